This design comes from an exercise in tuning for small area on the open sky130 flow, not from production work.
Where RTL was checked, it was by simulation tests only, not by an equivalence proof against the original.
Order is by start time. A run may have started before the one above it ended, and the first run may already hold edits.
Not every run is shown, and edits may drop behaviour that the tests do not exercise.
For run 8, only the layout was checked, not whether the RTL still works.
No activity file was given, so power comes from the tool's default toggle rates.

$ cat flow/run.sh
#!/bin/bash
# synth_recipe.tcl (not shown) runs the flow's synth.tcl, then flattens the netlist and writes it again
# the make line also repeats each setting of config.mk as NAME=value (left out here)
make -C /OpenROAD-flow-scripts/flow DESIGN_CONFIG=/design/flow/config.mk WORK_HOME=/design/flow/orfs CLKGATE_MAP_FILE= SYNTH_SCRIPT=/design/flow/synth_recipe.tcl finish
$ cat flow/config.mk
export PLATFORM = sky130hd
export DESIGN_NAME = exe_unit_w48
export DESIGN_NICKNAME = exe_unit_w48
export VERILOG_FILES = /design/flow/design.v
export SDC_FILE = /design/flow/constraint.sdc
export NUM_CORES = 4
export LEC_CHECK = 0
export CAP_MARGIN = 20
export CORE_MARGIN = 2
export CORE_UTILIZATION = 40
export PLACE_DENSITY = 0.6
export SLEW_MARGIN = 20
$ cat flow/constraint.sdc
create_clock -name core_clock -period 7.0 [get_ports {i_clk}]
set_input_delay 1.4000 -clock core_clock [delete_from_list [all_inputs] [get_ports {i_clk}]]
set_output_delay 1.4000 -clock core_clock [all_outputs]
set_load 0.01 [all_outputs]
$ cat flow/design.v
module Dodawanie (i_argA, i_argB, o_result, o_carry);
parameter WIDTH=32;
input logic [WIDTH-1:0]  i_argA, i_argB;
output logic [WIDTH-1:0] o_result;
output logic             o_carry;
always_comb
begin
{o_carry, o_result} = i_argA + i_argB;
end
endmodule
module Porownywanie (i_argA, i_argB, o_result);
    parameter BITS = 32;
    input  logic [BITS-1:0] i_argA, i_argB;
    output logic            o_result;
    always_comb
    begin
        if (i_argA <= i_argB)
        begin
        o_result = 1;
        end
        else o_result = 0;
    end
endmodule
module ustawianie (i_argA, i_argB, o_result, o_error);
    parameter BITS=32;
    localparam MAXINTEGER = 2**BITS-1;
    input logic  [BITS-1:0] i_argA;
    input logic  [BITS-1:0] i_argB;
          logic  [BITS-1:0] tymczasowy_rejestr;
    output logic [BITS-1:0] o_result;
    output logic o_error;
    integer n;
    always_comb begin
        tymczasowy_rejestr=0;
        o_error=0;
    for (n=0;n<BITS;n=n+1) begin
    if (i_argB==n) begin
        tymczasowy_rejestr[n]=1;
    end
    end
    if (i_argB[BITS-1]==1) begin
        o_error = 1;
    end
    if (i_argB>BITS-1) begin
        o_error = 1;
    end
    o_result=tymczasowy_rejestr|i_argA;
    end
endmodule
module konwersja (i_argA, o_result, o_error);
parameter WIDTH=32;
input  logic [WIDTH-1:0]  i_argA;
output logic [WIDTH-1:0]  o_result;
output logic              o_error;
always_comb
begin
    if (i_argA[WIDTH-1]==1) begin
      o_result = {1'b1, ~i_argA[WIDTH-2:0]+1'b1};
      if ((i_argA[WIDTH-1] == 1'b1) && (|i_argA[WIDTH-2:0] == 0) ) begin
         o_error = 1'b1;
         end
      else begin
         o_error = 1'b0;
         end
   end
   else begin
      o_result=i_argA;
      o_error=1'b0;
   end
end
endmodule
module exe_unit_w48 (i_argA, i_argB, i_oper, i_clk, i_rst, o_carry, o_result, o_status, o_error_konw, o_error_ust);
    parameter WIDTH = 32;
    input logic              i_clk;
    input logic              i_rst;
    input logic  [1:0]       i_oper;
    input logic  [WIDTH-1:0] i_argB;
    input logic  [WIDTH-1:0] i_argA;
    output logic [WIDTH-1:0] o_result;
    output logic [3:0]       o_status;
    output logic             o_error_konw;
    output logic             o_error_ust;
    output logic             o_carry;
     logic [WIDTH-1:0] wynik;
     logic [WIDTH-1:0] w_dod;
     logic [WIDTH-1:0] w_por;
     logic w_por_bit;
     logic [WIDTH-1:0] w_ust;
     logic [WIDTH-1:0] w_konw;
     logic flaga_carry;
     logic flaga_error;
     logic flaga_zero;
     logic flaga_negative;
     logic flaga_even;
    Dodawanie           #(.WIDTH(WIDTH))        
    Dodawanie            (.i_argA(i_argA), .i_argB(i_argB), .o_result(w_dod), .o_carry(o_carry));    
    Porownywanie        #(.BITS(WIDTH))        
    Porownywanie         (.i_argA(i_argA), .i_argB(i_argB), .o_result(w_por_bit));
    assign w_por = {{(WIDTH-1){1'b0}}, w_por_bit};
    ustawianie          #(.BITS(WIDTH))        
    ustawianie           (.i_argA(i_argA), .i_argB(i_argB), .o_result(w_ust), .o_error(o_error_ust));
    konwersja           #(.WIDTH(WIDTH))  
    konwersja            (.i_argA(i_argA), .o_result(w_konw), .o_error(o_error_konw));
    always_comb
    begin
        case(i_oper)
        2'b00 : wynik=w_dod;
        2'b01 : wynik=w_por; 
        2'b10 : wynik=w_ust; 
        2'b11 : wynik=w_konw; 
        default :
        wynik=0;
        endcase        
        if((o_error_konw==1'b1)||(o_error_ust==1'b1))
        flaga_error=1'b1;
        else
        flaga_error=1'b0;
        if(wynik=='0) 
        flaga_zero=1'b1;
        else
        flaga_zero=1'b0;
        if(wynik[WIDTH-1]==1)
        flaga_negative=1'b1;
        else
        flaga_negative=1'b0;
        if (^wynik==0)
        flaga_even=1'b1;
        else
        flaga_even=1'b0;
    end
    always_ff @(posedge i_clk, posedge i_rst) begin
        if(i_rst==1'b1)begin
            o_result<='0;
            o_status<='0;
    end
        else begin
            o_result<=wynik;
            o_status<={flaga_even, flaga_negative, flaga_zero, flaga_error};
    end
    end
endmodule
==> results of run 1 <==
[sequential cells by signal (all words and copies together) (netlist names)]
signal / cells
o_result: 31
o_status: 4
[per-layer routing]
metal  share of wire (%)  wire [µm]  global-route usage, %  up-vias
li1                    -          -                      -     2964
met1                  46      10100                   43.0     2880
met2                  42       9200                   42.6      299
met3                  10       2180                   6.09       34
met4                 1.6        341                   6.32        0
met5                   0          0                      0        -
[through the flow]
step / setup slack, ns / cells
global placement: 0.622 / 1016
finish: 0.581 / 1024
floorplan: 1.85 / 750
detailed placement: 0.586 / 1016
global route: 0.424 / 1024
CTS: 0.590 / 1024
[placed cells by master (no fill, tap or decap), drive strengths merged, types with 26 or more instances in the layout]
master / count
clkdlybuf4s50: 105
nand2: 38
nor2: 63
dfrtp: 35
a21oi: 60
o21ai: 35
inv: 73
xnor2: 33
ha: 81
xor2: 26
[final cells by class]
cell class / instances / area share [%]
sequential: 35 / 12.2
timing repair buffer: 119 / 16.1
inverter: 73 / 3.82
tap: 180 / 3.14
multi-input combinational: 609 / 62.3
clock inverter: 2 / 0.489
clock buffer: 6 / 1.94
[how the worst max path moves through the flow]
stage / slack, ns / depth (start not counted) / to
floorplan: 1.85 / 11 / o_carry
detailed placement: 0.59 / 11 / o_carry
finish: 0.58 / 11 / o_carry
global route: 0.42 / 11 / o_carry
CTS: 0.59 / 11 / o_carry
global placement: 0.62 / 12 / o_carry
[report_power, final]
part           switching (W)  internal [W]
Sequential        0.00000656      0.000231
Clock              0.0000713      0.000176
Combinational       0.000351      0.000285
[cell families (layout without fill, tap and decap cells)]
logic type | count (synthesis) | count (layout)
AND/OR/NAND/NOR | 226 | 226
XOR/XNOR | 59 | 59
buffers and inverters | 106 | 200
adder cells (fa/ha/maj) | 82 | 82
AO/OA/AOI/OAI | 238 | 238
flip-flops | 35 | 35
multiplexers | 4 | 4
==> flow_summary.html, run 1 <==
<table>
<tr><th>Metric</th><th>Value</th></tr>
<tr><th colspan="2">Die</th></tr>
<tr><td>Effective utilization at floorplan</td><td>between 40% and 50%</td></tr>
<tr><td>Die Outline Area</td><td>around 0.015 mm²</td></tr>
<tr><td>Chip width</td><td>between 100 and 150 µm</td></tr>
<tr><td>Number of standard-cell rows in the floorplan</td><td>43</td></tr>
<tr><td>Placeable Area</td><td>~0.014 mm²</td></tr>
<tr><td>Total I/O pin count</td><td>107</td></tr>
<tr><td>Die H</td><td>between 100 and 150 µm</td></tr>
<tr><th colspan="2">Yosys</th></tr>
<tr><td>Top cells by area in the synthesized netlist</td><td>sky130_fd_sc_hd__ha_1 (18%), sky130_fd_sc_hd__dfrtp_1 (15%), sky130_fd_sc_hd__a21oi_1 (5.2%)</td></tr>
<tr><td>Number of distinct library cells after synthesis</td><td>just under 70</td></tr>
<tr><td>Net Count, Synth</td><td>900</td></tr>
<tr><td>Area of the mapped netlist</td><td>roughly 0.0058 mm²</td></tr>
<tr><td>Synth Area in Compound Gates</td><td>a little under 30%</td></tr>
<tr><td>Synth warnings</td><td>5</td></tr>
<tr><td>Instance count of the mapped netlist</td><td>750</td></tr>
<tr><td>Syn avg cell area</td><td>~7.7 µm²</td></tr>
<tr><td>Largest family of logic cells by synthesized area</td><td>compound AO/OA/AOI/OAI gates</td></tr>
<tr><td>Yosys top cell by area</td><td>sky130_fd_sc_hd__ha_1</td></tr>
<tr><td>Post-synth top area share</td><td>about 18%</td></tr>
<tr><td>Library cell with the highest instance count after synthesis</td><td>sky130_fd_sc_hd__ha_1</td></tr>
<tr><td>Post-synthesis share of cell area spent on and, or, nand and nor gates</td><td>20.3%</td></tr>
<tr><td>Post-synthesis adder-cell area fraction</td><td>roughly 18%</td></tr>
<tr><td>Synth Flop Type</td><td>sky130_fd_sc_hd__dfrtp_1</td></tr>
<tr><td>Xor/xnor share of the synthesized area</td><td>8.98%</td></tr>
<tr><td>Most common library cells after synthesis</td><td>sky130_fd_sc_hd__ha_1 (81), sky130_fd_sc_hd__inv_1 (73), sky130_fd_sc_hd__nor2_1 (63), sky130_fd_sc_hd__a21oi_1 (60), sky130_fd_sc_hd__nand2_1 (38)</td></tr>
<tr><td>Mux cell area share after synthesis</td><td>less than 1%</td></tr>
<tr><td>Asr flop ratio synth</td><td>100%</td></tr>
<tr><td>EDFF count, synth</td><td>0</td></tr>
<tr><td>Sequential share of the synthesized area</td><td>roughly 15%</td></tr>
<tr><td>FF+latch count, synth</td><td>35</td></tr>
<tr><th colspan="2">Worst setup path</th></tr>
<tr><td>Crit. Startpoint</td><td>i_argA[9]</td></tr>
<tr><td>Cell repeated most along the worst path</td><td>sky130_fd_sc_hd__clkdlybuf4s50_1</td></tr>
<tr><td>Largest driver fanout on the critical path</td><td>7</td></tr>
<tr><td>Worst path required time</td><td>5.60 ns</td></tr>
<tr><td>Sort of element at the end of the critical path</td><td>primary output</td></tr>
<tr><td>Cell with the largest stage delay on the worst path</td><td>sky130_fd_sc_hd__clkdlybuf4s50_1</td></tr>
<tr><td>Critical Setup Path Class</td><td>primary input to primary output</td></tr>
<tr><td>Highest cell delay on the worst timing path</td><td>0.63 ns</td></tr>
<tr><td>Kind of cell adding the most delay to the critical path</td><td>simple AND/OR/NAND/NOR gates</td></tr>
<tr><td>Buffer and inverter count on the worst path</td><td>2</td></tr>
<tr><td>Crit path DAT</td><td>around 5 ns</td></tr>
<tr><td>CP cell instances</td><td>clkdlybuf4s50_1 &gt; ha_1 &gt; or3_1 &gt; or4_4 &gt; o21bai_4 &gt; o211a_1 &gt; nand3_1 &gt; a31oi_2 &gt; nor3_1 &gt; o32a_1 &gt; clkdlybuf4s50_1</td></tr>
<tr><td>Critical path startpoint category</td><td>primary input</td></tr>
<tr><th colspan="2">Placed design</th></tr>
<tr><td>Post-placement cell area</td><td>~0.007 mm²</td></tr>
<tr><td>Final HPWL DP</td><td>18000 µm</td></tr>
<tr><td>Count of input and output buffers</td><td>roughly 110</td></tr>
<tr><td>Final weighted congestion of routability-driven global placement</td><td>roughly 1.0</td></tr>
<tr><th colspan="2">Layout</th></tr>
<tr><td>Antenna Cells</td><td>0</td></tr>
<tr><td>Utilization after layout</td><td>51.3%</td></tr>
<tr><td>Layout cells sized above 1</td><td>about 4.4%</td></tr>
<tr><td>Number of filler cells placed in the layout</td><td>roughly 1400</td></tr>
<tr><td>Multi-input combinational cell area</td><td>between 0.004 and 0.005 mm²</td></tr>
<tr><td>Register Area</td><td>slightly below 900 µm²</td></tr>
<tr><td>Fin area</td><td>between 0.007 and 0.008 mm²</td></tr>
<tr><td>Area growth syn-to-layout</td><td>24.6%</td></tr>
<tr><td># nets final</td><td>between 900 and 1000</td></tr>
<tr><th colspan="2">Clock network</th></tr>
<tr><td># hold bufs at CTS</td><td>0</td></tr>
<tr><td>H-tree levels</td><td>2</td></tr>
<tr><td>Number of sinks on the clock net</td><td>35</td></tr>
<tr><td>Clock transition time at the flip-flop clock pins of the worst setup and hold paths</td><td>approximately 0.05 ns</td></tr>
<tr><td>Post-cts gate resize count</td><td>0</td></tr>
<tr><td>Library cell used as clock root buffer</td><td>sky130_fd_sc_hd__clkbuf_16</td></tr>
<tr><td>Maximum buffer depth of the clock tree</td><td>2</td></tr>
<tr><td>CTS tree</td><td>built</td></tr>
<tr><td>Number of buffers created by CTS</td><td>5</td></tr>
<tr><td>Buffers inserted by post-CTS timing repair</td><td>0</td></tr>
<tr><th colspan="2">STA</th></tr>
<tr><td>Relative slew slack</td><td>between 30% and 40%</td></tr>
<tr><td>Final setup violation count</td><td>0</td></tr>
<tr><td>Final Critical Period</td><td>~6.4 ns</td></tr>
<tr><td>Part of the cycle the worst path needs</td><td>91.7%</td></tr>
<tr><td>Unrepaired setup endpoints after global routing</td><td>false</td></tr>
<tr><td>Post-Route Setup TNS</td><td>0 ns</td></tr>
<tr><td>Min Hold Slack</td><td>roughly 1.5 ns</td></tr>
<tr><td>Peak clock frequency supported by timing</td><td>about 160 MHz</td></tr>
<tr><td>Max-slew violation count</td><td>0</td></tr>
<tr><td>Transition time at the pin with the least slew margin</td><td>1.03 ns</td></tr>
<tr><td>Hold Vio Cnt, Final</td><td>0</td></tr>
<tr><th colspan="2">Hold path</th></tr>
<tr><td>Type of the worst min-delay path</td><td>primary input to async pin</td></tr>
<tr><th colspan="2">Power and ir drop</th></tr>
<tr><td>Total power of the final layout</td><td>around 0.0011 W</td></tr>
<tr><td>Power density relative to cell area</td><td>156 mW/mm²</td></tr>
<tr><td>Peak ir drop on the vdd network</td><td>just over 0.09 mV</td></tr>
<tr><td>LEAKAGE</td><td>~3.0 nW</td></tr>
<tr><th colspan="2">Global route</th></tr>
<tr><td>All-Layer GR Usage</td><td>between 20% and 30%</td></tr>
<tr><td>Number of global-route vias before repair</td><td>roughly 5700</td></tr>
<tr><td>Wire length of the first global-routing pass</td><td>roughly 33000 µm</td></tr>
<tr><td>Total grt overflow</td><td>0</td></tr>
<tr><td>Largest net degree at the start of global routing</td><td>61</td></tr>
<tr><td>Antenna violations before repair</td><td>1</td></tr>
<tr><th colspan="2">Route</th></tr>
<tr><td>Final ANT Viol Nets</td><td>0</td></tr>
<tr><td>DR vias</td><td>6177</td></tr>
<tr><td>Post-detailed-route via-to-cell ratio</td><td>6.03</td></tr>
<tr><td>Length of the first detailed-routing pass in iterations</td><td>6</td></tr>
<tr><td>Routed wire length</td><td>approximately 22000 µm</td></tr>
<tr><td>Total DRC errors in the routed layout</td><td>0</td></tr>
<tr><td>Routed wire per std cell</td><td>between 20 and 25 µm</td></tr>
<tr><td>DRC marker count from the first detailed-route iteration</td><td>~570</td></tr>
<tr><th colspan="2">Outcome</th></tr>
<tr><td>Result of the run</td><td>finished clean</td></tr>
<tr><th colspan="2">Job</th></tr>
<tr><td>Max-cap viol count</td><td>0</td></tr>
</table>
==> inputs of run 2 (changes only) <==
==> flow/design.v (replaced) <==
module k_a21o(input logic a1, input logic a2, input logic b1, output logic y); assign y = (a1 & a2) | b1; endmodule
module k_a21oi(input logic a1, input logic a2, input logic b1, output logic y); assign y = ~((a1 & a2) | b1); endmodule
module k_a222oi(input logic a1, input logic a2, input logic b1, input logic b2, input logic c1, input logic c2, output logic y); assign y = ~((a1 & a2) | (b1 & b2) | (c1 & c2)); endmodule
module k_and2(input logic a, input logic b, output logic y); assign y = a & b; endmodule
module k_and3(input logic a, input logic b, input logic c, output logic y); assign y = a & b & c; endmodule
module k_inv(input logic a, output logic y); assign y = ~a; endmodule
module k_mux2i(input logic a0, input logic a1, input logic s, output logic y); assign y = ~(s ? a1 : a0); endmodule
module k_nand2(input logic a, input logic b, output logic y); assign y = ~(a & b); endmodule
module k_nand2b(input logic an, input logic b, output logic y); assign y = ~(~an & b); endmodule
module k_nor2(input logic a, input logic b, output logic y); assign y = ~(a | b); endmodule
module k_nor2b(input logic a, input logic bn, output logic y); assign y = ~(a | ~bn); endmodule
module k_nor3b(input logic a, input logic b, input logic cn, output logic y); assign y = ~(a | b | ~cn); endmodule
module k_o21a(input logic a1, input logic a2, input logic b1, output logic y); assign y = (a1 | a2) & b1; endmodule
module k_o21ai(input logic a1, input logic a2, input logic b1, output logic y); assign y = ~((a1 | a2) & b1); endmodule
module k_or2(input logic a, input logic b, output logic y); assign y = a | b; endmodule
module k_or3(input logic a, input logic b, input logic c, output logic y); assign y = a | b | c; endmodule
module k_or4(input logic a, input logic b, input logic c, input logic d, output logic y); assign y = a | b | c | d; endmodule
module k_xnor2(input logic a, input logic b, output logic y); assign y = ~(a ^ b); endmodule
module k_xor2(input logic a, input logic b, output logic y); assign y = a ^ b; endmodule
module k_ha(input logic a, input logic b, output logic s, output logic co); assign s = a ^ b; assign co = a & b; endmodule
module exe_unit_w48 (i_argA, i_argB, i_oper, i_clk, i_rst, o_carry, o_result, o_status, o_error_konw, o_error_ust);
    input  logic        i_clk;
    input  logic        i_rst;
    input  logic [1:0]  i_oper;
    input  logic [31:0] i_argB;
    input  logic [31:0] i_argA;
    output logic [31:0] o_result;
    output logic [3:0]  o_status;
    output logic        o_error_konw;
    output logic        o_error_ust;
    output logic        o_carry;
    logic [31:0] a, b, w;
    logic [1:0]  op;
    logic        err_d, err_q, v_q;
    assign a  = i_argA;
    assign b  = i_argB;
    assign op = i_oper;
    logic t0, g0, t1, g1, t2, g2, t3, g3, t4, g4, t5, g5, t6, g6, t7, g7, t8, g8, t9, g9, t10, g10, t11, g11, t12, g12, t13, g13, t14, g14, t15, g15, t16, g16, t17, g17, t18, g18, t19, g19, t20, g20, t21, g21, t22, g22, t23, g23, t24, g24, t25, g25, t26, g26, t27, g27, t28, g28, t29, g29, t30, g30, t31, g31, n33, n34, n35, n36, n37, n38, n39, n40, n41, n42, n43, n44, n45, n46, n47, n48, n49, n50, n51, n52, n53, n54, n55, n56, n57, n58, n59, n60, n61, n62, n63, n64, n65, n66, n67, n68, n69, n70, n71, n72, n73, n74, n75, n76, n77, n78, n79, n80, n81, n82, n83, n84, n85, n86, n87, n88, n89, n90, n91, n92, n93, n94, n95, n96, n97, n98, n99, n100, n101, n102, n103, n104, n105, n106, n107, n108, n109, n110, n111, n112, n113, n114, n115, n116, n117, n118, n119, n120, n121, n122, n123, n124, n125, n126, n127, n128, n129, n130, n131, n132, n133, n134, n135, n136, n137, n138, n139, n140, n141, n142, n143, n144, n145, n146, n147, n148, n149, n150, n151, n152, n153, n154, n155, n156, n157, n158, n159, n160, n161, n162, n163, n164, n165, n166, n167, n168, n169, n170, n171, n172, n173, n174, n175, n176, n177, n178, n179, n180, n181, n182, n183, n184, n185, n186, n187, n188, n189, n190, n191, n192, n193, n194, n195, n196, n197, n198, n199, n200, n201, n202, n203, n204, n205, n206, n207, n208, n209, n210, n211, n212, n213, n214, n215, n216, n217, n218, n219, n220, n221, n222, n223, n224, n225, n226, n227, n228, n229, n230, n231, n232, n233, n234, n235, n236, n237, n238, n239, n240, n241, n242, n243, n244, n245, n246, n247, n248, n249, n250, n251, n252, n253, n254, n255, n256, n257, n258, n259, n260, n261, n262, n263, n264, n265, n266, n267, n268, n269, n270, n271, n272, n273, n274, n275, n276, n277, n278, n279, n280, n281, n282, n283, n284, n285, n286, n287, n288, n289, n290, n291, n292, n293, n294, n295, n296, n297, n298, n299, n300, n301, n302, n303, n304, n305, n306, n307, n308, n309, n310, n311, n312, n313, n314, n315, n316, n317, n318, n319, n320, n321, n322, n323, n324, n325, n326, n327, n328, n329, n330, n331, n332, n333, n334, n335, n336, n337, n338, n339, n340, n341, n342, n343, n344, n345, n346, n347, n348, n349, n350, n351, n352, n353, n354, n355, n356, n357, n358, n359, n360, n361, n362, n363, n364, n365, n366, n367, n368, n369, n370, n371, n372, n373, n374, n375, n376;
    k_ha u1 (a[0], b[0], t0, g0);
    k_ha u2 (a[1], b[1], t1, g1);
    k_ha u3 (a[2], b[2], t2, g2);
    k_ha u4 (a[3], b[3], t3, g3);
    k_ha u5 (a[4], b[4], t4, g4);
    k_ha u6 (a[5], b[5], t5, g5);
    k_ha u7 (a[6], b[6], t6, g6);
    k_ha u8 (a[7], b[7], t7, g7);
    k_ha u9 (a[8], b[8], t8, g8);
    k_ha u10 (a[9], b[9], t9, g9);
    k_ha u11 (a[10], b[10], t10, g10);
    k_ha u12 (a[11], b[11], t11, g11);
    k_ha u13 (a[12], b[12], t12, g12);
    k_ha u14 (a[13], b[13], t13, g13);
    k_ha u15 (a[14], b[14], t14, g14);
    k_ha u16 (a[15], b[15], t15, g15);
    k_ha u17 (a[16], b[16], t16, g16);
    k_ha u18 (a[17], b[17], t17, g17);
    k_ha u19 (a[18], b[18], t18, g18);
    k_ha u20 (a[19], b[19], t19, g19);
    k_ha u21 (a[20], b[20], t20, g20);
    k_ha u22 (a[21], b[21], t21, g21);
    k_ha u23 (a[22], b[22], t22, g22);
    k_ha u24 (a[23], b[23], t23, g23);
    k_ha u25 (a[24], b[24], t24, g24);
    k_ha u26 (a[25], b[25], t25, g25);
    k_ha u27 (a[26], b[26], t26, g26);
    k_ha u28 (a[27], b[27], t27, g27);
    k_ha u29 (a[28], b[28], t28, g28);
    k_ha u30 (a[29], b[29], t29, g29);
    k_ha u31 (a[30], b[30], t30, g30);
    k_ha u32 (a[31], b[31], t31, g31);
    k_a21oi u33 (t5, g4, g5, n33);
    k_nand2 u34 (t5, t4, n34);
    k_a21oi u35 (t7, g6, g7, n35);
    k_nand2 u36 (t7, t6, n36);
    k_o21ai u37 (n36, n33, n35, n37);
    k_nor2 u38 (n36, n34, n38);
    k_a21oi u39 (t9, g8, g9, n39);
    k_nand2 u40 (t9, t8, n40);
    k_a21oi u41 (t11, g10, g11, n41);
    k_nand2 u42 (t11, t10, n42);
    k_o21ai u43 (n42, n39, n41, n43);
    k_nor2 u44 (n42, n40, n44);
    k_a21oi u45 (t13, g12, g13, n45);
    k_nand2 u46 (t13, t12, n46);
    k_a21oi u47 (t15, g14, g15, n47);
    k_nand2 u48 (t15, t14, n48);
    k_o21ai u49 (n48, n45, n47, n49);
    k_nor2 u50 (n48, n46, n50);
    k_a21oi u51 (t17, g16, g17, n51);
    k_nand2 u52 (t17, t16, n52);
    k_a21oi u53 (t19, g18, g19, n53);
    k_nand2 u54 (t19, t18, n54);
    k_o21ai u55 (n54, n51, n53, n55);
    k_nor2 u56 (n54, n52, n56);
    k_a21oi u57 (t21, g20, g21, n57);
    k_nand2 u58 (t21, t20, n58);
    k_a21oi u59 (t23, g22, g23, n59);
    k_nand2 u60 (t23, t22, n60);
    k_o21ai u61 (n60, n57, n59, n61);
    k_nor2 u62 (n60, n58, n62);
    k_a21oi u63 (t25, g24, g25, n63);
    k_nand2 u64 (t25, t24, n64);
    k_a21oi u65 (t27, g26, g27, n65);
    k_nand2 u66 (t27, t26, n66);
    k_o21ai u67 (n66, n63, n65, n67);
    k_nor2 u68 (n66, n64, n68);
    k_a21oi u69 (t29, g28, g29, n69);
    k_nand2 u70 (t29, t28, n70);
    k_a21oi u71 (t31, g30, g31, n71);
    k_nand2 u72 (t31, t30, n72);
    k_o21ai u73 (n72, n69, n71, n73);
    k_nor2 u74 (n72, n70, n74);
    k_a21o u75 (t1, g0, g1, n75);
    k_a21o u76 (t2, n75, g2, n76);
    k_a21o u77 (t3, n76, g3, n77);
    k_a21o u78 (n38, n77, n37, n78);
    k_a21o u79 (t4, n77, g4, n79);
    k_a21o u80 (t5, n79, g5, n80);
    k_a21o u81 (t6, n80, g6, n81);
    k_a21o u82 (n44, n78, n43, n82);
    k_a21o u83 (t8, n78, g8, n83);
    k_a21o u84 (t9, n83, g9, n84);
    k_a21o u85 (t10, n84, g10, n85);
    k_a21o u86 (n50, n82, n49, n86);
    k_a21o u87 (t12, n82, g12, n87);
    k_a21o u88 (t13, n87, g13, n88);
    k_a21o u89 (t14, n88, g14, n89);
    k_a21o u90 (n56, n86, n55, n90);
    k_a21o u91 (t16, n86, g16, n91);
    k_a21o u92 (t17, n91, g17, n92);
    k_a21o u93 (t18, n92, g18, n93);
    k_a21o u94 (n62, n90, n61, n94);
    k_a21o u95 (t20, n90, g20, n95);
    k_a21o u96 (t21, n95, g21, n96);
    k_a21o u97 (t22, n96, g22, n97);
    k_a21o u98 (n68, n94, n67, n98);
    k_a21o u99 (t24, n94, g24, n99);
    k_a21o u100 (t25, n99, g25, n100);
    k_a21o u101 (t26, n100, g26, n101);
    k_a21o u102 (n74, n98, n73, n102);
    k_a21o u103 (t28, n98, g28, n103);
    k_a21o u104 (t29, n103, g29, n104);
    k_a21o u105 (t30, n104, g30, n105);
    assign o_carry = n102;
    k_nand2 u106 (t0, a[0], n106);
    k_mux2i u107 (n106, b[1], t1, n107);
    k_mux2i u108 (n107, a[2], t2, n108);
    k_mux2i u109 (n108, b[3], t3, n109);
    k_nand2 u110 (t4, a[4], n110);
    k_mux2i u111 (n110, b[5], t5, n111);
    k_mux2i u112 (n111, a[6], t6, n112);
    k_mux2i u113 (n112, b[7], t7, n113);
    k_or4 u114 (t4, t5, t6, t7, n114);
    k_mux2i u115 (n109, n113, n114, n115);
    k_and2 u116 (t8, a[8], n116);
    k_mux2i u117 (n116, a[9], t9, n117);
    k_mux2i u118 (n117, b[10], t10, n118);
    k_mux2i u119 (n118, a[11], t11, n119);
    k_or4 u120 (t8, t9, t10, t11, n120);
    k_mux2i u121 (n115, n119, n120, n121);
    k_nand2 u122 (t12, a[12], n122);
    k_mux2i u123 (n122, b[13], t13, n123);
    k_mux2i u124 (n123, a[14], t14, n124);
    k_mux2i u125 (n124, b[15], t15, n125);
    k_or4 u126 (t12, t13, t14, t15, n126);
    k_mux2i u127 (n121, n125, n126, n127);
    k_and2 u128 (t16, a[16], n128);
    k_mux2i u129 (n128, a[17], t17, n129);
    k_mux2i u130 (n129, b[18], t18, n130);
    k_mux2i u131 (n130, a[19], t19, n131);
    k_or4 u132 (t16, t17, t18, t19, n132);
    k_mux2i u133 (n127, n131, n132, n133);
    k_nand2 u134 (t20, a[20], n134);
    k_mux2i u135 (n134, b[21], t21, n135);
    k_mux2i u136 (n135, a[22], t22, n136);
    k_mux2i u137 (n136, b[23], t23, n137);
    k_or4 u138 (t20, t21, t22, t23, n138);
    k_mux2i u139 (n133, n137, n138, n139);
    k_and2 u140 (t24, a[24], n140);
    k_mux2i u141 (n140, a[25], t25, n141);
    k_mux2i u142 (n141, b[26], t26, n142);
    k_mux2i u143 (n142, a[27], t27, n143);
    k_or4 u144 (t24, t25, t26, t27, n144);
    k_mux2i u145 (n139, n143, n144, n145);
    k_nand2 u146 (t28, a[28], n146);
    k_mux2i u147 (n146, b[29], t29, n147);
    k_mux2i u148 (n147, a[30], t30, n148);
    k_mux2i u149 (n148, b[31], t31, n149);
    k_or4 u150 (t28, t29, t30, t31, n150);
    k_mux2i u151 (n145, n149, n150, n151);
    k_inv u152 (n151, n152);
    k_or4 u153 (b[5], b[6], b[7], b[8], n153);
    k_or4 u154 (b[9], b[10], b[11], b[12], n154);
    k_or4 u155 (b[13], b[14], b[15], b[16], n155);
    k_or4 u156 (b[17], b[18], b[19], b[20], n156);
    k_or4 u157 (b[21], b[22], b[23], b[24], n157);
    k_or4 u158 (b[25], b[26], b[27], b[28], n158);
    k_or3 u159 (b[29], b[30], b[31], n159);
    k_or4 u160 (n153, n154, n155, n156, n160);
    k_or3 u161 (n157, n158, n159, n161);
    k_or2 u162 (n160, n161, n162);
    assign o_error_ust = n162;
    k_or4 u163 (a[0], a[1], a[2], a[3], n163);
    k_or4 u164 (a[4], a[5], a[6], a[7], n164);
    k_or4 u165 (a[8], a[9], a[10], a[11], n165);
    k_or4 u166 (a[12], a[13], a[14], a[15], n166);
    k_or4 u167 (a[16], a[17], a[18], a[19], n167);
    k_or4 u168 (a[20], a[21], a[22], a[23], n168);
    k_or4 u169 (a[24], a[25], a[26], a[27], n169);
    k_or3 u170 (a[28], a[29], a[30], n170);
    k_or4 u171 (n163, n164, n165, n166, n171);
    k_or3 u172 (n171, n167, n168, n172);
    k_or3 u173 (n172, n169, n170, n173);
    k_nor2b u174 (n173, a[31], n174);
    assign o_error_konw = n174;
    k_or2 u175 (n174, n162, n175);
    k_nor2 u176 (op[0], op[1], n176);
    k_nand2b u177 (op[1], op[0], n177);
    k_and3 u178 (op[0], op[1], a[31], n178);
    k_nor3b u179 (op[0], n162, op[1], n179);
    k_and2 u180 (n178, a[0], n180);
    k_o21a u181 (n163, n164, n178, n181);
    k_and2 u182 (n178, n171, n182);
    k_and2 u183 (n178, n172, n183);
    k_a21oi u184 (n178, a[1], n180, n184);
    k_nand2 u185 (n178, a[2], n185);
    k_nand2 u186 (n184, n185, n186);
    k_a21oi u187 (n178, a[3], n186, n187);
    k_nand2 u188 (n178, a[4], n188);
    k_nand2 u189 (n187, n188, n189);
    k_a21oi u190 (n178, a[5], n189, n190);
    k_nand2 u191 (n178, a[6], n191);
    k_nand2 u192 (n190, n191, n192);
    k_a21oi u193 (n178, a[8], n181, n193);
    k_nand2 u194 (n178, a[9], n194);
    k_nand2 u195 (n193, n194, n195);
    k_a21oi u196 (n178, a[10], n195, n196);
    k_nand2 u197 (n178, a[11], n197);
    k_nand2 u198 (n196, n197, n198);
    k_a21oi u199 (n178, a[12], n198, n199);
    k_nand2 u200 (n178, a[13], n200);
    k_nand2 u201 (n199, n200, n201);
    k_a21oi u202 (n178, a[14], n201, n202);
    k_a21oi u203 (n178, a[16], n182, n203);
    k_nand2 u204 (n178, a[17], n204);
    k_nand2 u205 (n203, n204, n205);
    k_a21oi u206 (n178, a[18], n205, n206);
    k_nand2 u207 (n178, a[19], n207);
    k_nand2 u208 (n206, n207, n208);
    k_a21oi u209 (n178, a[20], n208, n209);
    k_nand2 u210 (n178, a[21], n210);
    k_nand2 u211 (n209, n210, n211);
    k_a21oi u212 (n178, a[22], n211, n212);
    k_a21oi u213 (n178, a[24], n183, n213);
    k_nand2 u214 (n178, a[25], n214);
    k_nand2 u215 (n213, n214, n215);
    k_a21oi u216 (n178, a[26], n215, n216);
    k_nand2 u217 (n178, a[27], n217);
    k_nand2 u218 (n216, n217, n218);
    k_a21oi u219 (n178, a[28], n218, n219);
    k_nand2 u220 (n178, a[29], n220);
    k_nand2 u221 (n219, n220, n221);
    k_inv u222 (b[0], n222);
    k_inv u223 (b[1], n223);
    k_inv u224 (b[2], n224);
    k_inv u225 (b[3], n225);
    k_inv u226 (b[4], n226);
    k_and3 u227 (n222, n223, n179, n227);
    k_and3 u228 (b[0], n223, n179, n228);
    k_and3 u229 (n222, b[1], n179, n229);
    k_and3 u230 (b[0], b[1], n179, n230);
    k_and3 u231 (n224, n225, n226, n231);
    k_and3 u232 (b[2], n225, n226, n232);
    k_and3 u233 (n224, b[3], n226, n233);
    k_and3 u234 (b[2], b[3], n226, n234);
    k_and3 u235 (n224, n225, b[4], n235);
    k_and3 u236 (b[2], n225, b[4], n236);
    k_and3 u237 (n224, b[3], b[4], n237);
    k_and3 u238 (b[2], b[3], b[4], n238);
    k_a222oi u239 (n176, t0, op[1], a[0], n227, n231, n239);
    k_o21ai u240 (n177, n152, n239, n240);
    k_xor2 u241 (t1, g0, n241);
    k_a222oi u242 (n176, n241, op[1], a[1], n228, n231, n242);
    k_xnor2 u243 (n242, n180, n243);
    k_xor2 u244 (t2, n75, n244);
    k_a222oi u245 (n176, n244, op[1], a[2], n229, n231, n245);
    k_xor2 u246 (n245, n184, n246);
    k_xor2 u247 (t3, n76, n247);
    k_a222oi u248 (n176, n247, op[1], a[3], n230, n231, n248);
    k_xnor2 u249 (n248, n186, n249);
    k_xor2 u250 (t4, n77, n250);
    k_a222oi u251 (n176, n250, op[1], a[4], n227, n232, n251);
    k_xor2 u252 (n251, n187, n252);
    k_xor2 u253 (t5, n79, n253);
    k_a222oi u254 (n176, n253, op[1], a[5], n228, n232, n254);
    k_xnor2 u255 (n254, n189, n255);
    k_xor2 u256 (t6, n80, n256);
    k_a222oi u257 (n176, n256, op[1], a[6], n229, n232, n257);
    k_xor2 u258 (n257, n190, n258);
    k_xor2 u259 (t7, n81, n259);
    k_a222oi u260 (n176, n259, op[1], a[7], n230, n232, n260);
    k_xnor2 u261 (n260, n192, n261);
    k_xor2 u262 (t8, n78, n262);
    k_a222oi u263 (n176, n262, op[1], a[8], n227, n233, n263);
    k_xnor2 u264 (n263, n181, n264);
    k_xor2 u265 (t9, n83, n265);
    k_a222oi u266 (n176, n265, op[1], a[9], n228, n233, n266);
    k_xor2 u267 (n266, n193, n267);
    k_xor2 u268 (t10, n84, n268);
    k_a222oi u269 (n176, n268, op[1], a[10], n229, n233, n269);
    k_xnor2 u270 (n269, n195, n270);
    k_xor2 u271 (t11, n85, n271);
    k_a222oi u272 (n176, n271, op[1], a[11], n230, n233, n272);
    k_xor2 u273 (n272, n196, n273);
    k_xor2 u274 (t12, n82, n274);
    k_a222oi u275 (n176, n274, op[1], a[12], n227, n234, n275);
    k_xnor2 u276 (n275, n198, n276);
    k_xor2 u277 (t13, n87, n277);
    k_a222oi u278 (n176, n277, op[1], a[13], n228, n234, n278);
    k_xor2 u279 (n278, n199, n279);
    k_xor2 u280 (t14, n88, n280);
    k_a222oi u281 (n176, n280, op[1], a[14], n229, n234, n281);
    k_xnor2 u282 (n281, n201, n282);
    k_xor2 u283 (t15, n89, n283);
    k_a222oi u284 (n176, n283, op[1], a[15], n230, n234, n284);
    k_xor2 u285 (n284, n202, n285);
    k_xor2 u286 (t16, n86, n286);
    k_a222oi u287 (n176, n286, op[1], a[16], n227, n235, n287);
    k_xnor2 u288 (n287, n182, n288);
    k_xor2 u289 (t17, n91, n289);
    k_a222oi u290 (n176, n289, op[1], a[17], n228, n235, n290);
    k_xor2 u291 (n290, n203, n291);
    k_xor2 u292 (t18, n92, n292);
    k_a222oi u293 (n176, n292, op[1], a[18], n229, n235, n293);
    k_xnor2 u294 (n293, n205, n294);
    k_xor2 u295 (t19, n93, n295);
    k_a222oi u296 (n176, n295, op[1], a[19], n230, n235, n296);
    k_xor2 u297 (n296, n206, n297);
    k_xor2 u298 (t20, n90, n298);
    k_a222oi u299 (n176, n298, op[1], a[20], n227, n236, n299);
    k_xnor2 u300 (n299, n208, n300);
    k_xor2 u301 (t21, n95, n301);
    k_a222oi u302 (n176, n301, op[1], a[21], n228, n236, n302);
    k_xor2 u303 (n302, n209, n303);
    k_xor2 u304 (t22, n96, n304);
    k_a222oi u305 (n176, n304, op[1], a[22], n229, n236, n305);
    k_xnor2 u306 (n305, n211, n306);
    k_xor2 u307 (t23, n97, n307);
    k_a222oi u308 (n176, n307, op[1], a[23], n230, n236, n308);
    k_xor2 u309 (n308, n212, n309);
    k_xor2 u310 (t24, n94, n310);
    k_a222oi u311 (n176, n310, op[1], a[24], n227, n237, n311);
    k_xnor2 u312 (n311, n183, n312);
    k_xor2 u313 (t25, n99, n313);
    k_a222oi u314 (n176, n313, op[1], a[25], n228, n237, n314);
    k_xor2 u315 (n314, n213, n315);
    k_xor2 u316 (t26, n100, n316);
    k_a222oi u317 (n176, n316, op[1], a[26], n229, n237, n317);
    k_xnor2 u318 (n317, n215, n318);
    k_xor2 u319 (t27, n101, n319);
    k_a222oi u320 (n176, n319, op[1], a[27], n230, n237, n320);
    k_xor2 u321 (n320, n216, n321);
    k_xor2 u322 (t28, n98, n322);
    k_a222oi u323 (n176, n322, op[1], a[28], n227, n238, n323);
    k_xnor2 u324 (n323, n218, n324);
    k_xor2 u325 (t29, n103, n325);
    k_a222oi u326 (n176, n325, op[1], a[29], n228, n238, n326);
    k_xor2 u327 (n326, n219, n327);
    k_xor2 u328 (t30, n104, n328);
    k_a222oi u329 (n176, n328, op[1], a[30], n229, n238, n329);
    k_xnor2 u330 (n329, n221, n330);
    k_xor2 u331 (t31, n105, n331);
    k_a222oi u332 (n176, n331, op[1], a[31], n230, n238, n332);
    k_inv u333 (n332, n333);
    assign w = {n333, n330, n327, n324, n321, n318, n315, n312, n309, n306, n303, n300, n297, n294, n291, n288, n285, n282, n279, n276, n273, n270, n267, n264, n261, n258, n255, n252, n249, n246, n243, n240};
    assign err_d = n175;
    k_xor2 u334 (o_result[0], o_result[1], n334);
    k_xor2 u335 (o_result[2], o_result[3], n335);
    k_xor2 u336 (o_result[4], o_result[5], n336);
    k_xor2 u337 (o_result[6], o_result[7], n337);
    k_xor2 u338 (o_result[8], o_result[9], n338);
    k_xor2 u339 (o_result[10], o_result[11], n339);
    k_xor2 u340 (o_result[12], o_result[13], n340);
    k_xor2 u341 (o_result[14], o_result[15], n341);
    k_xor2 u342 (o_result[16], o_result[17], n342);
    k_xor2 u343 (o_result[18], o_result[19], n343);
    k_xor2 u344 (o_result[20], o_result[21], n344);
    k_xor2 u345 (o_result[22], o_result[23], n345);
    k_xor2 u346 (o_result[24], o_result[25], n346);
    k_xor2 u347 (o_result[26], o_result[27], n347);
    k_xor2 u348 (o_result[28], o_result[29], n348);
    k_xor2 u349 (o_result[30], o_result[31], n349);
    k_xor2 u350 (n334, n335, n350);
    k_xor2 u351 (n336, n337, n351);
    k_xor2 u352 (n338, n339, n352);
    k_xor2 u353 (n340, n341, n353);
    k_xor2 u354 (n342, n343, n354);
    k_xor2 u355 (n344, n345, n355);
    k_xor2 u356 (n346, n347, n356);
    k_xor2 u357 (n348, n349, n357);
    k_xor2 u358 (n350, n351, n358);
    k_xor2 u359 (n352, n353, n359);
    k_xor2 u360 (n354, n355, n360);
    k_xor2 u361 (n356, n357, n361);
    k_xor2 u362 (n358, n359, n362);
    k_xor2 u363 (n360, n361, n363);
    k_xor2 u364 (n362, n363, n364);
    k_xor2 u365 (n364, v_q, n365);
    k_or4 u366 (o_result[0], o_result[1], o_result[2], o_result[3], n366);
    k_or4 u367 (o_result[4], o_result[5], o_result[6], o_result[7], n367);
    k_or4 u368 (o_result[8], o_result[9], o_result[10], o_result[11], n368);
    k_or4 u369 (o_result[12], o_result[13], o_result[14], o_result[15], n369);
    k_or4 u370 (o_result[16], o_result[17], o_result[18], o_result[19], n370);
    k_or4 u371 (o_result[20], o_result[21], o_result[22], o_result[23], n371);
    k_or4 u372 (o_result[24], o_result[25], o_result[26], o_result[27], n372);
    k_or4 u373 (o_result[28], o_result[29], o_result[30], o_result[31], n373);
    k_or4 u374 (n366, n367, n368, n369, n374);
    k_or4 u375 (n370, n371, n372, n373, n375);
    k_nor3b u376 (n374, n375, v_q, n376);
    assign o_status = {n365, o_result[31], n376, err_q};
    always_ff @(posedge i_clk, posedge i_rst) begin
        if (i_rst) begin
            o_result <= '0;
            err_q    <= 1'b0;
            v_q      <= 1'b0;
        end else begin
            o_result <= w;
            err_q    <= err_d;
            v_q      <= 1'b1;
        end
    end
endmodule
--- a/flow/config.mk
+++ b/flow/config.mk
@@ -12 +12,2 @@
 export SLEW_MARGIN = 20
+export SYNTH_HIERARCHICAL = 1
==> run 2 against run 1 <==
Net effect:
- still clean on timing, DRC and antenna
- synthesized area decreased by 32%
- maximum frequency is 4.6% higher
- critical path depth rose by 2
- final area is 27% lower
- worst hold slack got worse by 0.0051 ns
==> flow_summary.html, run 2 <==
<table>
<tr><th>Metric</th><th>Value</th></tr>
<tr><th colspan="2">Clock network</th></tr>
<tr><td>Number of sinks on the clock net</td><td>34</td></tr>
<tr><td>Post-cts gate resize count</td><td>0</td></tr>
<tr><td>CTS tree</td><td>built</td></tr>
<tr><td>Library cell used as clock root buffer</td><td>sky130_fd_sc_hd__clkbuf_8</td></tr>
<tr><td>Maximum buffer depth of the clock tree</td><td>2</td></tr>
<tr><td>Number of buffers created by CTS</td><td>5</td></tr>
<tr><td># hold bufs at CTS</td><td>0</td></tr>
<tr><td>Clock transition time at the flip-flop clock pins of the worst setup and hold paths</td><td>~0.06 ns</td></tr>
<tr><td>H-tree levels</td><td>2</td></tr>
<tr><td>Buffers inserted by post-CTS timing repair</td><td>0</td></tr>
<tr><th colspan="2">Yosys</th></tr>
<tr><td>FF+latch count, synth</td><td>34</td></tr>
<tr><td>Asr flop ratio synth</td><td>100%</td></tr>
<tr><td>Sequential share of the synthesized area</td><td>between 20 and 25%</td></tr>
<tr><td>Post-synth top area share</td><td>around 22%</td></tr>
<tr><td>Top cells by area in the synthesized netlist</td><td>sky130_fd_sc_hd__dfrtp_1 (22%), sky130_fd_sc_hd__xor2_1 (17%), sky130_fd_sc_hd__ha_1 (10%)</td></tr>
<tr><td>Instance count of the mapped netlist</td><td>between 400 and 500</td></tr>
<tr><td>Yosys top cell by area</td><td>sky130_fd_sc_hd__dfrtp_1</td></tr>
<tr><td>Most common library cells after synthesis</td><td>sky130_fd_sc_hd__xor2_1 (77), sky130_fd_sc_hd__nand2_1 (43), sky130_fd_sc_hd__dfrtp_1 (34)</td></tr>
<tr><td>Synth warnings</td><td>7</td></tr>
<tr><td>Synth Flop Type</td><td>sky130_fd_sc_hd__dfrtp_1</td></tr>
<tr><td>Syn avg cell area</td><td>between 9 and 10 µm²</td></tr>
<tr><td>Net Count, Synth</td><td>roughly 520</td></tr>
<tr><td>Area of the mapped netlist</td><td>around 0.0039 mm²</td></tr>
<tr><td>Library cell with the highest instance count after synthesis</td><td>sky130_fd_sc_hd__xor2_1</td></tr>
<tr><td>Number of distinct library cells after synthesis</td><td>23</td></tr>
<tr><td>EDFF count, synth</td><td>0</td></tr>
<tr><th colspan="2">Route</th></tr>
<tr><td>Total DRC errors in the routed layout</td><td>0</td></tr>
<tr><td>Top layer reached by signal wires</td><td>met4</td></tr>
<tr><td>Detail Route met3 WL</td><td>~620 µm</td></tr>
<tr><td>Final ANT Viol Nets</td><td>0</td></tr>
<tr><td>Length of the first detailed-routing pass in iterations</td><td>8</td></tr>
<tr><td>Routed wire length</td><td>around 11000 µm</td></tr>
<tr><td>M1 wire length</td><td>between 5000 and 6000 µm</td></tr>
<tr><td>DRC marker count from the first detailed-route iteration</td><td>just under 400</td></tr>
<tr><td>Met2 WL post-DR</td><td>roughly 5000 µm</td></tr>
<tr><td>Post-detailed-route via-to-cell ratio</td><td>around 5.5</td></tr>
<tr><td>Routed wire per std cell</td><td>approximately 17 µm</td></tr>
<tr><td>DR vias</td><td>3665</td></tr>
<tr><th colspan="2">Die</th></tr>
<tr><td>Effective utilization at floorplan</td><td>between 40% and 50%</td></tr>
<tr><td>Number of standard-cell rows in the floorplan</td><td>36</td></tr>
<tr><td>Chip width</td><td>103 µm</td></tr>
<tr><td>Die Outline Area</td><td>0.0106 mm²</td></tr>
<tr><td>Die H</td><td>a little over 100 µm</td></tr>
<tr><td>Placeable Area</td><td>around 0.0096 mm²</td></tr>
<tr><td>Total I/O pin count</td><td>~110</td></tr>
<tr><th colspan="2">Job</th></tr>
<tr><td>Max-cap viol count</td><td>0</td></tr>
<tr><th colspan="2">STA</th></tr>
<tr><td>Worst-case setup margin in the final layout</td><td>between 0.8 and 0.9 ns</td></tr>
<tr><td>Unrepaired setup endpoints after global routing</td><td>false</td></tr>
<tr><td>Peak clock frequency supported by timing</td><td>roughly 160 MHz</td></tr>
<tr><td>Post-Route Setup TNS</td><td>0 ns</td></tr>
<tr><td>Final setup violation count</td><td>0</td></tr>
<tr><td>Part of the cycle the worst path needs</td><td>between 80% and 90%</td></tr>
<tr><td>Max-slew violation count</td><td>0</td></tr>
<tr><td>Final Critical Period</td><td>a little over 6 ns</td></tr>
<tr><td>Hold Vio Cnt, Final</td><td>0</td></tr>
<tr><th colspan="2">Global route</th></tr>
<tr><td>All-Layer GR Usage</td><td>20.8%</td></tr>
<tr><td>Number of global-route vias before repair</td><td>between 3000 and 4000</td></tr>
<tr><td>Total grt overflow</td><td>0</td></tr>
<tr><td>Largest net degree at the start of global routing</td><td>37</td></tr>
<tr><td>Antenna violations before repair</td><td>0</td></tr>
<tr><td>Wire length of the first global-routing pass</td><td>17300 µm</td></tr>
<tr><th colspan="2">Outcome</th></tr>
<tr><td>Result of the run</td><td>finished clean</td></tr>
<tr><th colspan="2">Layout</th></tr>
<tr><td>Leading cell types in the layout, fill and taps excluded</td><td>sky130_fd_sc_hd__clkdlybuf4s50_1 (106), sky130_fd_sc_hd__xor2_1 (77), sky130_fd_sc_hd__nand2_1 (43), sky130_fd_sc_hd__dfrtp_1 (34)</td></tr>
<tr><td>Area growth syn-to-layout</td><td>33.6%</td></tr>
<tr><td>Top register by number of flip-flops</td><td>o_result</td></tr>
<tr><td>Fin area</td><td>approximately 0.0052 mm²</td></tr>
<tr><td>Final standard cell count with taps included and fillers excluded</td><td>663</td></tr>
<tr><td>Utilization after layout</td><td>around 54%</td></tr>
<tr><td>Layout cells sized above 1</td><td>under 10%</td></tr>
<tr><td>Leading cell type in the layout, fill and taps excluded</td><td>sky130_fd_sc_hd__clkdlybuf4s50_1</td></tr>
<tr><td>Regs by FF count</td><td>o_result: 32 flops, err_q: 1 flops, v_q: 1 flops</td></tr>
<tr><td>Max FFs per register</td><td>32</td></tr>
<tr><td>Antenna Cells</td><td>0</td></tr>
<tr><td># nets final</td><td>approximately 630</td></tr>
<tr><th colspan="2">Worst setup path</th></tr>
<tr><td>Cell with the largest stage delay on the worst path</td><td>sky130_fd_sc_hd__clkdlybuf4s50_1</td></tr>
<tr><td>Worst path required time</td><td>approximately 5.6 ns</td></tr>
<tr><td>Sort of element at the end of the critical path</td><td>primary output</td></tr>
<tr><td>Crit path DAT</td><td>around 4.7 ns</td></tr>
<tr><td>Kind of cell adding the most delay to the critical path</td><td>compound AO/OA/AOI/OAI gates</td></tr>
<tr><td>Critical Setup Path Class</td><td>primary input to primary output</td></tr>
<tr><td>Critical path startpoint category</td><td>primary input</td></tr>
<tr><td>Largest driver fanout on the critical path</td><td>4</td></tr>
<tr><td>CP cell instances</td><td>clkdlybuf4s50_1 &gt; ha_1 &gt; a21o_1 &gt; a21o_1 &gt; a21o_1 &gt; a21o_1 &gt; a21o_1 &gt; a21o_1 &gt; a21o_1 &gt; a21o_1 &gt; a21o_1 &gt; a21o_1 &gt; clkdlybuf4s50_1</td></tr>
<tr><td>Buffer and inverter count on the worst path</td><td>2</td></tr>
<tr><td>Cell repeated most along the worst path</td><td>sky130_fd_sc_hd__a21o_1</td></tr>
<tr><td>Highest cell delay on the worst timing path</td><td>about 0.50 ns</td></tr>
<tr><th colspan="2">Placed design</th></tr>
<tr><td>Final weighted congestion of routability-driven global placement</td><td>0.888</td></tr>
<tr><td>Count of input and output buffers</td><td>~110</td></tr>
<tr><td>Placed cell count</td><td>between 600 and 700</td></tr>
<tr><td>Place WS</td><td>around 0.86 ns</td></tr>
<tr><td>Post-placement cell area</td><td>about 0.005 mm²</td></tr>
<tr><td>Final HPWL DP</td><td>around 9000 µm</td></tr>
<tr><th colspan="2">Power and ir drop</th></tr>
<tr><td>Peak ir drop on the vdd network</td><td>between 0.3 and 0.4 mV</td></tr>
<tr><td>Power density relative to cell area</td><td>between 150 and 200 mW/mm²</td></tr>
<tr><td>LEAKAGE</td><td>around 2.4 nW</td></tr>
<tr><th colspan="2">Hold path</th></tr>
<tr><td>Type of the worst min-delay path</td><td>primary input to async pin</td></tr>
</table>
==> run 2: cells by family (layout without fill, tap and decap cells) <==
logic type / after synthesis / count (layout) / synth area share, %
AND/OR/NAND/NOR: 113 / 113 / 16.3
AO/OA/AOI/OAI: 100 / 100 / 21.5
XOR/XNOR: 93 / 93 / 20.8
flip-flops: 34 / 34 / 21.7
adder cells (fa/ha/maj): 32 / 32 / 10.2
multiplexers: 31 / 31 / 7.91
buffers and inverters: 12 / 126 / 1.53
other: 1 / 1 / 0.0955
==> run 2: layout make-up <==
class,instances,area [µm²]
clock buffer,7,86.3
clock inverter,1,5.00
fill,921,4400
inverter,8,30.0
multi-input combinational,370,3010
sequential,34,851
tap,133,166
timing repair buffer,110,1090
==> run 2: through the flow <==
| stage | total power, W | hold WS [ns] |
|---|---|---|
| detailed placement | 0.000911 | 1.81 |
| floorplan | 0.000693 | 1.52 |
| CTS | 0.00105 | 1.52 |
| global route | 0.00112 | 1.58 |
| global placement | 0.000904 | 1.82 |
| finish | 0.00104 | 1.51 |
==> run 2: worst min-delay path, cell delays in order <==
cell and delay, ns:
sky130_fd_sc_hd__clkdlybuf4s50_1 0.40, sky130_fd_sc_hd__inv_1 0.05, sky130_fd_sc_hd__buf_4 0.35
==> run 2: modules after synthesis, one instance, submodules excluded, excerpt <==
| module | cell area, µm² | copies in the design | flops+latches | cells |
|---|---|---|---|---|
| exe_unit_w48 | 888 | 1 | 34 | 40 |
| k_nor3b | 12.5 | 2 | 0 | 1 |
| k_a222oi | 10.0 | 32 | 0 | 1 |
| k_o21a | 7.51 | 1 | 0 | 1 |
| k_or4 | 7.51 | 32 | 0 | 1 |
| k_or3 | 6.26 | 5 | 0 | 1 |
| k_o21ai | 5.00 | 8 | 0 | 1 |
| k_nor2 | 3.75 | 8 | 0 | 1 |
==> run 2: where the power goes <==
part | switching (W) | internal (W)
registers | 0.0000317 | 0.000232
clock network | 0.0000592 | 0.0000791
logic | 0.000303 | 0.000339
==> run 2: layer usage <==
layer | track usage (%) | vias to the layer above
li1 | - | 1816
met1 | 30.8 | 1702
met2 | 32.6 | 135
met3 | 1.56 | 12
met4 | 5.67 | 0
met5 | 0 | -
==> run 2: worst max path at each step <==
stage / startpoint / endpoint / slack (ns) / cells after the start
6_report: i_argA[1] / o_carry / 0.86 / 13
5_1_grt: i_argA[1] / o_carry / 0.73 / 13
4_1_cts: i_argA[1] / o_carry / 0.85 / 13
3_5_place_dp: i_argA[1] / o_carry / 0.86 / 13
3_3_place_gp: i_argA[1] / o_carry / 0.88 / 13
2_1_floorplan: i_argA[1] / o_carry / 2.03 / 11
==> inputs of run 3 (changes only) <==
==> flow/design.v (replaced) <==
module k_a21o(input logic a1, input logic a2, input logic b1, output logic y); assign y = (a1 & a2) | b1; endmodule
module k_a21oi(input logic a1, input logic a2, input logic b1, output logic y); assign y = ~((a1 & a2) | b1); endmodule
module k_a222oi(input logic a1, input logic a2, input logic b1, input logic b2, input logic c1, input logic c2, output logic y); assign y = ~((a1 & a2) | (b1 & b2) | (c1 & c2)); endmodule
module k_and2(input logic a, input logic b, output logic y); assign y = a & b; endmodule
module k_and3(input logic a, input logic b, input logic c, output logic y); assign y = a & b & c; endmodule
module k_inv(input logic a, output logic y); assign y = ~a; endmodule
module k_mux2i(input logic a0, input logic a1, input logic s, output logic y); assign y = ~(s ? a1 : a0); endmodule
module k_nand2(input logic a, input logic b, output logic y); assign y = ~(a & b); endmodule
module k_nand2b(input logic an, input logic b, output logic y); assign y = ~(~an & b); endmodule
module k_nor2(input logic a, input logic b, output logic y); assign y = ~(a | b); endmodule
module k_nor2b(input logic a, input logic bn, output logic y); assign y = ~(a | ~bn); endmodule
module k_nor3b(input logic a, input logic b, input logic cn, output logic y); assign y = ~(a | b | ~cn); endmodule
module k_o21a(input logic a1, input logic a2, input logic b1, output logic y); assign y = (a1 | a2) & b1; endmodule
module k_o21ai(input logic a1, input logic a2, input logic b1, output logic y); assign y = ~((a1 | a2) & b1); endmodule
module k_or2(input logic a, input logic b, output logic y); assign y = a | b; endmodule
module k_or3(input logic a, input logic b, input logic c, output logic y); assign y = a | b | c; endmodule
module k_or4(input logic a, input logic b, input logic c, input logic d, output logic y); assign y = a | b | c | d; endmodule
module k_xor2(input logic a, input logic b, output logic y); assign y = a ^ b; endmodule
module k_ha(input logic a, input logic b, output logic s, output logic co); assign s = a ^ b; assign co = a & b; endmodule
module exe_unit_w48 (i_argA, i_argB, i_oper, i_clk, i_rst, o_carry, o_result, o_status, o_error_konw, o_error_ust);
    input  logic        i_clk;
    input  logic        i_rst;
    input  logic [1:0]  i_oper;
    input  logic [31:0] i_argB;
    input  logic [31:0] i_argA;
    output logic [31:0] o_result;
    output logic [3:0]  o_status;
    output logic        o_error_konw;
    output logic        o_error_ust;
    output logic        o_carry;
    logic [31:0] a, b, w;
    logic [1:0]  op;
    logic        err_d, err_q, v_q;
    assign a  = i_argA;
    assign b  = i_argB;
    assign op = i_oper;
    logic t0, g0, t1, g1, t2, g2, t3, g3, t4, g4, t5, g5, t6, g6, t7, g7, t8, g8, t9, g9, t10, g10, t11, g11, t12, g12, t13, g13, t14, g14, t15, g15, t16, g16, t17, g17, t18, g18, t19, g19, t20, g20, t21, g21, t22, g22, t23, g23, t24, g24, t25, g25, t26, g26, t27, g27, t28, g28, t29, g29, t30, g30, t31, g31, n33, n34, n35, n36, n37, n38, n39, n40, n41, n42, n43, n44, n45, n46, n47, n48, n49, n50, n51, n52, n53, n54, n55, n56, n57, n58, n59, n60, n61, n62, n63, n64, n65, n66, n67, n68, n69, n70, n71, n72, n73, n74, n75, n76, n77, n78, n79, n80, n81, n82, n83, n84, n85, n86, n87, n88, n89, n90, n91, n92, n93, n94, n95, n96, n97, n98, n99, n100, n101, n102, n103, n104, n105, n106, n107, n108, n109, n110, n111, n112, n113, n114, n115, n116, n117, n118, n119, n120, n121, n122, n123, n124, n125, n126, n127, n128, n129, n130, n131, n132, n133, n134, n135, n136, n137, n138, n139, n140, n141, n142, n143, n144, n145, n146, n147, n148, n149, n150, n151, n152, n153, n154, n155, n156, n157, n158, n159, n160, n161, n162, n163, n164, n165, n166, n167, n168, n169, n170, n171, n172, n173, n174, n175, n176, n177, n178, n179, n180, n181, n182, n183, n184, n185, n186, n187, n188, n189, n190, n191, n192, n193, n194, n195, n196, n197, n198, n199, n200, n201, n202, n203, n204, n205, n206, n207, n208, n209, n210, n211, n212, n213, n214, n215, n216, n217, n218, n219, n220, n221, n222, n223, n224, n225, n226, n227, n228, n229, n230, n231, n232, n233, n234, n235, n236, n237, n238, n239, n240, n241, n242, n243, n244, n245, n246, n247, n248, n249, n250, n251, n252, n253, n254, n255, n256, n257, n258, n259, n260, n261, n262, n263, n264, n265, n266, n267, n268, n269, n270, n271, n272, n273, n274, n275, n276, n277, n278, n279, n280, n281, n282, n283, n284, n285, n286, n287, n288, n289, n290, n291, n292, n293, n294, n295, n296, n297, n298, n299, n300, n301, n302, n303, n304, n305, n306, n307, n308, n309, n310, n311, n312, n313, n314, n315, n316, n317, n318, n319, n320, n321, n322, n323, n324, n325, n326, n327, n328, n329, n330, n331, n332, n333, n334, n335, n336, n337, n338, n339, n340, n341, n342, n343, n344, n345, n346, n347, n348, n349, n350, n351, n352, n353, n354, n355, n356, n357, n358;
    k_ha u1 (a[0], b[0], t0, g0);
    k_ha u2 (a[1], b[1], t1, g1);
    k_ha u3 (a[2], b[2], t2, g2);
    k_ha u4 (a[3], b[3], t3, g3);
    k_ha u5 (a[4], b[4], t4, g4);
    k_ha u6 (a[5], b[5], t5, g5);
    k_ha u7 (a[6], b[6], t6, g6);
    k_ha u8 (a[7], b[7], t7, g7);
    k_ha u9 (a[8], b[8], t8, g8);
    k_ha u10 (a[9], b[9], t9, g9);
    k_ha u11 (a[10], b[10], t10, g10);
    k_ha u12 (a[11], b[11], t11, g11);
    k_ha u13 (a[12], b[12], t12, g12);
    k_ha u14 (a[13], b[13], t13, g13);
    k_ha u15 (a[14], b[14], t14, g14);
    k_ha u16 (a[15], b[15], t15, g15);
    k_ha u17 (a[16], b[16], t16, g16);
    k_ha u18 (a[17], b[17], t17, g17);
    k_ha u19 (a[18], b[18], t18, g18);
    k_ha u20 (a[19], b[19], t19, g19);
    k_ha u21 (a[20], b[20], t20, g20);
    k_ha u22 (a[21], b[21], t21, g21);
    k_ha u23 (a[22], b[22], t22, g22);
    k_ha u24 (a[23], b[23], t23, g23);
    k_ha u25 (a[24], b[24], t24, g24);
    k_ha u26 (a[25], b[25], t25, g25);
    k_ha u27 (a[26], b[26], t26, g26);
    k_ha u28 (a[27], b[27], t27, g27);
    k_ha u29 (a[28], b[28], t28, g28);
    k_ha u30 (a[29], b[29], t29, g29);
    k_ha u31 (a[30], b[30], t30, g30);
    k_ha u32 (a[31], b[31], t31, g31);
    k_a21oi u33 (t9, g8, g9, n33);
    k_nand2 u34 (t9, t8, n34);
    k_a21oi u35 (t11, g10, g11, n35);
    k_nand2 u36 (t11, t10, n36);
    k_o21ai u37 (n36, n33, n35, n37);
    k_nor2 u38 (n36, n34, n38);
    k_a21oi u39 (t13, g12, g13, n39);
    k_nand2 u40 (t13, t12, n40);
    k_a21oi u41 (t15, g14, g15, n41);
    k_nand2 u42 (t15, t14, n42);
    k_o21ai u43 (n42, n39, n41, n43);
    k_nor2 u44 (n42, n40, n44);
    k_a21oi u45 (t17, g16, g17, n45);
    k_nand2 u46 (t17, t16, n46);
    k_a21oi u47 (t19, g18, g19, n47);
    k_nand2 u48 (t19, t18, n48);
    k_o21ai u49 (n48, n45, n47, n49);
    k_nor2 u50 (n48, n46, n50);
    k_a21oi u51 (t21, g20, g21, n51);
    k_nand2 u52 (t21, t20, n52);
    k_a21oi u53 (t23, g22, g23, n53);
    k_nand2 u54 (t23, t22, n54);
    k_o21ai u55 (n54, n51, n53, n55);
    k_nor2 u56 (n54, n52, n56);
    k_a21oi u57 (t25, g24, g25, n57);
    k_nand2 u58 (t25, t24, n58);
    k_a21oi u59 (t27, g26, g27, n59);
    k_nand2 u60 (t27, t26, n60);
    k_o21ai u61 (n60, n57, n59, n61);
    k_nor2 u62 (n60, n58, n62);
    k_a21oi u63 (t29, g28, g29, n63);
    k_nand2 u64 (t29, t28, n64);
    k_a21oi u65 (t31, g30, g31, n65);
    k_nand2 u66 (t31, t30, n66);
    k_o21ai u67 (n66, n63, n65, n67);
    k_nor2 u68 (n66, n64, n68);
    k_a21o u69 (t1, g0, g1, n69);
    k_a21o u70 (t2, n69, g2, n70);
    k_a21o u71 (t3, n70, g3, n71);
    k_a21o u72 (t4, n71, g4, n72);
    k_a21o u73 (t5, n72, g5, n73);
    k_a21o u74 (t6, n73, g6, n74);
    k_a21o u75 (t7, n74, g7, n75);
    k_a21o u76 (n38, n75, n37, n76);
    k_a21o u77 (t8, n75, g8, n77);
    k_a21o u78 (t9, n77, g9, n78);
    k_a21o u79 (t10, n78, g10, n79);
    k_a21o u80 (n44, n76, n43, n80);
    k_a21o u81 (t12, n76, g12, n81);
    k_a21o u82 (t13, n81, g13, n82);
    k_a21o u83 (t14, n82, g14, n83);
    k_a21o u84 (n50, n80, n49, n84);
    k_a21o u85 (t16, n80, g16, n85);
    k_a21o u86 (t17, n85, g17, n86);
    k_a21o u87 (t18, n86, g18, n87);
    k_a21o u88 (n56, n84, n55, n88);
    k_a21o u89 (t20, n84, g20, n89);
    k_a21o u90 (t21, n89, g21, n90);
    k_a21o u91 (t22, n90, g22, n91);
    k_a21o u92 (n62, n88, n61, n92);
    k_a21o u93 (t24, n88, g24, n93);
    k_a21o u94 (t25, n93, g25, n94);
    k_a21o u95 (t26, n94, g26, n95);
    k_a21o u96 (n68, n92, n67, n96);
    k_a21o u97 (t28, n92, g28, n97);
    k_a21o u98 (t29, n97, g29, n98);
    k_a21o u99 (t30, n98, g30, n99);
    assign o_carry = n96;
    k_nand2 u100 (t0, a[0], n100);
    k_mux2i u101 (n100, b[1], t1, n101);
    k_mux2i u102 (n101, a[2], t2, n102);
    k_mux2i u103 (n102, b[3], t3, n103);
    k_nand2 u104 (t4, a[4], n104);
    k_mux2i u105 (n104, b[5], t5, n105);
    k_mux2i u106 (n105, a[6], t6, n106);
    k_mux2i u107 (n106, b[7], t7, n107);
    k_or4 u108 (t4, t5, t6, t7, n108);
    k_mux2i u109 (n103, n107, n108, n109);
    k_and2 u110 (t8, a[8], n110);
    k_mux2i u111 (n110, a[9], t9, n111);
    k_mux2i u112 (n111, b[10], t10, n112);
    k_mux2i u113 (n112, a[11], t11, n113);
    k_or4 u114 (t8, t9, t10, t11, n114);
    k_mux2i u115 (n109, n113, n114, n115);
    k_nand2 u116 (t12, a[12], n116);
    k_mux2i u117 (n116, b[13], t13, n117);
    k_mux2i u118 (n117, a[14], t14, n118);
    k_mux2i u119 (n118, b[15], t15, n119);
    k_or4 u120 (t12, t13, t14, t15, n120);
    k_mux2i u121 (n115, n119, n120, n121);
    k_and2 u122 (t16, a[16], n122);
    k_mux2i u123 (n122, a[17], t17, n123);
    k_mux2i u124 (n123, b[18], t18, n124);
    k_mux2i u125 (n124, a[19], t19, n125);
    k_or4 u126 (t16, t17, t18, t19, n126);
    k_mux2i u127 (n121, n125, n126, n127);
    k_nand2 u128 (t20, a[20], n128);
    k_mux2i u129 (n128, b[21], t21, n129);
    k_mux2i u130 (n129, a[22], t22, n130);
    k_mux2i u131 (n130, b[23], t23, n131);
    k_or4 u132 (t20, t21, t22, t23, n132);
    k_mux2i u133 (n127, n131, n132, n133);
    k_and2 u134 (t24, a[24], n134);
    k_mux2i u135 (n134, a[25], t25, n135);
    k_mux2i u136 (n135, b[26], t26, n136);
    k_mux2i u137 (n136, a[27], t27, n137);
    k_or4 u138 (t24, t25, t26, t27, n138);
    k_mux2i u139 (n133, n137, n138, n139);
    k_nand2 u140 (t28, a[28], n140);
    k_mux2i u141 (n140, b[29], t29, n141);
    k_mux2i u142 (n141, a[30], t30, n142);
    k_mux2i u143 (n142, b[31], t31, n143);
    k_or4 u144 (t28, t29, t30, t31, n144);
    k_mux2i u145 (n139, n143, n144, n145);
    k_inv u146 (n145, n146);
    k_or4 u147 (b[5], b[6], b[7], b[8], n147);
    k_or4 u148 (b[9], b[10], b[11], b[12], n148);
    k_or4 u149 (b[13], b[14], b[15], b[16], n149);
    k_or4 u150 (b[17], b[18], b[19], b[20], n150);
    k_or4 u151 (b[21], b[22], b[23], b[24], n151);
    k_or4 u152 (b[25], b[26], b[27], b[28], n152);
    k_or3 u153 (b[29], b[30], b[31], n153);
    k_or4 u154 (n147, n148, n149, n150, n154);
    k_or3 u155 (n151, n152, n153, n155);
    k_or2 u156 (n154, n155, n156);
    assign o_error_ust = n156;
    k_or4 u157 (a[0], a[1], a[2], a[3], n157);
    k_or4 u158 (a[4], a[5], a[6], a[7], n158);
    k_or4 u159 (a[8], a[9], a[10], a[11], n159);
    k_or4 u160 (a[12], a[13], a[14], a[15], n160);
    k_or4 u161 (a[16], a[17], a[18], a[19], n161);
    k_or4 u162 (a[20], a[21], a[22], a[23], n162);
    k_or4 u163 (a[24], a[25], a[26], a[27], n163);
    k_or3 u164 (a[28], a[29], a[30], n164);
    k_or4 u165 (n157, n158, n159, n160, n165);
    k_or3 u166 (n165, n161, n162, n166);
    k_or3 u167 (n166, n163, n164, n167);
    k_nor2b u168 (n167, a[31], n168);
    assign o_error_konw = n168;
    k_or2 u169 (n168, n156, n169);
    k_nor2 u170 (op[0], op[1], n170);
    k_nand2b u171 (op[1], op[0], n171);
    k_and3 u172 (op[0], op[1], a[31], n172);
    k_nor3b u173 (op[0], n156, op[1], n173);
    k_and2 u174 (n172, a[0], n174);
    k_o21a u175 (n157, n158, n172, n175);
    k_and2 u176 (n172, n165, n176);
    k_and2 u177 (n172, n166, n177);
    k_a21o u178 (n172, a[1], n174, n178);
    k_a21o u179 (n172, a[2], n178, n179);
    k_a21o u180 (n172, a[3], n179, n180);
    k_a21o u181 (n172, a[4], n180, n181);
    k_a21o u182 (n172, a[5], n181, n182);
    k_a21o u183 (n172, a[6], n182, n183);
    k_a21o u184 (n172, a[8], n175, n184);
    k_a21o u185 (n172, a[9], n184, n185);
    k_a21o u186 (n172, a[10], n185, n186);
    k_a21o u187 (n172, a[11], n186, n187);
    k_a21o u188 (n172, a[12], n187, n188);
    k_a21o u189 (n172, a[13], n188, n189);
    k_a21o u190 (n172, a[14], n189, n190);
    k_a21o u191 (n172, a[16], n176, n191);
    k_a21o u192 (n172, a[17], n191, n192);
    k_a21o u193 (n172, a[18], n192, n193);
    k_a21o u194 (n172, a[19], n193, n194);
    k_a21o u195 (n172, a[20], n194, n195);
    k_a21o u196 (n172, a[21], n195, n196);
    k_a21o u197 (n172, a[22], n196, n197);
    k_a21o u198 (n172, a[24], n177, n198);
    k_a21o u199 (n172, a[25], n198, n199);
    k_a21o u200 (n172, a[26], n199, n200);
    k_a21o u201 (n172, a[27], n200, n201);
    k_a21o u202 (n172, a[28], n201, n202);
    k_a21o u203 (n172, a[29], n202, n203);
    k_inv u204 (b[0], n204);
    k_inv u205 (b[1], n205);
    k_inv u206 (b[2], n206);
    k_inv u207 (b[3], n207);
    k_inv u208 (b[4], n208);
    k_and3 u209 (n204, n205, n173, n209);
    k_and3 u210 (b[0], n205, n173, n210);
    k_and3 u211 (n204, b[1], n173, n211);
    k_and3 u212 (b[0], b[1], n173, n212);
    k_and3 u213 (n206, n207, n208, n213);
    k_and3 u214 (b[2], n207, n208, n214);
    k_and3 u215 (n206, b[3], n208, n215);
    k_and3 u216 (b[2], b[3], n208, n216);
    k_and3 u217 (n206, n207, b[4], n217);
    k_and3 u218 (b[2], n207, b[4], n218);
    k_and3 u219 (n206, b[3], b[4], n219);
    k_and3 u220 (b[2], b[3], b[4], n220);
    k_a222oi u221 (n170, t0, op[1], a[0], n209, n213, n221);
    k_o21ai u222 (n171, n146, n221, n222);
    k_a222oi u223 (n170, t1, op[1], a[1], n210, n213, n223);
    k_a21oi u224 (n170, g0, n174, n224);
    k_xor2 u225 (n223, n224, n225);
    k_a222oi u226 (n170, t2, op[1], a[2], n211, n213, n226);
    k_a21oi u227 (n170, n69, n178, n227);
    k_xor2 u228 (n226, n227, n228);
    k_a222oi u229 (n170, t3, op[1], a[3], n212, n213, n229);
    k_a21oi u230 (n170, n70, n179, n230);
    k_xor2 u231 (n229, n230, n231);
    k_a222oi u232 (n170, t4, op[1], a[4], n209, n214, n232);
    k_a21oi u233 (n170, n71, n180, n233);
    k_xor2 u234 (n232, n233, n234);
    k_a222oi u235 (n170, t5, op[1], a[5], n210, n214, n235);
    k_a21oi u236 (n170, n72, n181, n236);
    k_xor2 u237 (n235, n236, n237);
    k_a222oi u238 (n170, t6, op[1], a[6], n211, n214, n238);
    k_a21oi u239 (n170, n73, n182, n239);
    k_xor2 u240 (n238, n239, n240);
    k_a222oi u241 (n170, t7, op[1], a[7], n212, n214, n241);
    k_a21oi u242 (n170, n74, n183, n242);
    k_xor2 u243 (n241, n242, n243);
    k_a222oi u244 (n170, t8, op[1], a[8], n209, n215, n244);
    k_a21oi u245 (n170, n75, n175, n245);
    k_xor2 u246 (n244, n245, n246);
    k_a222oi u247 (n170, t9, op[1], a[9], n210, n215, n247);
    k_a21oi u248 (n170, n77, n184, n248);
    k_xor2 u249 (n247, n248, n249);
    k_a222oi u250 (n170, t10, op[1], a[10], n211, n215, n250);
    k_a21oi u251 (n170, n78, n185, n251);
    k_xor2 u252 (n250, n251, n252);
    k_a222oi u253 (n170, t11, op[1], a[11], n212, n215, n253);
    k_a21oi u254 (n170, n79, n186, n254);
    k_xor2 u255 (n253, n254, n255);
    k_a222oi u256 (n170, t12, op[1], a[12], n209, n216, n256);
    k_a21oi u257 (n170, n76, n187, n257);
    k_xor2 u258 (n256, n257, n258);
    k_a222oi u259 (n170, t13, op[1], a[13], n210, n216, n259);
    k_a21oi u260 (n170, n81, n188, n260);
    k_xor2 u261 (n259, n260, n261);
    k_a222oi u262 (n170, t14, op[1], a[14], n211, n216, n262);
    k_a21oi u263 (n170, n82, n189, n263);
    k_xor2 u264 (n262, n263, n264);
    k_a222oi u265 (n170, t15, op[1], a[15], n212, n216, n265);
    k_a21oi u266 (n170, n83, n190, n266);
    k_xor2 u267 (n265, n266, n267);
    k_a222oi u268 (n170, t16, op[1], a[16], n209, n217, n268);
    k_a21oi u269 (n170, n80, n176, n269);
    k_xor2 u270 (n268, n269, n270);
    k_a222oi u271 (n170, t17, op[1], a[17], n210, n217, n271);
    k_a21oi u272 (n170, n85, n191, n272);
    k_xor2 u273 (n271, n272, n273);
    k_a222oi u274 (n170, t18, op[1], a[18], n211, n217, n274);
    k_a21oi u275 (n170, n86, n192, n275);
    k_xor2 u276 (n274, n275, n276);
    k_a222oi u277 (n170, t19, op[1], a[19], n212, n217, n277);
    k_a21oi u278 (n170, n87, n193, n278);
    k_xor2 u279 (n277, n278, n279);
    k_a222oi u280 (n170, t20, op[1], a[20], n209, n218, n280);
    k_a21oi u281 (n170, n84, n194, n281);
    k_xor2 u282 (n280, n281, n282);
    k_a222oi u283 (n170, t21, op[1], a[21], n210, n218, n283);
    k_a21oi u284 (n170, n89, n195, n284);
    k_xor2 u285 (n283, n284, n285);
    k_a222oi u286 (n170, t22, op[1], a[22], n211, n218, n286);
    k_a21oi u287 (n170, n90, n196, n287);
    k_xor2 u288 (n286, n287, n288);
    k_a222oi u289 (n170, t23, op[1], a[23], n212, n218, n289);
    k_a21oi u290 (n170, n91, n197, n290);
    k_xor2 u291 (n289, n290, n291);
    k_a222oi u292 (n170, t24, op[1], a[24], n209, n219, n292);
    k_a21oi u293 (n170, n88, n177, n293);
    k_xor2 u294 (n292, n293, n294);
    k_a222oi u295 (n170, t25, op[1], a[25], n210, n219, n295);
    k_a21oi u296 (n170, n93, n198, n296);
    k_xor2 u297 (n295, n296, n297);
    k_a222oi u298 (n170, t26, op[1], a[26], n211, n219, n298);
    k_a21oi u299 (n170, n94, n199, n299);
    k_xor2 u300 (n298, n299, n300);
    k_a222oi u301 (n170, t27, op[1], a[27], n212, n219, n301);
    k_a21oi u302 (n170, n95, n200, n302);
    k_xor2 u303 (n301, n302, n303);
    k_a222oi u304 (n170, t28, op[1], a[28], n209, n220, n304);
    k_a21oi u305 (n170, n92, n201, n305);
    k_xor2 u306 (n304, n305, n306);
    k_a222oi u307 (n170, t29, op[1], a[29], n210, n220, n307);
    k_a21oi u308 (n170, n97, n202, n308);
    k_xor2 u309 (n307, n308, n309);
    k_a222oi u310 (n170, t30, op[1], a[30], n211, n220, n310);
    k_a21oi u311 (n170, n98, n203, n311);
    k_xor2 u312 (n310, n311, n312);
    k_a222oi u313 (n170, t31, op[1], a[31], n212, n220, n313);
    k_nand2 u314 (n170, n99, n314);
    k_xor2 u315 (n313, n314, n315);
    assign w = {n315, n312, n309, n306, n303, n300, n297, n294, n291, n288, n285, n282, n279, n276, n273, n270, n267, n264, n261, n258, n255, n252, n249, n246, n243, n240, n237, n234, n231, n228, n225, n222};
    assign err_d = n169;
    k_xor2 u316 (o_result[0], o_result[1], n316);
    k_xor2 u317 (o_result[2], o_result[3], n317);
    k_xor2 u318 (o_result[4], o_result[5], n318);
    k_xor2 u319 (o_result[6], o_result[7], n319);
    k_xor2 u320 (o_result[8], o_result[9], n320);
    k_xor2 u321 (o_result[10], o_result[11], n321);
    k_xor2 u322 (o_result[12], o_result[13], n322);
    k_xor2 u323 (o_result[14], o_result[15], n323);
    k_xor2 u324 (o_result[16], o_result[17], n324);
    k_xor2 u325 (o_result[18], o_result[19], n325);
    k_xor2 u326 (o_result[20], o_result[21], n326);
    k_xor2 u327 (o_result[22], o_result[23], n327);
    k_xor2 u328 (o_result[24], o_result[25], n328);
    k_xor2 u329 (o_result[26], o_result[27], n329);
    k_xor2 u330 (o_result[28], o_result[29], n330);
    k_xor2 u331 (o_result[30], o_result[31], n331);
    k_xor2 u332 (n316, n317, n332);
    k_xor2 u333 (n318, n319, n333);
    k_xor2 u334 (n320, n321, n334);
    k_xor2 u335 (n322, n323, n335);
    k_xor2 u336 (n324, n325, n336);
    k_xor2 u337 (n326, n327, n337);
    k_xor2 u338 (n328, n329, n338);
    k_xor2 u339 (n330, n331, n339);
    k_xor2 u340 (n332, n333, n340);
    k_xor2 u341 (n334, n335, n341);
    k_xor2 u342 (n336, n337, n342);
    k_xor2 u343 (n338, n339, n343);
    k_xor2 u344 (n340, n341, n344);
    k_xor2 u345 (n342, n343, n345);
    k_xor2 u346 (n344, n345, n346);
    k_xor2 u347 (n346, v_q, n347);
    k_or4 u348 (o_result[0], o_result[1], o_result[2], o_result[3], n348);
    k_or4 u349 (o_result[4], o_result[5], o_result[6], o_result[7], n349);
    k_or4 u350 (o_result[8], o_result[9], o_result[10], o_result[11], n350);
    k_or4 u351 (o_result[12], o_result[13], o_result[14], o_result[15], n351);
    k_or4 u352 (o_result[16], o_result[17], o_result[18], o_result[19], n352);
    k_or4 u353 (o_result[20], o_result[21], o_result[22], o_result[23], n353);
    k_or4 u354 (o_result[24], o_result[25], o_result[26], o_result[27], n354);
    k_or4 u355 (o_result[28], o_result[29], o_result[30], o_result[31], n355);
    k_or4 u356 (n348, n349, n350, n351, n356);
    k_or4 u357 (n352, n353, n354, n355, n357);
    k_nor3b u358 (n356, n357, v_q, n358);
    assign o_status = {n347, o_result[31], n358, err_q};
    always_ff @(posedge i_clk, posedge i_rst) begin
        if (i_rst) begin
            o_result <= '0;
            err_q    <= 1'b0;
            v_q      <= 1'b0;
        end else begin
            o_result <= w;
            err_q    <= err_d;
            v_q      <= 1'b1;
        end
    end
endmodule
==> flow/flow/run.sh (new file) <==
#!/bin/bash
# Layout flow: the standard flow (standard.sh, ORFS) with two changes:
#  - after synthesis, combinational cells are set back to drive strength 1
#    (flow/downsize.tcl, run through ORFS's POST_SYNTH_TCL hook);
#  - the port buffers that ORFS inserts on every input and output are buf_1.
# The synthesis itself is the standard synthesis, unchanged.
set -euo pipefail
W=$(pwd)
export POST_SYNTH_TCL="$W/flow/downsize.tcl"
export BUFFER_PORTS_ARGS="-buffer_cell sky130_fd_sc_hd__buf_1"
bash standard.sh finish > "$W/orfs_flow.log" 2>&1
==> flow/flow/downsize.tcl (new file) <==
# Sourced by ORFS right after it loads the synthesized netlist (POST_SYNTH_TCL):
# every combinational cell that synthesis sized above drive strength 1 is set
# back to its drive-1 variant; the timing repair later in the flow upsizes
# only what the timing needs. Registers and tie cells are left alone.
set n 0
foreach inst [get_cells *] {
  set ref [get_property $inst ref_name]
  if {![regexp {^(sky130_fd_sc_hd__[a-z0-9]+)_([0-9]+)$} $ref -> base sz]} { continue }
  if {$sz <= 1} { continue }
  if {[string match "*__df*" $base] || [string match "*__conb*" $base]} { continue }
  set target ${base}_1
  if {[llength [get_lib_cells -quiet $target]] == 0} { continue }
  replace_cell $inst $target
  incr n
}
puts "downsize: $n cells set to drive strength 1"
==> flow/standard.sh (new file) <==
#!/bin/bash
# synth_recipe.tcl (not shown) runs the flow's synth.tcl, then flattens the netlist and writes it again
# the make line also repeats each setting of config.mk as NAME=value (left out here)
make -C /OpenROAD-flow-scripts/flow DESIGN_CONFIG=/design/flow/config.mk WORK_HOME=/design/flow/orfs CLKGATE_MAP_FILE= SYNTH_SCRIPT=/design/flow/synth_recipe.tcl "${@:-finish}"
removed: flow/run.sh
==> run 3 against run 2 <==
Net effect:
- still clean
- routed wire length grew 4.4%
- critical path depth grew 3
- worst setup slack gained 0.32 ns
- global-route usage grew 2.1 points
- flip-flop and latch count is the same
==> flow_summary.html, run 3 <==
<table>
<tr><th>Metric</th><th>Value</th></tr>
<tr><th colspan="2">Outcome</th></tr>
<tr><td>Result of the run</td><td>finished clean</td></tr>
<tr><th colspan="2">STA</th></tr>
<tr><td>Relative slew slack</td><td>53.3%</td></tr>
<tr><td>Post-Route Setup TNS</td><td>0 ns</td></tr>
<tr><td>Worst-case setup margin in the final layout</td><td>between 1 and 1.5 ns</td></tr>
<tr><td>Max-slew violation count</td><td>0</td></tr>
<tr><td>Final Critical Period</td><td>~5.8 ns</td></tr>
<tr><td>Peak clock frequency supported by timing</td><td>roughly 170 MHz</td></tr>
<tr><td>Part of the cycle the worst path needs</td><td>roughly 83%</td></tr>
<tr><td>Hold Vio Cnt, Final</td><td>0</td></tr>
<tr><td>Transition time at the pin with the least slew margin</td><td>0.698 ns</td></tr>
<tr><td>Final setup violation count</td><td>0</td></tr>
<tr><td>Unrepaired setup endpoints after global routing</td><td>false</td></tr>
<tr><th colspan="2">Die</th></tr>
<tr><td>Die H</td><td>between 90 and 100 µm</td></tr>
<tr><td>Total I/O pin count</td><td>around 110</td></tr>
<tr><td>Effective utilization at floorplan</td><td>40.6%</td></tr>
<tr><td>Number of standard-cell rows in the floorplan</td><td>35</td></tr>
<tr><td>Chip width</td><td>100 µm</td></tr>
<tr><td>Placeable Area</td><td>slightly above 0.009 mm²</td></tr>
<tr><td>Die Outline Area</td><td>between 0.009 and 0.01 mm²</td></tr>
<tr><th colspan="2">Clock network</th></tr>
<tr><td>Library cell used as clock root buffer</td><td>sky130_fd_sc_hd__clkbuf_8</td></tr>
<tr><td>Maximum buffer depth of the clock tree</td><td>2</td></tr>
<tr><td>Buffers inserted by post-CTS timing repair</td><td>0</td></tr>
<tr><td>H-tree levels</td><td>2</td></tr>
<tr><td>Post-cts gate resize count</td><td>0</td></tr>
<tr><td>Number of buffers created by CTS</td><td>5</td></tr>
<tr><td>Clock transition time at the flip-flop clock pins of the worst setup and hold paths</td><td>roughly 0.070 ns</td></tr>
<tr><td>CTS tree</td><td>built</td></tr>
<tr><td>Number of sinks on the clock net</td><td>34</td></tr>
<tr><td># hold bufs at CTS</td><td>0</td></tr>
<tr><th colspan="2">Worst setup path</th></tr>
<tr><td>CP cell instances</td><td>buf_1 &gt; ha_1 &gt; a21o_1 &gt; a21o_1 &gt; a21o_1 &gt; a21o_1 &gt; a21o_1 &gt; a21o_1 &gt; a21o_1 &gt; a21o_1 &gt; a21o_1 &gt; a21o_1 &gt; a21o_1 &gt; a21o_1 &gt; a21o_1 &gt; buf_1</td></tr>
<tr><td>Critical path startpoint category</td><td>primary input</td></tr>
<tr><td>Critical Setup Path Class</td><td>primary input to primary output</td></tr>
<tr><td>Cell with the largest stage delay on the worst path</td><td>sky130_fd_sc_hd__ha_1</td></tr>
<tr><td>Highest cell delay on the worst timing path</td><td>roughly 0.30 ns</td></tr>
<tr><td>Crit path DAT</td><td>around 4.4 ns</td></tr>
<tr><td>Kind of cell adding the most delay to the critical path</td><td>compound AO/OA/AOI/OAI gates</td></tr>
<tr><td>Largest driver fanout on the critical path</td><td>5</td></tr>
<tr><td>Cell repeated most along the worst path</td><td>sky130_fd_sc_hd__a21o_1</td></tr>
<tr><td>Sort of element at the end of the critical path</td><td>primary output</td></tr>
<tr><td>Worst path required time</td><td>5.60 ns</td></tr>
<tr><td>Buffer and inverter count on the worst path</td><td>2</td></tr>
<tr><th colspan="2">Power and ir drop</th></tr>
<tr><td>Peak ir drop on the vdd network</td><td>between 0.1 and 0.15 mV</td></tr>
<tr><td>Fraction of power spent switching nets</td><td>approximately 43%</td></tr>
<tr><td>Total power of the final layout</td><td>0.000960 W</td></tr>
<tr><td>Logic pwr share</td><td>~53%</td></tr>
<tr><td>Power density relative to cell area</td><td>approximately 220 mW/mm²</td></tr>
<tr><td>P_sw</td><td>roughly 0.00041 W</td></tr>
<tr><td>Share of power burned in registers</td><td>between 20 and 30%</td></tr>
<tr><td>Clock network fraction of total power</td><td>between 10% and 20%</td></tr>
<tr><td>Internal Pwr Total</td><td>between 0.0005 and 0.0006 W</td></tr>
<tr><td>LEAKAGE</td><td>2.14 nW</td></tr>
<tr><th colspan="2">Route</th></tr>
<tr><td>DR vias</td><td>3808</td></tr>
<tr><td>Routed wire per std cell</td><td>approximately 18 µm</td></tr>
<tr><td>Final ANT Viol Nets</td><td>0</td></tr>
<tr><td>Routed wire length</td><td>between 10000 and 15000 µm</td></tr>
<tr><td>DRC marker count from the first detailed-route iteration</td><td>347</td></tr>
<tr><td>Total DRC errors in the routed layout</td><td>0</td></tr>
<tr><td>Post-detailed-route via-to-cell ratio</td><td>6.11</td></tr>
<tr><td>Length of the first detailed-routing pass in iterations</td><td>9</td></tr>
<tr><th colspan="2">Layout</th></tr>
<tr><td>Top register by number of flip-flops</td><td>o_result</td></tr>
<tr><td>Utilization after layout</td><td>between 40 and 50%</td></tr>
<tr><td>Max FFs per register</td><td>32</td></tr>
<tr><td>Antenna Cells</td><td>0</td></tr>
<tr><td>Layout cells sized above 1</td><td>2.54%</td></tr>
<tr><td># nets final</td><td>just over 600</td></tr>
<tr><td>Area growth syn-to-layout</td><td>18.3%</td></tr>
<tr><td>Leading cell types in the layout, fill and taps excluded</td><td>sky130_fd_sc_hd__buf_1 (106), sky130_fd_sc_hd__xor2_1 (63), sky130_fd_sc_hd__a21o_1 (57), sky130_fd_sc_hd__a21oi_1 (42), sky130_fd_sc_hd__dfrtp_1 (34)</td></tr>
<tr><td>Regs by FF count</td><td>o_result: 32 flops, err_q: 1 flops, v_q: 1 flops</td></tr>
<tr><td>Leading cell type in the layout, fill and taps excluded</td><td>sky130_fd_sc_hd__buf_1</td></tr>
<tr><th colspan="2">Yosys</th></tr>
<tr><td>Synth warnings</td><td>7</td></tr>
<tr><td>Net Count, Synth</td><td>approximately 500</td></tr>
<tr><td>Syn avg cell area</td><td>about 9 µm²</td></tr>
<tr><td>Area of the mapped netlist</td><td>about 0.0037 mm²</td></tr>
<tr><td>Instance count of the mapped netlist</td><td>398</td></tr>
<tr><th colspan="2">Hold path</th></tr>
<tr><td>Type of the worst min-delay path</td><td>primary input to async pin</td></tr>
<tr><th colspan="2">Global route</th></tr>
<tr><td>Antenna violations before repair</td><td>0</td></tr>
<tr><td>Number of global-route vias before repair</td><td>between 3000 and 4000</td></tr>
<tr><td>Largest net degree at the start of global routing</td><td>37</td></tr>
<tr><td>All-Layer GR Usage</td><td>22.9%</td></tr>
<tr><td>Wire length of the first global-routing pass</td><td>around 18000 µm</td></tr>
<tr><td>Total grt overflow</td><td>0</td></tr>
<tr><th colspan="2">Placed design</th></tr>
<tr><td>Final weighted congestion of routability-driven global placement</td><td>about 0.9</td></tr>
<tr><td>Place WS</td><td>roughly 1.2 ns</td></tr>
<tr><td>Final HPWL DP</td><td>9080 µm</td></tr>
<tr><td>Count of input and output buffers</td><td>around 110</td></tr>
<tr><th colspan="2">Job</th></tr>
<tr><td>Max-cap viol count</td><td>0</td></tr>
</table>
[run 3: power groups by stage]
| stage | Combinational, W | Sequential [W] | Clock [W] |
|---|---|---|---|
| 2_1_floorplan | 0.000358 | 0.000282 | 0 |
| 3_3_place_gp | 0.000508 | 0.000270 | 0 |
| 3_5_place_dp | 0.000512 | 0.000272 | 0 |
| 4_1_cts | 0.000514 | 0.000268 | 0.000183 |
| 5_1_grt | 0.000568 | 0.000273 | 0.000194 |
| 6_report | 0.000512 | 0.000268 | 0.000180 |
[run 3: final cells by class]
type	instances	area, µm²
Fill cell	911	4710
Multi-Input combinational cell	353	2800
Sequential cell	34	851
Timing Repair Buffer	110	428
Tap cell	111	139
Clock buffer	5	68.8
Clock inverter	3	45.0
Inverter	7	26.3
[run 3: final timing paths]
path | start | end | slack (ns) | depth (start not counted)
max in group asynchronous | i_rst | o_result[3]$_DFF_PP0_ | 5.51 | 3
min in group core_clock | i_oper[0] | o_result[0]$_DFF_PP0_ | 1.46 | 3
min | i_rst | o_result[25]$_DFF_PP0_ | 1.18 | 3
max | i_argB[1] | o_carry | 1.18 | 16
[run 3: metrics by stage]
step	cells	instance area (µm²)	hold slack, ns
final	623	4360	1.18
after global routing	623	4360	1.22
after CTS	623	4360	1.20
after detailed placement	615	4240	1.50
after global placement	615	4240	1.49
after floorplan	398	3680	1.54
[run 3: per-layer routing]
metal / vias up / share of wire (%) / track usage (%) / wire length [µm]
met5: - / 0 / 0 / 0
met4: 0 / 1.7 / 6.64 / 190
met3: 23 / 7.9 / 2.72 / 900
met2: 187 / 49 / 39.9 / 5600
met1: 1786 / 41 / 30.1 / 4740
li1: 1812 / - / - / -
==> inputs of run 4 (changes only) <==
==> flow/design.v (replaced) <==
module k_a21o(input logic a1, input logic a2, input logic b1, output logic y); assign y = (a1 & a2) | b1; endmodule
module k_a21oi(input logic a1, input logic a2, input logic b1, output logic y); assign y = ~((a1 & a2) | b1); endmodule
module k_a222oi(input logic a1, input logic a2, input logic b1, input logic b2, input logic c1, input logic c2, output logic y); assign y = ~((a1 & a2) | (b1 & b2) | (c1 & c2)); endmodule
module k_and2(input logic a, input logic b, output logic y); assign y = a & b; endmodule
module k_and3(input logic a, input logic b, input logic c, output logic y); assign y = a & b & c; endmodule
module k_inv(input logic a, output logic y); assign y = ~a; endmodule
module k_mux2i(input logic a0, input logic a1, input logic s, output logic y); assign y = ~(s ? a1 : a0); endmodule
module k_nand2(input logic a, input logic b, output logic y); assign y = ~(a & b); endmodule
module k_nand2b(input logic an, input logic b, output logic y); assign y = ~(~an & b); endmodule
module k_nand3(input logic a, input logic b, input logic c, output logic y); assign y = ~(a & b & c); endmodule
module k_nand4(input logic a, input logic b, input logic c, input logic d, output logic y); assign y = ~(a & b & c & d); endmodule
module k_nor2(input logic a, input logic b, output logic y); assign y = ~(a | b); endmodule
module k_nor2b(input logic a, input logic bn, output logic y); assign y = ~(a | ~bn); endmodule
module k_nor3(input logic a, input logic b, input logic c, output logic y); assign y = ~(a | b | c); endmodule
module k_nor3b(input logic a, input logic b, input logic cn, output logic y); assign y = ~(a | b | ~cn); endmodule
module k_nor4(input logic a, input logic b, input logic c, input logic d, output logic y); assign y = ~(a | b | c | d); endmodule
module k_o21a(input logic a1, input logic a2, input logic b1, output logic y); assign y = (a1 | a2) & b1; endmodule
module k_o21ai(input logic a1, input logic a2, input logic b1, output logic y); assign y = ~((a1 | a2) & b1); endmodule
module k_or2(input logic a, input logic b, output logic y); assign y = a | b; endmodule
module k_or3(input logic a, input logic b, input logic c, output logic y); assign y = a | b | c; endmodule
module k_or4(input logic a, input logic b, input logic c, input logic d, output logic y); assign y = a | b | c | d; endmodule
module k_xor2(input logic a, input logic b, output logic y); assign y = a ^ b; endmodule
module k_ha(input logic a, input logic b, output logic s, output logic co); assign s = a ^ b; assign co = a & b; endmodule
module exe_unit_w48 (i_argA, i_argB, i_oper, i_clk, i_rst, o_carry, o_result, o_status, o_error_konw, o_error_ust);
    input  logic        i_clk;
    input  logic        i_rst;
    input  logic [1:0]  i_oper;
    input  logic [31:0] i_argB;
    input  logic [31:0] i_argA;
    output logic [31:0] o_result;
    output logic [3:0]  o_status;
    output logic        o_error_konw;
    output logic        o_error_ust;
    output logic        o_carry;
    logic [31:0] a, b, w;
    logic [1:0]  op;
    logic        err_d, err_q, v_q;
    assign a  = i_argA;
    assign b  = i_argB;
    assign op = i_oper;
    logic t0, g0, t1, g1, t2, g2, t3, g3, t4, g4, t5, g5, t6, g6, t7, g7, t8, g8, t9, g9, t10, g10, t11, g11, t12, g12, t13, g13, t14, g14, t15, g15, t16, g16, t17, g17, t18, g18, t19, g19, t20, g20, t21, g21, t22, g22, t23, g23, t24, g24, t25, g25, t26, g26, t27, g27, t28, g28, t29, g29, t30, g30, t31, g31, n33, n34, n35, n36, n37, n38, n39, n40, n41, n42, n43, n44, n45, n46, n47, n48, n49, n50, n51, n52, n53, n54, n55, n56, n57, n58, n59, n60, n61, n62, n63, n64, n65, n66, n67, n68, n69, n70, n71, n72, n73, n74, n75, n76, n77, n78, n79, n80, n81, n82, n83, n84, n85, n86, n87, n88, n89, n90, n91, n92, n93, n94, n95, n96, n97, n98, n99, n100, n101, n102, n103, n104, n105, n106, n107, n108, n109, n110, n111, n112, n113, n114, n115, n116, n117, n118, n119, n120, n121, n122, n123, n124, n125, n126, n127, n128, n129, n130, n131, n132, n133, n134, n135, n136, n137, n138, n139, n140, n141, n142, n143, n144, n145, n146, n147, n148, n149, n150, n151, n152, n153, n154, n155, n156, n157, n158, n159, n160, n161, n162, n163, n164, n165, n166, n167, n168, n169, n170, n171, n172, n173, n174, n175, n176, n177, n178, n179, n180, n181, n182, n183, n184, n185, n186, n187, n188, n189, n190, n191, n192, n193, n194, n195, n196, n197, n198, n199, n200, n201, n202, n203, n204, n205, n206, n207, n208, n209, n210, n211, n212, n213, n214, n215, n216, n217, n218, n219, n220, n221, n222, n223, n224, n225, n226, n227, n228, n229, n230, n231, n232, n233, n234, n235, n236, n237, n238, n239, n240, n241, n242, n243, n244, n245, n246, n247, n248, n249, n250, n251, n252, n253, n254, n255, n256, n257, n258, n259, n260, n261, n262, n263, n264, n265, n266, n267, n268, n269, n270, n271, n272, n273, n274, n275, n276, n277, n278, n279, n280, n281, n282, n283, n284, n285, n286, n287, n288, n289, n290, n291, n292, n293, n294, n295, n296, n297, n298, n299, n300, n301, n302, n303, n304, n305, n306, n307, n308, n309, n310, n311, n312, n313, n314, n315, n316, n317, n318, n319, n320, n321, n322, n323, n324, n325, n326, n327, n328, n329, n330, n331, n332, n333, n334, n335, n336, n337, n338, n339;
    k_ha u1 (a[0], b[0], t0, g0);
    k_ha u2 (a[1], b[1], t1, g1);
    k_ha u3 (a[2], b[2], t2, g2);
    k_ha u4 (a[3], b[3], t3, g3);
    k_ha u5 (a[4], b[4], t4, g4);
    k_ha u6 (a[5], b[5], t5, g5);
    k_ha u7 (a[6], b[6], t6, g6);
    k_ha u8 (a[7], b[7], t7, g7);
    k_ha u9 (a[8], b[8], t8, g8);
    k_ha u10 (a[9], b[9], t9, g9);
    k_ha u11 (a[10], b[10], t10, g10);
    k_ha u12 (a[11], b[11], t11, g11);
    k_ha u13 (a[12], b[12], t12, g12);
    k_ha u14 (a[13], b[13], t13, g13);
    k_ha u15 (a[14], b[14], t14, g14);
    k_ha u16 (a[15], b[15], t15, g15);
    k_ha u17 (a[16], b[16], t16, g16);
    k_ha u18 (a[17], b[17], t17, g17);
    k_ha u19 (a[18], b[18], t18, g18);
    k_ha u20 (a[19], b[19], t19, g19);
    k_ha u21 (a[20], b[20], t20, g20);
    k_ha u22 (a[21], b[21], t21, g21);
    k_ha u23 (a[22], b[22], t22, g22);
    k_ha u24 (a[23], b[23], t23, g23);
    k_ha u25 (a[24], b[24], t24, g24);
    k_ha u26 (a[25], b[25], t25, g25);
    k_ha u27 (a[26], b[26], t26, g26);
    k_ha u28 (a[27], b[27], t27, g27);
    k_ha u29 (a[28], b[28], t28, g28);
    k_ha u30 (a[29], b[29], t29, g29);
    k_ha u31 (a[30], b[30], t30, g30);
    k_ha u32 (a[31], b[31], t31, g31);
    k_a21oi u33 (t13, g12, g13, n33);
    k_nand2 u34 (t13, t12, n34);
    k_a21oi u35 (t15, g14, g15, n35);
    k_nand2 u36 (t15, t14, n36);
    k_o21ai u37 (n36, n33, n35, n37);
    k_nor2 u38 (n36, n34, n38);
    k_a21oi u39 (t17, g16, g17, n39);
    k_nand2 u40 (t17, t16, n40);
    k_a21oi u41 (t19, g18, g19, n41);
    k_nand2 u42 (t19, t18, n42);
    k_o21ai u43 (n42, n39, n41, n43);
    k_nor2 u44 (n42, n40, n44);
    k_a21oi u45 (t21, g20, g21, n45);
    k_nand2 u46 (t21, t20, n46);
    k_a21oi u47 (t23, g22, g23, n47);
    k_nand2 u48 (t23, t22, n48);
    k_o21ai u49 (n48, n45, n47, n49);
    k_nor2 u50 (n48, n46, n50);
    k_a21oi u51 (t25, g24, g25, n51);
    k_nand2 u52 (t25, t24, n52);
    k_a21oi u53 (t27, g26, g27, n53);
    k_nand2 u54 (t27, t26, n54);
    k_o21ai u55 (n54, n51, n53, n55);
    k_nor2 u56 (n54, n52, n56);
    k_a21oi u57 (t29, g28, g29, n57);
    k_nand2 u58 (t29, t28, n58);
    k_a21oi u59 (t31, g30, g31, n59);
    k_nand2 u60 (t31, t30, n60);
    k_o21ai u61 (n60, n57, n59, n61);
    k_nor2 u62 (n60, n58, n62);
    k_a21o u63 (t1, g0, g1, n63);
    k_a21o u64 (t2, n63, g2, n64);
    k_a21o u65 (t3, n64, g3, n65);
    k_a21o u66 (t4, n65, g4, n66);
    k_a21o u67 (t5, n66, g5, n67);
    k_a21o u68 (t6, n67, g6, n68);
    k_a21o u69 (t7, n68, g7, n69);
    k_a21o u70 (t8, n69, g8, n70);
    k_a21o u71 (t9, n70, g9, n71);
    k_a21o u72 (t10, n71, g10, n72);
    k_a21o u73 (t11, n72, g11, n73);
    k_a21o u74 (n38, n73, n37, n74);
    k_a21o u75 (t12, n73, g12, n75);
    k_a21o u76 (t13, n75, g13, n76);
    k_a21o u77 (t14, n76, g14, n77);
    k_a21o u78 (n44, n74, n43, n78);
    k_a21o u79 (t16, n74, g16, n79);
    k_a21o u80 (t17, n79, g17, n80);
    k_a21o u81 (t18, n80, g18, n81);
    k_a21o u82 (n50, n78, n49, n82);
    k_a21o u83 (t20, n78, g20, n83);
    k_a21o u84 (t21, n83, g21, n84);
    k_a21o u85 (t22, n84, g22, n85);
    k_a21o u86 (n56, n82, n55, n86);
    k_a21o u87 (t24, n82, g24, n87);
    k_a21o u88 (t25, n87, g25, n88);
    k_a21o u89 (t26, n88, g26, n89);
    k_a21o u90 (n62, n86, n61, n90);
    k_a21o u91 (t28, n86, g28, n91);
    k_a21o u92 (t29, n91, g29, n92);
    k_a21o u93 (t30, n92, g30, n93);
    assign o_carry = n90;
    k_and2 u94 (t0, a[0], n94);
    k_mux2i u95 (n94, a[1], t1, n95);
    k_mux2i u96 (n95, b[2], t2, n96);
    k_mux2i u97 (n96, a[3], t3, n97);
    k_mux2i u98 (n97, b[4], t4, n98);
    k_mux2i u99 (n98, a[5], t5, n99);
    k_mux2i u100 (n99, b[6], t6, n100);
    k_mux2i u101 (n100, a[7], t7, n101);
    k_mux2i u102 (n101, b[8], t8, n102);
    k_mux2i u103 (n102, a[9], t9, n103);
    k_mux2i u104 (n103, b[10], t10, n104);
    k_mux2i u105 (n104, a[11], t11, n105);
    k_mux2i u106 (n105, b[12], t12, n106);
    k_mux2i u107 (n106, a[13], t13, n107);
    k_mux2i u108 (n107, b[14], t14, n108);
    k_mux2i u109 (n108, a[15], t15, n109);
    k_mux2i u110 (n109, b[16], t16, n110);
    k_mux2i u111 (n110, a[17], t17, n111);
    k_mux2i u112 (n111, b[18], t18, n112);
    k_mux2i u113 (n112, a[19], t19, n113);
    k_mux2i u114 (n113, b[20], t20, n114);
    k_mux2i u115 (n114, a[21], t21, n115);
    k_mux2i u116 (n115, b[22], t22, n116);
    k_mux2i u117 (n116, a[23], t23, n117);
    k_mux2i u118 (n117, b[24], t24, n118);
    k_mux2i u119 (n118, a[25], t25, n119);
    k_mux2i u120 (n119, b[26], t26, n120);
    k_mux2i u121 (n120, a[27], t27, n121);
    k_and2 u122 (t28, a[28], n122);
    k_mux2i u123 (n122, a[29], t29, n123);
    k_mux2i u124 (n123, b[30], t30, n124);
    k_mux2i u125 (n124, a[31], t31, n125);
    k_or4 u126 (t28, t29, t30, t31, n126);
    k_mux2i u127 (n121, n125, n126, n127);
    k_nor4 u128 (b[5], b[6], b[7], b[8], n128);
    k_nor4 u129 (b[9], b[10], b[11], b[12], n129);
    k_nor4 u130 (b[13], b[14], b[15], b[16], n130);
    k_nor4 u131 (b[17], b[18], b[19], b[20], n131);
    k_nor4 u132 (b[21], b[22], b[23], b[24], n132);
    k_nor4 u133 (b[25], b[26], b[27], b[28], n133);
    k_nor3 u134 (b[29], b[30], b[31], n134);
    k_nand4 u135 (n128, n129, n130, n131, n135);
    k_nand3 u136 (n132, n133, n134, n136);
    k_or2 u137 (n135, n136, n137);
    assign o_error_ust = n137;
    k_or4 u138 (a[0], a[1], a[2], a[3], n138);
    k_or4 u139 (a[4], a[5], a[6], a[7], n139);
    k_or4 u140 (a[8], a[9], a[10], a[11], n140);
    k_or4 u141 (a[12], a[13], a[14], a[15], n141);
    k_or4 u142 (a[16], a[17], a[18], a[19], n142);
    k_or4 u143 (a[20], a[21], a[22], a[23], n143);
    k_or4 u144 (a[24], a[25], a[26], a[27], n144);
    k_or3 u145 (a[28], a[29], a[30], n145);
    k_or4 u146 (n138, n139, n140, n141, n146);
    k_or3 u147 (n146, n142, n143, n147);
    k_or3 u148 (n147, n144, n145, n148);
    k_nor2b u149 (n148, a[31], n149);
    assign o_error_konw = n149;
    k_or2 u150 (n149, n137, n150);
    k_nor2 u151 (op[0], op[1], n151);
    k_nand2b u152 (op[1], op[0], n152);
    k_and3 u153 (op[0], op[1], a[31], n153);
    k_nor3b u154 (op[0], n137, op[1], n154);
    k_and2 u155 (n153, a[0], n155);
    k_o21a u156 (n138, n139, n153, n156);
    k_and2 u157 (n153, n146, n157);
    k_and2 u158 (n153, n147, n158);
    k_a21o u159 (n153, a[1], n155, n159);
    k_a21o u160 (n153, a[2], n159, n160);
    k_a21o u161 (n153, a[3], n160, n161);
    k_a21o u162 (n153, a[4], n161, n162);
    k_a21o u163 (n153, a[5], n162, n163);
    k_a21o u164 (n153, a[6], n163, n164);
    k_a21o u165 (n153, a[8], n156, n165);
    k_a21o u166 (n153, a[9], n165, n166);
    k_a21o u167 (n153, a[10], n166, n167);
    k_a21o u168 (n153, a[11], n167, n168);
    k_a21o u169 (n153, a[12], n168, n169);
    k_a21o u170 (n153, a[13], n169, n170);
    k_a21o u171 (n153, a[14], n170, n171);
    k_a21o u172 (n153, a[16], n157, n172);
    k_a21o u173 (n153, a[17], n172, n173);
    k_a21o u174 (n153, a[18], n173, n174);
    k_a21o u175 (n153, a[19], n174, n175);
    k_a21o u176 (n153, a[20], n175, n176);
    k_a21o u177 (n153, a[21], n176, n177);
    k_a21o u178 (n153, a[22], n177, n178);
    k_a21o u179 (n153, a[24], n158, n179);
    k_a21o u180 (n153, a[25], n179, n180);
    k_a21o u181 (n153, a[26], n180, n181);
    k_a21o u182 (n153, a[27], n181, n182);
    k_a21o u183 (n153, a[28], n182, n183);
    k_a21o u184 (n153, a[29], n183, n184);
    k_inv u185 (b[0], n185);
    k_inv u186 (b[1], n186);
    k_inv u187 (b[2], n187);
    k_inv u188 (b[3], n188);
    k_inv u189 (b[4], n189);
    k_and3 u190 (n185, n186, n154, n190);
    k_and3 u191 (b[0], n186, n154, n191);
    k_and3 u192 (n185, b[1], n154, n192);
    k_and3 u193 (b[0], b[1], n154, n193);
    k_and3 u194 (n187, n188, n189, n194);
    k_and3 u195 (b[2], n188, n189, n195);
    k_and3 u196 (n187, b[3], n189, n196);
    k_and3 u197 (b[2], b[3], n189, n197);
    k_and3 u198 (n187, n188, b[4], n198);
    k_and3 u199 (b[2], n188, b[4], n199);
    k_and3 u200 (n187, b[3], b[4], n200);
    k_and3 u201 (b[2], b[3], b[4], n201);
    k_a222oi u202 (n151, t0, op[1], a[0], n190, n194, n202);
    k_o21ai u203 (n152, n127, n202, n203);
    k_a222oi u204 (n151, t1, op[1], a[1], n191, n194, n204);
    k_a21oi u205 (n151, g0, n155, n205);
    k_xor2 u206 (n204, n205, n206);
    k_a222oi u207 (n151, t2, op[1], a[2], n192, n194, n207);
    k_a21oi u208 (n151, n63, n159, n208);
    k_xor2 u209 (n207, n208, n209);
    k_a222oi u210 (n151, t3, op[1], a[3], n193, n194, n210);
    k_a21oi u211 (n151, n64, n160, n211);
    k_xor2 u212 (n210, n211, n212);
    k_a222oi u213 (n151, t4, op[1], a[4], n190, n195, n213);
    k_a21oi u214 (n151, n65, n161, n214);
    k_xor2 u215 (n213, n214, n215);
    k_a222oi u216 (n151, t5, op[1], a[5], n191, n195, n216);
    k_a21oi u217 (n151, n66, n162, n217);
    k_xor2 u218 (n216, n217, n218);
    k_a222oi u219 (n151, t6, op[1], a[6], n192, n195, n219);
    k_a21oi u220 (n151, n67, n163, n220);
    k_xor2 u221 (n219, n220, n221);
    k_a222oi u222 (n151, t7, op[1], a[7], n193, n195, n222);
    k_a21oi u223 (n151, n68, n164, n223);
    k_xor2 u224 (n222, n223, n224);
    k_a222oi u225 (n151, t8, op[1], a[8], n190, n196, n225);
    k_a21oi u226 (n151, n69, n156, n226);
    k_xor2 u227 (n225, n226, n227);
    k_a222oi u228 (n151, t9, op[1], a[9], n191, n196, n228);
    k_a21oi u229 (n151, n70, n165, n229);
    k_xor2 u230 (n228, n229, n230);
    k_a222oi u231 (n151, t10, op[1], a[10], n192, n196, n231);
    k_a21oi u232 (n151, n71, n166, n232);
    k_xor2 u233 (n231, n232, n233);
    k_a222oi u234 (n151, t11, op[1], a[11], n193, n196, n234);
    k_a21oi u235 (n151, n72, n167, n235);
    k_xor2 u236 (n234, n235, n236);
    k_a222oi u237 (n151, t12, op[1], a[12], n190, n197, n237);
    k_a21oi u238 (n151, n73, n168, n238);
    k_xor2 u239 (n237, n238, n239);
    k_a222oi u240 (n151, t13, op[1], a[13], n191, n197, n240);
    k_a21oi u241 (n151, n75, n169, n241);
    k_xor2 u242 (n240, n241, n242);
    k_a222oi u243 (n151, t14, op[1], a[14], n192, n197, n243);
    k_a21oi u244 (n151, n76, n170, n244);
    k_xor2 u245 (n243, n244, n245);
    k_a222oi u246 (n151, t15, op[1], a[15], n193, n197, n246);
    k_a21oi u247 (n151, n77, n171, n247);
    k_xor2 u248 (n246, n247, n248);
    k_a222oi u249 (n151, t16, op[1], a[16], n190, n198, n249);
    k_a21oi u250 (n151, n74, n157, n250);
    k_xor2 u251 (n249, n250, n251);
    k_a222oi u252 (n151, t17, op[1], a[17], n191, n198, n252);
    k_a21oi u253 (n151, n79, n172, n253);
    k_xor2 u254 (n252, n253, n254);
    k_a222oi u255 (n151, t18, op[1], a[18], n192, n198, n255);
    k_a21oi u256 (n151, n80, n173, n256);
    k_xor2 u257 (n255, n256, n257);
    k_a222oi u258 (n151, t19, op[1], a[19], n193, n198, n258);
    k_a21oi u259 (n151, n81, n174, n259);
    k_xor2 u260 (n258, n259, n260);
    k_a222oi u261 (n151, t20, op[1], a[20], n190, n199, n261);
    k_a21oi u262 (n151, n78, n175, n262);
    k_xor2 u263 (n261, n262, n263);
    k_a222oi u264 (n151, t21, op[1], a[21], n191, n199, n264);
    k_a21oi u265 (n151, n83, n176, n265);
    k_xor2 u266 (n264, n265, n266);
    k_a222oi u267 (n151, t22, op[1], a[22], n192, n199, n267);
    k_a21oi u268 (n151, n84, n177, n268);
    k_xor2 u269 (n267, n268, n269);
    k_a222oi u270 (n151, t23, op[1], a[23], n193, n199, n270);
    k_a21oi u271 (n151, n85, n178, n271);
    k_xor2 u272 (n270, n271, n272);
    k_a222oi u273 (n151, t24, op[1], a[24], n190, n200, n273);
    k_a21oi u274 (n151, n82, n158, n274);
    k_xor2 u275 (n273, n274, n275);
    k_a222oi u276 (n151, t25, op[1], a[25], n191, n200, n276);
    k_a21oi u277 (n151, n87, n179, n277);
    k_xor2 u278 (n276, n277, n278);
    k_a222oi u279 (n151, t26, op[1], a[26], n192, n200, n279);
    k_a21oi u280 (n151, n88, n180, n280);
    k_xor2 u281 (n279, n280, n281);
    k_a222oi u282 (n151, t27, op[1], a[27], n193, n200, n282);
    k_a21oi u283 (n151, n89, n181, n283);
    k_xor2 u284 (n282, n283, n284);
    k_a222oi u285 (n151, t28, op[1], a[28], n190, n201, n285);
    k_a21oi u286 (n151, n86, n182, n286);
    k_xor2 u287 (n285, n286, n287);
    k_a222oi u288 (n151, t29, op[1], a[29], n191, n201, n288);
    k_a21oi u289 (n151, n91, n183, n289);
    k_xor2 u290 (n288, n289, n290);
    k_a222oi u291 (n151, t30, op[1], a[30], n192, n201, n291);
    k_a21oi u292 (n151, n92, n184, n292);
    k_xor2 u293 (n291, n292, n293);
    k_a222oi u294 (n151, t31, op[1], a[31], n193, n201, n294);
    k_nand2 u295 (n151, n93, n295);
    k_xor2 u296 (n294, n295, n296);
    assign w = {n296, n293, n290, n287, n284, n281, n278, n275, n272, n269, n266, n263, n260, n257, n254, n251, n248, n245, n242, n239, n236, n233, n230, n227, n224, n221, n218, n215, n212, n209, n206, n203};
    assign err_d = n150;
    k_xor2 u297 (o_result[0], o_result[1], n297);
    k_xor2 u298 (o_result[2], o_result[3], n298);
    k_xor2 u299 (o_result[4], o_result[5], n299);
    k_xor2 u300 (o_result[6], o_result[7], n300);
    k_xor2 u301 (o_result[8], o_result[9], n301);
    k_xor2 u302 (o_result[10], o_result[11], n302);
    k_xor2 u303 (o_result[12], o_result[13], n303);
    k_xor2 u304 (o_result[14], o_result[15], n304);
    k_xor2 u305 (o_result[16], o_result[17], n305);
    k_xor2 u306 (o_result[18], o_result[19], n306);
    k_xor2 u307 (o_result[20], o_result[21], n307);
    k_xor2 u308 (o_result[22], o_result[23], n308);
    k_xor2 u309 (o_result[24], o_result[25], n309);
    k_xor2 u310 (o_result[26], o_result[27], n310);
    k_xor2 u311 (o_result[28], o_result[29], n311);
    k_xor2 u312 (o_result[30], o_result[31], n312);
    k_xor2 u313 (n297, n298, n313);
    k_xor2 u314 (n299, n300, n314);
    k_xor2 u315 (n301, n302, n315);
    k_xor2 u316 (n303, n304, n316);
    k_xor2 u317 (n305, n306, n317);
    k_xor2 u318 (n307, n308, n318);
    k_xor2 u319 (n309, n310, n319);
    k_xor2 u320 (n311, n312, n320);
    k_xor2 u321 (n313, n314, n321);
    k_xor2 u322 (n315, n316, n322);
    k_xor2 u323 (n317, n318, n323);
    k_xor2 u324 (n319, n320, n324);
    k_xor2 u325 (n321, n322, n325);
    k_xor2 u326 (n323, n324, n326);
    k_xor2 u327 (n325, n326, n327);
    k_xor2 u328 (n327, v_q, n328);
    k_nor4 u329 (o_result[0], o_result[1], o_result[2], o_result[3], n329);
    k_nor4 u330 (o_result[4], o_result[5], o_result[6], o_result[7], n330);
    k_nor4 u331 (o_result[8], o_result[9], o_result[10], o_result[11], n331);
    k_nor4 u332 (o_result[12], o_result[13], o_result[14], o_result[15], n332);
    k_nor4 u333 (o_result[16], o_result[17], o_result[18], o_result[19], n333);
    k_nor4 u334 (o_result[20], o_result[21], o_result[22], o_result[23], n334);
    k_nor4 u335 (o_result[24], o_result[25], o_result[26], o_result[27], n335);
    k_nor4 u336 (o_result[28], o_result[29], o_result[30], o_result[31], n336);
    k_nand4 u337 (n329, n330, n331, n332, n337);
    k_nand4 u338 (n333, n334, n335, n336, n338);
    k_nor3b u339 (n337, n338, v_q, n339);
    assign o_status = {n328, o_result[31], n339, err_q};
    always_ff @(posedge i_clk, posedge i_rst) begin
        if (i_rst) begin
            o_result <= '0;
            err_q    <= 1'b0;
            v_q      <= 1'b0;
        end else begin
            o_result <= w;
            err_q    <= err_d;
            v_q      <= 1'b1;
        end
    end
endmodule
==> flow/flow/run.sh (replaced) <==
#!/bin/bash
# Layout flow: the standard flow (standard.sh, ORFS) with these changes:
#  - after synthesis, combinational cells are set back to drive strength 1
#    (flow/downsize.tcl, run through ORFS's POST_SYNTH_TCL hook);
#  - the port buffers that ORFS inserts on every input and output are buf_1;
#  - clock tree: all 34 registers in one sink cluster, no dummy loads.
# The synthesis itself is the standard synthesis, unchanged.
set -euo pipefail
W=$(pwd)
export POST_SYNTH_TCL="$W/flow/downsize.tcl"
export BUFFER_PORTS_ARGS="-buffer_cell sky130_fd_sc_hd__buf_1"
export CTS_ARGS="-sink_clustering_enable -repair_clock_nets -sink_clustering_size 40 -sink_clustering_max_diameter 200 -dont_use_dummy_load -buf_list sky130_fd_sc_hd__clkbuf_4 -root_buf sky130_fd_sc_hd__clkbuf_4"
bash standard.sh finish > "$W/orfs_flow.log" 2>&1
--- a/flow/config.mk
+++ b/flow/config.mk
@@ -7,3 +7,3 @@
 export LEC_CHECK = 0
-export CAP_MARGIN = 20
+export CAP_MARGIN = 0
 export CORE_MARGIN = 2
@@ -11,3 +11,3 @@
 export PLACE_DENSITY = 0.6
-export SLEW_MARGIN = 20
+export SLEW_MARGIN = 0
 export SYNTH_HIERARCHICAL = 1
==> run 4 against run 3 <==
Net effect:
- via count decreased by 4.2%
- power fell by 10%
- routed wire length down 6.3%
- still clean on timing, DRC and antenna
- largest cell class unchanged
- synthesized area fell by 3.4%
- maximum frequency fell by 7.4%
- largest power group unchanged
- critical path depth grew 3
- final area shrank 4.7%
- clock power shrank 48%
- non-clock buffer count is the same
- die area fell by 3.2%
- worst setup slack worse by 0.47 ns
==> flow_summary.html, run 4 <==
<table>
<tr><th>Metric</th><th>Value</th></tr>
<tr><th colspan="2">Layout</th></tr>
<tr><td>Leading cell type in the layout, fill and taps excluded</td><td>sky130_fd_sc_hd__buf_1</td></tr>
<tr><td>Number of filler cells placed in the layout</td><td>~900</td></tr>
<tr><td>Area growth syn-to-layout</td><td>16.7%</td></tr>
<tr><td>Antenna Cells</td><td>0</td></tr>
<tr><td>Layout cells sized above 1</td><td>2.04%</td></tr>
<tr><td>Register Area</td><td>851 µm²</td></tr>
<tr><td>Top register by number of flip-flops</td><td>o_result</td></tr>
<tr><td>Final standard cell count with taps included and fillers excluded</td><td>about 600</td></tr>
<tr><td>Max FFs per register</td><td>32</td></tr>
<tr><td>Multi-input combinational cell area</td><td>between 0.002 and 0.003 mm²</td></tr>
<tr><td>Regs by FF count</td><td>o_result: 32 flops, err_q: 1 flops, v_q: 1 flops</td></tr>
<tr><td># nets final</td><td>592</td></tr>
<tr><td>Leading cell types in the layout, fill and taps excluded</td><td>sky130_fd_sc_hd__buf_1 (106), sky130_fd_sc_hd__xor2_1 (63), sky130_fd_sc_hd__a21o_1 (57), sky130_fd_sc_hd__a21oi_1 (40), sky130_fd_sc_hd__dfrtp_1 (34)</td></tr>
<tr><th colspan="2">Worst setup path</th></tr>
<tr><td>Highest cell delay on the worst timing path</td><td>0.35 ns</td></tr>
<tr><td>Sort of element at the end of the critical path</td><td>primary output</td></tr>
<tr><td>Critical Setup Path Class</td><td>primary input to primary output</td></tr>
<tr><td>Cell repeated most along the worst path</td><td>sky130_fd_sc_hd__a21o_1</td></tr>
<tr><td>CP cell instances</td><td>buf_1 &gt; ha_1 &gt; a21o_1 &gt; a21o_1 &gt; a21o_1 &gt; a21o_1 &gt; a21o_1 &gt; a21o_1 &gt; a21o_1 &gt; a21o_1 &gt; a21o_1 &gt; a21o_1 &gt; a21o_1 &gt; a21o_1 &gt; a21o_1 &gt; a21o_1 &gt; a21o_1 &gt; a21o_1 &gt; buf_1</td></tr>
<tr><td>Crit. Startpoint</td><td>i_argA[1]</td></tr>
<tr><td>Capturing instance or port of the critical path</td><td>o_carry</td></tr>
<tr><td>Critical path startpoint category</td><td>primary input</td></tr>
<tr><td>Worst path required time</td><td>around 5.6 ns</td></tr>
<tr><td>Largest driver fanout on the critical path</td><td>5</td></tr>
<tr><td>Crit path DAT</td><td>approximately 4.9 ns</td></tr>
<tr><td>Cell with the largest stage delay on the worst path</td><td>sky130_fd_sc_hd__ha_1</td></tr>
<tr><th colspan="2">STA</th></tr>
<tr><td>Transition time at the pin with the least slew margin</td><td>0.608 ns</td></tr>
<tr><td>Part of the cycle the worst path needs</td><td>around 90%</td></tr>
<tr><td>Post-Route Setup TNS</td><td>0 ns</td></tr>
<tr><td>Relative slew slack</td><td>roughly three fifths</td></tr>
<tr><td>Peak clock frequency supported by timing</td><td>around 160 MHz</td></tr>
<tr><td>Final setup violation count</td><td>0</td></tr>
<tr><td>Unrepaired setup endpoints after global routing</td><td>false</td></tr>
<tr><td>Hold Vio Cnt, Final</td><td>0</td></tr>
<tr><td>Max-slew violation count</td><td>0</td></tr>
<tr><td>Final Critical Period</td><td>6.29 ns</td></tr>
<tr><th colspan="2">Yosys</th></tr>
<tr><td>Synth warnings</td><td>7</td></tr>
<tr><td>Instance count of the mapped netlist</td><td>379</td></tr>
<tr><td>Net Count, Synth</td><td>479</td></tr>
<tr><td>Area of the mapped netlist</td><td>between 0.003 and 0.004 mm²</td></tr>
<tr><td>Syn avg cell area</td><td>9.39 µm²</td></tr>
<tr><th colspan="2">Outcome</th></tr>
<tr><td>Result of the run</td><td>finished clean</td></tr>
<tr><th colspan="2">Placed design</th></tr>
<tr><td>Count of input and output buffers</td><td>roughly 110</td></tr>
<tr><td>Final HPWL DP</td><td>8320 µm</td></tr>
<tr><td>Final weighted congestion of routability-driven global placement</td><td>slightly below 0.9</td></tr>
<tr><td>Placed cell count</td><td>593</td></tr>
<tr><th colspan="2">Die</th></tr>
<tr><td>Die Outline Area</td><td>just under 0.01 mm²</td></tr>
<tr><td>Effective utilization at floorplan</td><td>between 40% and 50%</td></tr>
<tr><td>Die H</td><td>98.3 µm</td></tr>
<tr><td>Total I/O pin count</td><td>between 100 and 150</td></tr>
<tr><td>Chip width</td><td>between 90 and 100 µm</td></tr>
<tr><td>Number of standard-cell rows in the floorplan</td><td>34</td></tr>
<tr><td>Placeable Area</td><td>just under 0.009 mm²</td></tr>
<tr><th colspan="2">Power and ir drop</th></tr>
<tr><td>Power density relative to cell area</td><td>between 200 and 250 mW/mm²</td></tr>
<tr><td>Clock network fraction of total power</td><td>10.8%</td></tr>
<tr><td>Internal Pwr Total</td><td>0.000474 W</td></tr>
<tr><td>Peak ir drop on the vdd network</td><td>0.121 mV</td></tr>
<tr><td>Fraction of power spent switching nets</td><td>45.1%</td></tr>
<tr><td>P_sw</td><td>about 0.00039 W</td></tr>
<tr><td>Logic pwr share</td><td>approximately 58%</td></tr>
<tr><td>Share of power burned in registers</td><td>a little under a third</td></tr>
<tr><td>LEAKAGE</td><td>2.05 nW</td></tr>
<tr><th colspan="2">Clock network</th></tr>
<tr><td>H-tree levels</td><td>2</td></tr>
<tr><td>Number of sinks on the clock net</td><td>34</td></tr>
<tr><td>Post-cts gate resize count</td><td>0</td></tr>
<tr><td>Buffers inserted by post-CTS timing repair</td><td>0</td></tr>
<tr><td># hold bufs at CTS</td><td>0</td></tr>
<tr><td>Maximum buffer depth of the clock tree</td><td>2</td></tr>
<tr><td>Library cell used as clock root buffer</td><td>sky130_fd_sc_hd__clkbuf_4</td></tr>
<tr><td>Number of buffers created by CTS</td><td>5</td></tr>
<tr><td>Clock transition time at the flip-flop clock pins of the worst setup and hold paths</td><td>0.10 ns</td></tr>
<tr><td>CTS tree</td><td>built</td></tr>
<tr><th colspan="2">Global route</th></tr>
<tr><td>Antenna violations before repair</td><td>0</td></tr>
<tr><td>Largest net degree at the start of global routing</td><td>64</td></tr>
<tr><td>All-Layer GR Usage</td><td>between 20% and 30%</td></tr>
<tr><td>Total grt overflow</td><td>0</td></tr>
<tr><td>Number of global-route vias before repair</td><td>3426</td></tr>
<tr><td>Wire length of the first global-routing pass</td><td>roughly 17000 µm</td></tr>
<tr><th colspan="2">Route</th></tr>
<tr><td>Routed wire length</td><td>between 10000 and 15000 µm</td></tr>
<tr><td>Post-detailed-route via-to-cell ratio</td><td>between 6 and 7</td></tr>
<tr><td>Total DRC errors in the routed layout</td><td>0</td></tr>
<tr><td>DRC marker count from the first detailed-route iteration</td><td>roughly 370</td></tr>
<tr><td>Length of the first detailed-routing pass in iterations</td><td>6</td></tr>
<tr><td>Final ANT Viol Nets</td><td>0</td></tr>
<tr><td>Routed wire per std cell</td><td>17.9 µm</td></tr>
<tr><td>DR vias</td><td>between 3000 and 4000</td></tr>
<tr><th colspan="2">Job</th></tr>
<tr><td>Max-cap viol count</td><td>0</td></tr>
<tr><th colspan="2">Hold path</th></tr>
<tr><td>Type of the worst min-delay path</td><td>primary input to async pin</td></tr>
</table>
[run 4: critical path, delay by kind of cell]
| family | cells | cell delay, ns |
|---|---|---|
| AOI/OAI and AO/OA | 16 | 2.91 |
| buffers and inverters | 2 | 0.24 |
| adders and majority gates | 1 | 0.35 |
[run 4: layout make-up]
type,count,area share (%)
clock buffer,5,0.904
inverter,6,0.542
multi-input combinational,335,64.5
sequential,34,20.5
tap,108,3.25
timing repair buffer,110,10.3
[run 4: stage by stage]
step	total power [W]	util [%]	hold slack [ns]	setup slack (ns)	area [µm²]
after global routing	0.000936	47.9	1.15	0.507	4150
final	0.000864	47.9	1.12	0.715	4150
after CTS	0.000873	47.9	1.12	0.755	4150
after detailed placement	0.000776	47.4	1.49	0.756	4120
after global placement	0.000771	47.4	1.49	0.822	4120
after floorplan	0.000637	-	1.54	1.24	3560
[run 4: worst min-delay path by stage]
stage                        endpoint  slack (ns)
3_3_place_gp   o_result[31]$_DFF_PP0_        1.49
5_1_grt        o_result[26]$_DFF_PP0_        1.15
3_5_place_dp   o_result[30]$_DFF_PP0_        1.49
2_1_floorplan         err_q$_DFF_PP0_        1.54
4_1_cts        o_result[26]$_DFF_PP0_        1.12
6_report       o_result[26]$_DFF_PP0_        1.12
[run 4: metal layers]
metal,global-route usage [%],vias up,routed length (µm)
li1,-,1733,-
met1,29.9,1716,4650
met2,36.2,175,4950
met3,2.43,23,868
met4,5.48,0,248
met5,0,-,0
[run 4: power groups by stage]
stage / combinational (W) / clock, W / sequential [W]
floorplan: 0.000353 / 0 / 0.000284
global placement: 0.000500 / 0 / 0.000271
detailed placement: 0.000503 / 0 / 0.000273
CTS: 0.000504 / 0.0000996 / 0.000269
global route: 0.000553 / 0.000108 / 0.000274
finish: 0.000502 / 0.0000930 / 0.000269
==> inputs of run 5 (changes only) <==
==> flow/design.v (replaced) <==
module k_a21o(input logic a1, input logic a2, input logic b1, output logic y); assign y = (a1 & a2) | b1; endmodule
module k_a21oi(input logic a1, input logic a2, input logic b1, output logic y); assign y = ~((a1 & a2) | b1); endmodule
module k_a222oi(input logic a1, input logic a2, input logic b1, input logic b2, input logic c1, input logic c2, output logic y); assign y = ~((a1 & a2) | (b1 & b2) | (c1 & c2)); endmodule
module k_and2(input logic a, input logic b, output logic y); assign y = a & b; endmodule
module k_and3(input logic a, input logic b, input logic c, output logic y); assign y = a & b & c; endmodule
module k_inv(input logic a, output logic y); assign y = ~a; endmodule
module k_mux2i(input logic a0, input logic a1, input logic s, output logic y); assign y = ~(s ? a1 : a0); endmodule
module k_nand2(input logic a, input logic b, output logic y); assign y = ~(a & b); endmodule
module k_nand2b(input logic an, input logic b, output logic y); assign y = ~(~an & b); endmodule
module k_nand3(input logic a, input logic b, input logic c, output logic y); assign y = ~(a & b & c); endmodule
module k_nand4(input logic a, input logic b, input logic c, input logic d, output logic y); assign y = ~(a & b & c & d); endmodule
module k_nor2(input logic a, input logic b, output logic y); assign y = ~(a | b); endmodule
module k_nor2b(input logic a, input logic bn, output logic y); assign y = ~(a | ~bn); endmodule
module k_nor3(input logic a, input logic b, input logic c, output logic y); assign y = ~(a | b | c); endmodule
module k_nor3b(input logic a, input logic b, input logic cn, output logic y); assign y = ~(a | b | ~cn); endmodule
module k_nor4(input logic a, input logic b, input logic c, input logic d, output logic y); assign y = ~(a | b | c | d); endmodule
module k_o21a(input logic a1, input logic a2, input logic b1, output logic y); assign y = (a1 | a2) & b1; endmodule
module k_o21ai(input logic a1, input logic a2, input logic b1, output logic y); assign y = ~((a1 | a2) & b1); endmodule
module k_or2(input logic a, input logic b, output logic y); assign y = a | b; endmodule
module k_or3(input logic a, input logic b, input logic c, output logic y); assign y = a | b | c; endmodule
module k_or4(input logic a, input logic b, input logic c, input logic d, output logic y); assign y = a | b | c | d; endmodule
module k_xor2(input logic a, input logic b, output logic y); assign y = a ^ b; endmodule
module k_ha(input logic a, input logic b, output logic s, output logic co); assign s = a ^ b; assign co = a & b; endmodule
module exe_unit_w48 (i_argA, i_argB, i_oper, i_clk, i_rst, o_carry, o_result, o_status, o_error_konw, o_error_ust);
    input  logic        i_clk;
    input  logic        i_rst;
    input  logic [1:0]  i_oper;
    input  logic [31:0] i_argB;
    input  logic [31:0] i_argA;
    output logic [31:0] o_result;
    output logic [3:0]  o_status;
    output logic        o_error_konw;
    output logic        o_error_ust;
    output logic        o_carry;
    logic [31:0] a, b, w;
    logic [1:0]  op;
    logic        err_d, err_q, v_q;
    assign a  = i_argA;
    assign b  = i_argB;
    assign op = i_oper;
    logic t0, g0, t1, g1, t2, g2, t3, g3, t4, g4, t5, g5, t6, g6, t7, g7, t8, g8, t9, g9, t10, g10, t11, g11, t12, g12, t13, g13, t14, g14, t15, g15, t16, g16, t17, g17, t18, g18, t19, g19, t20, g20, t21, g21, t22, g22, t23, g23, t24, g24, t25, g25, t26, g26, t27, g27, t28, g28, t29, g29, t30, g30, t31, g31, n33, n34, n35, n36, n37, n38, n39, n40, n41, n42, n43, n44, n45, n46, n47, n48, n49, n50, n51, n52, n53, n54, n55, n56, n57, n58, n59, n60, n61, n62, n63, n64, n65, n66, n67, n68, n69, n70, n71, n72, n73, n74, n75, n76, n77, n78, n79, n80, n81, n82, n83, n84, n85, n86, n87, n88, n89, n90, n91, n92, n93, n94, n95, n96, n97, n98, n99, n100, n101, n102, n103, n104, n105, n106, n107, n108, n109, n110, n111, n112, n113, n114, n115, n116, n117, n118, n119, n120, n121, n122, n123, n124, n125, n126, n127, n128, n129, n130, n131, n132, n133, n134, n135, n136, n137, n138, n139, n140, n141, n142, n143, n144, n145, n146, n147, n148, n149, n150, n151, n152, n153, n154, n155, n156, n157, n158, n159, n160, n161, n162, n163, n164, n165, n166, n167, n168, n169, n170, n171, n172, n173, n174, n175, n176, n177, n178, n179, n180, n181, n182, n183, n184, n185, n186, n187, n188, n189, n190, n191, n192, n193, n194, n195, n196, n197, n198, n199, n200, n201, n202, n203, n204, n205, n206, n207, n208, n209, n210, n211, n212, n213, n214, n215, n216, n217, n218, n219, n220, n221, n222, n223, n224, n225, n226, n227, n228, n229, n230, n231, n232, n233, n234, n235, n236, n237, n238, n239, n240, n241, n242, n243, n244, n245, n246, n247, n248, n249, n250, n251, n252, n253, n254, n255, n256, n257, n258, n259, n260, n261, n262, n263, n264, n265, n266, n267, n268, n269, n270, n271, n272, n273, n274, n275, n276, n277, n278, n279, n280, n281, n282, n283, n284, n285, n286, n287, n288, n289, n290, n291, n292, n293, n294, n295, n296, n297, n298, n299, n300, n301, n302, n303, n304, n305, n306, n307, n308, n309, n310, n311, n312, n313, n314, n315, n316, n317, n318, n319, n320, n321, n322, n323, n324, n325, n326, n327, n328, n329, n330, n331, n332, n333, n334, n335, n336, n337;
    k_ha u1 (a[0], b[0], t0, g0);
    k_ha u2 (a[1], b[1], t1, g1);
    k_ha u3 (a[2], b[2], t2, g2);
    k_ha u4 (a[3], b[3], t3, g3);
    k_ha u5 (a[4], b[4], t4, g4);
    k_ha u6 (a[5], b[5], t5, g5);
    k_ha u7 (a[6], b[6], t6, g6);
    k_ha u8 (a[7], b[7], t7, g7);
    k_ha u9 (a[8], b[8], t8, g8);
    k_ha u10 (a[9], b[9], t9, g9);
    k_ha u11 (a[10], b[10], t10, g10);
    k_ha u12 (a[11], b[11], t11, g11);
    k_ha u13 (a[12], b[12], t12, g12);
    k_ha u14 (a[13], b[13], t13, g13);
    k_ha u15 (a[14], b[14], t14, g14);
    k_ha u16 (a[15], b[15], t15, g15);
    k_ha u17 (a[16], b[16], t16, g16);
    k_ha u18 (a[17], b[17], t17, g17);
    k_ha u19 (a[18], b[18], t18, g18);
    k_ha u20 (a[19], b[19], t19, g19);
    k_ha u21 (a[20], b[20], t20, g20);
    k_ha u22 (a[21], b[21], t21, g21);
    k_ha u23 (a[22], b[22], t22, g22);
    k_ha u24 (a[23], b[23], t23, g23);
    k_ha u25 (a[24], b[24], t24, g24);
    k_ha u26 (a[25], b[25], t25, g25);
    k_ha u27 (a[26], b[26], t26, g26);
    k_ha u28 (a[27], b[27], t27, g27);
    k_ha u29 (a[28], b[28], t28, g28);
    k_ha u30 (a[29], b[29], t29, g29);
    k_ha u31 (a[30], b[30], t30, g30);
    k_ha u32 (a[31], b[31], t31, g31);
    k_a21oi u33 (t13, g12, g13, n33);
    k_nand2 u34 (t13, t12, n34);
    k_a21oi u35 (t15, g14, g15, n35);
    k_nand2 u36 (t15, t14, n36);
    k_o21ai u37 (n36, n33, n35, n37);
    k_nor2 u38 (n36, n34, n38);
    k_a21oi u39 (t17, g16, g17, n39);
    k_nand2 u40 (t17, t16, n40);
    k_a21oi u41 (t19, g18, g19, n41);
    k_nand2 u42 (t19, t18, n42);
    k_o21ai u43 (n42, n39, n41, n43);
    k_nor2 u44 (n42, n40, n44);
    k_a21oi u45 (t21, g20, g21, n45);
    k_nand2 u46 (t21, t20, n46);
    k_a21oi u47 (t23, g22, g23, n47);
    k_nand2 u48 (t23, t22, n48);
    k_o21ai u49 (n48, n45, n47, n49);
    k_nor2 u50 (n48, n46, n50);
    k_a21oi u51 (t25, g24, g25, n51);
    k_nand2 u52 (t25, t24, n52);
    k_a21oi u53 (t27, g26, g27, n53);
    k_nand2 u54 (t27, t26, n54);
    k_o21ai u55 (n54, n51, n53, n55);
    k_nor2 u56 (n54, n52, n56);
    k_a21oi u57 (t29, g28, g29, n57);
    k_nand2 u58 (t29, t28, n58);
    k_a21oi u59 (t31, g30, g31, n59);
    k_nand2 u60 (t31, t30, n60);
    k_o21ai u61 (n60, n57, n59, n61);
    k_nor2 u62 (n60, n58, n62);
    k_a21o u63 (t1, g0, g1, n63);
    k_a21o u64 (t2, n63, g2, n64);
    k_a21o u65 (t3, n64, g3, n65);
    k_a21o u66 (t4, n65, g4, n66);
    k_a21o u67 (t5, n66, g5, n67);
    k_a21o u68 (t6, n67, g6, n68);
    k_a21o u69 (t7, n68, g7, n69);
    k_a21o u70 (t8, n69, g8, n70);
    k_a21o u71 (t9, n70, g9, n71);
    k_a21o u72 (t10, n71, g10, n72);
    k_a21o u73 (t11, n72, g11, n73);
    k_a21o u74 (n38, n73, n37, n74);
    k_a21o u75 (t12, n73, g12, n75);
    k_a21o u76 (t13, n75, g13, n76);
    k_a21o u77 (t14, n76, g14, n77);
    k_a21o u78 (n44, n74, n43, n78);
    k_a21o u79 (t16, n74, g16, n79);
    k_a21o u80 (t17, n79, g17, n80);
    k_a21o u81 (t18, n80, g18, n81);
    k_a21o u82 (n50, n78, n49, n82);
    k_a21o u83 (t20, n78, g20, n83);
    k_a21o u84 (t21, n83, g21, n84);
    k_a21o u85 (t22, n84, g22, n85);
    k_a21o u86 (n56, n82, n55, n86);
    k_a21o u87 (t24, n82, g24, n87);
    k_a21o u88 (t25, n87, g25, n88);
    k_a21o u89 (t26, n88, g26, n89);
    k_a21o u90 (n62, n86, n61, n90);
    k_a21o u91 (t28, n86, g28, n91);
    k_a21o u92 (t29, n91, g29, n92);
    k_a21o u93 (t30, n92, g30, n93);
    assign o_carry = n90;
    k_nand2 u94 (t0, a[0], n94);
    k_mux2i u95 (n94, b[1], t1, n95);
    k_mux2i u96 (n95, a[2], t2, n96);
    k_mux2i u97 (n96, b[3], t3, n97);
    k_mux2i u98 (n97, a[4], t4, n98);
    k_mux2i u99 (n98, b[5], t5, n99);
    k_mux2i u100 (n99, a[6], t6, n100);
    k_mux2i u101 (n100, b[7], t7, n101);
    k_mux2i u102 (n101, a[8], t8, n102);
    k_mux2i u103 (n102, b[9], t9, n103);
    k_mux2i u104 (n103, a[10], t10, n104);
    k_mux2i u105 (n104, b[11], t11, n105);
    k_mux2i u106 (n105, a[12], t12, n106);
    k_mux2i u107 (n106, b[13], t13, n107);
    k_mux2i u108 (n107, a[14], t14, n108);
    k_mux2i u109 (n108, b[15], t15, n109);
    k_mux2i u110 (n109, a[16], t16, n110);
    k_mux2i u111 (n110, b[17], t17, n111);
    k_mux2i u112 (n111, a[18], t18, n112);
    k_mux2i u113 (n112, b[19], t19, n113);
    k_mux2i u114 (n113, a[20], t20, n114);
    k_mux2i u115 (n114, b[21], t21, n115);
    k_mux2i u116 (n115, a[22], t22, n116);
    k_mux2i u117 (n116, b[23], t23, n117);
    k_mux2i u118 (n117, a[24], t24, n118);
    k_mux2i u119 (n118, b[25], t25, n119);
    k_mux2i u120 (n119, a[26], t26, n120);
    k_mux2i u121 (n120, b[27], t27, n121);
    k_mux2i u122 (n121, a[28], t28, n122);
    k_mux2i u123 (n122, b[29], t29, n123);
    k_mux2i u124 (n123, a[30], t30, n124);
    k_mux2i u125 (n124, b[31], t31, n125);
    k_nor4 u126 (b[5], b[6], b[7], b[8], n126);
    k_nor4 u127 (b[9], b[10], b[11], b[12], n127);
    k_nor4 u128 (b[13], b[14], b[15], b[16], n128);
    k_nor4 u129 (b[17], b[18], b[19], b[20], n129);
    k_nor4 u130 (b[21], b[22], b[23], b[24], n130);
    k_nor4 u131 (b[25], b[26], b[27], b[28], n131);
    k_nor3 u132 (b[29], b[30], b[31], n132);
    k_nand4 u133 (n126, n127, n128, n129, n133);
    k_nand3 u134 (n130, n131, n132, n134);
    k_or2 u135 (n133, n134, n135);
    assign o_error_ust = n135;
    k_or4 u136 (a[0], a[1], a[2], a[3], n136);
    k_or4 u137 (a[4], a[5], a[6], a[7], n137);
    k_or4 u138 (a[8], a[9], a[10], a[11], n138);
    k_or4 u139 (a[12], a[13], a[14], a[15], n139);
    k_or4 u140 (a[16], a[17], a[18], a[19], n140);
    k_or4 u141 (a[20], a[21], a[22], a[23], n141);
    k_or4 u142 (a[24], a[25], a[26], a[27], n142);
    k_or3 u143 (a[28], a[29], a[30], n143);
    k_or4 u144 (n136, n137, n138, n139, n144);
    k_or3 u145 (n144, n140, n141, n145);
    k_or3 u146 (n145, n142, n143, n146);
    k_nor2b u147 (n146, a[31], n147);
    assign o_error_konw = n147;
    k_or2 u148 (n147, n135, n148);
    k_nor2 u149 (op[0], op[1], n149);
    k_nand2b u150 (op[1], op[0], n150);
    k_and3 u151 (op[0], op[1], a[31], n151);
    k_nor3b u152 (op[0], n135, op[1], n152);
    k_and2 u153 (n151, a[0], n153);
    k_o21a u154 (n136, n137, n151, n154);
    k_and2 u155 (n151, n144, n155);
    k_and2 u156 (n151, n145, n156);
    k_a21o u157 (n151, a[1], n153, n157);
    k_a21o u158 (n151, a[2], n157, n158);
    k_a21o u159 (n151, a[3], n158, n159);
    k_a21o u160 (n151, a[4], n159, n160);
    k_a21o u161 (n151, a[5], n160, n161);
    k_a21o u162 (n151, a[6], n161, n162);
    k_a21o u163 (n151, a[8], n154, n163);
    k_a21o u164 (n151, a[9], n163, n164);
    k_a21o u165 (n151, a[10], n164, n165);
    k_a21o u166 (n151, a[11], n165, n166);
    k_a21o u167 (n151, a[12], n166, n167);
    k_a21o u168 (n151, a[13], n167, n168);
    k_a21o u169 (n151, a[14], n168, n169);
    k_a21o u170 (n151, a[16], n155, n170);
    k_a21o u171 (n151, a[17], n170, n171);
    k_a21o u172 (n151, a[18], n171, n172);
    k_a21o u173 (n151, a[19], n172, n173);
    k_a21o u174 (n151, a[20], n173, n174);
    k_a21o u175 (n151, a[21], n174, n175);
    k_a21o u176 (n151, a[22], n175, n176);
    k_a21o u177 (n151, a[24], n156, n177);
    k_a21o u178 (n151, a[25], n177, n178);
    k_a21o u179 (n151, a[26], n178, n179);
    k_a21o u180 (n151, a[27], n179, n180);
    k_a21o u181 (n151, a[28], n180, n181);
    k_a21o u182 (n151, a[29], n181, n182);
    k_inv u183 (b[0], n183);
    k_inv u184 (b[1], n184);
    k_inv u185 (b[2], n185);
    k_inv u186 (b[3], n186);
    k_inv u187 (b[4], n187);
    k_and3 u188 (n183, n184, n152, n188);
    k_and3 u189 (b[0], n184, n152, n189);
    k_and3 u190 (n183, b[1], n152, n190);
    k_and3 u191 (b[0], b[1], n152, n191);
    k_and3 u192 (n185, n186, n187, n192);
    k_and3 u193 (b[2], n186, n187, n193);
    k_and3 u194 (n185, b[3], n187, n194);
    k_and3 u195 (b[2], b[3], n187, n195);
    k_and3 u196 (n185, n186, b[4], n196);
    k_and3 u197 (b[2], n186, b[4], n197);
    k_and3 u198 (n185, b[3], b[4], n198);
    k_and3 u199 (b[2], b[3], b[4], n199);
    k_a222oi u200 (n149, t0, op[1], a[0], n188, n192, n200);
    k_o21ai u201 (n150, n125, n200, n201);
    k_a222oi u202 (n149, t1, op[1], a[1], n189, n192, n202);
    k_a21oi u203 (n149, g0, n153, n203);
    k_xor2 u204 (n202, n203, n204);
    k_a222oi u205 (n149, t2, op[1], a[2], n190, n192, n205);
    k_a21oi u206 (n149, n63, n157, n206);
    k_xor2 u207 (n205, n206, n207);
    k_a222oi u208 (n149, t3, op[1], a[3], n191, n192, n208);
    k_a21oi u209 (n149, n64, n158, n209);
    k_xor2 u210 (n208, n209, n210);
    k_a222oi u211 (n149, t4, op[1], a[4], n188, n193, n211);
    k_a21oi u212 (n149, n65, n159, n212);
    k_xor2 u213 (n211, n212, n213);
    k_a222oi u214 (n149, t5, op[1], a[5], n189, n193, n214);
    k_a21oi u215 (n149, n66, n160, n215);
    k_xor2 u216 (n214, n215, n216);
    k_a222oi u217 (n149, t6, op[1], a[6], n190, n193, n217);
    k_a21oi u218 (n149, n67, n161, n218);
    k_xor2 u219 (n217, n218, n219);
    k_a222oi u220 (n149, t7, op[1], a[7], n191, n193, n220);
    k_a21oi u221 (n149, n68, n162, n221);
    k_xor2 u222 (n220, n221, n222);
    k_a222oi u223 (n149, t8, op[1], a[8], n188, n194, n223);
    k_a21oi u224 (n149, n69, n154, n224);
    k_xor2 u225 (n223, n224, n225);
    k_a222oi u226 (n149, t9, op[1], a[9], n189, n194, n226);
    k_a21oi u227 (n149, n70, n163, n227);
    k_xor2 u228 (n226, n227, n228);
    k_a222oi u229 (n149, t10, op[1], a[10], n190, n194, n229);
    k_a21oi u230 (n149, n71, n164, n230);
    k_xor2 u231 (n229, n230, n231);
    k_a222oi u232 (n149, t11, op[1], a[11], n191, n194, n232);
    k_a21oi u233 (n149, n72, n165, n233);
    k_xor2 u234 (n232, n233, n234);
    k_a222oi u235 (n149, t12, op[1], a[12], n188, n195, n235);
    k_a21oi u236 (n149, n73, n166, n236);
    k_xor2 u237 (n235, n236, n237);
    k_a222oi u238 (n149, t13, op[1], a[13], n189, n195, n238);
    k_a21oi u239 (n149, n75, n167, n239);
    k_xor2 u240 (n238, n239, n240);
    k_a222oi u241 (n149, t14, op[1], a[14], n190, n195, n241);
    k_a21oi u242 (n149, n76, n168, n242);
    k_xor2 u243 (n241, n242, n243);
    k_a222oi u244 (n149, t15, op[1], a[15], n191, n195, n244);
    k_a21oi u245 (n149, n77, n169, n245);
    k_xor2 u246 (n244, n245, n246);
    k_a222oi u247 (n149, t16, op[1], a[16], n188, n196, n247);
    k_a21oi u248 (n149, n74, n155, n248);
    k_xor2 u249 (n247, n248, n249);
    k_a222oi u250 (n149, t17, op[1], a[17], n189, n196, n250);
    k_a21oi u251 (n149, n79, n170, n251);
    k_xor2 u252 (n250, n251, n252);
    k_a222oi u253 (n149, t18, op[1], a[18], n190, n196, n253);
    k_a21oi u254 (n149, n80, n171, n254);
    k_xor2 u255 (n253, n254, n255);
    k_a222oi u256 (n149, t19, op[1], a[19], n191, n196, n256);
    k_a21oi u257 (n149, n81, n172, n257);
    k_xor2 u258 (n256, n257, n258);
    k_a222oi u259 (n149, t20, op[1], a[20], n188, n197, n259);
    k_a21oi u260 (n149, n78, n173, n260);
    k_xor2 u261 (n259, n260, n261);
    k_a222oi u262 (n149, t21, op[1], a[21], n189, n197, n262);
    k_a21oi u263 (n149, n83, n174, n263);
    k_xor2 u264 (n262, n263, n264);
    k_a222oi u265 (n149, t22, op[1], a[22], n190, n197, n265);
    k_a21oi u266 (n149, n84, n175, n266);
    k_xor2 u267 (n265, n266, n267);
    k_a222oi u268 (n149, t23, op[1], a[23], n191, n197, n268);
    k_a21oi u269 (n149, n85, n176, n269);
    k_xor2 u270 (n268, n269, n270);
    k_a222oi u271 (n149, t24, op[1], a[24], n188, n198, n271);
    k_a21oi u272 (n149, n82, n156, n272);
    k_xor2 u273 (n271, n272, n273);
    k_a222oi u274 (n149, t25, op[1], a[25], n189, n198, n274);
    k_a21oi u275 (n149, n87, n177, n275);
    k_xor2 u276 (n274, n275, n276);
    k_a222oi u277 (n149, t26, op[1], a[26], n190, n198, n277);
    k_a21oi u278 (n149, n88, n178, n278);
    k_xor2 u279 (n277, n278, n279);
    k_a222oi u280 (n149, t27, op[1], a[27], n191, n198, n280);
    k_a21oi u281 (n149, n89, n179, n281);
    k_xor2 u282 (n280, n281, n282);
    k_a222oi u283 (n149, t28, op[1], a[28], n188, n199, n283);
    k_a21oi u284 (n149, n86, n180, n284);
    k_xor2 u285 (n283, n284, n285);
    k_a222oi u286 (n149, t29, op[1], a[29], n189, n199, n286);
    k_a21oi u287 (n149, n91, n181, n287);
    k_xor2 u288 (n286, n287, n288);
    k_a222oi u289 (n149, t30, op[1], a[30], n190, n199, n289);
    k_a21oi u290 (n149, n92, n182, n290);
    k_xor2 u291 (n289, n290, n291);
    k_a222oi u292 (n149, t31, op[1], a[31], n191, n199, n292);
    k_nand2 u293 (n149, n93, n293);
    k_xor2 u294 (n292, n293, n294);
    assign w = {n294, n291, n288, n285, n282, n279, n276, n273, n270, n267, n264, n261, n258, n255, n252, n249, n246, n243, n240, n237, n234, n231, n228, n225, n222, n219, n216, n213, n210, n207, n204, n201};
    assign err_d = n148;
    k_xor2 u295 (o_result[0], o_result[1], n295);
    k_xor2 u296 (o_result[2], o_result[3], n296);
    k_xor2 u297 (o_result[4], o_result[5], n297);
    k_xor2 u298 (o_result[6], o_result[7], n298);
    k_xor2 u299 (o_result[8], o_result[9], n299);
    k_xor2 u300 (o_result[10], o_result[11], n300);
    k_xor2 u301 (o_result[12], o_result[13], n301);
    k_xor2 u302 (o_result[14], o_result[15], n302);
    k_xor2 u303 (o_result[16], o_result[17], n303);
    k_xor2 u304 (o_result[18], o_result[19], n304);
    k_xor2 u305 (o_result[20], o_result[21], n305);
    k_xor2 u306 (o_result[22], o_result[23], n306);
    k_xor2 u307 (o_result[24], o_result[25], n307);
    k_xor2 u308 (o_result[26], o_result[27], n308);
    k_xor2 u309 (o_result[28], o_result[29], n309);
    k_xor2 u310 (o_result[30], o_result[31], n310);
    k_xor2 u311 (n295, n296, n311);
    k_xor2 u312 (n297, n298, n312);
    k_xor2 u313 (n299, n300, n313);
    k_xor2 u314 (n301, n302, n314);
    k_xor2 u315 (n303, n304, n315);
    k_xor2 u316 (n305, n306, n316);
    k_xor2 u317 (n307, n308, n317);
    k_xor2 u318 (n309, n310, n318);
    k_xor2 u319 (n311, n312, n319);
    k_xor2 u320 (n313, n314, n320);
    k_xor2 u321 (n315, n316, n321);
    k_xor2 u322 (n317, n318, n322);
    k_xor2 u323 (n319, n320, n323);
    k_xor2 u324 (n321, n322, n324);
    k_xor2 u325 (n323, n324, n325);
    k_xor2 u326 (n325, v_q, n326);
    k_nor4 u327 (o_result[0], o_result[1], o_result[2], o_result[3], n327);
    k_nor4 u328 (o_result[4], o_result[5], o_result[6], o_result[7], n328);
    k_nor4 u329 (o_result[8], o_result[9], o_result[10], o_result[11], n329);
    k_nor4 u330 (o_result[12], o_result[13], o_result[14], o_result[15], n330);
    k_nor4 u331 (o_result[16], o_result[17], o_result[18], o_result[19], n331);
    k_nor4 u332 (o_result[20], o_result[21], o_result[22], o_result[23], n332);
    k_nor4 u333 (o_result[24], o_result[25], o_result[26], o_result[27], n333);
    k_nor4 u334 (o_result[28], o_result[29], o_result[30], o_result[31], n334);
    k_nand4 u335 (n327, n328, n329, n330, n335);
    k_nand4 u336 (n331, n332, n333, n334, n336);
    k_nor3b u337 (n335, n336, v_q, n337);
    assign o_status = {n326, o_result[31], n337, err_q};
    always_ff @(posedge i_clk, posedge i_rst) begin
        if (i_rst) begin
            o_result <= '0;
            err_q    <= 1'b0;
            v_q      <= 1'b0;
        end else begin
            o_result <= w;
            err_q    <= err_d;
            v_q      <= ~i_rst;
        end
    end
endmodule
==> run 5 against run 4 <==
Net effect:
- still clean
- critical path depth stayed put
- synthesized cell count down 0.79%
- clock power increased by 2.2%
- maximum frequency is 0.96% lower
- synthesized area is 0.56% lower
- routed wire length down 1.8%
- flip-flop and latch count is the same
- final cell count fell by 0.67%
- utilization shrank 0.083 points
- non-clock buffer count down 1
- largest power group unchanged
==> flow_summary.html, run 5 <==
<table>
<tr><th>Metric</th><th>Value</th></tr>
<tr><th colspan="2">Global route</th></tr>
<tr><td>Wire length of the first global-routing pass</td><td>about 17000 µm</td></tr>
<tr><td>Number of global-route vias before repair</td><td>approximately 3500</td></tr>
<tr><td>Total grt overflow</td><td>0</td></tr>
<tr><td>Antenna violations before repair</td><td>0</td></tr>
<tr><td>Largest net degree at the start of global routing</td><td>64</td></tr>
<tr><td>All-Layer GR Usage</td><td>a little over a fifth</td></tr>
<tr><th colspan="2">Layout</th></tr>
<tr><td>Register Area</td><td>851 µm²</td></tr>
<tr><td>Leading cell types in the layout, fill and taps excluded</td><td>sky130_fd_sc_hd__buf_1 (106), sky130_fd_sc_hd__xor2_1 (63), sky130_fd_sc_hd__a21o_1 (57), sky130_fd_sc_hd__a21oi_1 (40), sky130_fd_sc_hd__dfrtp_1 (34)</td></tr>
<tr><td>Max FFs per register</td><td>32</td></tr>
<tr><td>Leading cell type in the layout, fill and taps excluded</td><td>sky130_fd_sc_hd__buf_1</td></tr>
<tr><td>Top register by number of flip-flops</td><td>o_result</td></tr>
<tr><td>Multi-input combinational cell area</td><td>between 0.002 and 0.003 mm²</td></tr>
<tr><td>Layout cells sized above 1</td><td>under 10%</td></tr>
<tr><td>Number of filler cells placed in the layout</td><td>867</td></tr>
<tr><td>Regs by FF count</td><td>o_result: 32 flops, err_q: 1 flops, v_q: 1 flops</td></tr>
<tr><td>Area growth syn-to-layout</td><td>16.5%</td></tr>
<tr><td># nets final</td><td>588</td></tr>
<tr><td>Antenna Cells</td><td>0</td></tr>
<tr><th colspan="2">Route</th></tr>
<tr><td>DR vias</td><td>approximately 3600</td></tr>
<tr><td>Routed wire length</td><td>roughly 11000 µm</td></tr>
<tr><td>Final ANT Viol Nets</td><td>0</td></tr>
<tr><td>Routed wire per std cell</td><td>17.7 µm</td></tr>
<tr><td>DRC marker count from the first detailed-route iteration</td><td>315</td></tr>
<tr><td>Length of the first detailed-routing pass in iterations</td><td>5</td></tr>
<tr><td>Total DRC errors in the routed layout</td><td>0</td></tr>
<tr><td>Post-detailed-route via-to-cell ratio</td><td>approximately 6</td></tr>
<tr><th colspan="2">Placed design</th></tr>
<tr><td>Count of input and output buffers</td><td>106</td></tr>
<tr><td>Place WS</td><td>between 0.7 and 0.8 ns</td></tr>
<tr><td>Final weighted congestion of routability-driven global placement</td><td>a little under 0.9</td></tr>
<tr><td>Final HPWL DP</td><td>about 8200 µm</td></tr>
<tr><th colspan="2">Clock network</th></tr>
<tr><td># hold bufs at CTS</td><td>0</td></tr>
<tr><td>Library cell used as clock root buffer</td><td>sky130_fd_sc_hd__clkbuf_4</td></tr>
<tr><td>Buffers inserted by post-CTS timing repair</td><td>0</td></tr>
<tr><td>Clock transition time at the flip-flop clock pins of the worst setup and hold paths</td><td>about 0.11 ns</td></tr>
<tr><td>Number of buffers created by CTS</td><td>5</td></tr>
<tr><td>Maximum buffer depth of the clock tree</td><td>2</td></tr>
<tr><td>H-tree levels</td><td>2</td></tr>
<tr><td>Number of sinks on the clock net</td><td>34</td></tr>
<tr><td>CTS tree</td><td>built</td></tr>
<tr><td>Post-cts gate resize count</td><td>0</td></tr>
<tr><th colspan="2">Worst setup path</th></tr>
<tr><td>Critical path startpoint category</td><td>primary input</td></tr>
<tr><td>CP cell instances</td><td>buf_1 &gt; ha_1 &gt; a21o_1 &gt; a21o_1 &gt; a21o_1 &gt; a21o_1 &gt; a21o_1 &gt; a21o_1 &gt; a21o_1 &gt; a21o_1 &gt; a21o_1 &gt; a21o_1 &gt; a21o_1 &gt; a21o_1 &gt; a21o_1 &gt; a21o_1 &gt; a21o_1 &gt; a21o_1 &gt; buf_1</td></tr>
<tr><td>Critical Setup Path Class</td><td>primary input to primary output</td></tr>
<tr><td>Cell with the largest stage delay on the worst path</td><td>sky130_fd_sc_hd__ha_1</td></tr>
<tr><td>Largest driver fanout on the critical path</td><td>5</td></tr>
<tr><td>Worst path required time</td><td>between 5 and 6 ns</td></tr>
<tr><td>Kind of cell adding the most delay to the critical path</td><td>compound AO/OA/AOI/OAI gates</td></tr>
<tr><td>Buffer and inverter count on the worst path</td><td>2</td></tr>
<tr><td>Sort of element at the end of the critical path</td><td>primary output</td></tr>
<tr><td>Crit path DAT</td><td>just under 5 ns</td></tr>
<tr><td>Cell repeated most along the worst path</td><td>sky130_fd_sc_hd__a21o_1</td></tr>
<tr><td>Highest cell delay on the worst timing path</td><td>approximately 0.31 ns</td></tr>
<tr><th colspan="2">Power and ir drop</th></tr>
<tr><td>P_sw</td><td>around 0.00039 W</td></tr>
<tr><td>Fraction of power spent switching nets</td><td>between 40% and 50%</td></tr>
<tr><td>LEAKAGE</td><td>2.03 nW</td></tr>
<tr><td>Peak ir drop on the vdd network</td><td>about 0.11 mV</td></tr>
<tr><td>Logic pwr share</td><td>between 50% and 60%</td></tr>
<tr><td>Clock network fraction of total power</td><td>about 11%</td></tr>
<tr><td>Power density relative to cell area</td><td>approximately 210 mW/mm²</td></tr>
<tr><td>Internal Pwr Total</td><td>0.000474 W</td></tr>
<tr><td>Share of power burned in registers</td><td>approximately 31%</td></tr>
<tr><th colspan="2">Yosys</th></tr>
<tr><td>Syn avg cell area</td><td>around 9.4 µm²</td></tr>
<tr><td>Net Count, Synth</td><td>approximately 480</td></tr>
<tr><td>Synth warnings</td><td>7</td></tr>
<tr><td>Area of the mapped netlist</td><td>between 0.003 and 0.004 mm²</td></tr>
<tr><td>Instance count of the mapped netlist</td><td>between 300 and 400</td></tr>
<tr><th colspan="2">STA</th></tr>
<tr><td>Transition time at the pin with the least slew margin</td><td>1.28 ns</td></tr>
<tr><td>Worst-case setup margin in the final layout</td><td>0.653 ns</td></tr>
<tr><td>Post-Route Setup TNS</td><td>0 ns</td></tr>
<tr><td>Max-slew violation count</td><td>0</td></tr>
<tr><td>Final Critical Period</td><td>6.35 ns</td></tr>
<tr><td>Hold Vio Cnt, Final</td><td>0</td></tr>
<tr><td>Unrepaired setup endpoints after global routing</td><td>false</td></tr>
<tr><td>Part of the cycle the worst path needs</td><td>about nine tenths</td></tr>
<tr><td>Final setup violation count</td><td>0</td></tr>
<tr><td>Relative slew slack</td><td>approximately 14%</td></tr>
<tr><td>Peak clock frequency supported by timing</td><td>around 160 MHz</td></tr>
<tr><th colspan="2">Die</th></tr>
<tr><td>Number of standard-cell rows in the floorplan</td><td>34</td></tr>
<tr><td>Die Outline Area</td><td>~0.0096 mm²</td></tr>
<tr><td>Effective utilization at floorplan</td><td>~41%</td></tr>
<tr><td>Total I/O pin count</td><td>~110</td></tr>
<tr><td>Chip width</td><td>~100 µm</td></tr>
<tr><td>Die H</td><td>98.1 µm</td></tr>
<tr><td>Placeable Area</td><td>0.00864 mm²</td></tr>
<tr><th colspan="2">Job</th></tr>
<tr><td>Max-cap viol count</td><td>0</td></tr>
<tr><th colspan="2">Outcome</th></tr>
<tr><td>Result of the run</td><td>finished clean</td></tr>
<tr><th colspan="2">Hold path</th></tr>
<tr><td>Type of the worst min-delay path</td><td>primary input to async pin</td></tr>
</table>
## run 5: changes by cell type in the layout (fill, tap and decap cells not counted)
cell	delta
sky130_fd_sc_hd__buf_4	-1
sky130_fd_sc_hd__nand2_1	+1
sky130_fd_sc_hd__conb_1	-1
sky130_fd_sc_hd__and2_1	-2
sky130_fd_sc_hd__or4_1	-1
## run 5: path summary, 6_finish.rpt
path	from	endpoint	slack [ns]	cells after the start
setup / recovery	i_argB[1]	o_carry	0.65	19
max in group asynchronous	i_rst	o_result[9]$_DFF_PP0_	5.55	3
hold / removal	i_rst	o_result[27]$_DFF_PP0_	1.12	3
min in group core_clock	i_oper[0]	o_result[0]$_DFF_PP0_	1.42	3
## run 5: power groups by stage
stage | combinational (W) | clock, W | sequential [W]
2_1_floorplan | 0.000352 | 0 | 0.000284
3_3_place_gp | 0.000491 | 0 | 0.000272
3_5_place_dp | 0.000495 | 0 | 0.000274
4_1_cts | 0.000497 | 0.0000997 | 0.000270
5_1_grt | 0.000552 | 0.000108 | 0.000275
6_report | 0.000495 | 0.0000950 | 0.000269
## run 5: final cells by class
| type | instances | share of cell area (%) |
|---|---|---|
| tap | 108 | 3.28 |
| sequential | 34 | 20.6 |
| timing repair buffer | 109 | 10.2 |
| clock buffer | 5 | 0.910 |
| inverter | 6 | 0.546 |
| multi-input combinational | 332 | 64.5 |
## run 5: routing by layer
metal  vias to the layer above  share of wire (%)  global-route usage, %
met5                         -                  0                      0
met4                         0                1.9                   6.84
met2                       143                 47                   36.6
li1                       1722                  -                      -
met3                        16                6.8                   2.29
met1                      1691                 44                   29.7
## run 5: stage by stage
| stage | util (%) | total power, W | hold WS [ns] | area, µm² | instances |
|---|---|---|---|---|---|
| floorplan | - | 0.000636 | 1.54 | 3540 | 376 |
| global placement | 47.3 | 0.000763 | 1.49 | 4090 | 589 |
| detailed placement | 47.3 | 0.000769 | 1.50 | 4090 | 589 |
| CTS | 47.8 | 0.000866 | 1.12 | 4130 | 594 |
| global route | 47.8 | 0.000935 | 1.15 | 4130 | 594 |
| finish | 47.8 | 0.000859 | 1.12 | 4130 | 594 |
==> inputs of run 6 (changes only) <==
--- a/flow/config.mk
+++ b/flow/config.mk
@@ -9,4 +9,4 @@
 export CORE_MARGIN = 2
-export CORE_UTILIZATION = 40
-export PLACE_DENSITY = 0.6
+export CORE_UTILIZATION = 60
+export PLACE_DENSITY = 0.75
 export SLEW_MARGIN = 0
==> run 6 against run 5 <==
Net effect:
- final area is 1.1% lower
- largest power group unchanged
- largest cell class unchanged
- critical path depth stayed put
- flip-flop and latch count stayed put
- combinational power rose by 2%
- utilization increased by 25 points
- still clean on timing, DRC and antenna
- worst setup slack improved by 0.084 ns
==> flow_summary.html, run 6 <==
<table>
<tr><th>Metric</th><th>Value</th></tr>
<tr><th colspan="2">STA</th></tr>
<tr><td>Relative slew slack</td><td>between 10% and 20%</td></tr>
<tr><td>Unrepaired setup endpoints after global routing</td><td>false</td></tr>
<tr><td>Peak clock frequency supported by timing</td><td>approximately 160 MHz</td></tr>
<tr><td>Transition time at the pin with the least slew margin</td><td>1.31 ns</td></tr>
<tr><td>Min Hold Slack</td><td>about 1.1 ns</td></tr>
<tr><td>Max-slew violation count</td><td>0</td></tr>
<tr><td>Part of the cycle the worst path needs</td><td>89.5%</td></tr>
<tr><td>Final setup violation count</td><td>0</td></tr>
<tr><td>Post-Route Setup TNS</td><td>0 ns</td></tr>
<tr><td>Hold Vio Cnt, Final</td><td>0</td></tr>
<tr><td>Final Critical Period</td><td>around 6.3 ns</td></tr>
<tr><th colspan="2">Route</th></tr>
<tr><td>Total DRC errors in the routed layout</td><td>0</td></tr>
<tr><td>DR vias</td><td>around 3700</td></tr>
<tr><td>Routed wire length</td><td>10200 µm</td></tr>
<tr><td>Length of the first detailed-routing pass in iterations</td><td>7</td></tr>
<tr><td>Final ANT Viol Nets</td><td>0</td></tr>
<tr><td>Post-detailed-route via-to-cell ratio</td><td>6.56</td></tr>
<tr><td>DRC marker count from the first detailed-route iteration</td><td>380</td></tr>
<tr><td>Routed wire per std cell</td><td>18.3 µm</td></tr>
<tr><th colspan="2">Worst setup path</th></tr>
<tr><td>Critical path startpoint category</td><td>primary input</td></tr>
<tr><td>Cell repeated most along the worst path</td><td>sky130_fd_sc_hd__a21o_1</td></tr>
<tr><td>Critical Setup Path Class</td><td>primary input to primary output</td></tr>
<tr><td>Worst path required time</td><td>5.60 ns</td></tr>
<tr><td>Largest driver fanout on the critical path</td><td>5</td></tr>
<tr><td>Crit path DAT</td><td>a little under 5 ns</td></tr>
<tr><td>Cell with the largest stage delay on the worst path</td><td>sky130_fd_sc_hd__ha_1</td></tr>
<tr><td>Sort of element at the end of the critical path</td><td>primary output</td></tr>
<tr><td>Kind of cell adding the most delay to the critical path</td><td>compound AO/OA/AOI/OAI gates</td></tr>
<tr><td>CP cell instances</td><td>buf_1 &gt; ha_1 &gt; a21o_1 &gt; a21o_1 &gt; a21o_1 &gt; a21o_1 &gt; a21o_1 &gt; a21o_1 &gt; a21o_1 &gt; a21o_1 &gt; a21o_1 &gt; a21o_1 &gt; a21o_1 &gt; a21o_1 &gt; a21o_1 &gt; a21o_1 &gt; a21o_1 &gt; a21o_1 &gt; buf_1</td></tr>
<tr><td>Buffer and inverter count on the worst path</td><td>2</td></tr>
<tr><td>Highest cell delay on the worst timing path</td><td>just over 0.3 ns</td></tr>
<tr><th colspan="2">Clock network</th></tr>
<tr><td># hold bufs at CTS</td><td>0</td></tr>
<tr><td>H-tree levels</td><td>2</td></tr>
<tr><td>Number of sinks on the clock net</td><td>34</td></tr>
<tr><td>Clock transition time at the flip-flop clock pins of the worst setup and hold paths</td><td>0.10 ns</td></tr>
<tr><td>Buffers inserted by post-CTS timing repair</td><td>0</td></tr>
<tr><td>Post-cts gate resize count</td><td>0</td></tr>
<tr><td>CTS tree</td><td>built</td></tr>
<tr><td>Maximum buffer depth of the clock tree</td><td>2</td></tr>
<tr><td>Library cell used as clock root buffer</td><td>sky130_fd_sc_hd__clkbuf_4</td></tr>
<tr><td>Number of buffers created by CTS</td><td>5</td></tr>
<tr><th colspan="2">Power and ir drop</th></tr>
<tr><td>Peak ir drop on the vdd network</td><td>0.219 mV</td></tr>
<tr><td>Power density relative to cell area</td><td>213 mW/mm²</td></tr>
<tr><td>LEAKAGE</td><td>between 2 and 2.5 nW</td></tr>
<tr><th colspan="2">Global route</th></tr>
<tr><td>All-Layer GR Usage</td><td>31.6%</td></tr>
<tr><td>Total grt overflow</td><td>0</td></tr>
<tr><td>Wire length of the first global-routing pass</td><td>16000 µm</td></tr>
<tr><td>Number of global-route vias before repair</td><td>about 3400</td></tr>
<tr><td>Antenna violations before repair</td><td>0</td></tr>
<tr><td>Largest net degree at the start of global routing</td><td>64</td></tr>
<tr><th colspan="2">Placed design</th></tr>
<tr><td>Final weighted congestion of routability-driven global placement</td><td>roughly 0.9</td></tr>
<tr><td>Final HPWL DP</td><td>between 7000 and 8000 µm</td></tr>
<tr><td>Count of input and output buffers</td><td>roughly 110</td></tr>
<tr><th colspan="2">Die</th></tr>
<tr><td>Number of standard-cell rows in the floorplan</td><td>27</td></tr>
<tr><td>Die H</td><td>80.8 µm</td></tr>
<tr><td>Effective utilization at floorplan</td><td>a little over three fifths</td></tr>
<tr><td>Placeable Area</td><td>0.00561 mm²</td></tr>
<tr><td>Chip width</td><td>a little over 80 µm</td></tr>
<tr><td>Total I/O pin count</td><td>~110</td></tr>
<tr><td>Die Outline Area</td><td>approximately 0.0065 mm²</td></tr>
<tr><th colspan="2">Yosys</th></tr>
<tr><td>Synth warnings</td><td>7</td></tr>
<tr><td>Syn avg cell area</td><td>9.41 µm²</td></tr>
<tr><td>Instance count of the mapped netlist</td><td>roughly 380</td></tr>
<tr><td>Area of the mapped netlist</td><td>~0.0035 mm²</td></tr>
<tr><td>Net Count, Synth</td><td>476</td></tr>
<tr><th colspan="2">Outcome</th></tr>
<tr><td>Result of the run</td><td>finished clean</td></tr>
<tr><th colspan="2">Layout</th></tr>
<tr><td># nets final</td><td>~590</td></tr>
<tr><td>Layout cells sized above 1</td><td>1.85%</td></tr>
<tr><td>Leading cell type in the layout, fill and taps excluded</td><td>sky130_fd_sc_hd__buf_1</td></tr>
<tr><td>Top register by number of flip-flops</td><td>o_result</td></tr>
<tr><td>Regs by FF count</td><td>o_result: 32 flops, err_q: 1 flops, v_q: 1 flops</td></tr>
<tr><td>Antenna Cells</td><td>0</td></tr>
<tr><td>Area growth syn-to-layout</td><td>15.3%</td></tr>
<tr><td>Leading cell types in the layout, fill and taps excluded</td><td>sky130_fd_sc_hd__buf_1 (106), sky130_fd_sc_hd__xor2_1 (63), sky130_fd_sc_hd__a21o_1 (57), sky130_fd_sc_hd__a21oi_1 (40), sky130_fd_sc_hd__dfrtp_1 (34)</td></tr>
<tr><td>Max FFs per register</td><td>32</td></tr>
<tr><th colspan="2">Hold path</th></tr>
<tr><td>Type of the worst min-delay path</td><td>primary input to async pin</td></tr>
<tr><th colspan="2">Job</th></tr>
<tr><td>Max-cap viol count</td><td>0</td></tr>
</table>
run 6: how the worst max path moves through the flow:
stage	start	to	slack [ns]	depth (start not counted)
finish	i_argB[1]	o_carry	0.74	19
global route	i_argB[1]	o_carry	0.58	19
CTS	i_argB[1]	o_carry	0.79	19
detailed placement	i_argB[1]	o_carry	0.79	19
global placement	i_argA[1]	o_carry	0.87	19
floorplan	i_argA[1]	o_carry	1.24	17
run 6: metrics by stage:
step	worst slack [ns]	power (W)	instance area (µm²)	utilization, %	instances
3_3_place_gp	0.868	0.000761	4040	72.1	553
6_report	0.737	0.000867	4080	72.8	558
2_1_floorplan	1.24	0.000636	3540	-	376
4_1_cts	0.788	0.000867	4080	72.8	558
3_5_place_dp	0.789	0.000771	4040	72.1	553
5_1_grt	0.579	0.000924	4080	72.8	558
run 6: report_power, final:
group	internal, W	leakage [nW]	total (W)	switching [W]
clock	0.0000336	0.0230	0.0000934	0.0000599
sequential	0.000232	0.402	0.000270	0.0000375
combinational	0.000208	1.61	0.000504	0.000296
total	0.000474	2.03	0.000867	0.000393
run 6: layout make-up:
| cell class | instances | area, µm² |
|---|---|---|
| fillers | 491 | 1530 |
| flip-flops and latches | 34 | 851 |
| inverters | 6 | 22.5 |
| multi-input cells | 332 | 2660 |
| clock buffers | 5 | 37.5 |
| well taps | 72 | 90.1 |
| repair buffers | 109 | 420 |
run 6: metal layers:
metal | global-route usage, % | vias up | share of wire [%] | wire (µm)
met1 | 41.7 | 1741 | 41 | 4200
met4 | 10.3 | 0 | 1.8 | 185
li1 | - | 1725 | - | -
met3 | 4.56 | 16 | 8.2 | 832
met2 | 53.1 | 181 | 49 | 4970
met5 | 0 | - | 0 | 0
==> inputs of run 7 (changes only) <==
--- a/flow/design.v
+++ b/flow/design.v
@@ -5,2 +5,3 @@
 module k_and3(input logic a, input logic b, input logic c, output logic y); assign y = a & b & c; endmodule
+module k_and4b(input logic an, input logic b, input logic c, input logic d, output logic y); assign y = ~an & b & c & d; endmodule
 module k_inv(input logic a, output logic y); assign y = ~a; endmodule
@@ -10,5 +11,5 @@
 module k_nand3(input logic a, input logic b, input logic c, output logic y); assign y = ~(a & b & c); endmodule
+module k_nand3b(input logic an, input logic b, input logic c, output logic y); assign y = ~(~an & b & c); endmodule
 module k_nand4(input logic a, input logic b, input logic c, input logic d, output logic y); assign y = ~(a & b & c & d); endmodule
 module k_nor2(input logic a, input logic b, output logic y); assign y = ~(a | b); endmodule
-module k_nor2b(input logic a, input logic bn, output logic y); assign y = ~(a | ~bn); endmodule
 module k_nor3(input logic a, input logic b, input logic c, output logic y); assign y = ~(a | b | c); endmodule
@@ -16,7 +17,4 @@
 module k_nor4(input logic a, input logic b, input logic c, input logic d, output logic y); assign y = ~(a | b | c | d); endmodule
-module k_o21a(input logic a1, input logic a2, input logic b1, output logic y); assign y = (a1 | a2) & b1; endmodule
 module k_o21ai(input logic a1, input logic a2, input logic b1, output logic y); assign y = ~((a1 | a2) & b1); endmodule
 module k_or2(input logic a, input logic b, output logic y); assign y = a | b; endmodule
-module k_or3(input logic a, input logic b, input logic c, output logic y); assign y = a | b | c; endmodule
-module k_or4(input logic a, input logic b, input logic c, input logic d, output logic y); assign y = a | b | c | d; endmodule
 module k_xor2(input logic a, input logic b, output logic y); assign y = a ^ b; endmodule
@@ -178,50 +176,50 @@
     assign o_error_ust = n135;
-    k_or4 u136 (a[0], a[1], a[2], a[3], n136);
-    k_or4 u137 (a[4], a[5], a[6], a[7], n137);
-    k_or4 u138 (a[8], a[9], a[10], a[11], n138);
-    k_or4 u139 (a[12], a[13], a[14], a[15], n139);
-    k_or4 u140 (a[16], a[17], a[18], a[19], n140);
-    k_or4 u141 (a[20], a[21], a[22], a[23], n141);
-    k_or4 u142 (a[24], a[25], a[26], a[27], n142);
-    k_or3 u143 (a[28], a[29], a[30], n143);
-    k_or4 u144 (n136, n137, n138, n139, n144);
-    k_or3 u145 (n144, n140, n141, n145);
-    k_or3 u146 (n145, n142, n143, n146);
-    k_nor2b u147 (n146, a[31], n147);
-    assign o_error_konw = n147;
-    k_or2 u148 (n147, n135, n148);
-    k_nor2 u149 (op[0], op[1], n149);
-    k_nand2b u150 (op[1], op[0], n150);
-    k_and3 u151 (op[0], op[1], a[31], n151);
-    k_nor3b u152 (op[0], n135, op[1], n152);
-    k_and2 u153 (n151, a[0], n153);
-    k_o21a u154 (n136, n137, n151, n154);
-    k_and2 u155 (n151, n144, n155);
-    k_and2 u156 (n151, n145, n156);
-    k_a21o u157 (n151, a[1], n153, n157);
-    k_a21o u158 (n151, a[2], n157, n158);
-    k_a21o u159 (n151, a[3], n158, n159);
-    k_a21o u160 (n151, a[4], n159, n160);
-    k_a21o u161 (n151, a[5], n160, n161);
-    k_a21o u162 (n151, a[6], n161, n162);
-    k_a21o u163 (n151, a[8], n154, n163);
-    k_a21o u164 (n151, a[9], n163, n164);
-    k_a21o u165 (n151, a[10], n164, n165);
-    k_a21o u166 (n151, a[11], n165, n166);
-    k_a21o u167 (n151, a[12], n166, n167);
-    k_a21o u168 (n151, a[13], n167, n168);
-    k_a21o u169 (n151, a[14], n168, n169);
-    k_a21o u170 (n151, a[16], n155, n170);
-    k_a21o u171 (n151, a[17], n170, n171);
-    k_a21o u172 (n151, a[18], n171, n172);
-    k_a21o u173 (n151, a[19], n172, n173);
-    k_a21o u174 (n151, a[20], n173, n174);
-    k_a21o u175 (n151, a[21], n174, n175);
-    k_a21o u176 (n151, a[22], n175, n176);
-    k_a21o u177 (n151, a[24], n156, n177);
-    k_a21o u178 (n151, a[25], n177, n178);
-    k_a21o u179 (n151, a[26], n178, n179);
-    k_a21o u180 (n151, a[27], n179, n180);
-    k_a21o u181 (n151, a[28], n180, n181);
-    k_a21o u182 (n151, a[29], n181, n182);
+    k_nor4 u136 (a[0], a[1], a[2], a[3], n136);
+    k_nor4 u137 (a[4], a[5], a[6], a[7], n137);
+    k_nor4 u138 (a[8], a[9], a[10], a[11], n138);
+    k_nor4 u139 (a[12], a[13], a[14], a[15], n139);
+    k_nor4 u140 (a[16], a[17], a[18], a[19], n140);
+    k_nor4 u141 (a[20], a[21], a[22], a[23], n141);
+    k_nor4 u142 (a[24], a[25], a[26], a[27], n142);
+    k_nor3 u143 (a[28], a[29], a[30], n143);
+    k_nand4 u144 (n136, n137, n138, n139, n144);
+    k_nand3b u145 (n144, n140, n141, n145);
+    k_and4b u146 (n145, n142, n143, a[31], n146);
+    assign o_error_konw = n146;
+    k_or2 u147 (n146, n135, n147);
+    k_nor2 u148 (op[0], op[1], n148);
+    k_nand2b u149 (op[1], op[0], n149);
+    k_and3 u150 (op[0], op[1], a[31], n150);
+    k_nor3b u151 (op[0], n135, op[1], n151);
+    k_and2 u152 (n150, a[0], n152);
+    k_nand2 u153 (n136, n137, n153);
+    k_and2 u154 (n150, n153, n154);
+    k_and2 u155 (n150, n144, n155);
+    k_and2 u156 (n150, n145, n156);
+    k_a21o u157 (n150, a[1], n152, n157);
+    k_a21o u158 (n150, a[2], n157, n158);
+    k_a21o u159 (n150, a[3], n158, n159);
+    k_a21o u160 (n150, a[4], n159, n160);
+    k_a21o u161 (n150, a[5], n160, n161);
+    k_a21o u162 (n150, a[6], n161, n162);
+    k_a21o u163 (n150, a[8], n154, n163);
+    k_a21o u164 (n150, a[9], n163, n164);
+    k_a21o u165 (n150, a[10], n164, n165);
+    k_a21o u166 (n150, a[11], n165, n166);
+    k_a21o u167 (n150, a[12], n166, n167);
+    k_a21o u168 (n150, a[13], n167, n168);
+    k_a21o u169 (n150, a[14], n168, n169);
+    k_a21o u170 (n150, a[16], n155, n170);
+    k_a21o u171 (n150, a[17], n170, n171);
+    k_a21o u172 (n150, a[18], n171, n172);
+    k_a21o u173 (n150, a[19], n172, n173);
+    k_a21o u174 (n150, a[20], n173, n174);
+    k_a21o u175 (n150, a[21], n174, n175);
+    k_a21o u176 (n150, a[22], n175, n176);
+    k_a21o u177 (n150, a[24], n156, n177);
+    k_a21o u178 (n150, a[25], n177, n178);
+    k_a21o u179 (n150, a[26], n178, n179);
+    k_a21o u180 (n150, a[27], n179, n180);
+    k_a21o u181 (n150, a[28], n180, n181);
+    k_a21o u182 (n150, a[29], n181, n182);
     k_inv u183 (b[0], n183);
@@ -231,6 +229,6 @@
     k_inv u187 (b[4], n187);
-    k_and3 u188 (n183, n184, n152, n188);
-    k_and3 u189 (b[0], n184, n152, n189);
-    k_and3 u190 (n183, b[1], n152, n190);
-    k_and3 u191 (b[0], b[1], n152, n191);
+    k_and3 u188 (n183, n184, n151, n188);
+    k_and3 u189 (b[0], n184, n151, n189);
+    k_and3 u190 (n183, b[1], n151, n190);
+    k_and3 u191 (b[0], b[1], n151, n191);
     k_and3 u192 (n185, n186, n187, n192);
@@ -243,99 +241,99 @@
     k_and3 u199 (b[2], b[3], b[4], n199);
-    k_a222oi u200 (n149, t0, op[1], a[0], n188, n192, n200);
-    k_o21ai u201 (n150, n125, n200, n201);
-    k_a222oi u202 (n149, t1, op[1], a[1], n189, n192, n202);
-    k_a21oi u203 (n149, g0, n153, n203);
+    k_a222oi u200 (n148, t0, op[1], a[0], n188, n192, n200);
+    k_o21ai u201 (n149, n125, n200, n201);
+    k_a222oi u202 (n148, t1, op[1], a[1], n189, n192, n202);
+    k_a21oi u203 (n148, g0, n152, n203);
     k_xor2 u204 (n202, n203, n204);
-    k_a222oi u205 (n149, t2, op[1], a[2], n190, n192, n205);
-    k_a21oi u206 (n149, n63, n157, n206);
+    k_a222oi u205 (n148, t2, op[1], a[2], n190, n192, n205);
+    k_a21oi u206 (n148, n63, n157, n206);
     k_xor2 u207 (n205, n206, n207);
-    k_a222oi u208 (n149, t3, op[1], a[3], n191, n192, n208);
-    k_a21oi u209 (n149, n64, n158, n209);
+    k_a222oi u208 (n148, t3, op[1], a[3], n191, n192, n208);
+    k_a21oi u209 (n148, n64, n158, n209);
     k_xor2 u210 (n208, n209, n210);
-    k_a222oi u211 (n149, t4, op[1], a[4], n188, n193, n211);
-    k_a21oi u212 (n149, n65, n159, n212);
+    k_a222oi u211 (n148, t4, op[1], a[4], n188, n193, n211);
+    k_a21oi u212 (n148, n65, n159, n212);
     k_xor2 u213 (n211, n212, n213);
-    k_a222oi u214 (n149, t5, op[1], a[5], n189, n193, n214);
-    k_a21oi u215 (n149, n66, n160, n215);
+    k_a222oi u214 (n148, t5, op[1], a[5], n189, n193, n214);
+    k_a21oi u215 (n148, n66, n160, n215);
     k_xor2 u216 (n214, n215, n216);
-    k_a222oi u217 (n149, t6, op[1], a[6], n190, n193, n217);
-    k_a21oi u218 (n149, n67, n161, n218);
+    k_a222oi u217 (n148, t6, op[1], a[6], n190, n193, n217);
+    k_a21oi u218 (n148, n67, n161, n218);
     k_xor2 u219 (n217, n218, n219);
-    k_a222oi u220 (n149, t7, op[1], a[7], n191, n193, n220);
-    k_a21oi u221 (n149, n68, n162, n221);
+    k_a222oi u220 (n148, t7, op[1], a[7], n191, n193, n220);
+    k_a21oi u221 (n148, n68, n162, n221);
     k_xor2 u222 (n220, n221, n222);
-    k_a222oi u223 (n149, t8, op[1], a[8], n188, n194, n223);
-    k_a21oi u224 (n149, n69, n154, n224);
+    k_a222oi u223 (n148, t8, op[1], a[8], n188, n194, n223);
+    k_a21oi u224 (n148, n69, n154, n224);
     k_xor2 u225 (n223, n224, n225);
-    k_a222oi u226 (n149, t9, op[1], a[9], n189, n194, n226);
-    k_a21oi u227 (n149, n70, n163, n227);
+    k_a222oi u226 (n148, t9, op[1], a[9], n189, n194, n226);
+    k_a21oi u227 (n148, n70, n163, n227);
     k_xor2 u228 (n226, n227, n228);
-    k_a222oi u229 (n149, t10, op[1], a[10], n190, n194, n229);
-    k_a21oi u230 (n149, n71, n164, n230);
+    k_a222oi u229 (n148, t10, op[1], a[10], n190, n194, n229);
+    k_a21oi u230 (n148, n71, n164, n230);
     k_xor2 u231 (n229, n230, n231);
-    k_a222oi u232 (n149, t11, op[1], a[11], n191, n194, n232);
-    k_a21oi u233 (n149, n72, n165, n233);
+    k_a222oi u232 (n148, t11, op[1], a[11], n191, n194, n232);
+    k_a21oi u233 (n148, n72, n165, n233);
     k_xor2 u234 (n232, n233, n234);
-    k_a222oi u235 (n149, t12, op[1], a[12], n188, n195, n235);
-    k_a21oi u236 (n149, n73, n166, n236);
+    k_a222oi u235 (n148, t12, op[1], a[12], n188, n195, n235);
+    k_a21oi u236 (n148, n73, n166, n236);
     k_xor2 u237 (n235, n236, n237);
-    k_a222oi u238 (n149, t13, op[1], a[13], n189, n195, n238);
-    k_a21oi u239 (n149, n75, n167, n239);
+    k_a222oi u238 (n148, t13, op[1], a[13], n189, n195, n238);
+    k_a21oi u239 (n148, n75, n167, n239);
     k_xor2 u240 (n238, n239, n240);
-    k_a222oi u241 (n149, t14, op[1], a[14], n190, n195, n241);
-    k_a21oi u242 (n149, n76, n168, n242);
+    k_a222oi u241 (n148, t14, op[1], a[14], n190, n195, n241);
+    k_a21oi u242 (n148, n76, n168, n242);
     k_xor2 u243 (n241, n242, n243);
-    k_a222oi u244 (n149, t15, op[1], a[15], n191, n195, n244);
-    k_a21oi u245 (n149, n77, n169, n245);
+    k_a222oi u244 (n148, t15, op[1], a[15], n191, n195, n244);
+    k_a21oi u245 (n148, n77, n169, n245);
     k_xor2 u246 (n244, n245, n246);
-    k_a222oi u247 (n149, t16, op[1], a[16], n188, n196, n247);
-    k_a21oi u248 (n149, n74, n155, n248);
+    k_a222oi u247 (n148, t16, op[1], a[16], n188, n196, n247);
+    k_a21oi u248 (n148, n74, n155, n248);
     k_xor2 u249 (n247, n248, n249);
-    k_a222oi u250 (n149, t17, op[1], a[17], n189, n196, n250);
-    k_a21oi u251 (n149, n79, n170, n251);
+    k_a222oi u250 (n148, t17, op[1], a[17], n189, n196, n250);
+    k_a21oi u251 (n148, n79, n170, n251);
     k_xor2 u252 (n250, n251, n252);
-    k_a222oi u253 (n149, t18, op[1], a[18], n190, n196, n253);
-    k_a21oi u254 (n149, n80, n171, n254);
+    k_a222oi u253 (n148, t18, op[1], a[18], n190, n196, n253);
+    k_a21oi u254 (n148, n80, n171, n254);
     k_xor2 u255 (n253, n254, n255);
-    k_a222oi u256 (n149, t19, op[1], a[19], n191, n196, n256);
-    k_a21oi u257 (n149, n81, n172, n257);
+    k_a222oi u256 (n148, t19, op[1], a[19], n191, n196, n256);
+    k_a21oi u257 (n148, n81, n172, n257);
     k_xor2 u258 (n256, n257, n258);
-    k_a222oi u259 (n149, t20, op[1], a[20], n188, n197, n259);
-    k_a21oi u260 (n149, n78, n173, n260);
+    k_a222oi u259 (n148, t20, op[1], a[20], n188, n197, n259);
+    k_a21oi u260 (n148, n78, n173, n260);
     k_xor2 u261 (n259, n260, n261);
-    k_a222oi u262 (n149, t21, op[1], a[21], n189, n197, n262);
-    k_a21oi u263 (n149, n83, n174, n263);
+    k_a222oi u262 (n148, t21, op[1], a[21], n189, n197, n262);
+    k_a21oi u263 (n148, n83, n174, n263);
     k_xor2 u264 (n262, n263, n264);
-    k_a222oi u265 (n149, t22, op[1], a[22], n190, n197, n265);
-    k_a21oi u266 (n149, n84, n175, n266);
+    k_a222oi u265 (n148, t22, op[1], a[22], n190, n197, n265);
+    k_a21oi u266 (n148, n84, n175, n266);
     k_xor2 u267 (n265, n266, n267);
-    k_a222oi u268 (n149, t23, op[1], a[23], n191, n197, n268);
-    k_a21oi u269 (n149, n85, n176, n269);
+    k_a222oi u268 (n148, t23, op[1], a[23], n191, n197, n268);
+    k_a21oi u269 (n148, n85, n176, n269);
     k_xor2 u270 (n268, n269, n270);
-    k_a222oi u271 (n149, t24, op[1], a[24], n188, n198, n271);
-    k_a21oi u272 (n149, n82, n156, n272);
+    k_a222oi u271 (n148, t24, op[1], a[24], n188, n198, n271);
+    k_a21oi u272 (n148, n82, n156, n272);
     k_xor2 u273 (n271, n272, n273);
-    k_a222oi u274 (n149, t25, op[1], a[25], n189, n198, n274);
-    k_a21oi u275 (n149, n87, n177, n275);
+    k_a222oi u274 (n148, t25, op[1], a[25], n189, n198, n274);
+    k_a21oi u275 (n148, n87, n177, n275);
     k_xor2 u276 (n274, n275, n276);
-    k_a222oi u277 (n149, t26, op[1], a[26], n190, n198, n277);
-    k_a21oi u278 (n149, n88, n178, n278);
+    k_a222oi u277 (n148, t26, op[1], a[26], n190, n198, n277);
+    k_a21oi u278 (n148, n88, n178, n278);
     k_xor2 u279 (n277, n278, n279);
-    k_a222oi u280 (n149, t27, op[1], a[27], n191, n198, n280);
-    k_a21oi u281 (n149, n89, n179, n281);
+    k_a222oi u280 (n148, t27, op[1], a[27], n191, n198, n280);
+    k_a21oi u281 (n148, n89, n179, n281);
     k_xor2 u282 (n280, n281, n282);
-    k_a222oi u283 (n149, t28, op[1], a[28], n188, n199, n283);
-    k_a21oi u284 (n149, n86, n180, n284);
+    k_a222oi u283 (n148, t28, op[1], a[28], n188, n199, n283);
+    k_a21oi u284 (n148, n86, n180, n284);
     k_xor2 u285 (n283, n284, n285);
-    k_a222oi u286 (n149, t29, op[1], a[29], n189, n199, n286);
-    k_a21oi u287 (n149, n91, n181, n287);
+    k_a222oi u286 (n148, t29, op[1], a[29], n189, n199, n286);
+    k_a21oi u287 (n148, n91, n181, n287);
     k_xor2 u288 (n286, n287, n288);
-    k_a222oi u289 (n149, t30, op[1], a[30], n190, n199, n289);
-    k_a21oi u290 (n149, n92, n182, n290);
+    k_a222oi u289 (n148, t30, op[1], a[30], n190, n199, n289);
+    k_a21oi u290 (n148, n92, n182, n290);
     k_xor2 u291 (n289, n290, n291);
-    k_a222oi u292 (n149, t31, op[1], a[31], n191, n199, n292);
-    k_nand2 u293 (n149, n93, n293);
+    k_a222oi u292 (n148, t31, op[1], a[31], n191, n199, n292);
+    k_nand2 u293 (n148, n93, n293);
     k_xor2 u294 (n292, n293, n294);
     assign w = {n294, n291, n288, n285, n282, n279, n276, n273, n270, n267, n264, n261, n258, n255, n252, n249, n246, n243, n240, n237, n234, n231, n228, n225, n222, n219, n216, n213, n210, n207, n204, n201};
-    assign err_d = n148;
+    assign err_d = n147;
     k_xor2 u295 (o_result[0], o_result[1], n295);
--- a/flow/config.mk
+++ b/flow/config.mk
@@ -9,4 +9,4 @@
 export CORE_MARGIN = 2
-export CORE_UTILIZATION = 60
-export PLACE_DENSITY = 0.75
+export CORE_UTILIZATION = 40
+export PLACE_DENSITY = 0.6
 export SLEW_MARGIN = 0
==> run 7 against run 6 <==
Net effect:
- flip-flop and latch count unchanged
- synthesized cell count unchanged
- worst hold slack improved by 0.042 ns
- critical path depth unchanged
- still clean on timing, DRC and antenna
- critical path type unchanged
==> flow_summary.html, run 7 <==
<table>
<tr><th>Metric</th><th>Value</th></tr>
<tr><th colspan="2">Route</th></tr>
<tr><td>Routed wire per std cell</td><td>17.7 µm</td></tr>
<tr><td>DRC marker count from the first detailed-route iteration</td><td>about 360</td></tr>
<tr><td>Total DRC errors in the routed layout</td><td>0</td></tr>
<tr><td>Post-detailed-route via-to-cell ratio</td><td>5.97</td></tr>
<tr><td>Final ANT Viol Nets</td><td>0</td></tr>
<tr><td>Routed wire length</td><td>around 11000 µm</td></tr>
<tr><td>DR vias</td><td>roughly 3500</td></tr>
<tr><td>Length of the first detailed-routing pass in iterations</td><td>7</td></tr>
<tr><th colspan="2">Worst setup path</th></tr>
<tr><td>Largest driver fanout on the critical path</td><td>5</td></tr>
<tr><td>Cell with the largest stage delay on the worst path</td><td>sky130_fd_sc_hd__ha_1</td></tr>
<tr><td>Sort of element at the end of the critical path</td><td>primary output</td></tr>
<tr><td>Kind of cell adding the most delay to the critical path</td><td>compound AO/OA/AOI/OAI gates</td></tr>
<tr><td>CP cell instances</td><td>buf_1 &gt; ha_1 &gt; a21o_1 &gt; a21o_1 &gt; a21o_1 &gt; a21o_1 &gt; a21o_1 &gt; a21o_1 &gt; a21o_1 &gt; a21o_1 &gt; a21o_1 &gt; a21o_1 &gt; a21o_1 &gt; a21o_1 &gt; a21o_1 &gt; a21o_1 &gt; a21o_1 &gt; a21o_1 &gt; buf_1</td></tr>
<tr><td>Worst path required time</td><td>about 5.6 ns</td></tr>
<tr><td>Highest cell delay on the worst timing path</td><td>~0.31 ns</td></tr>
<tr><td>Critical Setup Path Class</td><td>primary input to primary output</td></tr>
<tr><td>Buffer and inverter count on the worst path</td><td>2</td></tr>
<tr><td>Critical path startpoint category</td><td>primary input</td></tr>
<tr><td>Crit path DAT</td><td>roughly 4.9 ns</td></tr>
<tr><td>Cell repeated most along the worst path</td><td>sky130_fd_sc_hd__a21o_1</td></tr>
<tr><th colspan="2">Clock network</th></tr>
<tr><td>Post-cts gate resize count</td><td>0</td></tr>
<tr><td># hold bufs at CTS</td><td>0</td></tr>
<tr><td>Clock transition time at the flip-flop clock pins of the worst setup and hold paths</td><td>roughly 0.10 ns</td></tr>
<tr><td>Maximum buffer depth of the clock tree</td><td>2</td></tr>
<tr><td>H-tree levels</td><td>2</td></tr>
<tr><td>CTS tree</td><td>built</td></tr>
<tr><td>Buffers inserted by post-CTS timing repair</td><td>0</td></tr>
<tr><td>Number of sinks on the clock net</td><td>34</td></tr>
<tr><td>Number of buffers created by CTS</td><td>5</td></tr>
<tr><td>Library cell used as clock root buffer</td><td>sky130_fd_sc_hd__clkbuf_4</td></tr>
<tr><th colspan="2">Die</th></tr>
<tr><td>Number of standard-cell rows in the floorplan</td><td>34</td></tr>
<tr><td>Placeable Area</td><td>about 0.0086 mm²</td></tr>
<tr><td>Total I/O pin count</td><td>107</td></tr>
<tr><td>Die H</td><td>about 100 µm</td></tr>
<tr><td>Effective utilization at floorplan</td><td>40.9%</td></tr>
<tr><td>Chip width</td><td>97.9 µm</td></tr>
<tr><td>Die Outline Area</td><td>approximately 0.0096 mm²</td></tr>
<tr><th colspan="2">Global route</th></tr>
<tr><td>Number of global-route vias before repair</td><td>between 3000 and 4000</td></tr>
<tr><td>Largest net degree at the start of global routing</td><td>64</td></tr>
<tr><td>All-Layer GR Usage</td><td>21.5%</td></tr>
<tr><td>Wire length of the first global-routing pass</td><td>between 15000 and 20000 µm</td></tr>
<tr><td>Antenna violations before repair</td><td>0</td></tr>
<tr><td>Total grt overflow</td><td>0</td></tr>
<tr><th colspan="2">Power and ir drop</th></tr>
<tr><td>Peak ir drop on the vdd network</td><td>about 0.17 mV</td></tr>
<tr><td>Power density relative to cell area</td><td>207 mW/mm²</td></tr>
<tr><td>LEAKAGE</td><td>a little over 2 nW</td></tr>
<tr><td>Total power of the final layout</td><td>0.000852 W</td></tr>
<tr><th colspan="2">Layout</th></tr>
<tr><td>Max FFs per register</td><td>32</td></tr>
<tr><td>Leading cell type in the layout, fill and taps excluded</td><td>sky130_fd_sc_hd__buf_1</td></tr>
<tr><td>Top register by number of flip-flops</td><td>o_result</td></tr>
<tr><td>Register Area</td><td>between 800 and 900 µm²</td></tr>
<tr><td>Antenna Cells</td><td>0</td></tr>
<tr><td>Area growth syn-to-layout</td><td>16.6%</td></tr>
<tr><td>Leading cell types in the layout, fill and taps excluded</td><td>sky130_fd_sc_hd__buf_1 (106), sky130_fd_sc_hd__xor2_1 (63), sky130_fd_sc_hd__a21o_1 (57), sky130_fd_sc_hd__a21oi_1 (40), sky130_fd_sc_hd__dfrtp_1 (34)</td></tr>
<tr><td>Number of filler cells placed in the layout</td><td>900</td></tr>
<tr><td># nets final</td><td>588</td></tr>
<tr><td>Utilization after layout</td><td>between 40% and 50%</td></tr>
<tr><td>Layout cells sized above 1</td><td>approximately 1.9%</td></tr>
<tr><td>Multi-input combinational cell area</td><td>0.00265 mm²</td></tr>
<tr><td>Regs by FF count</td><td>o_result: 32 flops, err_q: 1 flops, v_q: 1 flops</td></tr>
<tr><th colspan="2">STA</th></tr>
<tr><td>Part of the cycle the worst path needs</td><td>between 90 and 100%</td></tr>
<tr><td>Post-Route Setup TNS</td><td>0 ns</td></tr>
<tr><td>Relative slew slack</td><td>between 10% and 20%</td></tr>
<tr><td>Peak clock frequency supported by timing</td><td>~160 MHz</td></tr>
<tr><td>Transition time at the pin with the least slew margin</td><td>approximately 1.3 ns</td></tr>
<tr><td>Max-slew violation count</td><td>0</td></tr>
<tr><td>Min Hold Slack</td><td>roughly 1.1 ns</td></tr>
<tr><td>Unrepaired setup endpoints after global routing</td><td>false</td></tr>
<tr><td>Final setup violation count</td><td>0</td></tr>
<tr><td>Final Critical Period</td><td>around 6.3 ns</td></tr>
<tr><td>Hold Vio Cnt, Final</td><td>0</td></tr>
<tr><th colspan="2">Placed design</th></tr>
<tr><td>Count of input and output buffers</td><td>between 100 and 150</td></tr>
<tr><td>Final HPWL DP</td><td>approximately 8200 µm</td></tr>
<tr><td>Final weighted congestion of routability-driven global placement</td><td>a little under 0.9</td></tr>
<tr><th colspan="2">Yosys</th></tr>
<tr><td>Net Count, Synth</td><td>476</td></tr>
<tr><td>Syn avg cell area</td><td>~9.4 µm²</td></tr>
<tr><td>Synth warnings</td><td>7</td></tr>
<tr><td>Area of the mapped netlist</td><td>around 0.0035 mm²</td></tr>
<tr><td>Instance count of the mapped netlist</td><td>around 380</td></tr>
<tr><th colspan="2">Hold path</th></tr>
<tr><td>Type of the worst min-delay path</td><td>primary input to async pin</td></tr>
<tr><th colspan="2">Job</th></tr>
<tr><td>Max-cap viol count</td><td>0</td></tr>
<tr><th colspan="2">Outcome</th></tr>
<tr><td>Result of the run</td><td>finished clean</td></tr>
</table>
run 7: path summary, 6_finish.rpt:
check / startpoint / endpoint / depth (start not counted)
worst max-delay path: i_argB[1] / o_carry / 19
worst min-delay path: i_rst / o_result[27]$_DFF_PP0_ / 3
max in group asynchronous: i_rst / o_result[9]$_DFF_PP0_ / 3
min in group core_clock: i_oper[0] / o_result[0]$_DFF_PP0_ / 3
run 7: layout make-up:
cell class	instances	share of cell area, %
Timing Repair Buffer	109	10.2
Tap cell	108	3.28
Clock buffer	5	0.912
Multi-Input combinational cell	332	64.4
Inverter	6	0.547
Sequential cell	34	20.7
run 7: tightest hold or removal path, delay by kind of cell:
kind     cells  cell delay [ns]
buf+inv      3             0.50
run 7: where the power goes:
| group | leakage [nW] | total, W | internal (W) | switching [W] |
|---|---|---|---|---|
| Clock | 0.0230 | 0.0000911 | 0.0000335 | 0.0000576 |
| Combinational | 1.61 | 0.000492 | 0.000208 | 0.000284 |
| Sequential | 0.402 | 0.000269 | 0.000232 | 0.0000367 |
run 7: per-stage QoR:
stage / instance area, µm² / setup slack (ns) / instances
floorplan: 3530 / 1.24 / 376
global placement: 4080 / 0.834 / 589
detailed placement: 4080 / 0.754 / 589
CTS: 4120 / 0.735 / 594
global route: 4120 / 0.510 / 594
finish: 4120 / 0.685 / 594
run 7: routing by layer:
metal / share of wire (%) / vias to the layer above / track usage, %
met4: 2.0 / 0 / 6.62
met1: 45 / 1665 / 29.6
met2: 47 / 144 / 35.2
met3: 5.8 / 14 / 2.65
met5: 0 / - / 0
li1: - / 1721 / -
==> inputs of run 8 (changes only) <==
==> flow/design.v (replaced) <==
module k_a21o(input logic a1, input logic a2, input logic b1, output logic y); assign y = (a1 & a2) | b1; endmodule
module k_a21oi(input logic a1, input logic a2, input logic b1, output logic y); assign y = ~((a1 & a2) | b1); endmodule
module k_a222oi(input logic a1, input logic a2, input logic b1, input logic b2, input logic c1, input logic c2, output logic y); assign y = ~((a1 & a2) | (b1 & b2) | (c1 & c2)); endmodule
module k_and2(input logic a, input logic b, output logic y); assign y = a & b; endmodule
module k_and3(input logic a, input logic b, input logic c, output logic y); assign y = a & b & c; endmodule
module k_and4b(input logic an, input logic b, input logic c, input logic d, output logic y); assign y = ~an & b & c & d; endmodule
module k_inv(input logic a, output logic y); assign y = ~a; endmodule
module k_mux2i(input logic a0, input logic a1, input logic s, output logic y); assign y = ~(s ? a1 : a0); endmodule
module k_nand2(input logic a, input logic b, output logic y); assign y = ~(a & b); endmodule
module k_nand2b(input logic an, input logic b, output logic y); assign y = ~(~an & b); endmodule
module k_nand3(input logic a, input logic b, input logic c, output logic y); assign y = ~(a & b & c); endmodule
module k_nand3b(input logic an, input logic b, input logic c, output logic y); assign y = ~(~an & b & c); endmodule
module k_nand4(input logic a, input logic b, input logic c, input logic d, output logic y); assign y = ~(a & b & c & d); endmodule
module k_nor2(input logic a, input logic b, output logic y); assign y = ~(a | b); endmodule
module k_nor3(input logic a, input logic b, input logic c, output logic y); assign y = ~(a | b | c); endmodule
module k_nor3b(input logic a, input logic b, input logic cn, output logic y); assign y = ~(a | b | ~cn); endmodule
module k_nor4(input logic a, input logic b, input logic c, input logic d, output logic y); assign y = ~(a | b | c | d); endmodule
module k_o21ai(input logic a1, input logic a2, input logic b1, output logic y); assign y = ~((a1 | a2) & b1); endmodule
module k_or2(input logic a, input logic b, output logic y); assign y = a | b; endmodule
module k_xor2(input logic a, input logic b, output logic y); assign y = a ^ b; endmodule
module k_ha(input logic a, input logic b, output logic s, output logic co); assign s = a ^ b; assign co = a & b; endmodule
module exe_unit_w48 (i_argA, i_argB, i_oper, i_clk, i_rst, o_carry, o_result, o_status, o_error_konw, o_error_ust);
    input  logic        i_clk;
    input  logic        i_rst;
    input  logic [1:0]  i_oper;
    input  logic [31:0] i_argB;
    input  logic [31:0] i_argA;
    output logic [31:0] o_result;
    output logic [3:0]  o_status;
    output logic        o_error_konw;
    output logic        o_error_ust;
    output logic        o_carry;
    logic [31:0] a, b, w;
    logic [1:0]  op;
    logic        err_d, err_q, v_q;
    assign a  = i_argA;
    assign b  = i_argB;
    assign op = i_oper;
    logic t0, g0, t1, g1, t2, g2, t3, g3, t4, g4, t5, g5, t6, g6, t7, g7, t8, g8, t9, g9, t10, g10, t11, g11, t12, g12, t13, g13, t14, g14, t15, g15, t16, g16, t17, g17, t18, g18, t19, g19, t20, g20, t21, g21, t22, g22, t23, g23, t24, g24, t25, g25, t26, g26, t27, g27, t28, g28, t29, g29, t30, g30, t31, g31, n33, n34, n35, n36, n37, n38, n39, n40, n41, n42, n43, n44, n45, n46, n47, n48, n49, n50, n51, n52, n53, n54, n55, n56, n57, n58, n59, n60, n61, n62, n63, n64, n65, n66, n67, n68, n69, n70, n71, n72, n73, n74, n75, n76, n77, n78, n79, n80, n81, n82, n83, n84, n85, n86, n87, n88, n89, n90, n91, n92, n93, n94, n95, n96, n97, n98, n99, n100, n101, n102, n103, n104, n105, n106, n107, n108, n109, n110, n111, n112, n113, n114, n115, n116, n117, n118, n119, n120, n121, n122, n123, n124, n125, n126, n127, n128, n129, n130, n131, n132, n133, n134, n135, n136, n137, n138, n139, n140, n141, n142, n143, n144, n145, n146, n147, n148, n149, n150, n151, n152, n153, n154, n155, n156, n157, n158, n159, n160, n161, n162, n163, n164, n165, n166, n167, n168, n169, n170, n171, n172, n173, n174, n175, n176, n177, n178, n179, n180, n181, n182, n183, n184, n185, n186, n187, n188, n189, n190, n191, n192, n193, n194, n195, n196, n197, n198, n199, n200, n201, n202, n203, n204, n205, n206, n207, n208, n209, n210, n211, n212, n213, n214, n215, n216, n217, n218, n219, n220, n221, n222, n223, n224, n225, n226, n227, n228, n229, n230, n231, n232, n233, n234, n235, n236, n237, n238, n239, n240, n241, n242, n243, n244, n245, n246, n247, n248, n249, n250, n251, n252, n253, n254, n255, n256, n257, n258, n259, n260, n261, n262, n263, n264, n265, n266, n267, n268, n269, n270, n271, n272, n273, n274, n275, n276, n277, n278, n279, n280, n281, n282, n283, n284, n285, n286, n287, n288, n289, n290, n291, n292, n293, n294, n295, n296, n297, n298, n299, n300, n301, n302, n303, n304, n305, n306, n307, n308, n309, n310, n311, n312, n313, n314, n315, n316, n317, n318, n319, n320, n321, n322, n323, n324, n325, n326, n327, n328, n329, n330, n331, n332, n333, n334, n335, n336, n337, n338, n339;
    k_ha u1 (a[0], b[0], t0, g0);
    k_ha u2 (a[1], b[1], t1, g1);
    k_ha u3 (a[2], b[2], t2, g2);
    k_ha u4 (a[3], b[3], t3, g3);
    k_ha u5 (a[4], b[4], t4, g4);
    k_ha u6 (a[5], b[5], t5, g5);
    k_ha u7 (a[6], b[6], t6, g6);
    k_ha u8 (a[7], b[7], t7, g7);
    k_ha u9 (a[8], b[8], t8, g8);
    k_ha u10 (a[9], b[9], t9, g9);
    k_ha u11 (a[10], b[10], t10, g10);
    k_ha u12 (a[11], b[11], t11, g11);
    k_ha u13 (a[12], b[12], t12, g12);
    k_ha u14 (a[13], b[13], t13, g13);
    k_ha u15 (a[14], b[14], t14, g14);
    k_ha u16 (a[15], b[15], t15, g15);
    k_ha u17 (a[16], b[16], t16, g16);
    k_ha u18 (a[17], b[17], t17, g17);
    k_ha u19 (a[18], b[18], t18, g18);
    k_ha u20 (a[19], b[19], t19, g19);
    k_ha u21 (a[20], b[20], t20, g20);
    k_ha u22 (a[21], b[21], t21, g21);
    k_ha u23 (a[22], b[22], t22, g22);
    k_ha u24 (a[23], b[23], t23, g23);
    k_ha u25 (a[24], b[24], t24, g24);
    k_ha u26 (a[25], b[25], t25, g25);
    k_ha u27 (a[26], b[26], t26, g26);
    k_ha u28 (a[27], b[27], t27, g27);
    k_ha u29 (a[28], b[28], t28, g28);
    k_ha u30 (a[29], b[29], t29, g29);
    k_ha u31 (a[30], b[30], t30, g30);
    k_ha u32 (a[31], b[31], t31, g31);
    k_a21oi u33 (t13, g12, g13, n33);
    k_nand2 u34 (t13, t12, n34);
    k_a21oi u35 (t15, g14, g15, n35);
    k_nand2 u36 (t15, t14, n36);
    k_o21ai u37 (n36, n33, n35, n37);
    k_nor2 u38 (n36, n34, n38);
    k_a21oi u39 (t17, g16, g17, n39);
    k_nand2 u40 (t17, t16, n40);
    k_a21oi u41 (t19, g18, g19, n41);
    k_nand2 u42 (t19, t18, n42);
    k_o21ai u43 (n42, n39, n41, n43);
    k_nor2 u44 (n42, n40, n44);
    k_a21oi u45 (t21, g20, g21, n45);
    k_nand2 u46 (t21, t20, n46);
    k_a21oi u47 (t23, g22, g23, n47);
    k_nand2 u48 (t23, t22, n48);
    k_o21ai u49 (n48, n45, n47, n49);
    k_nor2 u50 (n48, n46, n50);
    k_a21oi u51 (t25, g24, g25, n51);
    k_nand2 u52 (t25, t24, n52);
    k_a21oi u53 (t27, g26, g27, n53);
    k_nand2 u54 (t27, t26, n54);
    k_o21ai u55 (n54, n51, n53, n55);
    k_nor2 u56 (n54, n52, n56);
    k_a21oi u57 (t29, g28, g29, n57);
    k_nand2 u58 (t29, t28, n58);
    k_a21oi u59 (t31, g30, g31, n59);
    k_nand2 u60 (t31, t30, n60);
    k_o21ai u61 (n60, n57, n59, n61);
    k_nor2 u62 (n60, n58, n62);
    k_a21o u63 (t1, g0, g1, n63);
    k_a21o u64 (t2, n63, g2, n64);
    k_a21o u65 (t3, n64, g3, n65);
    k_a21o u66 (t4, n65, g4, n66);
    k_a21o u67 (t5, n66, g5, n67);
    k_a21o u68 (t6, n67, g6, n68);
    k_a21o u69 (t7, n68, g7, n69);
    k_a21o u70 (t8, n69, g8, n70);
    k_a21o u71 (t9, n70, g9, n71);
    k_a21o u72 (t10, n71, g10, n72);
    k_a21o u73 (t11, n72, g11, n73);
    k_a21o u74 (n38, n73, n37, n74);
    k_a21o u75 (t12, n73, g12, n75);
    k_a21o u76 (t13, n75, g13, n76);
    k_a21o u77 (t14, n76, g14, n77);
    k_a21o u78 (n44, n74, n43, n78);
    k_a21o u79 (t16, n74, g16, n79);
    k_a21o u80 (t17, n79, g17, n80);
    k_a21o u81 (t18, n80, g18, n81);
    k_a21o u82 (n50, n78, n49, n82);
    k_a21o u83 (t20, n78, g20, n83);
    k_a21o u84 (t21, n83, g21, n84);
    k_a21o u85 (t22, n84, g22, n85);
    k_a21o u86 (n56, n82, n55, n86);
    k_a21o u87 (t24, n82, g24, n87);
    k_a21o u88 (t25, n87, g25, n88);
    k_a21o u89 (t26, n88, g26, n89);
    k_a21o u90 (n62, n86, n61, n90);
    k_a21o u91 (t28, n86, g28, n91);
    k_a21o u92 (t29, n91, g29, n92);
    k_a21o u93 (t30, n92, g30, n93);
    assign o_carry = n90;
    k_nand2 u94 (t0, a[0], n94);
    k_mux2i u95 (n94, b[1], t1, n95);
    k_mux2i u96 (n95, a[2], t2, n96);
    k_mux2i u97 (n96, b[3], t3, n97);
    k_mux2i u98 (n97, a[4], t4, n98);
    k_mux2i u99 (n98, b[5], t5, n99);
    k_mux2i u100 (n99, a[6], t6, n100);
    k_mux2i u101 (n100, b[7], t7, n101);
    k_mux2i u102 (n101, a[8], t8, n102);
    k_mux2i u103 (n102, b[9], t9, n103);
    k_mux2i u104 (n103, a[10], t10, n104);
    k_mux2i u105 (n104, b[11], t11, n105);
    k_mux2i u106 (n105, a[12], t12, n106);
    k_mux2i u107 (n106, b[13], t13, n107);
    k_mux2i u108 (n107, a[14], t14, n108);
    k_mux2i u109 (n108, b[15], t15, n109);
    k_mux2i u110 (n109, a[16], t16, n110);
    k_mux2i u111 (n110, b[17], t17, n111);
    k_mux2i u112 (n111, a[18], t18, n112);
    k_mux2i u113 (n112, b[19], t19, n113);
    k_mux2i u114 (n113, a[20], t20, n114);
    k_mux2i u115 (n114, b[21], t21, n115);
    k_mux2i u116 (n115, a[22], t22, n116);
    k_mux2i u117 (n116, b[23], t23, n117);
    k_mux2i u118 (n117, a[24], t24, n118);
    k_mux2i u119 (n118, b[25], t25, n119);
    k_mux2i u120 (n119, a[26], t26, n120);
    k_mux2i u121 (n120, b[27], t27, n121);
    k_mux2i u122 (n121, a[28], t28, n122);
    k_mux2i u123 (n122, b[29], t29, n123);
    k_mux2i u124 (n123, a[30], t30, n124);
    k_mux2i u125 (n124, b[31], t31, n125);
    k_nor4 u126 (b[5], b[6], b[7], b[8], n126);
    k_nor4 u127 (b[9], b[10], b[11], b[12], n127);
    k_nor4 u128 (b[13], b[14], b[15], b[16], n128);
    k_nor4 u129 (b[17], b[18], b[19], b[20], n129);
    k_nor4 u130 (b[21], b[22], b[23], b[24], n130);
    k_nor4 u131 (b[25], b[26], b[27], b[28], n131);
    k_nor3 u132 (b[29], b[30], b[31], n132);
    k_nand4 u133 (n126, n127, n128, n129, n133);
    k_nand3 u134 (n130, n131, n132, n134);
    k_or2 u135 (n133, n134, n135);
    assign o_error_ust = n135;
    k_nor4 u136 (a[0], a[1], a[2], a[3], n136);
    k_nor4 u137 (a[4], a[5], a[6], a[7], n137);
    k_nor4 u138 (a[8], a[9], a[10], a[11], n138);
    k_nor4 u139 (a[12], a[13], a[14], a[15], n139);
    k_nor4 u140 (a[16], a[17], a[18], a[19], n140);
    k_nor4 u141 (a[20], a[21], a[22], a[23], n141);
    k_nor4 u142 (a[24], a[25], a[26], a[27], n142);
    k_nor3 u143 (a[28], a[29], a[30], n143);
    k_nand4 u144 (n136, n137, n138, n139, n144);
    k_nand3b u145 (n144, n140, n141, n145);
    k_and4b u146 (n145, n142, n143, a[31], n146);
    assign o_error_konw = n146;
    k_or2 u147 (n146, n135, n147);
    k_nor2 u148 (op[0], op[1], n148);
    k_nor2 u149 (op[0], op[1], n149);
    k_nand2b u150 (op[1], op[0], n150);
    k_and3 u151 (op[0], op[1], a[31], n151);
    k_and3 u152 (op[0], op[1], a[31], n152);
    k_nor3b u153 (op[0], n135, op[1], n153);
    k_and2 u154 (n151, a[0], n154);
    k_nand2 u155 (n136, n137, n155);
    k_and2 u156 (n151, n155, n156);
    k_and2 u157 (n152, n144, n157);
    k_and2 u158 (n152, n145, n158);
    k_a21o u159 (n151, a[1], n154, n159);
    k_a21o u160 (n151, a[2], n159, n160);
    k_a21o u161 (n151, a[3], n160, n161);
    k_a21o u162 (n151, a[4], n161, n162);
    k_a21o u163 (n151, a[5], n162, n163);
    k_a21o u164 (n151, a[6], n163, n164);
    k_a21o u165 (n151, a[8], n156, n165);
    k_a21o u166 (n151, a[9], n165, n166);
    k_a21o u167 (n151, a[10], n166, n167);
    k_a21o u168 (n151, a[11], n167, n168);
    k_a21o u169 (n151, a[12], n168, n169);
    k_a21o u170 (n151, a[13], n169, n170);
    k_a21o u171 (n151, a[14], n170, n171);
    k_a21o u172 (n152, a[16], n157, n172);
    k_a21o u173 (n152, a[17], n172, n173);
    k_a21o u174 (n152, a[18], n173, n174);
    k_a21o u175 (n152, a[19], n174, n175);
    k_a21o u176 (n152, a[20], n175, n176);
    k_a21o u177 (n152, a[21], n176, n177);
    k_a21o u178 (n152, a[22], n177, n178);
    k_a21o u179 (n152, a[24], n158, n179);
    k_a21o u180 (n152, a[25], n179, n180);
    k_a21o u181 (n152, a[26], n180, n181);
    k_a21o u182 (n152, a[27], n181, n182);
    k_a21o u183 (n152, a[28], n182, n183);
    k_a21o u184 (n152, a[29], n183, n184);
    k_inv u185 (b[0], n185);
    k_inv u186 (b[1], n186);
    k_inv u187 (b[2], n187);
    k_inv u188 (b[3], n188);
    k_inv u189 (b[4], n189);
    k_and3 u190 (n185, n186, n153, n190);
    k_and3 u191 (b[0], n186, n153, n191);
    k_and3 u192 (n185, b[1], n153, n192);
    k_and3 u193 (b[0], b[1], n153, n193);
    k_and3 u194 (n187, n188, n189, n194);
    k_and3 u195 (b[2], n188, n189, n195);
    k_and3 u196 (n187, b[3], n189, n196);
    k_and3 u197 (b[2], b[3], n189, n197);
    k_and3 u198 (n187, n188, b[4], n198);
    k_and3 u199 (b[2], n188, b[4], n199);
    k_and3 u200 (n187, b[3], b[4], n200);
    k_and3 u201 (b[2], b[3], b[4], n201);
    k_a222oi u202 (n148, t0, op[1], a[0], n190, n194, n202);
    k_o21ai u203 (n150, n125, n202, n203);
    k_a222oi u204 (n148, t1, op[1], a[1], n191, n194, n204);
    k_a21oi u205 (n149, g0, n154, n205);
    k_xor2 u206 (n204, n205, n206);
    k_a222oi u207 (n148, t2, op[1], a[2], n192, n194, n207);
    k_a21oi u208 (n149, n63, n159, n208);
    k_xor2 u209 (n207, n208, n209);
    k_a222oi u210 (n148, t3, op[1], a[3], n193, n194, n210);
    k_a21oi u211 (n149, n64, n160, n211);
    k_xor2 u212 (n210, n211, n212);
    k_a222oi u213 (n148, t4, op[1], a[4], n190, n195, n213);
    k_a21oi u214 (n149, n65, n161, n214);
    k_xor2 u215 (n213, n214, n215);
    k_a222oi u216 (n148, t5, op[1], a[5], n191, n195, n216);
    k_a21oi u217 (n149, n66, n162, n217);
    k_xor2 u218 (n216, n217, n218);
    k_a222oi u219 (n148, t6, op[1], a[6], n192, n195, n219);
    k_a21oi u220 (n149, n67, n163, n220);
    k_xor2 u221 (n219, n220, n221);
    k_a222oi u222 (n148, t7, op[1], a[7], n193, n195, n222);
    k_a21oi u223 (n149, n68, n164, n223);
    k_xor2 u224 (n222, n223, n224);
    k_a222oi u225 (n148, t8, op[1], a[8], n190, n196, n225);
    k_a21oi u226 (n149, n69, n156, n226);
    k_xor2 u227 (n225, n226, n227);
    k_a222oi u228 (n148, t9, op[1], a[9], n191, n196, n228);
    k_a21oi u229 (n149, n70, n165, n229);
    k_xor2 u230 (n228, n229, n230);
    k_a222oi u231 (n148, t10, op[1], a[10], n192, n196, n231);
    k_a21oi u232 (n149, n71, n166, n232);
    k_xor2 u233 (n231, n232, n233);
    k_a222oi u234 (n148, t11, op[1], a[11], n193, n196, n234);
    k_a21oi u235 (n149, n72, n167, n235);
    k_xor2 u236 (n234, n235, n236);
    k_a222oi u237 (n148, t12, op[1], a[12], n190, n197, n237);
    k_a21oi u238 (n149, n73, n168, n238);
    k_xor2 u239 (n237, n238, n239);
    k_a222oi u240 (n148, t13, op[1], a[13], n191, n197, n240);
    k_a21oi u241 (n149, n75, n169, n241);
    k_xor2 u242 (n240, n241, n242);
    k_a222oi u243 (n148, t14, op[1], a[14], n192, n197, n243);
    k_a21oi u244 (n149, n76, n170, n244);
    k_xor2 u245 (n243, n244, n245);
    k_a222oi u246 (n148, t15, op[1], a[15], n193, n197, n246);
    k_a21oi u247 (n149, n77, n171, n247);
    k_xor2 u248 (n246, n247, n248);
    k_a222oi u249 (n148, t16, op[1], a[16], n190, n198, n249);
    k_a21oi u250 (n149, n74, n157, n250);
    k_xor2 u251 (n249, n250, n251);
    k_a222oi u252 (n148, t17, op[1], a[17], n191, n198, n252);
    k_a21oi u253 (n149, n79, n172, n253);
    k_xor2 u254 (n252, n253, n254);
    k_a222oi u255 (n148, t18, op[1], a[18], n192, n198, n255);
    k_a21oi u256 (n149, n80, n173, n256);
    k_xor2 u257 (n255, n256, n257);
    k_a222oi u258 (n148, t19, op[1], a[19], n193, n198, n258);
    k_a21oi u259 (n149, n81, n174, n259);
    k_xor2 u260 (n258, n259, n260);
    k_a222oi u261 (n148, t20, op[1], a[20], n190, n199, n261);
    k_a21oi u262 (n149, n78, n175, n262);
    k_xor2 u263 (n261, n262, n263);
    k_a222oi u264 (n148, t21, op[1], a[21], n191, n199, n264);
    k_a21oi u265 (n149, n83, n176, n265);
    k_xor2 u266 (n264, n265, n266);
    k_a222oi u267 (n148, t22, op[1], a[22], n192, n199, n267);
    k_a21oi u268 (n149, n84, n177, n268);
    k_xor2 u269 (n267, n268, n269);
    k_a222oi u270 (n148, t23, op[1], a[23], n193, n199, n270);
    k_a21oi u271 (n149, n85, n178, n271);
    k_xor2 u272 (n270, n271, n272);
    k_a222oi u273 (n148, t24, op[1], a[24], n190, n200, n273);
    k_a21oi u274 (n149, n82, n158, n274);
    k_xor2 u275 (n273, n274, n275);
    k_a222oi u276 (n148, t25, op[1], a[25], n191, n200, n276);
    k_a21oi u277 (n149, n87, n179, n277);
    k_xor2 u278 (n276, n277, n278);
    k_a222oi u279 (n148, t26, op[1], a[26], n192, n200, n279);
    k_a21oi u280 (n149, n88, n180, n280);
    k_xor2 u281 (n279, n280, n281);
    k_a222oi u282 (n148, t27, op[1], a[27], n193, n200, n282);
    k_a21oi u283 (n149, n89, n181, n283);
    k_xor2 u284 (n282, n283, n284);
    k_a222oi u285 (n148, t28, op[1], a[28], n190, n201, n285);
    k_a21oi u286 (n149, n86, n182, n286);
    k_xor2 u287 (n285, n286, n287);
    k_a222oi u288 (n148, t29, op[1], a[29], n191, n201, n288);
    k_a21oi u289 (n149, n91, n183, n289);
    k_xor2 u290 (n288, n289, n290);
    k_a222oi u291 (n148, t30, op[1], a[30], n192, n201, n291);
    k_a21oi u292 (n149, n92, n184, n292);
    k_xor2 u293 (n291, n292, n293);
    k_a222oi u294 (n148, t31, op[1], a[31], n193, n201, n294);
    k_nand2 u295 (n149, n93, n295);
    k_xor2 u296 (n294, n295, n296);
    assign w = {n296, n293, n290, n287, n284, n281, n278, n275, n272, n269, n266, n263, n260, n257, n254, n251, n248, n245, n242, n239, n236, n233, n230, n227, n224, n221, n218, n215, n212, n209, n206, n203};
    assign err_d = n147;
    k_xor2 u297 (o_result[0], o_result[1], n297);
    k_xor2 u298 (o_result[2], o_result[3], n298);
    k_xor2 u299 (o_result[4], o_result[5], n299);
    k_xor2 u300 (o_result[6], o_result[7], n300);
    k_xor2 u301 (o_result[8], o_result[9], n301);
    k_xor2 u302 (o_result[10], o_result[11], n302);
    k_xor2 u303 (o_result[12], o_result[13], n303);
    k_xor2 u304 (o_result[14], o_result[15], n304);
    k_xor2 u305 (o_result[16], o_result[17], n305);
    k_xor2 u306 (o_result[18], o_result[19], n306);
    k_xor2 u307 (o_result[20], o_result[21], n307);
    k_xor2 u308 (o_result[22], o_result[23], n308);
    k_xor2 u309 (o_result[24], o_result[25], n309);
    k_xor2 u310 (o_result[26], o_result[27], n310);
    k_xor2 u311 (o_result[28], o_result[29], n311);
    k_xor2 u312 (o_result[30], o_result[31], n312);
    k_xor2 u313 (n297, n298, n313);
    k_xor2 u314 (n299, n300, n314);
    k_xor2 u315 (n301, n302, n315);
    k_xor2 u316 (n303, n304, n316);
    k_xor2 u317 (n305, n306, n317);
    k_xor2 u318 (n307, n308, n318);
    k_xor2 u319 (n309, n310, n319);
    k_xor2 u320 (n311, n312, n320);
    k_xor2 u321 (n313, n314, n321);
    k_xor2 u322 (n315, n316, n322);
    k_xor2 u323 (n317, n318, n323);
    k_xor2 u324 (n319, n320, n324);
    k_xor2 u325 (n321, n322, n325);
    k_xor2 u326 (n323, n324, n326);
    k_xor2 u327 (n325, n326, n327);
    k_xor2 u328 (n327, v_q, n328);
    k_nor4 u329 (o_result[0], o_result[1], o_result[2], o_result[3], n329);
    k_nor4 u330 (o_result[4], o_result[5], o_result[6], o_result[7], n330);
    k_nor4 u331 (o_result[8], o_result[9], o_result[10], o_result[11], n331);
    k_nor4 u332 (o_result[12], o_result[13], o_result[14], o_result[15], n332);
    k_nor4 u333 (o_result[16], o_result[17], o_result[18], o_result[19], n333);
    k_nor4 u334 (o_result[20], o_result[21], o_result[22], o_result[23], n334);
    k_nor4 u335 (o_result[24], o_result[25], o_result[26], o_result[27], n335);
    k_nor4 u336 (o_result[28], o_result[29], o_result[30], o_result[31], n336);
    k_nand4 u337 (n329, n330, n331, n332, n337);
    k_nand4 u338 (n333, n334, n335, n336, n338);
    k_nor3b u339 (n337, n338, v_q, n339);
    assign o_status = {n328, o_result[31], n339, err_q};
    always_ff @(posedge i_clk, posedge i_rst) begin
        if (i_rst) begin
            o_result <= '0;
            err_q    <= 1'b0;
            v_q      <= 1'b0;
        end else begin
            o_result <= w;
            err_q    <= err_d;
            v_q      <= ~i_rst;
        end
    end
endmodule
==> run 8 against run 7 <==
Net effect:
- routed wire length grew 4.4%
- final area grew 0.36%
- sequential share of layout area shrank 0.075 points
- power grew 2.3%
- non-clock buffer count grew 1
- first-iteration DRC count grew 25%
- critical path type unchanged
- largest power group unchanged
- highest routed layer unchanged
==> flow_summary.html, run 8 <==
<table>
<tr><th>Metric</th><th>Value</th></tr>
<tr><th colspan="2">Outcome</th></tr>
<tr><td>Result of the run</td><td>finished clean</td></tr>
<tr><th colspan="2">Power and ir drop</th></tr>
<tr><td>Internal Pwr Total</td><td>roughly 0.00047 W</td></tr>
<tr><td>Fraction of power spent switching nets</td><td>a little under half</td></tr>
<tr><td>P_sw</td><td>around 0.0004 W</td></tr>
<tr><td>Power density relative to cell area</td><td>211 mW/mm²</td></tr>
<tr><td>Logic pwr share</td><td>58.4%</td></tr>
<tr><td>Peak ir drop on the vdd network</td><td>0.148 mV</td></tr>
<tr><td>LEAKAGE</td><td>approximately 2.0 nW</td></tr>
<tr><td>Clock network fraction of total power</td><td>~11%</td></tr>
<tr><td>Share of power burned in registers</td><td>around 31%</td></tr>
<tr><th colspan="2">Job</th></tr>
<tr><td>Max-cap viol count</td><td>0</td></tr>
<tr><th colspan="2">Worst setup path</th></tr>
<tr><td>Worst path required time</td><td>5.60 ns</td></tr>
<tr><td>Cell repeated most along the worst path</td><td>sky130_fd_sc_hd__a21o_1</td></tr>
<tr><td>Critical Setup Path Class</td><td>primary input to primary output</td></tr>
<tr><td>Sort of element at the end of the critical path</td><td>primary output</td></tr>
<tr><td>Critical path startpoint category</td><td>primary input</td></tr>
<tr><td>CP cell instances</td><td>buf_1 &gt; ha_1 &gt; a21o_1 &gt; a21o_1 &gt; a21o_1 &gt; a21o_1 &gt; a21o_1 &gt; a21o_1 &gt; a21o_1 &gt; a21o_1 &gt; a21o_1 &gt; a21o_1 &gt; a21o_1 &gt; a21o_1 &gt; a21o_1 &gt; a21o_1 &gt; a21o_1 &gt; a21o_1 &gt; buf_1</td></tr>
<tr><td>Cell with the largest stage delay on the worst path</td><td>sky130_fd_sc_hd__ha_1</td></tr>
<tr><td>Buffer and inverter count on the worst path</td><td>2</td></tr>
<tr><td>Largest driver fanout on the critical path</td><td>4</td></tr>
<tr><td>Crit path DAT</td><td>4.90 ns</td></tr>
<tr><td>Kind of cell adding the most delay to the critical path</td><td>compound AO/OA/AOI/OAI gates</td></tr>
<tr><td>Highest cell delay on the worst timing path</td><td>approximately 0.35 ns</td></tr>
<tr><th colspan="2">Die</th></tr>
<tr><td>Placeable Area</td><td>between 0.008 and 0.009 mm²</td></tr>
<tr><td>Die Outline Area</td><td>0.00962 mm²</td></tr>
<tr><td>Total I/O pin count</td><td>~110</td></tr>
<tr><td>Die H</td><td>between 90 and 100 µm</td></tr>
<tr><td>Effective utilization at floorplan</td><td>between 40% and 50%</td></tr>
<tr><td>Chip width</td><td>a little under 100 µm</td></tr>
<tr><td>Number of standard-cell rows in the floorplan</td><td>34</td></tr>
<tr><th colspan="2">STA</th></tr>
<tr><td>Peak clock frequency supported by timing</td><td>159 MHz</td></tr>
<tr><td>Relative slew slack</td><td>52.2%</td></tr>
<tr><td>Part of the cycle the worst path needs</td><td>approximately 90%</td></tr>
<tr><td>Transition time at the pin with the least slew margin</td><td>0.716 ns</td></tr>
<tr><td>Final Critical Period</td><td>~6.3 ns</td></tr>
<tr><td>Worst-case setup margin in the final layout</td><td>0.704 ns</td></tr>
<tr><td>Post-Route Setup TNS</td><td>0 ns</td></tr>
<tr><td>Unrepaired setup endpoints after global routing</td><td>false</td></tr>
<tr><td>Max-slew violation count</td><td>0</td></tr>
<tr><td>Final setup violation count</td><td>0</td></tr>
<tr><td>Hold Vio Cnt, Final</td><td>0</td></tr>
<tr><th colspan="2">Layout</th></tr>
<tr><td>Antenna Cells</td><td>0</td></tr>
<tr><td>Leading cell types in the layout, fill and taps excluded</td><td>sky130_fd_sc_hd__buf_1 (106), sky130_fd_sc_hd__xor2_1 (63), sky130_fd_sc_hd__a21o_1 (57), sky130_fd_sc_hd__a21oi_1 (40), sky130_fd_sc_hd__dfrtp_1 (34)</td></tr>
<tr><td>Max FFs per register</td><td>32</td></tr>
<tr><td>Layout cells sized above 1</td><td>roughly 2.2%</td></tr>
<tr><td># nets final</td><td>a little under 600</td></tr>
<tr><td>Regs by FF count</td><td>o_result: 32 flops, err_q: 1 flops, v_q: 1 flops</td></tr>
<tr><td>Leading cell type in the layout, fill and taps excluded</td><td>sky130_fd_sc_hd__buf_1</td></tr>
<tr><td>Area growth syn-to-layout</td><td>16.7%</td></tr>
<tr><td>Number of filler cells placed in the layout</td><td>858</td></tr>
<tr><td>Top register by number of flip-flops</td><td>o_result</td></tr>
<tr><th colspan="2">Global route</th></tr>
<tr><td>Total grt overflow</td><td>0</td></tr>
<tr><td>Wire length of the first global-routing pass</td><td>18000 µm</td></tr>
<tr><td>All-Layer GR Usage</td><td>a little under a quarter</td></tr>
<tr><td>Antenna violations before repair</td><td>0</td></tr>
<tr><td>Number of global-route vias before repair</td><td>between 3000 and 4000</td></tr>
<tr><td>Largest net degree at the start of global routing</td><td>39</td></tr>
<tr><th colspan="2">Clock network</th></tr>
<tr><td>Clock transition time at the flip-flop clock pins of the worst setup and hold paths</td><td>about 0.10 ns</td></tr>
<tr><td>Buffers inserted by post-CTS timing repair</td><td>0</td></tr>
<tr><td>Number of buffers created by CTS</td><td>5</td></tr>
<tr><td>Maximum buffer depth of the clock tree</td><td>2</td></tr>
<tr><td>Number of sinks on the clock net</td><td>34</td></tr>
<tr><td>Post-cts gate resize count</td><td>0</td></tr>
<tr><td># hold bufs at CTS</td><td>0</td></tr>
<tr><td>H-tree levels</td><td>2</td></tr>
<tr><td>Library cell used as clock root buffer</td><td>sky130_fd_sc_hd__clkbuf_4</td></tr>
<tr><td>CTS tree</td><td>built</td></tr>
<tr><th colspan="2">Yosys</th></tr>
<tr><td>Synth warnings</td><td>7</td></tr>
<tr><td>Instance count of the mapped netlist</td><td>378</td></tr>
<tr><td>Area of the mapped netlist</td><td>about 0.0035 mm²</td></tr>
<tr><td>Syn avg cell area</td><td>9.36 µm²</td></tr>
<tr><td>Net Count, Synth</td><td>around 480</td></tr>
<tr><th colspan="2">Route</th></tr>
<tr><td>DR vias</td><td>roughly 3700</td></tr>
<tr><td>Routed wire length</td><td>11000 µm</td></tr>
<tr><td>Post-detailed-route via-to-cell ratio</td><td>roughly 6.2</td></tr>
<tr><td>Final ANT Viol Nets</td><td>0</td></tr>
<tr><td>DRC marker count from the first detailed-route iteration</td><td>450</td></tr>
<tr><td>Total DRC errors in the routed layout</td><td>0</td></tr>
<tr><td>Routed wire per std cell</td><td>~18 µm</td></tr>
<tr><td>Length of the first detailed-routing pass in iterations</td><td>10</td></tr>
<tr><th colspan="2">Placed design</th></tr>
<tr><td>Count of input and output buffers</td><td>approximately 110</td></tr>
<tr><td>Final weighted congestion of routability-driven global placement</td><td>around 0.9</td></tr>
<tr><td>Place WS</td><td>~0.75 ns</td></tr>
<tr><td>Final HPWL DP</td><td>just under 9000 µm</td></tr>
<tr><th colspan="2">Hold path</th></tr>
<tr><td>Type of the worst min-delay path</td><td>primary input to async pin</td></tr>
</table>
## run 8: final timing paths
| check | start | cells past startpoint | slack, ns | end |
|---|---|---|---|---|
| setup / recovery | i_argA[1] | 19 | 0.70 | o_carry |
| hold / removal | i_rst | 3 | 1.13 | o_result[26]$_DFF_PP0_ |
| max in group asynchronous | i_rst | 3 | 5.54 | o_result[8]$_DFF_PP0_ |
| min in group core_clock | i_oper[0] | 3 | 1.41 | o_result[0]$_DFF_PP0_ |
## run 8: stage by stage
step | instance area (µm²) | util (%) | total power [W] | cells | hold slack, ns
5_1_grt | 4130 | 47.8 | 0.000950 | 597 | 1.17
3_3_place_gp | 4090 | 47.4 | 0.000772 | 592 | 1.50
2_1_floorplan | 3540 | - | 0.000636 | 378 | 1.54
6_report | 4130 | 47.8 | 0.000871 | 597 | 1.13
3_5_place_dp | 4090 | 47.4 | 0.000779 | 592 | 1.50
4_1_cts | 4130 | 47.8 | 0.000876 | 597 | 1.13
## run 8: tightest hold or removal path, stage by stage
cell and delay [ns]:
sky130_fd_sc_hd__buf_1 0.07, sky130_fd_sc_hd__inv_1 0.04, sky130_fd_sc_hd__buf_4 0.39
## run 8: final cells by class
cell class              instances  area (µm²)  share of cell area, %
clock buffers                   5        37.5                  0.909
multi-input cells             334        2660                   64.3
flip-flops and latches         34         851                   20.6
repair buffers                110         428                   10.4
well taps                     108         135                   3.27
inverters                       6        22.5                  0.545
## run 8: power by group through the flow
stage / clock network (W) / registers, W / logic [W]
6_report: 0.0000943 / 0.000268 / 0.000509
5_1_grt: 0.000108 / 0.000275 / 0.000566
4_1_cts: 0.0000995 / 0.000269 / 0.000508
3_5_place_dp: 0 / 0.000273 / 0.000506
3_3_place_gp: 0 / 0.000271 / 0.000501
2_1_floorplan: 0 / 0.000284 / 0.000352
## run 8: layer usage
layer / routed length [µm] / vias to the layer above / track usage [%]
li1: - / 1727 / -
met1: 4790 / 1770 / 30.8
met2: 5190 / 180 / 38.3
met3: 790 / 16 / 3.08
met4: 208 / 0 / 6.94
met5: 0 / - / 0
==> inputs of run 9 (changes only) <==
==> flow/design.v (replaced) <==
module k_a21o(input logic a1, input logic a2, input logic b1, output logic y); assign y = (a1 & a2) | b1; endmodule
module k_a21oi(input logic a1, input logic a2, input logic b1, output logic y); assign y = ~((a1 & a2) | b1); endmodule
module k_a222oi(input logic a1, input logic a2, input logic b1, input logic b2, input logic c1, input logic c2, output logic y); assign y = ~((a1 & a2) | (b1 & b2) | (c1 & c2)); endmodule
module k_and2(input logic a, input logic b, output logic y); assign y = a & b; endmodule
module k_and3(input logic a, input logic b, input logic c, output logic y); assign y = a & b & c; endmodule
module k_and4b(input logic an, input logic b, input logic c, input logic d, output logic y); assign y = ~an & b & c & d; endmodule
module k_inv(input logic a, output logic y); assign y = ~a; endmodule
module k_mux2i(input logic a0, input logic a1, input logic s, output logic y); assign y = ~(s ? a1 : a0); endmodule
module k_nand2(input logic a, input logic b, output logic y); assign y = ~(a & b); endmodule
module k_nand2b(input logic an, input logic b, output logic y); assign y = ~(~an & b); endmodule
module k_nand3(input logic a, input logic b, input logic c, output logic y); assign y = ~(a & b & c); endmodule
module k_nand3b(input logic an, input logic b, input logic c, output logic y); assign y = ~(~an & b & c); endmodule
module k_nand4(input logic a, input logic b, input logic c, input logic d, output logic y); assign y = ~(a & b & c & d); endmodule
module k_nor2(input logic a, input logic b, output logic y); assign y = ~(a | b); endmodule
module k_nor3(input logic a, input logic b, input logic c, output logic y); assign y = ~(a | b | c); endmodule
module k_nor3b(input logic a, input logic b, input logic cn, output logic y); assign y = ~(a | b | ~cn); endmodule
module k_nor4(input logic a, input logic b, input logic c, input logic d, output logic y); assign y = ~(a | b | c | d); endmodule
module k_o21ai(input logic a1, input logic a2, input logic b1, output logic y); assign y = ~((a1 | a2) & b1); endmodule
module k_or2(input logic a, input logic b, output logic y); assign y = a | b; endmodule
module k_xor2(input logic a, input logic b, output logic y); assign y = a ^ b; endmodule
module k_ha(input logic a, input logic b, output logic s, output logic co); assign s = a ^ b; assign co = a & b; endmodule
module exe_unit_w48 (i_argA, i_argB, i_oper, i_clk, i_rst, o_carry, o_result, o_status, o_error_konw, o_error_ust);
    input  logic        i_clk;
    input  logic        i_rst;
    input  logic [1:0]  i_oper;
    input  logic [31:0] i_argB;
    input  logic [31:0] i_argA;
    output logic [31:0] o_result;
    output logic [3:0]  o_status;
    output logic        o_error_konw;
    output logic        o_error_ust;
    output logic        o_carry;
    logic [31:0] a, b, w;
    logic [1:0]  op;
    logic        err_d, err_q, v_q;
    assign a  = i_argA;
    assign b  = i_argB;
    assign op = i_oper;
    logic t0, g0, t1, g1, t2, g2, t3, g3, t4, g4, t5, g5, t6, g6, t7, g7, t8, g8, t9, g9, t10, g10, t11, g11, t12, g12, t13, g13, t14, g14, t15, g15, t16, g16, t17, g17, t18, g18, t19, g19, t20, g20, t21, g21, t22, g22, t23, g23, t24, g24, t25, g25, t26, g26, t27, g27, t28, g28, t29, g29, t30, g30, t31, g31, n33, n34, n35, n36, n37, n38, n39, n40, n41, n42, n43, n44, n45, n46, n47, n48, n49, n50, n51, n52, n53, n54, n55, n56, n57, n58, n59, n60, n61, n62, n63, n64, n65, n66, n67, n68, n69, n70, n71, n72, n73, n74, n75, n76, n77, n78, n79, n80, n81, n82, n83, n84, n85, n86, n87, n88, n89, n90, n91, n92, n93, n94, n95, n96, n97, n98, n99, n100, n101, n102, n103, n104, n105, n106, n107, n108, n109, n110, n111, n112, n113, n114, n115, n116, n117, n118, n119, n120, n121, n122, n123, n124, n125, n126, n127, n128, n129, n130, n131, n132, n133, n134, n135, n136, n137, n138, n139, n140, n141, n142, n143, n144, n145, n146, n147, n148, n149, n150, n151, n152, n153, n154, n155, n156, n157, n158, n159, n160, n161, n162, n163, n164, n165, n166, n167, n168, n169, n170, n171, n172, n173, n174, n175, n176, n177, n178, n179, n180, n181, n182, n183, n184, n185, n186, n187, n188, n189, n190, n191, n192, n193, n194, n195, n196, n197, n198, n199, n200, n201, n202, n203, n204, n205, n206, n207, n208, n209, n210, n211, n212, n213, n214, n215, n216, n217, n218, n219, n220, n221, n222, n223, n224, n225, n226, n227, n228, n229, n230, n231, n232, n233, n234, n235, n236, n237, n238, n239, n240, n241, n242, n243, n244, n245, n246, n247, n248, n249, n250, n251, n252, n253, n254, n255, n256, n257, n258, n259, n260, n261, n262, n263, n264, n265, n266, n267, n268, n269, n270, n271, n272, n273, n274, n275, n276, n277, n278, n279, n280, n281, n282, n283, n284, n285, n286, n287, n288, n289, n290, n291, n292, n293, n294, n295, n296, n297, n298, n299, n300, n301, n302, n303, n304, n305, n306, n307, n308, n309, n310, n311, n312, n313, n314, n315, n316, n317, n318, n319, n320, n321, n322, n323, n324, n325, n326, n327, n328, n329, n330, n331;
    k_ha u1 (a[0], b[0], t0, g0);
    k_ha u2 (a[1], b[1], t1, g1);
    k_ha u3 (a[2], b[2], t2, g2);
    k_ha u4 (a[3], b[3], t3, g3);
    k_ha u5 (a[4], b[4], t4, g4);
    k_ha u6 (a[5], b[5], t5, g5);
    k_ha u7 (a[6], b[6], t6, g6);
    k_ha u8 (a[7], b[7], t7, g7);
    k_ha u9 (a[8], b[8], t8, g8);
    k_ha u10 (a[9], b[9], t9, g9);
    k_ha u11 (a[10], b[10], t10, g10);
    k_ha u12 (a[11], b[11], t11, g11);
    k_ha u13 (a[12], b[12], t12, g12);
    k_ha u14 (a[13], b[13], t13, g13);
    k_ha u15 (a[14], b[14], t14, g14);
    k_ha u16 (a[15], b[15], t15, g15);
    k_ha u17 (a[16], b[16], t16, g16);
    k_ha u18 (a[17], b[17], t17, g17);
    k_ha u19 (a[18], b[18], t18, g18);
    k_ha u20 (a[19], b[19], t19, g19);
    k_ha u21 (a[20], b[20], t20, g20);
    k_ha u22 (a[21], b[21], t21, g21);
    k_ha u23 (a[22], b[22], t22, g22);
    k_ha u24 (a[23], b[23], t23, g23);
    k_ha u25 (a[24], b[24], t24, g24);
    k_ha u26 (a[25], b[25], t25, g25);
    k_ha u27 (a[26], b[26], t26, g26);
    k_ha u28 (a[27], b[27], t27, g27);
    k_ha u29 (a[28], b[28], t28, g28);
    k_ha u30 (a[29], b[29], t29, g29);
    k_ha u31 (a[30], b[30], t30, g30);
    k_ha u32 (a[31], b[31], t31, g31);
    k_a21oi u33 (t17, g16, g17, n33);
    k_nand2 u34 (t17, t16, n34);
    k_a21oi u35 (t19, g18, g19, n35);
    k_nand2 u36 (t19, t18, n36);
    k_o21ai u37 (n36, n33, n35, n37);
    k_nor2 u38 (n36, n34, n38);
    k_a21oi u39 (t21, g20, g21, n39);
    k_nand2 u40 (t21, t20, n40);
    k_a21oi u41 (t23, g22, g23, n41);
    k_nand2 u42 (t23, t22, n42);
    k_o21ai u43 (n42, n39, n41, n43);
    k_nor2 u44 (n42, n40, n44);
    k_a21oi u45 (t25, g24, g25, n45);
    k_nand2 u46 (t25, t24, n46);
    k_a21oi u47 (t27, g26, g27, n47);
    k_nand2 u48 (t27, t26, n48);
    k_o21ai u49 (n48, n45, n47, n49);
    k_nor2 u50 (n48, n46, n50);
    k_a21oi u51 (t29, g28, g29, n51);
    k_nand2 u52 (t29, t28, n52);
    k_a21oi u53 (t31, g30, g31, n53);
    k_nand2 u54 (t31, t30, n54);
    k_o21ai u55 (n54, n51, n53, n55);
    k_nor2 u56 (n54, n52, n56);
    k_a21o u57 (t1, g0, g1, n57);
    k_a21o u58 (t2, n57, g2, n58);
    k_a21o u59 (t3, n58, g3, n59);
    k_a21o u60 (t4, n59, g4, n60);
    k_a21o u61 (t5, n60, g5, n61);
    k_a21o u62 (t6, n61, g6, n62);
    k_a21o u63 (t7, n62, g7, n63);
    k_a21o u64 (t8, n63, g8, n64);
    k_a21o u65 (t9, n64, g9, n65);
    k_a21o u66 (t10, n65, g10, n66);
    k_a21o u67 (t11, n66, g11, n67);
    k_a21o u68 (t12, n67, g12, n68);
    k_a21o u69 (t13, n68, g13, n69);
    k_a21o u70 (t14, n69, g14, n70);
    k_a21o u71 (t15, n70, g15, n71);
    k_a21o u72 (n38, n71, n37, n72);
    k_a21o u73 (t16, n71, g16, n73);
    k_a21o u74 (t17, n73, g17, n74);
    k_a21o u75 (t18, n74, g18, n75);
    k_a21o u76 (n44, n72, n43, n76);
    k_a21o u77 (t20, n72, g20, n77);
    k_a21o u78 (t21, n77, g21, n78);
    k_a21o u79 (t22, n78, g22, n79);
    k_a21o u80 (n50, n76, n49, n80);
    k_a21o u81 (t24, n76, g24, n81);
    k_a21o u82 (t25, n81, g25, n82);
    k_a21o u83 (t26, n82, g26, n83);
    k_a21o u84 (n56, n80, n55, n84);
    k_a21o u85 (t28, n80, g28, n85);
    k_a21o u86 (t29, n85, g29, n86);
    k_a21o u87 (t30, n86, g30, n87);
    assign o_carry = n84;
    k_nand2 u88 (t0, a[0], n88);
    k_mux2i u89 (n88, b[1], t1, n89);
    k_mux2i u90 (n89, a[2], t2, n90);
    k_mux2i u91 (n90, b[3], t3, n91);
    k_mux2i u92 (n91, a[4], t4, n92);
    k_mux2i u93 (n92, b[5], t5, n93);
    k_mux2i u94 (n93, a[6], t6, n94);
    k_mux2i u95 (n94, b[7], t7, n95);
    k_mux2i u96 (n95, a[8], t8, n96);
    k_mux2i u97 (n96, b[9], t9, n97);
    k_mux2i u98 (n97, a[10], t10, n98);
    k_mux2i u99 (n98, b[11], t11, n99);
    k_mux2i u100 (n99, a[12], t12, n100);
    k_mux2i u101 (n100, b[13], t13, n101);
    k_mux2i u102 (n101, a[14], t14, n102);
    k_mux2i u103 (n102, b[15], t15, n103);
    k_mux2i u104 (n103, a[16], t16, n104);
    k_mux2i u105 (n104, b[17], t17, n105);
    k_mux2i u106 (n105, a[18], t18, n106);
    k_mux2i u107 (n106, b[19], t19, n107);
    k_mux2i u108 (n107, a[20], t20, n108);
    k_mux2i u109 (n108, b[21], t21, n109);
    k_mux2i u110 (n109, a[22], t22, n110);
    k_mux2i u111 (n110, b[23], t23, n111);
    k_mux2i u112 (n111, a[24], t24, n112);
    k_mux2i u113 (n112, b[25], t25, n113);
    k_mux2i u114 (n113, a[26], t26, n114);
    k_mux2i u115 (n114, b[27], t27, n115);
    k_mux2i u116 (n115, a[28], t28, n116);
    k_mux2i u117 (n116, b[29], t29, n117);
    k_mux2i u118 (n117, a[30], t30, n118);
    k_mux2i u119 (n118, b[31], t31, n119);
    k_nor4 u120 (b[5], b[6], b[7], b[8], n120);
    k_nor4 u121 (b[9], b[10], b[11], b[12], n121);
    k_nor4 u122 (b[13], b[14], b[15], b[16], n122);
    k_nor4 u123 (b[17], b[18], b[19], b[20], n123);
    k_nor4 u124 (b[21], b[22], b[23], b[24], n124);
    k_nor4 u125 (b[25], b[26], b[27], b[28], n125);
    k_nor3 u126 (b[29], b[30], b[31], n126);
    k_nand4 u127 (n120, n121, n122, n123, n127);
    k_nand3 u128 (n124, n125, n126, n128);
    k_or2 u129 (n127, n128, n129);
    assign o_error_ust = n129;
    k_nor4 u130 (a[0], a[1], a[2], a[3], n130);
    k_nor4 u131 (a[4], a[5], a[6], a[7], n131);
    k_nor4 u132 (a[8], a[9], a[10], a[11], n132);
    k_nor4 u133 (a[12], a[13], a[14], a[15], n133);
    k_nor4 u134 (a[16], a[17], a[18], a[19], n134);
    k_nor4 u135 (a[20], a[21], a[22], a[23], n135);
    k_nor4 u136 (a[24], a[25], a[26], a[27], n136);
    k_nor3 u137 (a[28], a[29], a[30], n137);
    k_nand4 u138 (n130, n131, n132, n133, n138);
    k_nand3b u139 (n138, n134, n135, n139);
    k_and4b u140 (n139, n136, n137, a[31], n140);
    assign o_error_konw = n140;
    k_or2 u141 (n140, n129, n141);
    k_nor2 u142 (op[0], op[1], n142);
    k_nand2b u143 (op[1], op[0], n143);
    k_and3 u144 (op[0], op[1], a[31], n144);
    k_nor3b u145 (op[0], n129, op[1], n145);
    k_and2 u146 (n144, a[0], n146);
    k_nand2 u147 (n130, n131, n147);
    k_and2 u148 (n144, n147, n148);
    k_and2 u149 (n144, n138, n149);
    k_and2 u150 (n144, n139, n150);
    k_a21o u151 (n144, a[1], n146, n151);
    k_a21o u152 (n144, a[2], n151, n152);
    k_a21o u153 (n144, a[3], n152, n153);
    k_a21o u154 (n144, a[4], n153, n154);
    k_a21o u155 (n144, a[5], n154, n155);
    k_a21o u156 (n144, a[6], n155, n156);
    k_a21o u157 (n144, a[8], n148, n157);
    k_a21o u158 (n144, a[9], n157, n158);
    k_a21o u159 (n144, a[10], n158, n159);
    k_a21o u160 (n144, a[11], n159, n160);
    k_a21o u161 (n144, a[12], n160, n161);
    k_a21o u162 (n144, a[13], n161, n162);
    k_a21o u163 (n144, a[14], n162, n163);
    k_a21o u164 (n144, a[16], n149, n164);
    k_a21o u165 (n144, a[17], n164, n165);
    k_a21o u166 (n144, a[18], n165, n166);
    k_a21o u167 (n144, a[19], n166, n167);
    k_a21o u168 (n144, a[20], n167, n168);
    k_a21o u169 (n144, a[21], n168, n169);
    k_a21o u170 (n144, a[22], n169, n170);
    k_a21o u171 (n144, a[24], n150, n171);
    k_a21o u172 (n144, a[25], n171, n172);
    k_a21o u173 (n144, a[26], n172, n173);
    k_a21o u174 (n144, a[27], n173, n174);
    k_a21o u175 (n144, a[28], n174, n175);
    k_a21o u176 (n144, a[29], n175, n176);
    k_inv u177 (b[0], n177);
    k_inv u178 (b[1], n178);
    k_inv u179 (b[2], n179);
    k_inv u180 (b[3], n180);
    k_inv u181 (b[4], n181);
    k_and3 u182 (n177, n178, n145, n182);
    k_and3 u183 (b[0], n178, n145, n183);
    k_and3 u184 (n177, b[1], n145, n184);
    k_and3 u185 (b[0], b[1], n145, n185);
    k_and3 u186 (n179, n180, n181, n186);
    k_and3 u187 (b[2], n180, n181, n187);
    k_and3 u188 (n179, b[3], n181, n188);
    k_and3 u189 (b[2], b[3], n181, n189);
    k_and3 u190 (n179, n180, b[4], n190);
    k_and3 u191 (b[2], n180, b[4], n191);
    k_and3 u192 (n179, b[3], b[4], n192);
    k_and3 u193 (b[2], b[3], b[4], n193);
    k_a222oi u194 (n142, t0, op[1], a[0], n182, n186, n194);
    k_o21ai u195 (n143, n119, n194, n195);
    k_a222oi u196 (n142, t1, op[1], a[1], n183, n186, n196);
    k_a21oi u197 (n142, g0, n146, n197);
    k_xor2 u198 (n196, n197, n198);
    k_a222oi u199 (n142, t2, op[1], a[2], n184, n186, n199);
    k_a21oi u200 (n142, n57, n151, n200);
    k_xor2 u201 (n199, n200, n201);
    k_a222oi u202 (n142, t3, op[1], a[3], n185, n186, n202);
    k_a21oi u203 (n142, n58, n152, n203);
    k_xor2 u204 (n202, n203, n204);
    k_a222oi u205 (n142, t4, op[1], a[4], n182, n187, n205);
    k_a21oi u206 (n142, n59, n153, n206);
    k_xor2 u207 (n205, n206, n207);
    k_a222oi u208 (n142, t5, op[1], a[5], n183, n187, n208);
    k_a21oi u209 (n142, n60, n154, n209);
    k_xor2 u210 (n208, n209, n210);
    k_a222oi u211 (n142, t6, op[1], a[6], n184, n187, n211);
    k_a21oi u212 (n142, n61, n155, n212);
    k_xor2 u213 (n211, n212, n213);
    k_a222oi u214 (n142, t7, op[1], a[7], n185, n187, n214);
    k_a21oi u215 (n142, n62, n156, n215);
    k_xor2 u216 (n214, n215, n216);
    k_a222oi u217 (n142, t8, op[1], a[8], n182, n188, n217);
    k_a21oi u218 (n142, n63, n148, n218);
    k_xor2 u219 (n217, n218, n219);
    k_a222oi u220 (n142, t9, op[1], a[9], n183, n188, n220);
    k_a21oi u221 (n142, n64, n157, n221);
    k_xor2 u222 (n220, n221, n222);
    k_a222oi u223 (n142, t10, op[1], a[10], n184, n188, n223);
    k_a21oi u224 (n142, n65, n158, n224);
    k_xor2 u225 (n223, n224, n225);
    k_a222oi u226 (n142, t11, op[1], a[11], n185, n188, n226);
    k_a21oi u227 (n142, n66, n159, n227);
    k_xor2 u228 (n226, n227, n228);
    k_a222oi u229 (n142, t12, op[1], a[12], n182, n189, n229);
    k_a21oi u230 (n142, n67, n160, n230);
    k_xor2 u231 (n229, n230, n231);
    k_a222oi u232 (n142, t13, op[1], a[13], n183, n189, n232);
    k_a21oi u233 (n142, n68, n161, n233);
    k_xor2 u234 (n232, n233, n234);
    k_a222oi u235 (n142, t14, op[1], a[14], n184, n189, n235);
    k_a21oi u236 (n142, n69, n162, n236);
    k_xor2 u237 (n235, n236, n237);
    k_a222oi u238 (n142, t15, op[1], a[15], n185, n189, n238);
    k_a21oi u239 (n142, n70, n163, n239);
    k_xor2 u240 (n238, n239, n240);
    k_a222oi u241 (n142, t16, op[1], a[16], n182, n190, n241);
    k_a21oi u242 (n142, n71, n149, n242);
    k_xor2 u243 (n241, n242, n243);
    k_a222oi u244 (n142, t17, op[1], a[17], n183, n190, n244);
    k_a21oi u245 (n142, n73, n164, n245);
    k_xor2 u246 (n244, n245, n246);
    k_a222oi u247 (n142, t18, op[1], a[18], n184, n190, n247);
    k_a21oi u248 (n142, n74, n165, n248);
    k_xor2 u249 (n247, n248, n249);
    k_a222oi u250 (n142, t19, op[1], a[19], n185, n190, n250);
    k_a21oi u251 (n142, n75, n166, n251);
    k_xor2 u252 (n250, n251, n252);
    k_a222oi u253 (n142, t20, op[1], a[20], n182, n191, n253);
    k_a21oi u254 (n142, n72, n167, n254);
    k_xor2 u255 (n253, n254, n255);
    k_a222oi u256 (n142, t21, op[1], a[21], n183, n191, n256);
    k_a21oi u257 (n142, n77, n168, n257);
    k_xor2 u258 (n256, n257, n258);
    k_a222oi u259 (n142, t22, op[1], a[22], n184, n191, n259);
    k_a21oi u260 (n142, n78, n169, n260);
    k_xor2 u261 (n259, n260, n261);
    k_a222oi u262 (n142, t23, op[1], a[23], n185, n191, n262);
    k_a21oi u263 (n142, n79, n170, n263);
    k_xor2 u264 (n262, n263, n264);
    k_a222oi u265 (n142, t24, op[1], a[24], n182, n192, n265);
    k_a21oi u266 (n142, n76, n150, n266);
    k_xor2 u267 (n265, n266, n267);
    k_a222oi u268 (n142, t25, op[1], a[25], n183, n192, n268);
    k_a21oi u269 (n142, n81, n171, n269);
    k_xor2 u270 (n268, n269, n270);
    k_a222oi u271 (n142, t26, op[1], a[26], n184, n192, n271);
    k_a21oi u272 (n142, n82, n172, n272);
    k_xor2 u273 (n271, n272, n273);
    k_a222oi u274 (n142, t27, op[1], a[27], n185, n192, n274);
    k_a21oi u275 (n142, n83, n173, n275);
    k_xor2 u276 (n274, n275, n276);
    k_a222oi u277 (n142, t28, op[1], a[28], n182, n193, n277);
    k_a21oi u278 (n142, n80, n174, n278);
    k_xor2 u279 (n277, n278, n279);
    k_a222oi u280 (n142, t29, op[1], a[29], n183, n193, n280);
    k_a21oi u281 (n142, n85, n175, n281);
    k_xor2 u282 (n280, n281, n282);
    k_a222oi u283 (n142, t30, op[1], a[30], n184, n193, n283);
    k_a21oi u284 (n142, n86, n176, n284);
    k_xor2 u285 (n283, n284, n285);
    k_a222oi u286 (n142, t31, op[1], a[31], n185, n193, n286);
    k_nand2 u287 (n142, n87, n287);
    k_xor2 u288 (n286, n287, n288);
    assign w = {n288, n285, n282, n279, n276, n273, n270, n267, n264, n261, n258, n255, n252, n249, n246, n243, n240, n237, n234, n231, n228, n225, n222, n219, n216, n213, n210, n207, n204, n201, n198, n195};
    assign err_d = n141;
    k_xor2 u289 (o_result[0], o_result[1], n289);
    k_xor2 u290 (o_result[2], o_result[3], n290);
    k_xor2 u291 (o_result[4], o_result[5], n291);
    k_xor2 u292 (o_result[6], o_result[7], n292);
    k_xor2 u293 (o_result[8], o_result[9], n293);
    k_xor2 u294 (o_result[10], o_result[11], n294);
    k_xor2 u295 (o_result[12], o_result[13], n295);
    k_xor2 u296 (o_result[14], o_result[15], n296);
    k_xor2 u297 (o_result[16], o_result[17], n297);
    k_xor2 u298 (o_result[18], o_result[19], n298);
    k_xor2 u299 (o_result[20], o_result[21], n299);
    k_xor2 u300 (o_result[22], o_result[23], n300);
    k_xor2 u301 (o_result[24], o_result[25], n301);
    k_xor2 u302 (o_result[26], o_result[27], n302);
    k_xor2 u303 (o_result[28], o_result[29], n303);
    k_xor2 u304 (o_result[30], o_result[31], n304);
    k_xor2 u305 (n289, n290, n305);
    k_xor2 u306 (n291, n292, n306);
    k_xor2 u307 (n293, n294, n307);
    k_xor2 u308 (n295, n296, n308);
    k_xor2 u309 (n297, n298, n309);
    k_xor2 u310 (n299, n300, n310);
    k_xor2 u311 (n301, n302, n311);
    k_xor2 u312 (n303, n304, n312);
    k_xor2 u313 (n305, n306, n313);
    k_xor2 u314 (n307, n308, n314);
    k_xor2 u315 (n309, n310, n315);
    k_xor2 u316 (n311, n312, n316);
    k_xor2 u317 (n313, n314, n317);
    k_xor2 u318 (n315, n316, n318);
    k_xor2 u319 (n317, n318, n319);
    k_xor2 u320 (n319, v_q, n320);
    k_nor4 u321 (o_result[0], o_result[1], o_result[2], o_result[3], n321);
    k_nor4 u322 (o_result[4], o_result[5], o_result[6], o_result[7], n322);
    k_nor4 u323 (o_result[8], o_result[9], o_result[10], o_result[11], n323);
    k_nor4 u324 (o_result[12], o_result[13], o_result[14], o_result[15], n324);
    k_nor4 u325 (o_result[16], o_result[17], o_result[18], o_result[19], n325);
    k_nor4 u326 (o_result[20], o_result[21], o_result[22], o_result[23], n326);
    k_nor4 u327 (o_result[24], o_result[25], o_result[26], o_result[27], n327);
    k_nor4 u328 (o_result[28], o_result[29], o_result[30], o_result[31], n328);
    k_nand4 u329 (n321, n322, n323, n324, n329);
    k_nand4 u330 (n325, n326, n327, n328, n330);
    k_nor3b u331 (n329, n330, v_q, n331);
    assign o_status = {n320, o_result[31], n331, err_q};
    always_ff @(posedge i_clk, posedge i_rst) begin
        if (i_rst) begin
            o_result <= '0;
            err_q    <= 1'b0;
            v_q      <= 1'b0;
        end else begin
            o_result <= w;
            err_q    <= err_d;
            v_q      <= ~i_rst;
        end
    end
endmodule
==> run 9 against run 8 <==
Net effect:
- via count down 6.1%
- die area down 0.99%
- largest power group unchanged
- worst hold slack worse by 0.019 ns
- synthesized area down 1.0%
- critical path type unchanged
- flip-flop and latch count unchanged
==> flow_summary.html, run 9 <==
<table>
<tr><th>Metric</th><th>Value</th></tr>
<tr><th colspan="2">Layout</th></tr>
<tr><td>Number of filler cells placed in the layout</td><td>904</td></tr>
<tr><td>Area growth syn-to-layout</td><td>16.7%</td></tr>
<tr><td># nets final</td><td>roughly 580</td></tr>
<tr><td>Leading cell type in the layout, fill and taps excluded</td><td>sky130_fd_sc_hd__buf_1</td></tr>
<tr><td>Top register by number of flip-flops</td><td>o_result</td></tr>
<tr><td>Fin area</td><td>approximately 0.004 mm²</td></tr>
<tr><td>Final standard cell count with taps included and fillers excluded</td><td>around 590</td></tr>
<tr><td>Max FFs per register</td><td>32</td></tr>
<tr><td>Layout cells sized above 1</td><td>2.08%</td></tr>
<tr><td>Leading cell types in the layout, fill and taps excluded</td><td>sky130_fd_sc_hd__buf_1 (105), sky130_fd_sc_hd__xor2_1 (63), sky130_fd_sc_hd__a21o_1 (57), sky130_fd_sc_hd__a21oi_1 (38), sky130_fd_sc_hd__dfrtp_1 (34)</td></tr>
<tr><td>Regs by FF count</td><td>o_result: 32 flops, err_q: 1 flops, v_q: 1 flops</td></tr>
<tr><td>Antenna Cells</td><td>0</td></tr>
<tr><th colspan="2">Clock network</th></tr>
<tr><td># hold bufs at CTS</td><td>0</td></tr>
<tr><td>Post-cts gate resize count</td><td>0</td></tr>
<tr><td>CTS tree</td><td>built</td></tr>
<tr><td>Number of buffers created by CTS</td><td>5</td></tr>
<tr><td>Buffers inserted by post-CTS timing repair</td><td>0</td></tr>
<tr><td>Clock transition time at the flip-flop clock pins of the worst setup and hold paths</td><td>about 0.11 ns</td></tr>
<tr><td>Maximum buffer depth of the clock tree</td><td>2</td></tr>
<tr><td>Library cell used as clock root buffer</td><td>sky130_fd_sc_hd__clkbuf_4</td></tr>
<tr><td>Number of sinks on the clock net</td><td>34</td></tr>
<tr><td>H-tree levels</td><td>2</td></tr>
<tr><th colspan="2">Yosys</th></tr>
<tr><td>Syn avg cell area</td><td>~9.5 µm²</td></tr>
<tr><td>Synth warnings</td><td>7</td></tr>
<tr><td>Area of the mapped netlist</td><td>around 0.0035 mm²</td></tr>
<tr><td>Instance count of the mapped netlist</td><td>370</td></tr>
<tr><td>Net Count, Synth</td><td>470</td></tr>
<tr><th colspan="2">STA</th></tr>
<tr><td>Post-Route Setup TNS</td><td>0 ns</td></tr>
<tr><td>Relative slew slack</td><td>14.2%</td></tr>
<tr><td>Hold Vio Cnt, Final</td><td>0</td></tr>
<tr><td>Min Hold Slack</td><td>between 1 and 1.5 ns</td></tr>
<tr><td>Final setup violation count</td><td>0</td></tr>
<tr><td>Worst-case setup margin in the final layout</td><td>roughly 0.20 ns</td></tr>
<tr><td>Peak clock frequency supported by timing</td><td>~150 MHz</td></tr>
<tr><td>Unrepaired setup endpoints after global routing</td><td>false</td></tr>
<tr><td>Part of the cycle the worst path needs</td><td>97.2%</td></tr>
<tr><td>Max-slew violation count</td><td>0</td></tr>
<tr><td>Transition time at the pin with the least slew margin</td><td>around 1.3 ns</td></tr>
<tr><td>Final Critical Period</td><td>6.80 ns</td></tr>
<tr><th colspan="2">Global route</th></tr>
<tr><td>Antenna violations before repair</td><td>0</td></tr>
<tr><td>Total grt overflow</td><td>0</td></tr>
<tr><td>All-Layer GR Usage</td><td>between 20% and 30%</td></tr>
<tr><td>Wire length of the first global-routing pass</td><td>roughly 17000 µm</td></tr>
<tr><td>Largest net degree at the start of global routing</td><td>64</td></tr>
<tr><td>Number of global-route vias before repair</td><td>approximately 3400</td></tr>
<tr><th colspan="2">Power and ir drop</th></tr>
<tr><td>Power density relative to cell area</td><td>~210 mW/mm²</td></tr>
<tr><td>LEAKAGE</td><td>around 2 nW</td></tr>
<tr><td>P_sw</td><td>between 0.0003 and 0.0004 W</td></tr>
<tr><td>Logic pwr share</td><td>just under 60%</td></tr>
<tr><td>Clock network fraction of total power</td><td>between 10% and 20%</td></tr>
<tr><td>Peak ir drop on the vdd network</td><td>0.120 mV</td></tr>
<tr><td>Fraction of power spent switching nets</td><td>roughly 46%</td></tr>
<tr><td>Share of power burned in registers</td><td>a little under a third</td></tr>
<tr><td>Internal Pwr Total</td><td>approximately 0.00047 W</td></tr>
<tr><th colspan="2">Placed design</th></tr>
<tr><td>Final HPWL DP</td><td>~8100 µm</td></tr>
<tr><td>Count of input and output buffers</td><td>~110</td></tr>
<tr><td>Post-placement cell area</td><td>roughly 0.0041 mm²</td></tr>
<tr><td>Placed cell count</td><td>about 580</td></tr>
<tr><td>Place WS</td><td>~0.21 ns</td></tr>
<tr><td>Final weighted congestion of routability-driven global placement</td><td>a little over 0.9</td></tr>
<tr><th colspan="2">Route</th></tr>
<tr><td>Final ANT Viol Nets</td><td>0</td></tr>
<tr><td>Routed wire per std cell</td><td>17.7 µm</td></tr>
<tr><td>Routed wire length</td><td>roughly 10000 µm</td></tr>
<tr><td>Total DRC errors in the routed layout</td><td>0</td></tr>
<tr><td>Length of the first detailed-routing pass in iterations</td><td>10</td></tr>
<tr><td>DR vias</td><td>~3500</td></tr>
<tr><td>DRC marker count from the first detailed-route iteration</td><td>368</td></tr>
<tr><td>Post-detailed-route via-to-cell ratio</td><td>approximately 5.9</td></tr>
<tr><th colspan="2">Worst setup path</th></tr>
<tr><td>Largest driver fanout on the critical path</td><td>4</td></tr>
<tr><td>Critical path startpoint category</td><td>primary input</td></tr>
<tr><td>Critical Setup Path Class</td><td>primary input to primary output</td></tr>
<tr><td>Sort of element at the end of the critical path</td><td>primary output</td></tr>
<tr><td>Worst path required time</td><td>roughly 5.6 ns</td></tr>
<tr><td>Crit path DAT</td><td>approximately 5.4 ns</td></tr>
<tr><th colspan="2">Die</th></tr>
<tr><td>Die H</td><td>about 100 µm</td></tr>
<tr><td>Die Outline Area</td><td>0.00952 mm²</td></tr>
<tr><td>Placeable Area</td><td>0.00859 mm²</td></tr>
<tr><td>Chip width</td><td>slightly below 100 µm</td></tr>
<tr><td>Total I/O pin count</td><td>107</td></tr>
<tr><td>Effective utilization at floorplan</td><td>about two fifths</td></tr>
<tr><td>Number of standard-cell rows in the floorplan</td><td>34</td></tr>
<tr><th colspan="2">Hold path</th></tr>
<tr><td>Type of the worst min-delay path</td><td>primary input to async pin</td></tr>
<tr><th colspan="2">Outcome</th></tr>
<tr><td>Result of the run</td><td>finished clean</td></tr>
<tr><th colspan="2">Job</th></tr>
<tr><td>Max-cap viol count</td><td>0</td></tr>
</table>
## run 9: changes by cell type in the layout (fill, tap and decap cells not counted)
cell,delta
sky130_fd_sc_hd__a21oi_1,-2
sky130_fd_sc_hd__nor2_2,-2
sky130_fd_sc_hd__nand2_1,-2
sky130_fd_sc_hd__nor2_4,+1
sky130_fd_sc_hd__buf_4,-1
sky130_fd_sc_hd__o21ai_1,-1
sky130_fd_sc_hd__clkbuf_2,+1
sky130_fd_sc_hd__and3_1,-1
sky130_fd_sc_hd__nor2_1,-1
sky130_fd_sc_hd__buf_1,-1
## run 9: worst paths after layout
path	endpoint	start	slack [ns]
max	o_carry	i_argA[1]	0.20
min	o_result[27]$_DFF_PP0_	i_rst	1.11
max in group asynchronous	o_result[12]$_DFF_PP0_	i_rst	5.56
min in group core_clock	o_result[0]$_DFF_PP0_	i_oper[0]	1.41
## run 9: power groups by stage
stage / clock [W] / combinational [W] / sequential [W]
6_report: 0.0000956 / 0.000504 / 0.000270
5_1_grt: 0.000111 / 0.000562 / 0.000275
3_5_place_dp: 0 / 0.000501 / 0.000274
4_1_cts: 0.0000988 / 0.000503 / 0.000270
2_1_floorplan: 0 / 0.000349 / 0.000284
3_3_place_gp: 0 / 0.000497 / 0.000272
## run 9: metrics by stage
stage               utilization, %  total power [W]
floorplan                        -         0.000633
global placement              47.1         0.000768
detailed placement            47.1         0.000775
CTS                           47.6         0.000872
global route                  47.6         0.000948
finish                        47.6         0.000869
## run 9: critical path, stage by stage
cell and delay, ns:
sky130_fd_sc_hd__buf_1 0.12, sky130_fd_sc_hd__ha_1 0.35, sky130_fd_sc_hd__a21o_1 0.21, sky130_fd_sc_hd__a21o_1 0.17, sky130_fd_sc_hd__a21o_1 0.17, sky130_fd_sc_hd__a21o_1 0.17, sky130_fd_sc_hd__a21o_1 0.18, sky130_fd_sc_hd__a21o_1 0.17
sky130_fd_sc_hd__a21o_1 0.17, sky130_fd_sc_hd__a21o_1 0.18, sky130_fd_sc_hd__a21o_1 0.17, sky130_fd_sc_hd__a21o_1 0.17, sky130_fd_sc_hd__a21o_1 0.17, sky130_fd_sc_hd__a21o_1 0.17, sky130_fd_sc_hd__a21o_1 0.17, sky130_fd_sc_hd__a21o_1 0.17
sky130_fd_sc_hd__a21o_1 0.19, sky130_fd_sc_hd__a21o_1 0.20, sky130_fd_sc_hd__a21o_1 0.20, sky130_fd_sc_hd__a21o_1 0.21, sky130_fd_sc_hd__a21o_1 0.17, sky130_fd_sc_hd__buf_1 0.12
## run 9: per-layer routing
metal / GRT usage (%) / share of wire (%)
met2: 36.3 / 47
met5: 0 / 0
met4: 6.73 / 2.4
met3: 3.24 / 6.0
met1: 29.7 / 45
## run 9: cell type report
class	instances	area, µm²	area share [%]
well taps	108	135	3.30
multi-input cells	326	2620	64.1
flip-flops and latches	34	851	20.8
inverters	6	22.5	0.551
clock buffers	5	37.5	0.918
repair buffers	109	422	10.3

==> static timing again, ports no longer ideal <==
The results above use ideal ports. As a check the final layouts listed here were re-extracted and re-timed, cells and wires unchanged. Step 1 (the two cells are an assumption about what drives the block):
set clk [get_ports {i_clk}]
set_driving_cell -lib_cell sky130_fd_sc_hd__clkbuf_16 $clk
set_driving_cell -lib_cell sky130_fd_sc_hd__buf_2 [delete_from_list [all_inputs] $clk]
Step 2 moves the port delays by t, midway between the first and last clock arrival at a register: inputs arrive t later, outputs are due t later. That takes back most of the time a late clock gives input paths. a / b / c = ideal / step 1 / step 2; a / b = the first two.
run | t (ns) | setup WS [ns] | slew at the worst register clock pin (ns) | cell pins on the clock port's net
run 1 | 0.301 | 0.581 / 0.559 / 0.559 | 0.05 / 0.05 | 1
run 2 | 0.294 | 0.863 / 0.840 / 0.840 | 0.06 / 0.06 | 1
run 3 | 0.314 | 1.183 / 1.155 / 1.155 | 0.07 / 0.07 | 1
run 4 | 0.352 | 0.715 / 0.693 / 0.693 | 0.10 / 0.10 | 1
run 5 | 0.354 | 0.653 / 0.623 / 0.623 | 0.11 / 0.11 | 1
run 6 | 0.349 | 0.737 / 0.713 / 0.713 | 0.10 / 0.10 | 1
run 7 | 0.350 | 0.685 / 0.643 / 0.643 | 0.10 / 0.10 | 1
run 8 | 0.350 | 0.704 / 0.679 / 0.679 | 0.10 / 0.10 | 1
run 9 | 0.357 | 0.199 / 0.175 / 0.175 | 0.11 / 0.11 | 1
After both steps every run listed still meets setup and hold. The setup slack of run 7, which loses most, moves by -0.042 ns with the drivers and by -0.042 ns with both steps.
